Context: an optimization exercise on an open-source flow, tuned for small area, a short achievable clock period and few clock cycles per item. The choices shown serve that exercise and are no tape-out recipe. RTL that was checked went through simulation tests only; none was proved equivalent to the original. Runs are listed by start time; runs that overlapped did not see each other's results, and the first one shown may already differ from the original design. Not every run is shown, and edits may drop behaviour that the tests do not exercise. Function not checked in run 2: the RTL went through the layout flow alone.

**flow/run.sh**
```bash
#!/bin/bash
# synth_recipe.tcl (not shown) runs the flow's synth.tcl, then flattens the netlist and writes it again
# the make line also repeats each setting of config.mk as NAME=value (left out here)
make -C /OpenROAD-flow-scripts/flow DESIGN_CONFIG=/design/flow/config.mk WORK_HOME=/design/flow/orfs CLKGATE_MAP_FILE= SYNTH_SCRIPT=/design/flow/synth_recipe.tcl finish
```
**flow/config.mk**
```make
export PLATFORM = sky130hd
export DESIGN_NAME = Bicubic
export DESIGN_NICKNAME = Bicubic
export VERILOG_FILES = /design/flow/design.v
export SDC_FILE = /design/flow/constraint.sdc
export NUM_CORES = 4
export LEC_CHECK = 0
export CAP_MARGIN = 20
export CORE_MARGIN = 2
export CORE_UTILIZATION = 40
export SLEW_MARGIN = 20
```
**flow/constraint.sdc**
```tcl
create_clock -name core_clock -period 110.0 [get_ports {CLK}]
set_input_delay 22.0000 -clock core_clock [delete_from_list [all_inputs] [get_ports {CLK}]]
set_output_delay 22.0000 -clock core_clock [all_outputs]
set_load 0.01 [all_outputs]
```
**flow/design.v**
```verilog
module Bicubic(
           input CLK,
           input RST,
           input enable,
           input [7:0] input_data,
           output reg [13:0] iaddr,
           output reg ird,
           output reg we,
           output reg [13:0] waddr,
           output reg [7:0] output_data,
           input [6:0] V0,
           input [6:0] H0,
           input [4:0] SW,
           input [4:0] SH,
           input [5:0] TW,
           input [5:0] TH,
           output reg DONE
       );
parameter
    initialize    =   0,
    get_addr      =   1,
    judge         =   2,
    both_on_step1 =   3,
    both_on_step2 =   4,
    both_on_step3 =   5,
    on_step1    =   6,
    on_step2    =   7,
    on_step3    =   8,
    on_step4    =   9,
    on_step5    =   10,
    on_step6    =   11,
    on_step7    =   12,
    on_step8    =   13,
    on_step9    =   14,
    on_rounding =   15,
    both_not_on   =   16,
    load          =   17;
reg [4:0] state,nextstate;
reg [6:0] x,y;
reg [21:0] row;
reg [21:0] column;
reg [6:0] row_update;
reg [6:0] column_update1;
reg [13:0] column_update2;
reg [13:0] addr;
reg valid;
reg [1:0] two_dimension;
reg [7:0] bicu[0:3];
reg signed [54:0] x0,x1,x2;
wire signed [55:0] mul = x0*x1+x2;
reg [10:0] p0,p1,p2,p3;
reg [11:0] a,b,c,d;
reg set;
reg signal;
reg signal_nxt;
always @(*)
begin
    column = (({x,15'd0}) * (SW - 1)) / (TW - 1); 
    row = (({y,15'd0}) * (SH - 1)) / (TH - 1); 
    row_update = (row[21:15]+V0);
    column_update1 = (column[21:15]+H0);
    column_update2 = ({column_update1,7'd0}-({column_update1,5'd0}))+({column_update1,2'd0});
    addr = (row_update+column_update2);
    a = (({p1,1'd0} + p1) - ({p2,1'd0} + p2)) + (p3 - p0);
    b = ({p0,1'd0} - ({p1,2'd0} + p1)) + ({p2,2'd0} - p3);
    c = (p2-p0);
    d = {p1,1'd0};
end
always @(posedge CLK )
begin
    case(state)
        initialize:
        begin
            DONE<=0;
            x<=-1;
            y<=0;
            ird<=0;
            waddr<=-1;
            two_dimension<=-1;
            we<=0;
            valid<=0;
        end
        get_addr:
        begin
            waddr<=waddr+1;
            we<=0;
            valid<=0;
            if(x == TW - 1 && y == TH - 1)
                DONE <= 1;
            else
                if(x == TW - 1)
                begin
                    x <= 0;
                    y <= y + 1;
                end
                else
                    x <= x + 1;
        end
        both_on_step1:
        begin
            ird<=1;
            iaddr<=addr;
        end
        both_on_step2:
        begin
            we<=1;
        end
        both_on_step3:
        begin
            output_data<=input_data;
        end
        on_step1:
        begin
            ird<=1;
            if(valid==1)
            begin
                iaddr<=((addr-101)+({two_dimension,2'd0}))+(({two_dimension,7'd0})-({two_dimension,5'd0}));
            end
            else
            begin
                if(signal==1)
                    iaddr<=addr-100;
                else
                    iaddr<=addr-1;
            end
        end
        on_step2:
        begin
            if(signal==1)
                iaddr<=iaddr+100;
            else
                iaddr<=iaddr+1;
        end
        on_step3:
        begin
            p0<=input_data;
            if(signal==1)
                iaddr<=iaddr+100;
            else
                iaddr<=iaddr+1;
        end
        on_step4:
        begin
            p1<=input_data;
            if(signal==1)
                iaddr<=iaddr+100;
            else
                iaddr<=iaddr+1;
        end
        on_step5:
        begin
            p2<=input_data;
        end
        on_step6:
        begin
            p3<=input_data;
        end
        on_step7:
        begin
            x0 <= {{60{a[11]}},a};
            x2 <= {{45{b[11]}},b,15'd0};
            if(signal==1)
                x1 <= column[14:0];
            else
                x1 <= row[14:0];
        end
        on_step8:
        begin
            x0 <= mul;
            x2 <= {{30{c[11]}},c,30'd0};
            if(signal==1)
                x1 <= column[14:0];
            else
                x1 <= row[14:0];
        end
        on_step9:
        begin
            x0 <= mul;
            x2 <= {{15{d[11]}},d,45'd0};
            if(!valid)
            begin
                we<=1;
            end
            if(signal==1)
                x1 <= column[14:0];
            else
                x1 <= row[14:0];
        end
        on_rounding:
        begin
            we<=1;
            if(mul[55]==1)
            begin
                if(signal!=1)
                    bicu[two_dimension]<=0;
                output_data<=0;
            end
            else
            begin
                case (mul[45])
                    0:
                    begin
                        if(mul[55:46]>255)
                        begin
                            if(signal!=1)
                                bicu[two_dimension]<=255;
                            output_data<=255;
                        end
                        else
                        begin
                            if(signal!=1)
                                bicu[two_dimension]<=mul[55:46];
                            output_data<=mul[55:46];
                        end
                    end
                    1:
                    begin
                        if(mul[55:46]>254)
                        begin
                            if(signal!=1)
                                bicu[two_dimension]<=255;
                            output_data<=255;
                        end
                        else
                        begin
                            if(signal!=1)
                                bicu[two_dimension]<=mul[55:46]+1;
                            output_data<=mul[55:46]+1;
                        end
                    end
                endcase
            end
        end
        both_not_on:
        begin
            valid<=1;
            two_dimension<=two_dimension+1;
        end
        load:
        begin
            p0<=bicu[0];
            p1<=bicu[1];
            p2<=bicu[2];
            p3<=bicu[3];
        end
    endcase
end
always @(*)
begin
    signal_nxt=signal;
    case(state)
        initialize:
        begin
            nextstate=get_addr;
            signal_nxt=0;
        end
        get_addr:
        begin
            nextstate=judge;
        end
        judge:
        begin
            if(DONE)
            begin
                nextstate = initialize;
            end
            else
            begin
                if(row[14:0]==0 && column[14:0] == 0)
                begin
                    nextstate = both_on_step1;
                end
                else
                begin
                    if(row[14:0] == 0)
                    begin
                        nextstate = on_step1;
                        signal_nxt=1;
                    end
                    else
                    begin
                        signal_nxt=0;
                        if(column[14:0] == 0)
                        begin
                            nextstate = on_step1;
                        end
                        else
                            nextstate = both_not_on;
                    end
                end
            end
        end
        both_on_step1:
        begin
            nextstate=both_on_step2;
        end
        both_on_step2:
        begin
            nextstate=both_on_step3;
        end
        both_on_step3:
        begin
            nextstate=get_addr;
        end
        on_step1:
            nextstate=on_step2;
        on_step2:
            nextstate=on_step3;
        on_step3:
            nextstate=on_step4;
        on_step4:
            nextstate=on_step5;
        on_step5:
            nextstate=on_step6;
        on_step6:
            nextstate=on_step7;
        on_step7:
            nextstate=on_step8;
        on_step8:
            nextstate=on_step9;
        on_step9:
            nextstate=on_rounding;
        on_rounding:
        begin
            if(signal==1)
                nextstate=get_addr;
            else
            begin
                if(valid)
                    nextstate=(two_dimension==3)?load:both_not_on;
                else
                    nextstate=get_addr;
            end
        end
        both_not_on:
        begin
            nextstate=on_step1;
        end
        load:
        begin
            nextstate=on_step7;
            signal_nxt=1;
        end
        default:
        begin
            nextstate=on_rounding;
            signal_nxt=0;
        end
    endcase
end
always @(posedge CLK)
    signal <= signal_nxt;
always @(posedge CLK or posedge RST)
begin
    if(RST)
    begin
        state<=0;
        set<=0;
    end
    else
    begin
        if(enable)
            set<=1;
        else
            if(set)
               state <= nextstate;
    end
end
endmodule
```
==> key figures, run 1 <==
Status
  • Status: complete, no violations

Synthesis
  • Synth top area cells: ha_1 17%, fa_1 14%, edfxtp_1 6.2%
  • Synth Area in Simple Gates: 0.192
  • Compound-Gate Fraction of Synth Area: 0.257
  • Sequential share of the synthesized area: 0.0632
  • Post-synthesis mux area share: 0.0189
  • Yosys reg bits: 229
  • Synth top area share: 0.173
  • Mapped Cells: 14,537
  • EDFF count, synth: 223
  • Post-Synth XOR/XNOR Area: 0.0747
  • Ys Warns: 1
  • Mean area per synthesized cell: 7.45 sq um
  • Mapped cell area: 108,000 sq um
  • Post-Synth Adder-Cell Area: 0.317
  • Largest family of logic cells by synthesized area: adder cells
  • Async set-or-reset flop fraction in the synthesized netlist: 0.0262
  • Library cells used by synthesis: 104
  • Dominant synthesized flop cell: edfxtp_1
  • Yosys top cell by area: ha_1

Global routing
  • Global-route wire length before repair: 588 mm
  • Total GRT Usage: 0.267
  • Vias in the first global route: 101,364
  • Grt ovf: 0
  • Largest net degree at the start of global routing: 109
  • Initial antenna violation count: 12

Worst setup path
  • R2R cell count: 310
  • R2r setup slk: 26,560 ps
  • Reg2Reg Launch Point: y[1]
  • Crit start category: input pin
  • Crit path kind: in2reg
  • R2R Path End: signal
  • Data required time at the worst endpoint: 110,350 ps
  • CP endpoint kind: flop
  • Worst setup startpoint: SH[0]
  • CP Data Arrival Time: 106,090 ps
  • Max stage delay on crit path: 740 ps
  • Crit path top cell by count: ha_1
  • CP Max Fanout: 27
  • Slowest CP cell: o21ai_0

Clocking
  • Root Driver: clkbuf_16
  • CTS tree: built
  • Post-CTS Hold Buffers: 0
  • Clock buffer count from CTS: 29
  • H-tree Lvls: 1
  • Clock tree buffer depth: 3
  • Clock latency at the later pin of the worst-skew pair: 650 ps
  • Clk pin slew, worst setup/hold paths: 60 ps
  • Clock Sinks: 229

Final layout
  • Commonest non-fill, non-tap cell in the layout: inv_1
  • Most frequent cells in the layout: 1,688 x inv_1, 1,654 x nand2_1, 1,498 x ha_1
  • Fill count: 28,052
  • Layout Area Growth over Synthesis: 6.29%
  • Fin cells: 17,968
  • Net count, final: 16,695
  • Share of layout cells above drive strength 1: 0.0490
  • Final core utilization: 0.426

Detailed routing
  • Avg WL per Cell: 20.9 um
  • Initial DRC Count: 9,276
  • Remaining DRCs: 0
  • DR vias/cell: 5.86
  • ANT nets after route: 0
  • Routed wire length: 376 mm
  • DR pass1 iterations: 8
  • Via count: 105,370

Place
  • HPWL after detailed placement: 304 mm
  • Worst slack, placed: -1170 ps
  • # placed instances: 17,892
  • RD Place Congestion: 1.00
  • IO buf count: 85

Die
  • Std cell rows: 191
  • IO Count: 86
  • Starting Density: 0.401
  • Die area: 275,000 sq um
  • Core region area: 270,000 sq um
  • Die height: 524 um
  • Die width: 524 um

Min path
  • Hold path endpoint: p3[1]
  • Worst Hold Class: reg2reg
  • Worst hold start: bicu[3][1]
  • Hold Path Stages: 1

Timing
  • Clock skew: 48.8 ps
  • Final setup viols: 0
  • Final hold vios: 0
  • Setup WS post-layout: 4270 ps
  • Fin. max-slew vios: 0
  • Fin crit share: 0.961
  • Fin crit period: 105,730 ps
  • Worst Tran Pin Value: 1140 ps
  • Setup tns final: 0 ps
  • Max-slew headroom: 0.230
  • Max Fclk: 9.46 MHz

Run
  • MaxCap Viol Count: 0
[through the flow]
step                      instance area [sq um]  hold WS, ps
after CTS                                115000          478
after detailed placement                 114000          485
after floorplan                          108000          456
after global placement                   114000          471
final                                    115000          490
after global routing                     115000          505
[worst max path at each step]
stage / endpoint / slack (ps)
after floorplan: signal / 12640
after global placement: signal / -1210
after detailed placement: state[4] / -1170
after CTS: state[2] / 130
after global routing: signal / -40
final: signal / 4270
[routing by layer]
layer / track usage / wire length (um) / vias to the layer above
li1: - / - / 50757
met1: 0.363 / 167000 / 50320
met2: 0.441 / 171000 / 3594
met3: 0.0251 / 23500 / 693
met4: 0.0927 / 15200 / 6
met5: 0 / 37 / -
[Yosys cell counts (all sizes together) (163+ instances only)]
library cell and number:
ha 1500, o21a 252, o21bai 163, o21ai 834, and2 312, nand3 270, nor2 1056, fa 776
edfxtp 223, a21o 549, a31oi 173, xnor2 612, clkbuf 396, xor2 312, inv 1700, a21oi 1126
nand2 1662, nor3 259
[critical path, delay by kind of cell]
family                   cells  cell delay [ps]
multiplexers                 2              600
AND/OR/NAND/NOR             89            21550
AO/OA/AOI/OAI              158            43190
adder cells (fa/ha/maj)     38            13270
buffers and inverters       26             5220
[flip-flops by register name, summed over array words and instances (netlist names), 2 cells and up]
register       flops
p2                 8
state              5
y                  7
x1                15
output_data        8
x2                32
x0                55
p3                 8
bicu              32
p1                 8
two_dimension      2
p0                 8
waddr             14
iaddr             14
x                  7
[what timing repair did]
item                       CTS  global route
buffers inserted             0            11
resized for setup            5            95
pin swaps                    0             5
gates cloned                 0             8
setup endpoints to repair    6             9
[logic make-up (layout without fill, tap and decap cells)]
logic type	Yosys count	in the layout
flip-flops	229	229
other	1	7
AND/OR/NAND/NOR	4469	4471
multiplexers	190	190
adder cells (fa/ha/maj)	2276	2276
XOR/XNOR	924	924
buffers and inverters	2201	2052
AO/OA/AOI/OAI	4247	4249
[cell type report]
| class | count | area [sq um] | area share |
|---|---|---|---|
| Timing Repair Buffer | 292 | 2420 | 0.0211 |
| Tap cell | 3570 | 4470 | 0.0388 |
| Timing Repair inverter | 4 | 25.0 | 0.000217 |
| Clock inverter | 22 | 319 | 0.00277 |
| Clock buffer | 32 | 737 | 0.00640 |
| Antenna cell | 3 | 7.51 | 0.0000652 |
| Sequential cell | 229 | 6850 | 0.0595 |
| Inverter | 1702 | 6440 | 0.0559 |
| Multi-Input combinational cell | 12114 | 93800 | 0.815 |
Testbench counts, summed over its fixed seeds: cycles 2,471,760, pixels 56,749.
Power of run 1 is left out: the tool's default activity adds up to more than one toggle a clock period on the data nets, which glitch-free logic cannot reach.
==> inputs of run 2 (changes only) <==
==> flow/design.v (replaced) <==
module Bicubic(
           input CLK,
           input RST,
           input enable,
           input [7:0] input_data,
           output reg [13:0] iaddr,
           output reg ird,
           output reg we,
           output reg [13:0] waddr,
           output reg [7:0] output_data,
           input [6:0] V0,
           input [6:0] H0,
           input [4:0] SW,
           input [4:0] SH,
           input [5:0] TW,
           input [5:0] TH,
           output reg DONE
       );
localparam S_IDLE = 3'd0,
           S_LOAD = 3'd1,
           S_DIV  = 3'd2,
           S_ROW  = 3'd3,
           S_RUN  = 3'd4,
           S_END  = 3'd5;
reg [2:0] state;
reg [6:0] rV0, rH0;
reg [4:0] rSW, rSH;
reg [5:0] rTW, rTH;
always @(posedge CLK) begin
    rV0 <= V0; rH0 <= H0; rSW <= SW; rSH <= SH; rTW <= TW; rTH <= TH;
end
wire [5:0] tw1 = rTW - 6'd1;
wire [5:0] th1 = rTH - 6'd1;
reg [19:0] hq, vq;
reg [5:0]  hr, vr;
reg [4:0]  cnt;
reg [5:0]  x, y;
reg [19:0] col, row;       
reg [5:0]  crem, rrem;
wire [4:0]  ci = col[19:15];
wire [14:0] cf = col[14:0];
wire [14:0] rf = row[14:0];
reg [7:0] W0, W1, W2, W3, N;
reg [4:0] base;
reg [2:0] wcnt;
reg       nvalid;
reg [5:0] rdj;             
reg [1:0] rdk;             
reg       rdact;           
reg       v1;              
reg [7:0] P0, P1, P2, P3;
reg [2:0] pcnt;
wire doV = (state == S_RUN) && (pcnt == 3'd4);
wire doH = (state == S_RUN) && !doV && (wcnt == 3'd4) && (base == ci);
wire [7:0] k0 = doV ? P0 : W0;
wire [7:0] k1 = doV ? P1 : W1;
wire [7:0] k2 = doV ? P2 : W2;
wire [7:0] k3 = doV ? P3 : W3;
wire [14:0] kf = doV ? rf : cf;
wire signed [11:0] ka = $signed({4'd0, k3}) - $signed({4'd0, k0})
                      + $signed({3'd0, k1, 1'b0}) + $signed({4'd0, k1})
                      - $signed({3'd0, k2, 1'b0}) - $signed({4'd0, k2});
wire signed [11:0] kb = $signed({3'd0, k0, 1'b0}) + $signed({2'd0, k2, 2'b0})
                      - $signed({2'd0, k1, 2'b0}) - $signed({4'd0, k1})
                      - $signed({4'd0, k3});
wire signed [9:0]  kc = $signed({2'd0, k2}) - $signed({2'd0, k0});
wire signed [15:0] kfs = $signed({1'b0, kf});
wire signed [27:0] s1 = ka * kfs + $signed({kb, 15'd0});
wire signed [43:0] s2 = s1 * kfs + $signed({kc, 30'd0});
wire signed [58:0] s3 = s2 * kfs + $signed({2'b00, k1, 1'b0, 45'd0});
wire [12:0] rnd = s3[58:46] + {12'd0, s3[45]};
wire [7:0] kres = s3[58] ? 8'd0 : ((|rnd[12:8]) ? 8'd255 : rnd[7:0]);
wire [6:0]  crem_s = {1'b0, crem} + {1'b0, hr};
wire        ccar   = crem_s >= {1'b0, tw1};
wire [19:0] col_n  = col + hq + {19'd0, ccar};
wire [5:0]  crem_n = ccar ? crem_s[5:0] - tw1 : crem_s[5:0];
wire [6:0]  rrem_s = {1'b0, rrem} + {1'b0, vr};
wire        rcar   = rrem_s >= {1'b0, th1};
wire [19:0] row_n  = row + vq + {19'd0, rcar};
wire [5:0]  rrem_n = rcar ? rrem_s[5:0] - th1 : rrem_s[5:0];
wire [6:0] hdt = {hr, hq[19]};
wire       hdb = hdt >= {1'b0, tw1};
wire [6:0] vdt = {vr, vq[19]};
wire       vdb = vdt >= {1'b0, th1};
wire [4:0] ci_next = doH ? col_n[19:15] : ci;
wire       shift   = (state == S_RUN) && nvalid && (ci_next != base);
wire [5:0] lastcol = {1'b0, rSW} + 6'd2;
wire       rdstart = (state == S_RUN) && !rdact && (rdj <= lastcol) && ({1'b0, rdj} <= {2'b0, base} + 7'd4);
wire       rdgo    = rdact || rdstart;
wire [13:0] rowaddr = {1'b0, rH0, 6'd0} + {2'b0, rH0, 5'd0} + {5'b0, rH0, 2'd0}
                    + {7'd0, rV0} + {9'd0, row[19:15]} - 14'd101;
always @(posedge CLK or posedge RST) begin
    if (RST) begin
        state <= S_IDLE;
        DONE  <= 1'b0;
        we    <= 1'b0;
        ird   <= 1'b0;
    end else begin
        case (state)
        S_IDLE: begin
            DONE <= 1'b0;
            we   <= 1'b0;
            ird  <= 1'b0;
            if (enable) state <= S_LOAD;
        end
        S_LOAD: begin
            state <= S_DIV;
        end
        S_DIV: begin
            if (cnt == 5'd19) state <= S_ROW;
        end
        S_ROW: begin
            state <= S_RUN;
        end
        S_RUN: begin
            ird <= rdgo;
            we  <= doH;
            if (doH && x == tw1 && y == th1) state <= S_END;
        end
        S_END: begin
            we   <= 1'b0;
            ird  <= 1'b0;
            DONE <= 1'b1;
        end
        default: state <= S_IDLE;
        endcase
    end
end
always @(posedge CLK) begin
    case (state)
    S_LOAD: begin
        hq  <= {rSW - 5'd1, 15'd0};
        vq  <= {rSH - 5'd1, 15'd0};
        hr  <= 6'd0;
        vr  <= 6'd0;
        cnt <= 5'd0;
        y   <= 6'd0;
        row <= 20'd0;
        rrem <= 6'd0;
        waddr <= 14'h3fff;
    end
    S_DIV: begin
        cnt <= cnt + 5'd1;
        hr  <= hdb ? hdt[5:0] - tw1 : hdt[5:0];
        hq  <= {hq[18:0], hdb};
        vr  <= vdb ? vdt[5:0] - th1 : vdt[5:0];
        vq  <= {vq[18:0], vdb};
    end
    default: ;
    endcase
    if (state == S_ROW || (state == S_RUN && doH && x == tw1)) begin
        x      <= 6'd0;
        col    <= 20'd0;
        crem   <= 6'd0;
        base   <= 5'd0;
        wcnt   <= 3'd0;
        nvalid <= 1'b0;
        rdj    <= 6'd0;
        rdk    <= 2'd0;
        rdact  <= 1'b0;
        pcnt   <= 3'd0;
        v1     <= 1'b0;
        if (state == S_RUN) begin
            y    <= y + 6'd1;
            row  <= row_n;
            rrem <= rrem_n;
        end
    end else if (state == S_RUN) begin
        v1 <= ird;
        if (rdgo) begin
            if (rdstart && rdj == 6'd0) iaddr <= rowaddr;
            else if (rdstart)           iaddr <= iaddr + 14'd97;
            else                        iaddr <= iaddr + 14'd1;
            rdk   <= rdk + 2'd1;
            rdact <= (rdk != 2'd3);
            if (rdk == 2'd3) rdj <= rdj + 6'd1;
        end
        if (v1) begin
            P0 <= P1; P1 <= P2; P2 <= P3; P3 <= input_data;
        end
        if (doV) pcnt <= v1 ? 3'd1 : 3'd0;
        else if (v1) pcnt <= pcnt + 3'd1;
        if (shift) begin
            W0 <= W1; W1 <= W2; W2 <= W3; W3 <= N;
            base <= base + 5'd1;
            nvalid <= doV;
            if (doV) N <= kres;
        end else if (doV) begin
            if (wcnt != 3'd4) begin
                W0 <= W1; W1 <= W2; W2 <= W3; W3 <= kres;
                wcnt <= wcnt + 3'd1;
            end else begin
                N <= kres;
                nvalid <= 1'b1;
            end
        end
        if (doH) begin
            x    <= x + 6'd1;
            col  <= col_n;
            crem <= crem_n;
        end
    end
    if (state == S_RUN && doH) begin
        output_data <= kres;
        waddr <= waddr + 14'd1;
    end
end
endmodule
==> run 2 against run 1 <==
  * Critical path depth fell by 230
  * Non-clock buffer count fell by 110
  * Area after synthesis fell by 42%
  * Flip-flop and latch count rose by 64
  * Design area fell by 42%
  * Sequential share of layout area rose by 5.3 points
  * Still clean
  * Maximum frequency rose to 4.1 times the previous value
  * Routed wire length fell by 53%
  * Register-to-register slack improved by 57000 ps
  * Synthesized cell count fell by 52%
  * Largest cell class unchanged
  * Count of clock-buffer cells in the layout rose by 1
==> key figures, run 2 <==
Status
  • Status: complete, no violations (unchanged)

Worst setup path
  • Reg2Reg Launch Point: state[1] (was y[1])
  • R2R cell count: 83 (was 310)
  • CP Data Arrival Time: 26,440 ps (was 106,090 ps)
  • Crit path top cell by count: fa_1 (was ha_1)
  • Crit start category: flop (was input pin)
  • CP delay by family, top: adder cells (was compound AO/OA/AOI/OAI gates)
  • WP buf/inv: 13 (was 26)
  • R2R Path End: W3[6] (was signal)
  • CP Max Fanout: 42 (was 27)
  • R2r setup slk: 83,900 ps (was 26,560 ps)
  • CP endpoint kind: flop (unchanged)
  • Data required time at the worst endpoint: 110,330 ps (was 110,350 ps)
  • Crit path kind: reg2reg (was in2reg)
  • Slowest CP cell: o21ai_1 (was o21ai_0)
  • Max stage delay on crit path: 830 ps (was 740 ps)

Clocking
  • Root Driver: clkbuf_16 (unchanged)
  • Post-CTS Hold Buffers: 0 (unchanged)
  • Clock tree buffer depth: 3 (unchanged)
  • Clock latency at the later pin of the worst-skew pair: 600 ps (was 650 ps)
  • Clock Sinks: 293 (was 229)
  • Clock buffer count from CTS: 26 (was 29)
  • Post-CTS setup buffers: 0 (unchanged)
  • CTS tree: built (unchanged)
  • H-tree Lvls: 1 (unchanged)
  • Clk pin slew, worst setup/hold paths: 70 ps (was 60 ps)
  • Cts repair resizes: 0 (was 5)

Detailed routing
  • Routed wire length: 175 mm (was 376 mm)
  • Remaining DRCs: 0 (unchanged)
  • DR vias/cell: 5.14 (was 5.86)
  • ANT nets after route: 0 (unchanged)
  • DR pass1 iterations: 6 (was 8)
  • Initial DRC Count: 3,126 (was 9,276)
  • Avg WL per Cell: 19.3 um (was 20.9 um)
  • Via count: 46,513 (was 105,370)

Global routing
  • Vias in the first global route: 49,321 (was 101,364)
  • Grt ovf: 0 (unchanged)
  • Global-route wire length before repair: 281 mm (was 588 mm)
  • Largest net degree at the start of global routing: 58 (was 109)
  • Initial antenna violation count: 2 (was 12)
  • Total GRT Usage: 0.227 (was 0.267)

Die
  • Std cell rows: 145 (was 191)
  • IO Count: 86 (unchanged)
  • Core region area: 156,000 sq um (was 270,000 sq um)
  • Starting Density: 0.401 (about the same)
  • Die width: 399 um (was 524 um)
  • Die height: 399 um (was 524 um)
  • Die area: 160,000 sq um (was 275,000 sq um)

Synthesis
  • Yosys top cell by area: fa_1 (was ha_1)
  • Synth top area cells: fa_1 39%, ha_1 11%, inv_1 9.4% (was ha_1 17%, fa_1 14%, edfxtp_1 6.2%)
  • Synth Area in Simple Gates: 0.142 (was 0.192)
  • Mapped cell area: 62,500 sq um (was 108,000 sq um)
  • Dominant synthesized flop cell: edfxtp_1 (unchanged)
  • Synth cell count leaders: 1,566 x inv_1, 1,219 x fa_1, 869 x nand2_1 (was 1,696 x inv_1, 1,661 x nand2_1, 1,500 x ha_1)
  • Compound-Gate Fraction of Synth Area: 0.0685 (was 0.257)
  • Post-Synth XOR/XNOR Area: 0.0442 (was 0.0747)
  • Largest family of logic cells by synthesized area: adder cells (unchanged)
  • Post-Synth Adder-Cell Area: 0.503 (was 0.317)
  • Async set-or-reset flop fraction in the synthesized netlist: 0.0205 (was 0.0262)
  • Mean area per synthesized cell: 8.92 sq um (was 7.45 sq um)
  • Sequential share of the synthesized area: 0.121 (was 0.0632)
  • Mapped Cells: 7,010 (was 14,537)
  • Synth top area share: 0.390 (was 0.173)
  • Post-synthesis mux area share: 0.0121 (was 0.0189)
  • Library cells used by synthesis: 87 (was 104)
  • Ys Warns: 1 (unchanged)
  • EDFF count, synth: 165 (was 223)
  • Most numerous cell in the Yosys netlist: inv_1 (unchanged)
  • Yosys reg bits: 293 (was 229)

Timing
  • Max-slew headroom: 0.203 (was 0.230)
  • RSZ-0062 raised after global routing: no
  • Fin. max-slew vios: 0 (unchanged)
  • Worst Tran Pin Value: 1190 ps (was 1140 ps)
  • Clock skew: 22.6 ps (was 48.8 ps)
  • Final setup viols: 0 (unchanged)
  • Setup tns final: 0 ps (unchanged)
  • Max Fclk: 38.3 MHz (was 9.46 MHz)
  • Fin crit share: 0.237 (was 0.961)
  • Fin crit period: 26,100 ps (was 105,730 ps)
  • Worst Hold Slack: 451 ps (was 490 ps)
  • Final hold vios: 0 (unchanged)

Final layout
  • Commonest non-fill, non-tap cell in the layout: inv_1 (unchanged)
  • Share of layout cells above drive strength 1: 0.0326 (was 0.0490)
  • Design area: 66,900 sq um (was 115,000 sq um)
  • Net count, final: 8,801 (was 16,695)
  • Layout Area Growth over Synthesis: 6.97% (was 6.29%)
  • Most frequent cells in the layout: 1,567 x inv_1, 1,219 x fa_1, 855 x nand2_1 (was 1,688 x inv_1, 1,654 x nand2_1, 1,498 x ha_1)

Min path
  • Hold path endpoint: W0[4] (was p3[1])
  • Worst hold start: W1[4] (was bicu[3][1])
  • Worst Hold Class: reg2reg (unchanged)
  • Hold Path Stages: 0 (was 1)

Run
  • MaxCap Viol Count: 0 (unchanged)

Place
  • IO buf count: 85 (unchanged)
  • RD Place Congestion: 0.923 (was 1.00)
  • HPWL after detailed placement: 141 mm (was 304 mm)
  • DP Area: 66,000 sq um (was 114,000 sq um)
run 2: cell types whose count changed after synthesis, sizes merged, moves of 186 or more:
cell,delta
a21o,-449
clkbuf,-191
a21oi,-921
nand3,-188
nor2,-358
ha,-941
xor2,-186
fa,+443
nand2,-792
xnor2,-424
o21a,-218
and2,-225
o21ai,-697
run 2: logic make-up (layout without fill, tap and decap cells):
kind of cell / after synthesis / after routing
other: 0 / 1
AO/OA/AOI/OAI: 669 / 669
multiplexers: 74 / 74
adder cells (fa/ha/maj): 1785 / 1785
buffers and inverters: 1810 / 1796
XOR/XNOR: 314 / 314
AND/OR/NAND/NOR: 2065 / 2065
flip-flops: 293 / 293
run 2: stage by stage:
| step | util | setup slack [ps] | cells |
|---|---|---|---|
| CTS | 0.429 | 83550 | 9054 |
| finish | 0.429 | 83900 | 9055 |
| detailed placement | 0.424 | 83640 | 9006 |
| floorplan | - | 86460 | 7010 |
| global route | 0.429 | 81890 | 9054 |
| global placement | 0.423 | 83980 | 9006 |
run 2: metal layers:
layer  up-vias  routed length [um]  global-route usage
li1      21342                   -                   -
met1     23556               74300               0.304
met2      1382               82400               0.380
met3       231               12400              0.0314
met4         2                5930              0.0667
met5         -                  20                   0
run 2: worst max-delay path by stage:
stage | startpoint | to | slack [ps] | cells after the start
after global routing | state[1] | W3[6] | 81890 | 84
final | state[1] | W3[6] | 83900 | 83
after floorplan | pcnt[0] | W3[6] | 86460 | 85
after detailed placement | state[1] | W3[6] | 83640 | 86
after CTS | state[1] | W3[6] | 83550 | 85
after global placement | state[1] | N[7] | 83980 | 85
run 2: cell type report:
class                      instances  area [sq um]
sequential                       293          7550
multi-input combinational       4907         48500
timing repair buffer             182          1580
clock buffer                      33           719
inverter                        1566          5880
antenna                            1          2.50
clock inverter                    15           145
fill                           15372         88900
tap                             2058          2570
Power of run 2 is left out for the same reason.
==> inputs of run 3 (changes only) <==
--- a/flow/design.v
+++ b/flow/design.v
@@ -40,10 +40,14 @@
 wire [4:0]  ci = col[19:15];
 wire [14:0] cf = col[14:0];
 wire [14:0] rf = row[14:0];
-reg [7:0] W0, W1, W2, W3, N;
+localparam QN = 6;
+reg [8*QN-1:0] Q;
 reg [4:0] base;
-reg [2:0] wcnt;
-reg       nvalid;
+reg [3:0] qcnt;
+wire [7:0] W0 = Q[7:0];
+wire [7:0] W1 = Q[15:8];
+wire [7:0] W2 = Q[23:16];
+wire [7:0] W3 = Q[31:24];
 reg [5:0] rdj;             
 reg [1:0] rdk;             
 reg       rdact;           
@@ -51,25 +55,21 @@
 reg [7:0] P0, P1, P2, P3;
 reg [2:0] pcnt;
 wire doV = (state == S_RUN) && (pcnt == 3'd4);
-wire doH = (state == S_RUN) && !doV && (wcnt == 3'd4) && (base == ci);
+wire doH = (state == S_RUN) && !doV && (qcnt >= 4'd4) && (base == ci);
 wire [7:0] k0 = doV ? P0 : W0;
 wire [7:0] k1 = doV ? P1 : W1;
 wire [7:0] k2 = doV ? P2 : W2;
 wire [7:0] k3 = doV ? P3 : W3;
 wire [14:0] kf = doV ? rf : cf;
-wire signed [11:0] ka = $signed({4'd0, k3}) - $signed({4'd0, k0})
-                      + $signed({3'd0, k1, 1'b0}) + $signed({4'd0, k1})
-                      - $signed({3'd0, k2, 1'b0}) - $signed({4'd0, k2});
-wire signed [11:0] kb = $signed({3'd0, k0, 1'b0}) + $signed({2'd0, k2, 2'b0})
-                      - $signed({2'd0, k1, 2'b0}) - $signed({4'd0, k1})
-                      - $signed({4'd0, k3});
-wire signed [9:0]  kc = $signed({2'd0, k2}) - $signed({2'd0, k0});
-wire signed [15:0] kfs = $signed({1'b0, kf});
-wire signed [27:0] s1 = ka * kfs + $signed({kb, 15'd0});
-wire signed [43:0] s2 = s1 * kfs + $signed({kc, 30'd0});
-wire signed [58:0] s3 = s2 * kfs + $signed({2'b00, k1, 1'b0, 45'd0});
-wire [12:0] rnd = s3[58:46] + {12'd0, s3[45]};
-wire [7:0] kres = s3[58] ? 8'd0 : ((|rnd[12:8]) ? 8'd255 : rnd[7:0]);
+wire [10:0] kA = {3'd0, k1, 1'b0} + {3'd0, k1} + {3'd0, k3} - {3'd0, k0}
+               - {3'd0, k2, 1'b0} - {3'd0, k2} + 11'd1024;
+wire [11:0] kB = {3'd0, k0, 1'b0} + {2'd0, k2, 2'b0} - {2'd0, k1, 2'b0}
+               - {4'd0, k1} - {4'd0, k3} + 12'd2048;
+wire [8:0]  kC = {1'b0, k2} - {1'b0, k0} + 9'd256;
+wire [26:0] S1 = kA * kf + {kB, 15'd0} - {12'd0, kf, 10'd0};
+wire [40:0] S2 = S1 * kf + {2'd0, kC, 30'd0} + {41'h3 << 38} - {kf, 26'd0};
+wire [55:0] kQ = S2 * kf + {2'd0, k1, 46'd0} + (56'd1 << 45) + (56'd1 << 54) - {1'b0, kf, 40'd0};
+wire [7:0] kres = kQ[55] ? 8'd255 : (kQ[54] ? kQ[53:46] : 8'd0);
 wire [6:0]  crem_s = {1'b0, crem} + {1'b0, hr};
 wire        ccar   = crem_s >= {1'b0, tw1};
 wire [19:0] col_n  = col + hq + {19'd0, ccar};
@@ -83,9 +83,10 @@
 wire [6:0] vdt = {vr, vq[19]};
 wire       vdb = vdt >= {1'b0, th1};
 wire [4:0] ci_next = doH ? col_n[19:15] : ci;
-wire       shift   = (state == S_RUN) && nvalid && (ci_next != base);
+wire       shift   = (state == S_RUN) && (qcnt >= 4'd5) && (ci_next != base);
+wire [3:0] qpos    = shift ? qcnt - 4'd1 : qcnt;
 wire [5:0] lastcol = {1'b0, rSW} + 6'd2;
-wire       rdstart = (state == S_RUN) && !rdact && (rdj <= lastcol) && ({1'b0, rdj} <= {2'b0, base} + 7'd4);
+wire       rdstart = (state == S_RUN) && !rdact && (rdj <= lastcol) && ({1'b0, rdj} <= {2'b0, base} + QN - 1);
 wire       rdgo    = rdact || rdstart;
 wire [13:0] rowaddr = {1'b0, rH0, 6'd0} + {2'b0, rH0, 5'd0} + {5'b0, rH0, 2'd0}
                     + {7'd0, rV0} + {9'd0, row[19:15]} - 14'd101;
@@ -126,6 +127,7 @@
         endcase
     end
 end
+integer i;
 always @(posedge CLK) begin
     case (state)
     S_LOAD: begin
@@ -153,8 +155,7 @@
         col    <= 20'd0;
         crem   <= 6'd0;
         base   <= 5'd0;
-        wcnt   <= 3'd0;
-        nvalid <= 1'b0;
+        qcnt   <= 4'd0;
         rdj    <= 6'd0;
         rdk    <= 2'd0;
         rdact  <= 1'b0;
@@ -180,20 +181,14 @@
         end
         if (doV) pcnt <= v1 ? 3'd1 : 3'd0;
         else if (v1) pcnt <= pcnt + 3'd1;
-        if (shift) begin
-            W0 <= W1; W1 <= W2; W2 <= W3; W3 <= N;
-            base <= base + 5'd1;
-            nvalid <= doV;
-            if (doV) N <= kres;
-        end else if (doV) begin
-            if (wcnt != 3'd4) begin
-                W0 <= W1; W1 <= W2; W2 <= W3; W3 <= kres;
-                wcnt <= wcnt + 3'd1;
-            end else begin
-                N <= kres;
-                nvalid <= 1'b1;
-            end
-        end
+        for (i = 0; i < QN; i = i + 1) begin
+            if (doV && qpos == i)
+                Q[8*i +: 8] <= kres;
+            else if (shift && i < QN - 1)
+                Q[8*i +: 8] <= Q[8*i + 8 +: 8];
+        end
+        if (shift) base <= base + 5'd1;
+        qcnt <= qcnt + {3'd0, doV} - {3'd0, shift};
         if (doH) begin
             x    <= x + 6'd1;
             col  <= col_n;
==> run 3 against run 2 <==
  * Maximum frequency grew 1.8%
  * Via count decreased by 8.2%
  * Die area shrank 7.0%
  * Core utilization is 0.49 points higher
  * Clock skew increased by 20 ps
  * Global-route usage decreased by 1.1 points
  * Critical path type unchanged
  * First-iteration DRC count shrank 15%
  * Routed wire length fell by 11%
  * Hold slack worse by 11 ps
  * Setup slack improved by 470 ps
  * Register-to-register slack gained 470 ps
  * Area after synthesis shrank 7.1%
==> key figures, run 3 <==
Timing
  • Fin crit share: 0.233 (was 0.237)
  • Final hold vios: 0 (unchanged)
  • Clock skew: 43.0 ps (was 22.6 ps)
  • Max Fclk: 39.0 MHz (was 38.3 MHz)
  • RSZ-0062 raised after global routing: no (unchanged)
  • Final setup viols: 0 (unchanged)
  • Worst Hold Slack: 439 ps (was 451 ps)
  • Worst Tran Pin Value: 1160 ps (was 1190 ps)
  • Fin. max-slew vios: 0 (unchanged)
  • Setup tns final: 0 ps (unchanged)
  • Max-slew headroom: 0.225 (was 0.203)
  • Fin crit period: 25,640 ps (was 26,100 ps)

Synthesis
  • Synth cell count leaders: 1,399 x inv_1, 1,094 x fa_1, 870 x nand2_1 (was 1,566 x inv_1, 1,219 x fa_1, 869 x nand2_1)
  • Mapped Cells: 6,407 (was 7,010)
  • EDFF count, synth: 173 (was 165)
  • Synth top area share: 0.377 (was 0.390)
  • Async set-or-reset flop fraction in the synthesized netlist: 0.0199 (was 0.0205)
  • Library cells used by synthesis: 94 (was 87)
  • Most numerous cell in the Yosys netlist: inv_1 (unchanged)
  • Ys Warns: 2 (was 1)
  • Yosys top cell by area: fa_1 (unchanged)
  • Mapped cell area: 58,100 sq um (was 62,500 sq um)
  • Sequential share of the synthesized area: 0.134 (was 0.121)
  • Synth top area cells: fa_1 38%, ha_1 12%, inv_1 9.0% (was fa_1 39%, ha_1 11%, inv_1 9.4%)
  • Yosys reg bits: 301 (was 293)
  • Mean area per synthesized cell: 9.07 sq um (was 8.92 sq um)
  • Dominant synthesized flop cell: edfxtp_1 (unchanged)

Clocking
  • Root Driver: clkbuf_16 (unchanged)
  • H-tree Lvls: 2 (was 1)
  • Post-CTS setup buffers: 0 (unchanged)
  • Cts repair resizes: 0 (unchanged)
  • Clock latency at the later pin of the worst-skew pair: 550 ps (was 600 ps)
  • Post-CTS Hold Buffers: 0 (unchanged)
  • Clock Sinks: 301 (was 293)
  • CTS tree: built (unchanged)
  • Clk pin slew, worst setup/hold paths: 60 ps (was 70 ps)
  • Clock tree buffer depth: 3 (unchanged)
  • Clock buffer count from CTS: 34 (was 26)

Worst setup path
  • Max stage delay on crit path: 780 ps (was 830 ps)
  • CP Data Arrival Time: 26,000 ps (was 26,440 ps)
  • Slowest CP cell: and2_2 (was o21ai_1)
  • CP Max Fanout: 31 (was 42)
  • CP endpoint kind: flop (unchanged)
  • Data required time at the worst endpoint: 110,360 ps (was 110,330 ps)
  • Crit path kind: reg2reg (unchanged)
  • Crit start category: flop (unchanged)
  • Crit path top cell by count: fa_1 (unchanged)

Place
  • HPWL after detailed placement: 123 mm (was 141 mm)
  • IO buf count: 85 (unchanged)
  • RD Place Congestion: 0.881 (was 0.923)

Global routing
  • Vias in the first global route: 45,566 (was 49,321)
  • Initial antenna violation count: 3 (was 2)
  • Largest net degree at the start of global routing: 56 (was 58)
  • Grt ovf: 0 (unchanged)
  • Global-route wire length before repair: 253 mm (was 281 mm)
  • Total GRT Usage: 0.216 (was 0.227)

Die
  • Die height: 385 um (was 399 um)
  • Die width: 385 um (was 399 um)
  • Starting Density: 0.404 (was 0.401)
  • Std cell rows: 139 (was 145)
  • IO Count: 86 (unchanged)
  • Core region area: 144,000 sq um (was 156,000 sq um)
  • Die area: 148,000 sq um (was 160,000 sq um)

Run
  • MaxCap Viol Count: 0 (unchanged)

Final layout
  • Most frequent cells in the layout: 1,393 x inv_1, 1,094 x fa_1, 859 x nand2_1 (was 1,567 x inv_1, 1,219 x fa_1, 855 x nand2_1)
  • Layout Area Growth over Synthesis: 7.54% (was 6.97%)
  • Max reg flops: 48
  • Most flops, register: Q
  • Share of layout cells above drive strength 1: 0.0414 (was 0.0326)
  • Fill count: 14,217 (was 15,372)
  • Commonest non-fill, non-tap cell in the layout: inv_1 (unchanged)
  • Footprint of the multi-input gates: 44,400 sq um (was 48,500 sq um)
  • Final core utilization: 0.434 (was 0.429)
  • Register Area: 7790 sq um (was 7550 sq um)
  • Net count, final: 8,066 (was 8,801)

Status
  • Status: complete, no violations (unchanged)

Detailed routing
  • Routed wire length: 156 mm (was 175 mm)
  • Via count: 42,686 (was 46,513)
  • Initial DRC Count: 2,642 (was 3,126)
  • Avg WL per Cell: 18.7 um (was 19.3 um)
  • DR pass1 iterations: 5 (was 6)
  • Remaining DRCs: 0 (unchanged)
  • DR vias/cell: 5.14 (about the same)
  • ANT nets after route: 0 (unchanged)

Min path
  • Worst Hold Class: reg2reg (unchanged)
[run 3: cell types whose count changed after synthesis, moves of 29 or more]
cell     before   now
and2_1       87   156
fa_1       1219  1094
inv_1      1566  1399
nor2_1      697   478
nor3_1       78    49
xnor2_1     187   156
[run 3: logic make-up (layout without fill, tap and decap cells)]
| family | Yosys count | after routing | synth area share |
|---|---|---|---|
| buffers and inverters | 1645 | 1645 | 0.106 |
| xor gates and xnor gates | 262 | 262 | 0.0395 |
| AOI/OAI and AO/OA | 620 | 620 | 0.0680 |
| DFF | 301 | 301 | 0.134 |
| other | 1 | 2 | 0.0000645 |
| muxes | 94 | 94 | 0.0189 |
| adders and majority gates | 1640 | 1640 | 0.494 |
| and+or+nand+nor | 1844 | 1844 | 0.139 |
[run 3: area by class of cell]
cell class / count / share of cell area
clock buffer: 48 / 0.0154
antenna: 1 / 0.0000400
clock inverter: 13 / 0.00266
inverter: 1402 / 0.0842
multi-input combinational: 4461 / 0.710
sequential: 301 / 0.125
tap: 1903 / 0.0381
timing repair buffer: 182 / 0.0256
[run 3: layer usage]
layer	track usage	vias to the layer above	wire [um]
li1	-	19553	-
met1	0.291	21782	67300
met2	0.370	1137	76000
met3	0.0249	214	8490
met4	0.0522	0	3920
met5	0	-	0
[run 3: worst paths after layout]
check	slack, ps	to	startpoint	depth (start not counted)
setup / recovery	84360	Q[4]	state[1]	84
hold / removal	440	P0[6]	P1[6]	0
setup reg to reg	84360	Q[4]	state[1]	84
hold reg to reg	440	P0[6]	P1[6]	0
max in group asynchronous	88100	ird	RST	2
min in group asynchronous	21700	state[2]	RST	2
[run 3: worst max-delay path, delay by kind of cell (launching register included)]
family | cells | cell delay [ps]
fa+ha+maj | 23 | 10640
compound gates | 20 | 5370
simple gates | 16 | 3870
xor+xnor | 6 | 2510
buf+inv | 17 | 1810
mux | 2 | 620
flops | 1 | 490
[run 3: metrics by stage]
stage | area (sq um) | setup slack [ps] | instances
final | 62500 | 84360 | 8311
after floorplan | 58100 | 87540 | 6407
after global routing | 62500 | 82610 | 8310
after global placement | 61400 | 85330 | 8248
after detailed placement | 61400 | 84770 | 8249
after CTS | 62500 | 84650 | 8310
Testbench counts for the RTL of run 3, summed over its fixed seeds: cycles 133,827, pixels 56,749.
Power of run 3 is left out for the same reason.
==> run 4: too many edits to list; what changed since run 3 <==
flow/design.v: 203 -> 3583 lines; modules unchanged: 0
  Bicubic: edited, 203 -> 241 lines
  bicubic_kst1: new, 1624 lines, not shown
  bicubic_kst2: new, 1718 lines, shown in part
==> module Bicubic as of run 4 <==
module Bicubic(
           input CLK,
           input RST,
           input enable,
           input [7:0] input_data,
           output reg [13:0] iaddr,
           output reg ird,
           output reg we,
           output reg [13:0] waddr,
           output reg [7:0] output_data,
           input [6:0] V0,
           input [6:0] H0,
           input [4:0] SW,
           input [4:0] SH,
           input [5:0] TW,
           input [5:0] TH,
           output reg DONE
       );
localparam S_IDLE = 3'd0,
           S_LOAD = 3'd1,
           S_DIV  = 3'd2,
           S_STEP = 3'd3,
           S_RUN  = 3'd4,
           S_FIN1 = 3'd5,
           S_FIN2 = 3'd6;
localparam QN = 6;
reg [2:0] state;
reg [6:0] rV0, rH0;
reg [4:0] rSW, rSH;
reg [5:0] rTW, rTH;
always @(posedge CLK) begin
    rV0 <= V0; rH0 <= H0; rSW <= SW; rSH <= SH; rTW <= TW; rTH <= TH;
end
wire [5:0] tw1 = rTW - 6'd1;
wire [5:0] th1 = rTH - 6'd1;
reg [19:0] hq, vq;
reg [5:0]  hr, vr;
reg [4:0]  cnt;
reg [5:0]  y;
reg [19:0] rowA, rowB;
reg [5:0]  remA, remB;
reg [1:0]  nstep;          
reg        pm;             
reg        n5;             
reg [5:0]  x;
reg [19:0] col;
reg [5:0]  crem;
reg        hsel;           
wire [4:0]  ci = col[19:15];
wire [14:0] cf = col[14:0];
reg [8*QN-1:0] QA, QB;
reg [4:0] base;
reg [3:0] qcnt;
reg [5:0] rdj;             
reg [2:0] rdk;             
reg       rdact;           
reg       v1;              
reg [7:0] P0, P1, P2, P3, P4;
reg [2:0] pcnt;
reg       vbp;             
reg       vbs;             
reg [40:0] S2r;
reg [7:0]  k1r;
reg [14:0] kfr;
reg        st2;            
reg [1:0]  st2d;           
reg        st2l;           
reg [13:0] wa;             
wire [2:0] npix  = n5 ? 3'd5 : 3'd4;
wire       run   = (state == S_RUN);
wire       issVa = (pcnt == npix);
wire       issVb = vbp;
wire       hwin  = (base == ci) && ((qcnt >= 4'd4) || (cf == 15'd0 && qcnt >= 4'd2));
wire       issH  = run && !issVa && !issVb && hwin;
wire       xadv  = issH && (hsel || !pm);
wire       plo = issVa ? n5 : vbs;       
wire [7:0] v0 = plo ? P0 : P1;
wire [7:0] v1d = plo ? P1 : P2;
wire [7:0] v2 = plo ? P2 : P3;
wire [7:0] v3 = plo ? P3 : P4;
wire [7:0] k0 = (issVa | issVb) ? v0  : (hsel ? QB[7:0]   : QA[7:0]);
wire [7:0] k1 = (issVa | issVb) ? v1d : (hsel ? QB[15:8]  : QA[15:8]);
wire [7:0] k2 = (issVa | issVb) ? v2  : (hsel ? QB[23:16] : QA[23:16]);
wire [7:0] k3 = (issVa | issVb) ? v3  : (hsel ? QB[31:24] : QA[31:24]);
wire [14:0] kf = issVa ? rowA[14:0] : (issVb ? rowB[14:0] : cf);
wire [40:0] S2;
bicubic_kst1 u_kst1(.k0(k0), .k1(k1), .k2(k2), .k3(k3), .f(kf), .S2(S2));
wire [7:0] kres;
bicubic_kst2 u_kst2(.S2(S2r), .k1(k1r), .f(kfr), .res(kres));
wire [6:0]  crem_s = {1'b0, crem} + {1'b0, hr};
wire        ccar   = crem_s >= {1'b0, tw1};
wire [19:0] col_n  = col + hq + {19'd0, ccar};
wire [5:0]  crem_n = ccar ? crem_s[5:0] - tw1 : crem_s[5:0];
wire [6:0]  rrem_s = {1'b0, remB} + {1'b0, vr};
wire        rcar   = rrem_s >= {1'b0, th1};
wire [19:0] row_n  = rowB + vq + {19'd0, rcar};
wire [5:0]  rrem_n = rcar ? rrem_s[5:0] - th1 : rrem_s[5:0];
wire [6:0] hdt = {hr, hq[19]};
wire       hdb = hdt >= {1'b0, tw1};
wire [6:0] vdt = {vr, vq[19]};
wire       vdb = vdt >= {1'b0, th1};
wire       st2v    = st2 && !st2d[1];
wire       qinc    = st2v && (st2d[0] || !pm);
wire [4:0] ci_next = xadv ? col_n[19:15] : ci;
wire       shift   = (qcnt != 4'd0) && (ci_next != base);
wire [3:0] qpos    = shift ? qcnt - 4'd1 : qcnt;
wire [5:0] lastcol = {1'b0, rSW} + 6'd1;
wire       rdstart = run && !rdact && (rdj <= lastcol) && ({1'b0, rdj} <= {2'b0, base} + QN - 1);
wire       rdgo    = rdact || rdstart;
wire       quiet   = !rdact && !v1 && (pcnt == 3'd0) && !vbp && !st2;
wire [13:0] rowaddr = {1'b0, rH0, 6'd0} + {2'b0, rH0, 5'd0} + {5'b0, rH0, 2'd0}
                    + {7'd0, rV0} + {9'd0, rowA[19:15]} - 14'd101;
wire [4:0] rid    = rowB[19:15] - rowA[19:15];
wire       pm_new = (y != th1) && (rid <= 5'd1);
wire       lastrow = (pm ? y + 6'd1 : y) == th1;
wire [13:0] wsum = wa + ((st2d == 2'd3) ? {8'd0, rTW} : 14'd0);
always @(posedge CLK or posedge RST) begin
    if (RST) begin
        state <= S_IDLE;
        DONE  <= 1'b0;
        we    <= 1'b0;
        ird   <= 1'b0;
        st2   <= 1'b0;
    end else begin
        st2 <= issVa | issVb | issH;
        we  <= st2 && st2d[1];
        ird <= rdgo;
        case (state)
        S_IDLE: begin
            DONE <= 1'b0;
            if (enable) state <= S_LOAD;
        end
        S_LOAD: state <= S_DIV;
        S_DIV:  if (cnt == 5'd19) state <= S_STEP;
        S_STEP: if (nstep == 2'd0 && quiet) state <= S_RUN;
        S_RUN:  if (xadv && x == tw1) state <= lastrow ? S_FIN1 : S_STEP;
        S_FIN1: state <= S_FIN2;
        S_FIN2: DONE <= 1'b1;
        default: state <= S_IDLE;
        endcase
    end
end
integer i;
always @(posedge CLK) begin
    if (state == S_LOAD) begin
        hq    <= {rSW - 5'd1, 15'd0};
        vq    <= {rSH - 5'd1, 15'd0};
        hr    <= 6'd0;
        vr    <= 6'd0;
        cnt   <= 5'd0;
        y     <= 6'h3f;
        rowB  <= 20'd0;
        remB  <= 6'd0;
        nstep <= 2'd1;
        wa    <= 14'd0;
        rdj   <= 6'd63;
        rdact <= 1'b0;
    end
    if (state == S_DIV) begin
        cnt <= cnt + 5'd1;
        hr  <= hdb ? hdt[5:0] - tw1 : hdt[5:0];
        hq  <= {hq[18:0], hdb};
        vr  <= vdb ? vdt[5:0] - th1 : vdt[5:0];
        vq  <= {vq[18:0], vdb};
    end
    if (state == S_STEP) begin
        if (nstep != 2'd0) begin
            y     <= y + 6'd1;
            rowA  <= rowB;
            remA  <= remB;
            rowB  <= row_n;
            remB  <= rrem_n;
            nstep <= nstep - 2'd1;
        end else if (quiet) begin
            pm    <= pm_new;
            n5    <= pm_new && (rid != 5'd0);
            x     <= 6'd0;
            col   <= 20'd0;
            crem  <= 6'd0;
            hsel  <= 1'b0;
            base  <= 5'd0;
            qcnt  <= 4'd0;
            rdj   <= 6'd0;
            rdk   <= 3'd0;
        end
    end
    if (run && xadv && x == tw1) nstep <= pm ? 2'd2 : 2'd1;
    v1 <= ird;
    if (rdgo) begin
        if (rdstart && rdj == 6'd0) iaddr <= rowaddr;
        else if (rdstart)           iaddr <= iaddr + (n5 ? 14'd96 : 14'd97);
        else                        iaddr <= iaddr + 14'd1;
        rdact <= (rdk != npix - 3'd1);
        if (rdk == npix - 3'd1) begin
            rdk <= 3'd0;
            rdj <= rdj + 6'd1;
        end else begin
            rdk <= rdk + 3'd1;
        end
    end
    if (v1) begin
        P0 <= P1; P1 <= P2; P2 <= P3; P3 <= P4; P4 <= input_data;
    end
    if (state == S_LOAD || state == S_DIV) pcnt <= 3'd0;
    else if (issVa) pcnt <= v1 ? 3'd1 : 3'd0;
    else if (v1) pcnt <= pcnt + 3'd1;
    vbp <= issVa && pm;
    vbs <= v1;
    if (issH) hsel <= !xadv;
    if (xadv) begin
        x    <= x + 6'd1;
        col  <= col_n;
        crem <= crem_n;
    end
    S2r  <= S2;
    k1r  <= k1;
    kfr  <= kf;
    st2d <= issVa ? 2'd0 : (issVb ? 2'd1 : (hsel ? 2'd3 : 2'd2));
    st2l <= (x == tw1);
    for (i = 0; i < QN; i = i + 1) begin
        if (st2v && !st2d[0] && qpos == i)
            QA[8*i +: 8] <= kres;
        else if (shift && i < QN - 1)
            QA[8*i +: 8] <= QA[8*i + 8 +: 8];
        if (st2v && st2d[0] && qpos == i)
            QB[8*i +: 8] <= kres;
        else if (shift && i < QN - 1)
            QB[8*i +: 8] <= QB[8*i + 8 +: 8];
    end
    if (run) begin
        if (shift) base <= base + 5'd1;
        qcnt <= qcnt + {3'd0, qinc} - {3'd0, shift};
    end
    if (st2 && st2d[1]) begin
        output_data <= kres;
        waddr       <= wsum;
        if (st2d[0] || !pm)
            wa <= ((st2d[0] && st2l) ? wsum : wa) + 14'd1;
    end
end
endmodule
==> module bicubic_kst2 as of run 4, first 6 of 1718 lines <==
module bicubic_kst2(
    input  [40:0] S2,
    input  [7:0]  k1,
    input  [14:0] f,
    output [7:0]  res
);
==> run 4 against run 3 <==
  * Die area up 6.7%
  * Core utilization increased by 0.20 points
  * Area after synthesis up 6.8%
  * Count of clock-buffer cells in the layout up 20
  * Synthesized cell count shrank 0.42%
  * Register-to-register slack gained 6800 ps
  * Critical path depth fell by 83
  * Non-clock buffer count is 4 higher
  * Final cell count rose by 1.6%
  * Clock skew increased by 8.7 ps
  * Flip-flop and latch count rose by 166
  * Global-route usage fell by 0.58 points
==> key figures, run 4 <==
Status
  • Status: complete, no violations (unchanged)

Final layout
  • Footprint of the multi-input gates: 45,000 sq um (was 44,400 sq um)
  • Layout Area Growth over Synthesis: 8.23% (was 7.54%)
  • Net count, final: 7,840 (was 8,066)
  • Fill count: 14,861 (was 14,217)
  • Commonest non-fill, non-tap cell in the layout: fa_1 (was inv_1)
  • Most frequent cells in the layout: 1,068 x fa_1, 1,036 x inv_1, 577 x and2_1 (was 1,393 x inv_1, 1,094 x fa_1, 859 x nand2_1)
  • Largest regs: QA: 48 flops, QB: 48 flops, S2r: 41 flops
  • Share of layout cells above drive strength 1: 0.0574 (was 0.0414)
  • Register Area: 12,300 sq um (was 7790 sq um)

Clocking
  • Clk pin slew, worst setup/hold paths: 60 ps (about the same)
  • Post-CTS setup buffers: 0 (unchanged)
  • Cts repair resizes: 0 (unchanged)
  • Clock latency at the later pin of the worst-skew pair: 680 ps (was 550 ps)
  • H-tree Lvls: 2 (unchanged)
  • CTS tree: built (unchanged)
  • Clock tree buffer depth: 3 (unchanged)
  • Clock Sinks: 467 (was 301)
  • Clock buffer count from CTS: 54 (was 34)
  • Root Driver: clkbuf_16 (unchanged)
  • Post-CTS Hold Buffers: 0 (unchanged)

Min path
  • Worst hold start: ird (was P1[6])
  • Worst Hold Class: reg2reg (unchanged)
  • Hold path endpoint: v1 (was P0[6])
  • Hold Path Stages: 0 (unchanged)

Timing
  • Fin crit share: 0.215 (was 0.233)
  • Max-slew headroom: 0.237 (was 0.225)
  • Final hold vios: 0 (unchanged)
  • Fin. max-slew vios: 0 (unchanged)
  • Max Fclk: 42.2 MHz (was 39.0 MHz)
  • Clock skew: 51.7 ps (was 43.0 ps)
  • Worst Tran Pin Value: 1140 ps (was 1160 ps)
  • Fin crit period: 23,670 ps (was 25,640 ps)
  • Final setup viols: 0 (unchanged)
  • RSZ-0062 raised after global routing: no (unchanged)
  • Setup tns final: 0 ps (unchanged)

Synthesis
  • Synth cell count leaders: 1,068 x fa_1, 1,036 x inv_1, 578 x and2_1 (was 1,399 x inv_1, 1,094 x fa_1, 870 x nand2_1)
  • Most numerous cell in the Yosys netlist: fa_1 (was inv_1)
  • Mapped cell area: 62,100 sq um (was 58,100 sq um)
  • Async set-or-reset flop fraction in the synthesized netlist: 0.0150 (was 0.0199)
  • Yosys reg bits: 467 (was 301)
  • EDFF count, synth: 292 (was 173)
  • Mean area per synthesized cell: 9.73 sq um (was 9.07 sq um)
  • Yosys top cell by area: fa_1 (unchanged)
  • Dominant synthesized flop cell: edfxtp_1 (unchanged)
  • Synth top area cells: fa_1 34%, edfxtp_1 14%, ha_1 7.5% (was fa_1 38%, ha_1 12%, inv_1 9.0%)
  • Ys Warns: 3 (was 2)
  • Sequential share of the synthesized area: 0.198 (was 0.134)
  • Synth top area share: 0.344 (was 0.377)
  • Library cells used by synthesis: 88 (was 94)
  • Mapped Cells: 6,380 (was 6,407)

Run
  • MaxCap Viol Count: 0 (unchanged)

Die
  • IO Count: 86 (unchanged)
  • Starting Density: 0.403 (was 0.404)
  • Die height: 398 um (was 385 um)
  • Die width: 398 um (was 385 um)
  • Std cell rows: 144 (was 139)
  • Core region area: 154,000 sq um (was 144,000 sq um)
  • Die area: 158,000 sq um (was 148,000 sq um)

Detailed routing
  • ANT nets after route: 0 (unchanged)
  • DR pass1 iterations: 5 (unchanged)
  • Routed wire length: 163 mm (was 156 mm)
  • Remaining DRCs: 0 (unchanged)
  • DR vias/cell: 5.19 (was 5.14)
  • Initial DRC Count: 2,686 (was 2,642)
  • Via count: 43,827 (was 42,686)
  • Avg WL per Cell: 19.3 um (was 18.7 um)

Global routing
  • Total GRT Usage: 0.210 (was 0.216)
  • Largest net degree at the start of global routing: 50 (was 56)
  • Vias in the first global route: 47,347 (was 45,566)
  • Global-route wire length before repair: 263 mm (was 253 mm)
  • Grt ovf: 0 (unchanged)
  • Initial antenna violation count: 3 (unchanged)

Place
  • RD Place Congestion: 0.879 (was 0.881)
  • IO buf count: 85 (unchanged)
  • HPWL after detailed placement: 120 mm (was 123 mm)

Worst setup path
  • CP Data Arrival Time: 1670 ps (was 26,000 ps)
  • Reg2Reg Launch Point: n5 (was state[1])
  • R2R cell count: 63 (was 84)
  • CP Max Fanout: 5 (was 31)
  • Crit start category: flop (unchanged)
  • CP delay by family, top: buffers and inverters (was adder cells)
  • Max stage delay on crit path: 570 ps (was 780 ps)
  • Slowest CP cell: clkdlybuf4s50_1 (was and2_2)
  • WP buf/inv: 1 (was 17)
  • R2r setup slk: 91,150 ps (was 84,360 ps)
  • Crit path cell chain: clkdlybuf4s50_1
  • CP endpoint kind: output port (was flop)
  • Data required time at the worst endpoint: 88,000 ps (was 110,360 ps)
  • Crit path kind: reg2out (was reg2reg)
  • R2R Path End: S2r[34] (was Q[4])
==> run 4: cell count changes after synthesis, sizes merged, moves of 28 or more <==
| cell | change |
|---|---|
| and2 | +422 |
| inv | -365 |
| nand2 | -323 |
| ha | -172 |
| edfxtp | +119 |
| mux2 | +48 |
| dfxtp | +46 |
| mux2i | +38 |
| a21oi | +31 |
| o21ai | +29 |
| nor2b | +28 |
==> run 4: area by class of cell <==
class,count,share of cell area
clock buffer,68,0.0220
clock inverter,32,0.00533
timing repair buffer,186,0.0239
tap,2044,0.0381
antenna,1,0.0000372
inverter,1042,0.0582
sequential,467,0.183
multi-input combinational,4603,0.669
==> run 4: worst max path at each step <==
stage                        start        to  depth (start not counted)
final                     iaddr[7]  iaddr[7]                          1
after global routing        enable   base[4]                          9
after CTS                 iaddr[2]  iaddr[2]                          1
after detailed placement    enable   base[4]                          9
after global placement      enable   base[4]                          9
after floorplan             enable    col[0]                          6
==> run 4: cell families (layout without fill, tap and decap cells) <==
logic type | after synthesis | after routing | share of synthesized area
other | 0 | 1 | 0
xor gates and xnor gates | 283 | 283 | 0.0400
DFF | 467 | 467 | 0.198
buffers and inverters | 1310 | 1328 | 0.0795
muxes | 180 | 180 | 0.0309
and+or+nand+nor | 1971 | 1971 | 0.158
AOI/OAI and AO/OA | 730 | 730 | 0.0740
adders and majority gates | 1439 | 1439 | 0.419
==> run 4: stage by stage <==
stage / setup slack (ps) / utilization / cells / cell area, sq um / hold WS [ps]
6_report: 86330 / 0.436 / 8443 / 67200 / 368
5_1_grt: 86090 / 0.436 / 8442 / 67200 / 380
4_1_cts: 86290 / 0.436 / 8442 / 67200 / 370
3_5_place_dp: 85780 / 0.424 / 8342 / 65300 / 357
3_3_place_gp: 85740 / 0.424 / 8342 / 65300 / 351
2_1_floorplan: 86060 / - / 6380 / 62100 / 410
==> run 4: per-layer routing <==
layer,wire (um),up-vias,GRT usage
met4,4230,2,0.0560
met3,9220,299,0.0265
li1,-,20036,-
met5,12,-,0
met2,79400,1247,0.365
met1,69800,22243,0.276
Testbench counts for the RTL of run 4, summed over its fixed seeds: cycles 98,726, pixels 56,749.
Power of run 4 is left out for the same reason.
--- run 5: outline of the changes from run 4 ---
flow/design.v: 3583 -> 4301 lines; modules unchanged: 0
  Bicubic: edited, 241 -> 275 lines
  bicubic_kst1: edited, 1624 -> 1992 lines, not shown
  bicubic_kst2: edited, 1718 -> 2034 lines, shown in part
==> module Bicubic as of run 5 <==
module Bicubic(
           input CLK,
           input RST,
           input enable,
           input [7:0] input_data,
           output reg [13:0] iaddr,
           output reg ird,
           output reg we,
           output reg [13:0] waddr,
           output reg [7:0] output_data,
           input [6:0] V0,
           input [6:0] H0,
           input [4:0] SW,
           input [4:0] SH,
           input [5:0] TW,
           input [5:0] TH,
           output reg DONE
       );
localparam S_IDLE = 3'd0,
           S_LOAD = 3'd1,
           S_DIV  = 3'd2,
           S_RUN  = 3'd3,
           S_FIN1 = 3'd4,
           S_FIN2 = 3'd5;
localparam R_STEP = 2'd0,      
           R_COLS = 2'd1,      
           R_DONE = 2'd2;      
localparam QN = 6;
reg [2:0] state;
reg [1:0] rstate;
reg       hrun;            
reg       ahead;           
reg [6:0] rV0, rH0;
reg [4:0] rSW, rSH;
reg [5:0] rTW, rTH;
always @(posedge CLK) begin
    rV0 <= V0; rH0 <= H0; rSW <= SW; rSH <= SH; rTW <= TW; rTH <= TH;
end
wire [5:0] tw1 = rTW - 6'd1;
wire [5:0] th1 = rTH - 6'd1;
reg [19:0] hq, vq;
reg [5:0]  hr, vr;
reg [5:0]  y;
reg [19:0] rowA, rowB;
reg [5:0]  remB;
reg [1:0]  nstep;          
reg        pmr;            
reg        n5;             
reg        lastr;          
reg        pmh;            
reg        lasth;          
reg [5:0]  x;
reg [19:0] col;
reg [5:0]  crem;
reg        hsel;           
wire [4:0]  ci = col[19:15];
wire [14:0] cf = col[14:0];
reg [8*QN-1:0] QA, QB;
reg [5:0] base;            
reg [3:0] qcnt;            
reg [2:0] credit;          
reg [5:0] rdj;             
reg [2:0] rdk;             
reg       rdact;           
reg       v1;              
reg [7:0] P0, P1, P2, P3, P4;
reg [2:0] pcnt;
reg       vbp;             
reg       vbs;             
reg [40:0] S2r;
reg [7:0]  k1r;
reg [14:0] kfr;
reg        st2;            
reg [1:0]  st2d;           
reg        st2l;           
reg        st2p;           
reg [13:0] wa;             
wire [2:0] npix  = n5 ? 3'd5 : 3'd4;
wire       run   = (state == S_RUN);
wire       issVa = (pcnt == npix);
wire       issVb = vbp;
wire       hwin  = (base == {1'b0, ci}) && ((qcnt >= 4'd4) || (cf == 15'd0 && qcnt >= 4'd2));
wire       issH  = run && hrun && !issVa && !issVb && hwin;
wire       xadv  = issH && (hsel || !pmh);
wire       hend  = xadv && (x == tw1);
wire       htake  = run && (hend || !hrun) && ahead && !(hend && lasth);
wire       rstart = run && (rstate == R_STEP) && (nstep == 2'd0) && (!ahead || htake);
wire       plo = issVa ? n5 : vbs;       
wire [7:0] v0  = plo ? P0 : P1;
wire [7:0] v1d = plo ? P1 : P2;
wire [7:0] v2  = plo ? P2 : P3;
wire [7:0] v3  = plo ? P3 : P4;
wire [7:0] k0 = (issVa | issVb) ? v0  : (hsel ? QB[7:0]   : QA[7:0]);
wire [7:0] k1 = (issVa | issVb) ? v1d : (hsel ? QB[15:8]  : QA[15:8]);
wire [7:0] k2 = (issVa | issVb) ? v2  : (hsel ? QB[23:16] : QA[23:16]);
wire [7:0] k3 = (issVa | issVb) ? v3  : (hsel ? QB[31:24] : QA[31:24]);
wire [14:0] kf = issVa ? rowA[14:0] : (issVb ? rowB[14:0] : cf);
wire [40:0] S2;
bicubic_kst1 u_kst1(.k0(k0), .k1(k1), .k2(k2), .k3(k3), .f(kf), .S2(S2));
wire [7:0] kres;
bicubic_kst2 u_kst2(.S2(S2r), .k1(k1r), .f(kfr), .res(kres));
wire [6:0]  crem_s = {1'b0, crem} + {1'b0, hr};
wire        ccar   = crem_s >= {1'b0, tw1};
wire [19:0] col_n  = col + hq + {19'd0, ccar};
wire [5:0]  crem_n = ccar ? crem_s[5:0] - tw1 : crem_s[5:0];
wire [6:0]  rrem_s = {1'b0, remB} + {1'b0, vr};
wire        rcar   = rrem_s >= {1'b0, th1};
wire [19:0] row_n  = rowB + vq + {19'd0, rcar};
wire [5:0]  rrem_n = rcar ? rrem_s[5:0] - th1 : rrem_s[5:0];
wire [6:0] hdt = {hr, hq[19]};
wire       hdb = hdt >= {1'b0, tw1};
wire [6:0] vdt = {vr, vq[19]};
wire       vdb = vdt >= {1'b0, th1};
wire       st2v    = st2 && !st2d[1];
wire       qinc    = st2v && (st2d[0] || !pmr);
wire [5:0] ci_next = xadv ? {1'b0, col_n[19:15]} : {1'b0, ci};
wire       shift   = (qcnt != 4'd0) && (ci_next != base);
wire [3:0] qpos    = shift ? qcnt - 4'd1 : qcnt;
wire [5:0] lastcol = {1'b0, rSW} + 6'd1;
wire       rdstart = run && (rstate == R_COLS) && !rdact && (rdj <= lastcol) && (credit != 3'd0);
wire       rdgo    = rdact || rdstart;
wire       vquiet  = !rdact && !v1 && (pcnt == 3'd0) && !vbp;
wire [13:0] rowaddr = {1'b0, rH0, 6'd0} + {2'b0, rH0, 5'd0} + {5'b0, rH0, 2'd0}
                    + {7'd0, rV0} + {9'd0, rowA[19:15]} - 14'd101;
wire [4:0] rid    = rowB[19:15] - rowA[19:15];
wire       pm_new = (y != th1) && (rid <= 5'd1);
wire [13:0] wsum = wa + ((st2d == 2'd3) ? {8'd0, rTW} : 14'd0);
always @(posedge CLK or posedge RST) begin
    if (RST) begin
        state <= S_IDLE;
        DONE  <= 1'b0;
        we    <= 1'b0;
        ird   <= 1'b0;
        st2   <= 1'b0;
    end else begin
        st2 <= issVa | issVb | issH;
        we  <= st2 && st2d[1];
        ird <= rdgo;
        case (state)
        S_IDLE: begin
            DONE <= 1'b0;
            if (enable) state <= S_LOAD;
        end
        S_LOAD: state <= S_DIV;
        S_DIV:  if (x == 6'd19) state <= S_RUN;
        S_RUN:  if (hend && lasth) state <= S_FIN1;
        S_FIN1: state <= S_FIN2;
        S_FIN2: DONE <= 1'b1;
        default: state <= S_IDLE;
        endcase
    end
end
integer i;
always @(posedge CLK) begin
    if (state == S_LOAD) begin
        hq     <= {rSW - 5'd1, 15'd0};
        vq     <= {rSH - 5'd1, 15'd0};
        hr     <= 6'd0;
        vr     <= 6'd0;
        x      <= 6'd0;
        y      <= 6'h3f;
        rowB   <= 20'd0;
        remB   <= 6'd0;
        nstep  <= 2'd1;
        rstate <= R_STEP;
        hrun   <= 1'b0;
        ahead  <= 1'b0;
        wa     <= 14'd0;
        rdact  <= 1'b0;
        base   <= 6'd0;
        qcnt   <= 4'd0;
        credit <= QN;
    end
    if (state == S_DIV) begin
        x   <= x + 6'd1;
        hr  <= hdb ? hdt[5:0] - tw1 : hdt[5:0];
        hq  <= {hq[18:0], hdb};
        vr  <= vdb ? vdt[5:0] - th1 : vdt[5:0];
        vq  <= {vq[18:0], vdb};
    end
    if (run) begin
        case (rstate)
        R_STEP: begin
            if (nstep != 2'd0) begin
                y     <= y + 6'd1;
                rowA  <= rowB;
                rowB  <= row_n;
                remB  <= rrem_n;
                nstep <= nstep - 2'd1;
            end else if (rstart) begin
                pmr    <= pm_new;
                n5     <= pm_new && (rid != 5'd0);
                lastr  <= (pm_new ? y + 6'd1 : y) == th1;
                rdj    <= 6'd0;
                rdk    <= 3'd0;
                rstate <= R_COLS;
            end
        end
        R_COLS: begin
            if (rdj > lastcol && vquiet) begin
                nstep  <= pmr ? 2'd2 : 2'd1;
                rstate <= lastr ? R_DONE : R_STEP;
            end
        end
        default: ;
        endcase
    end
    v1 <= ird;
    if (rdgo) begin
        if (rdstart && rdj == 6'd0) iaddr <= rowaddr;
        else if (rdstart)           iaddr <= iaddr + (n5 ? 14'd96 : 14'd97);
        else                        iaddr <= iaddr + 14'd1;
        rdact <= (rdk != npix - 3'd1);
        if (rdk == npix - 3'd1) begin
            rdk <= 3'd0;
            rdj <= rdj + 6'd1;
        end else begin
            rdk <= rdk + 3'd1;
        end
    end
    if (v1) begin
        P0 <= P1; P1 <= P2; P2 <= P3; P3 <= P4; P4 <= input_data;
    end
    if (state == S_LOAD || state == S_DIV) pcnt <= 3'd0;
    else if (issVa) pcnt <= v1 ? 3'd1 : 3'd0;
    else if (v1) pcnt <= pcnt + 3'd1;
    vbp <= issVa && pmr;
    vbs <= v1;
    if (issH) hsel <= !xadv;
    if (xadv) begin
        x    <= x + 6'd1;
        col  <= col_n;
        crem <= crem_n;
    end
    if (htake || hend) begin
        x     <= 6'd0;
        col   <= 20'd0;
        crem  <= 6'd0;
        hsel  <= 1'b0;
        hrun  <= htake;
    end
    if (htake) begin
        pmh   <= pmr;
        lasth <= lastr;
    end
    if (run) ahead <= rstart || (ahead && !htake);
    S2r  <= S2;
    k1r  <= k1;
    kfr  <= kf;
    st2d <= issVa ? 2'd0 : (issVb ? 2'd1 : (hsel ? 2'd3 : 2'd2));
    st2l <= (x == tw1);
    st2p <= pmh;
    for (i = 0; i < QN; i = i + 1) begin
        if (st2v && !st2d[0] && qpos == i)
            QA[8*i +: 8] <= kres;
        else if (shift && i < QN - 1)
            QA[8*i +: 8] <= QA[8*i + 8 +: 8];
        if (st2v && st2d[0] && qpos == i)
            QB[8*i +: 8] <= kres;
        else if (shift && i < QN - 1)
            QB[8*i +: 8] <= QB[8*i + 8 +: 8];
    end
    if (run) begin
        base   <= base + {5'd0, shift} - (hend ? lastcol + 6'd1 : 6'd0);
        qcnt   <= qcnt + {3'd0, qinc} - {3'd0, shift};
        credit <= credit + {2'd0, shift} - {2'd0, rdstart};
    end
    if (st2 && st2d[1]) begin
        output_data <= kres;
        waddr       <= wsum;
        if (st2d[0] || !st2p)
            wa <= ((st2d[0] && st2l) ? wsum : wa) + 14'd1;
    end
end
endmodule
==> module bicubic_kst2 as of run 5, first 6 of 2034 lines <==
module bicubic_kst2(
    input  [40:0] S2,
    input  [7:0]  k1,
    input  [14:0] f,
    output [7:0]  res
);
==> run 5 against run 4 <==
  * Setup slack lost 38 ps
  * Clock skew shrank 16 ps
  * Area after synthesis grew 0.86%
  * Critical path depth is the same
  * Maximum frequency shrank 0.16%
  * Via count shrank 0.94%
  * Sequential share of layout area shrank 0.34 points
  * Global-route usage shrank 0.34 points
  * Die area grew 0.85%
  * Non-clock buffer count shrank 6
  * Critical path type unchanged
  * Largest cell class unchanged
==> key figures, run 5 <==
Global routing
  • Initial antenna violation count: 2 (was 3)
  • Largest net degree at the start of global routing: 47 (was 50)
  • Total GRT Usage: 0.207 (was 0.210)
  • Grt ovf: 0 (unchanged)
  • Global-route wire length before repair: 260 mm (was 263 mm)
  • Vias in the first global route: 46,647 (was 47,347)

Clocking
  • H-tree Lvls: 2 (unchanged)
  • Cts repair resizes: 0 (unchanged)
  • Clock tree buffer depth: 3 (unchanged)
  • Post-CTS setup buffers: 0 (unchanged)
  • CTS tree: built (unchanged)
  • Clock latency at the later pin of the worst-skew pair: 690 ps (was 680 ps)
  • Clock Sinks: 474 (was 467)
  • Clk pin slew, worst setup/hold paths: 60 ps (about the same)
  • Clock buffer count from CTS: 59 (was 54)
  • Root Driver: clkbuf_16 (unchanged)
  • Post-CTS Hold Buffers: 0 (unchanged)

Detailed routing
  • ANT nets after route: 0 (unchanged)
  • DR vias/cell: 5.12 (was 5.19)
  • Avg WL per Cell: 19.0 um (was 19.3 um)
  • Routed wire length: 161 mm (was 163 mm)
  • Remaining DRCs: 0 (unchanged)
  • Via count: 43,414 (was 43,827)
  • Initial DRC Count: 2,577 (was 2,686)
  • DR pass1 iterations: 7 (was 5)

Timing
  • Worst Tran Pin Value: 1130 ps (was 1140 ps)
  • Fin crit period: 23,710 ps (was 23,670 ps)
  • Max-slew headroom: 0.246 (was 0.237)
  • Setup tns final: 0 ps (unchanged)
  • Final setup viols: 0 (unchanged)
  • RSZ-0062 raised after global routing: no (unchanged)
  • Clock skew: 35.8 ps (was 51.7 ps)
  • Fin. max-slew vios: 0 (unchanged)
  • Final hold vios: 0 (unchanged)
  • Fin crit share: 0.216 (was 0.215)
  • Max Fclk: 42.2 MHz (about the same)

Final layout
  • Fill count: 14,986 (was 14,861)
  • Fin cells: 8,473 (was 8,443)
  • Antenna diode count: 0 (was 1)
  • Largest regs: QA: 48 flops, QB: 48 flops, S2r: 41 flops (unchanged)
  • Most frequent cells in the layout: 1,151 x inv_1, 1,108 x fa_1, 586 x nor2_1 (was 1,068 x fa_1, 1,036 x inv_1, 577 x and2_1)
  • Layout Area Growth over Synthesis: 8.46% (was 8.23%)
  • Design area: 67,900 sq um (was 67,200 sq um)
  • Commonest non-fill, non-tap cell in the layout: inv_1 (was fa_1)
  • Net count, final: 7,893 (was 7,840)
  • Share of layout cells above drive strength 1: 0.0571 (was 0.0574)

Synthesis
  • Library cells used by synthesis: 96 (was 88)
  • Mapped cell area: 62,600 sq um (was 62,100 sq um)
  • Yosys reg bits: 474 (was 467)
  • Dominant synthesized flop cell: edfxtp_1 (unchanged)
  • Post-Synth XOR/XNOR Area: 0.0334 (was 0.0400)
  • Synth top area cells: fa_1 35%, edfxtp_1 13%, ha_1 7.5% (was fa_1 34%, edfxtp_1 14%, ha_1 7.5%)
  • Ys Warns: 3 (unchanged)
  • Yosys top cell by area: fa_1 (unchanged)
  • Synth top area share: 0.354 (was 0.344)
  • Async set-or-reset flop fraction in the synthesized netlist: 0.0148 (was 0.0150)
  • Post-Synth Adder-Cell Area: 0.429 (was 0.419)
  • Synth Area in Simple Gates: 0.154 (was 0.158)
  • Synth cell count leaders: 1,151 x inv_1, 1,108 x fa_1, 586 x nor2_1 (was 1,068 x fa_1, 1,036 x inv_1, 578 x and2_1)
  • Compound-Gate Fraction of Synth Area: 0.0693 (was 0.0740)
  • Post-synthesis mux area share: 0.0327 (was 0.0309)
  • Mapped Cells: 6,399 (was 6,380)
  • Most numerous cell in the Yosys netlist: inv_1 (was fa_1)
  • Mean area per synthesized cell: 9.78 sq um (was 9.73 sq um)
  • EDFF count, synth: 268 (was 292)
  • Largest family of logic cells by synthesized area: adder cells (unchanged)
  • Sequential share of the synthesized area: 0.195 (was 0.198)

Die
  • Starting Density: 0.402 (was 0.403)
  • Die height: 400 um (was 398 um)
  • Die area: 160,000 sq um (was 158,000 sq um)
  • Std cell rows: 145 (was 144)
  • IO Count: 86 (unchanged)
  • Die width: 400 um (was 398 um)
  • Core region area: 156,000 sq um (was 154,000 sq um)

Worst setup path
  • Slowest CP cell: clkdlybuf4s50_1 (unchanged)
  • Crit path kind: reg2out (unchanged)
  • R2R Path End: S2r[40] (was S2r[34])
  • Crit start category: flop (unchanged)
  • Data required time at the worst endpoint: 88,000 ps (about the same)
  • CP delay by family, top: buffers and inverters (unchanged)
  • Reg2Reg Launch Point: n5 (unchanged)
  • Max stage delay on crit path: 580 ps (was 570 ps)
  • Crit path cell chain: clkdlybuf4s50_1 (unchanged)
  • CP endpoint kind: output port (unchanged)
  • R2R cell count: 63 (unchanged)
  • CP Max Fanout: 6 (was 5)
  • CP Data Arrival Time: 1710 ps (was 1670 ps)
  • R2r setup slk: 91,520 ps (was 91,150 ps)
  • WP buf/inv: 1 (unchanged)

Place
  • RD Place Congestion: 0.845 (was 0.879)
  • IO buf count: 85 (unchanged)
  • HPWL after detailed placement: 115 mm (was 120 mm)
  • # placed instances: 8,361 (was 8,342)
  • DP Area: 65,900 sq um (was 65,300 sq um)

Status
  • Status: complete, no violations (unchanged)

Min path
  • Hold path endpoint: v1 (unchanged)
  • Worst Hold Class: reg2reg (unchanged)
  • Worst hold start: ird (unchanged)
  • Hold Path Stages: 0 (unchanged)

Run
  • MaxCap Viol Count: 0 (unchanged)
run 5: changes by cell type after synthesis, sizes merged, moves of 14 or more:
cell | previous run | this run
edfxtp | 292 | 268
xnor2 | 170 | 132
and3 | 40 | 26
fa | 1068 | 1108
inv | 1037 | 1155
nand2 | 547 | 378
dfxtp | 168 | 199
clkbuf | 232 | 246
a21oi | 234 | 207
nor2 | 478 | 586
nand2b | 57 | 93
run 5: worst max-delay path by stage:
stage | start | end | slack [ps] | cells past startpoint
after floorplan | enable | state[0] | 87430 | 3
after global placement | enable | state[0] | 86940 | 4
after detailed placement | iaddr[2] | iaddr[2] | 86990 | 1
after CTS | iaddr[2] | iaddr[2] | 86260 | 1
after global routing | iaddr[2] | iaddr[2] | 86250 | 1
final | iaddr[2] | iaddr[2] | 86290 | 1
run 5: per-layer routing:
metal	vias to the layer above	GRT usage	share of wire
li1	19788	-	-
met1	22150	0.266	0.42
met2	1196	0.364	0.50
met3	278	0.0275	0.054
met4	2	0.0542	0.027
met5	-	0	0.000081
run 5: layout make-up:
cell class | instances | area, sq um | area share
clock inverter | 41 | 467 | 0.00687
sequential | 474 | 12200 | 0.180
tap | 2058 | 2570 | 0.0379
timing repair buffer | 180 | 1560 | 0.0230
inverter | 1157 | 4340 | 0.0639
multi-input combinational | 4492 | 45200 | 0.665
clock buffer | 71 | 1580 | 0.0233
run 5: through the flow:
stage,setup WS [ps],hold WS (ps),util
floorplan,87430,363,-
global placement,86940,355,0.422
detailed placement,86990,363,0.423
CTS,86260,384,0.436
global route,86250,391,0.436
finish,86290,382,0.436
run 5: cell families after synthesis:
logic type               Yosys count
XOR/XNOR                         235
AO/OA/AOI/OAI                    678
AND/OR/NAND/NOR                 1922
buffers and inverters           1433
flip-flops                       474
multiplexers                     174
adder cells (fa/ha/maj)         1483
Testbench counts for the RTL of run 5, summed over its fixed seeds: cycles 93,712, pixels 56,749.
Power of run 5 is left out for the same reason.
==> inputs of run 6 (changes only) <==
--- a/flow/design.v
+++ b/flow/design.v
@@ -66,35 +66,41 @@
 reg [7:0] P0, P1, P2, P3, P4;
 reg [2:0] pcnt;
 reg       vbp;             
-reg       vbs;             
 reg [40:0] S2r;
 reg [7:0]  k1r;
 reg [14:0] kfr;
-reg        st2;            
-reg [1:0]  st2d;           
-reg        st2l;           
-reg        st2p;           
+reg [7:0]  bpv;            
+reg        vs, vsb, vsy;   
+reg        hs, hsb, hsy;   
+reg        hsl;            
+reg        hsp;            
+reg        rfzA, rfzB;     
 reg [13:0] wa;             
 wire [2:0] npix  = n5 ? 3'd5 : 3'd4;
 wire       run   = (state == S_RUN);
 wire       issVa = (pcnt == npix);
 wire       issVb = vbp;
 wire       hwin  = (base == {1'b0, ci}) && ((qcnt >= 4'd4) || (cf == 15'd0 && qcnt >= 4'd2));
-wire       issH  = run && hrun && !issVa && !issVb && hwin;
+wire       issV  = issVa | issVb;
+wire       hcand = run && hrun && hwin;
+wire       fVz   = issVa ? rfzA : rfzB;
+wire       engV  = issV && !(fVz && hcand);    
+wire       issH  = hcand && (!issV || fVz || cf == 15'd0);
 wire       xadv  = issH && (hsel || !pmh);
 wire       hend  = xadv && (x == tw1);
 wire       htake  = run && (hend || !hrun) && ahead && !(hend && lasth);
 wire       rstart = run && (rstate == R_STEP) && (nstep == 2'd0) && (!ahead || htake);
-wire       plo = issVa ? n5 : vbs;       
+wire       plo = issVa ? n5 : 1'b1;      
 wire [7:0] v0  = plo ? P0 : P1;
 wire [7:0] v1d = plo ? P1 : P2;
 wire [7:0] v2  = plo ? P2 : P3;
 wire [7:0] v3  = plo ? P3 : P4;
-wire [7:0] k0 = (issVa | issVb) ? v0  : (hsel ? QB[7:0]   : QA[7:0]);
-wire [7:0] k1 = (issVa | issVb) ? v1d : (hsel ? QB[15:8]  : QA[15:8]);
-wire [7:0] k2 = (issVa | issVb) ? v2  : (hsel ? QB[23:16] : QA[23:16]);
-wire [7:0] k3 = (issVa | issVb) ? v3  : (hsel ? QB[31:24] : QA[31:24]);
-wire [14:0] kf = issVa ? rowA[14:0] : (issVb ? rowB[14:0] : cf);
+wire [7:0] h1 = hsel ? QB[15:8] : QA[15:8];
+wire [7:0] k0 = engV ? v0  : (hsel ? QB[7:0]   : QA[7:0]);
+wire [7:0] k1 = engV ? v1d : h1;
+wire [7:0] k2 = engV ? v2  : (hsel ? QB[23:16] : QA[23:16]);
+wire [7:0] k3 = engV ? v3  : (hsel ? QB[31:24] : QA[31:24]);
+wire [14:0] kf = engV ? (issVa ? rowA[14:0] : rowB[14:0]) : cf;
 wire [40:0] S2;
 bicubic_kst1 u_kst1(.k0(k0), .k1(k1), .k2(k2), .k3(k3), .f(kf), .S2(S2));
 wire [7:0] kres;
@@ -111,8 +117,9 @@
 wire       hdb = hdt >= {1'b0, tw1};
 wire [6:0] vdt = {vr, vq[19]};
 wire       vdb = vdt >= {1'b0, th1};
-wire       st2v    = st2 && !st2d[1];
-wire       qinc    = st2v && (st2d[0] || !pmr);
+wire       qinc    = vs && (vsb || !pmr);
+wire [7:0] vres    = vsy ? bpv : kres;
+wire [7:0] hres    = hsy ? bpv : kres;
 wire [5:0] ci_next = xadv ? {1'b0, col_n[19:15]} : {1'b0, ci};
 wire       shift   = (qcnt != 4'd0) && (ci_next != base);
 wire [3:0] qpos    = shift ? qcnt - 4'd1 : qcnt;
@@ -124,17 +131,19 @@
                     + {7'd0, rV0} + {9'd0, rowA[19:15]} - 14'd101;
 wire [4:0] rid    = rowB[19:15] - rowA[19:15];
 wire       pm_new = (y != th1) && (rid <= 5'd1);
-wire [13:0] wsum = wa + ((st2d == 2'd3) ? {8'd0, rTW} : 14'd0);
+wire [13:0] wsum = wa + (hsb ? {8'd0, rTW} : 14'd0);
 always @(posedge CLK or posedge RST) begin
     if (RST) begin
         state <= S_IDLE;
         DONE  <= 1'b0;
         we    <= 1'b0;
         ird   <= 1'b0;
-        st2   <= 1'b0;
+        vs    <= 1'b0;
+        hs    <= 1'b0;
     end else begin
-        st2 <= issVa | issVb | issH;
-        we  <= st2 && st2d[1];
+        vs  <= issV;
+        hs  <= issH;
+        we  <= hs;
         ird <= rdgo;
         case (state)
         S_IDLE: begin
@@ -160,6 +169,7 @@
         x      <= 6'd0;
         y      <= 6'h3f;
         rowB   <= 20'd0;
+        rfzB   <= 1'b1;
         remB   <= 6'd0;
         nstep  <= 2'd1;
         rstate <= R_STEP;
@@ -185,6 +195,8 @@
                 y     <= y + 6'd1;
                 rowA  <= rowB;
                 rowB  <= row_n;
+                rfzA  <= rfzB;
+                rfzB  <= (row_n[14:0] == 15'd0);
                 remB  <= rrem_n;
                 nstep <= nstep - 2'd1;
             end else if (rstart) begin
@@ -218,14 +230,11 @@
             rdk <= rdk + 3'd1;
         end
     end
-    if (v1) begin
-        P0 <= P1; P1 <= P2; P2 <= P3; P3 <= P4; P4 <= input_data;
-    end
+    P0 <= P1; P1 <= P2; P2 <= P3; P3 <= P4; P4 <= input_data;
     if (state == S_LOAD || state == S_DIV) pcnt <= 3'd0;
     else if (issVa) pcnt <= v1 ? 3'd1 : 3'd0;
     else if (v1) pcnt <= pcnt + 3'd1;
     vbp <= issVa && pmr;
-    vbs <= v1;
     if (issH) hsel <= !xadv;
     if (xadv) begin
         x    <= x + 6'd1;
@@ -247,16 +256,20 @@
     S2r  <= S2;
     k1r  <= k1;
     kfr  <= kf;
-    st2d <= issVa ? 2'd0 : (issVb ? 2'd1 : (hsel ? 2'd3 : 2'd2));
-    st2l <= (x == tw1);
-    st2p <= pmh;
+    bpv  <= engV ? h1 : v1d;
+    vsb  <= issVb;
+    vsy  <= !engV;
+    hsb  <= hsel;
+    hsy  <= engV;
+    hsl  <= (x == tw1);
+    hsp  <= pmh;
     for (i = 0; i < QN; i = i + 1) begin
-        if (st2v && !st2d[0] && qpos == i)
-            QA[8*i +: 8] <= kres;
+        if (vs && !vsb && qpos == i)
+            QA[8*i +: 8] <= vres;
         else if (shift && i < QN - 1)
             QA[8*i +: 8] <= QA[8*i + 8 +: 8];
-        if (st2v && st2d[0] && qpos == i)
-            QB[8*i +: 8] <= kres;
+        if (vs && vsb && qpos == i)
+            QB[8*i +: 8] <= vres;
         else if (shift && i < QN - 1)
             QB[8*i +: 8] <= QB[8*i + 8 +: 8];
     end
@@ -265,11 +278,11 @@
         qcnt   <= qcnt + {3'd0, qinc} - {3'd0, shift};
         credit <= credit + {2'd0, shift} - {2'd0, rdstart};
     end
-    if (st2 && st2d[1]) begin
-        output_data <= kres;
+    if (hs) begin
+        output_data <= hres;
         waddr       <= wsum;
-        if (st2d[0] || !st2p)
-            wa <= ((st2d[0] && st2l) ? wsum : wa) + 14'd1;
+        if (hsb || !hsp)
+            wa <= ((hsb && hsl) ? wsum : wa) + 14'd1;
     end
 end
 endmodule
==> run 6 against run 5 <==
  * Still clean
  * Routed wire length is 0.67% lower
  * Maximum frequency is 0.27% higher
  * First-iteration DRC count is 3.9% lower
  * Register-to-register slack worse by 2300 ps
  * Die area is 0.66% lower
  * Via count is 0.76% lower
  * Flip-flop and latch count is 12 higher
  * Synthesized cell count hardly changed
==> key figures, run 6 <==
Min path
  • Hold path endpoint: P1[1] (was v1)
  • Worst hold start: P2[1] (was ird)
  • Worst Hold Class: reg2reg (unchanged)
  • Hold Path Stages: 0 (unchanged)

Global routing
  • Initial antenna violation count: 2 (unchanged)
  • Grt ovf: 0 (unchanged)
  • Global-route wire length before repair: 258 mm (was 260 mm)
  • Largest net degree at the start of global routing: 44 (was 47)
  • Total GRT Usage: 0.207 (about the same)
  • Vias in the first global route: 46,388 (was 46,647)

Synthesis
  • Sequential share of the synthesized area: 0.194 (was 0.195)
  • Mapped cell area: 62,200 sq um (was 62,600 sq um)
  • Async set-or-reset flop fraction in the synthesized netlist: 0.0165 (was 0.0148)
  • Largest family of logic cells by synthesized area: adder cells (unchanged)
  • Mapped Cells: 6,394 (was 6,399)
  • Synth top area cells: fa_1 36%, edfxtp_1 11%, dfxtp_1 8.0% (was fa_1 35%, edfxtp_1 13%, ha_1 7.5%)
  • Most numerous cell in the Yosys netlist: inv_1 (unchanged)
  • Synth cell count leaders: 1,152 x inv_1, 1,106 x fa_1, 604 x nor2_1 (was 1,151 x inv_1, 1,108 x fa_1, 586 x nor2_1)
  • Yosys top cell by area: fa_1 (unchanged)
  • Ys Warns: 3 (unchanged)
  • Yosys reg bits: 486 (was 474)
  • Post-synthesis mux area share: 0.0372 (was 0.0327)
  • EDFF count, synth: 229 (was 268)
  • Post-Synth XOR/XNOR Area: 0.0342 (was 0.0334)
  • Compound-Gate Fraction of Synth Area: 0.0621 (was 0.0693)
  • Mean area per synthesized cell: 9.73 sq um (was 9.78 sq um)
  • Library cells used by synthesis: 85 (was 96)
  • Dominant synthesized flop cell: dfxtp_1 (was edfxtp_1)
  • Synth Area in Simple Gates: 0.155 (was 0.154)
  • Synth top area share: 0.356 (was 0.354)
  • Post-Synth Adder-Cell Area: 0.430 (was 0.429)

Die
  • Std cell rows: 144 (was 145)
  • IO Count: 86 (unchanged)
  • Die height: 398 um (was 400 um)
  • Core region area: 154,000 sq um (was 156,000 sq um)
  • Die area: 159,000 sq um (was 160,000 sq um)
  • Starting Density: 0.403 (was 0.402)
  • Die width: 398 um (was 400 um)

Timing
  • Fin crit period: 23,640 ps (was 23,710 ps)
  • Worst Tran Pin Value: 1130 ps (about the same)
  • Setup tns final: 0 ps (unchanged)
  • Max-slew headroom: 0.243 (was 0.246)
  • RSZ-0062 raised after global routing: no (unchanged)
  • Clock skew: 44.0 ps (was 35.8 ps)
  • Max Fclk: 42.3 MHz (was 42.2 MHz)
  • Final setup viols: 0 (unchanged)
  • Fin. max-slew vios: 0 (unchanged)
  • Final hold vios: 0 (unchanged)
  • Fin crit share: 0.215 (was 0.216)

Clocking
  • Root Driver: clkbuf_16 (unchanged)
  • Post-CTS Hold Buffers: 0 (unchanged)
  • Clock tree buffer depth: 3 (unchanged)
  • Clock latency at the later pin of the worst-skew pair: 670 ps (was 690 ps)
  • Post-CTS setup buffers: 0 (unchanged)
  • Cts repair resizes: 0 (unchanged)
  • H-tree Lvls: 2 (unchanged)
  • CTS tree: built (unchanged)
  • Clock buffer count from CTS: 58 (was 59)
  • Clk pin slew, worst setup/hold paths: 60 ps (about the same)
  • Clock Sinks: 486 (was 474)

Detailed routing
  • Routed wire length: 160 mm (was 161 mm)
  • ANT nets after route: 0 (unchanged)
  • Remaining DRCs: 0 (unchanged)
  • DR vias/cell: 5.11 (was 5.12)
  • Avg WL per Cell: 19.0 um (about the same)
  • DR pass1 iterations: 5 (was 7)
  • Initial DRC Count: 2,476 (was 2,577)
  • Via count: 43,086 (was 43,414)

Place
  • RD Place Congestion: 0.838 (was 0.845)
  • IO buf count: 85 (unchanged)
  • # placed instances: 8,316 (was 8,361)
  • HPWL after detailed placement: 116 mm (was 115 mm)

Worst setup path
  • CP delay by family, top: buffers and inverters (unchanged)
  • R2R Path End: S2r[38] (was S2r[40])
  • R2R cell count: 62 (was 63)
  • Max stage delay on crit path: 560 ps (was 580 ps)
  • CP Data Arrival Time: 1640 ps (was 1710 ps)
  • Worst setup startpoint: iaddr[11] (was iaddr[2])
  • Crit path cell chain: clkdlybuf4s50_1 (unchanged)
  • CP Max Fanout: 4 (was 6)
  • WP buf/inv: 1 (unchanged)
  • R2r setup slk: 89,220 ps (was 91,520 ps)
  • CP endpoint kind: output port (unchanged)
  • Slowest CP cell: clkdlybuf4s50_1 (unchanged)
  • Reg2Reg Launch Point: state[1] (was n5)
  • Data required time at the worst endpoint: 88,000 ps (about the same)
  • Crit start category: flop (unchanged)
  • Crit path kind: reg2out (unchanged)

Final layout
  • Commonest non-fill, non-tap cell in the layout: inv_1 (unchanged)
  • Fill count: 14,961 (was 14,986)
  • Layout Area Growth over Synthesis: 8.03% (was 8.46%)
  • Share of layout cells above drive strength 1: 0.0508 (was 0.0571)
  • Net count, final: 7,855 (was 7,893)
  • Fin cells: 8,429 (was 8,473)
  • Final core utilization: 0.436 (about the same)
  • Most frequent cells in the layout: 1,152 x inv_1, 1,106 x fa_1, 603 x nor2_1 (was 1,151 x inv_1, 1,108 x fa_1, 586 x nor2_1)
  • Register Area: 12,100 sq um (was 12,200 sq um)
  • Footprint of the multi-input gates: 44,800 sq um (was 45,200 sq um)
  • Largest regs: QA: 48 flops, QB: 48 flops, S2r: 41 flops (unchanged)

Run
  • MaxCap Viol Count: 0 (unchanged)

Status
  • Status: complete, no violations (unchanged)
==> run 6: how the worst max path moves through the flow <==
stage           endpoint  slack (ps)  depth (start not counted)
3_5_place_dp   iaddr[11]       87050                          1
4_1_cts         iaddr[2]       86320                          1
5_1_grt         iaddr[2]       86300                          1
6_report       iaddr[11]       86360                          1
2_1_floorplan  iaddr[11]       87560                          0
3_3_place_gp   iaddr[11]       87040                          1
==> run 6: layout make-up <==
cell class,count,area share
timing repair buffer,161,0.0212
clock inverter,31,0.00533
antenna,5,0.000186
multi-input combinational,4469,0.667
clock buffer,77,0.0245
tap,2044,0.0381
sequential,486,0.180
inverter,1156,0.0646
==> run 6: per-layer routing <==
layer	track usage	vias up	routed length, um
met5	0	-	0
met4	0.0513	0	3960
met3	0.0274	252	8900
met2	0.351	1158	76600
met1	0.280	22061	70400
li1	-	19615	-
==> run 6: kinds of logic (layout without fill, tap and decap cells) <==
kind of cell / Yosys count / in the layout
multiplexers: 212 / 212
other: 0 / 5
buffers and inverters: 1439 / 1425
AO/OA/AOI/OAI: 608 / 608
flip-flops: 486 / 486
AND/OR/NAND/NOR: 1930 / 1930
XOR/XNOR: 243 / 243
adder cells (fa/ha/maj): 1476 / 1476
==> run 6: metrics by stage <==
stage / hold slack (ps) / cell area (sq um) / setup slack [ps]
finish: 368 / 67200 / 86360
CTS: 366 / 67200 / 86320
global placement: 352 / 65200 / 87040
floorplan: 329 / 62200 / 87560
global route: 374 / 67200 / 86300
detailed placement: 359 / 65200 / 87050
Testbench counts for the RTL of run 6, summed over its fixed seeds: cycles 91,885, pixels 56,749.
Power of run 6 is left out for the same reason.
==> inputs of run 7 (changes only) <==
--- a/flow/design.v
+++ b/flow/design.v
@@ -33,6 +33,7 @@
 reg [6:0] rV0, rH0;
 reg [4:0] rSW, rSH;
 reg [5:0] rTW, rTH;
+reg       ren;             
 always @(posedge CLK) begin
     rV0 <= V0; rH0 <= H0; rSW <= SW; rSH <= SH; rTW <= TW; rTH <= TH;
 end
@@ -135,12 +136,14 @@
 always @(posedge CLK or posedge RST) begin
     if (RST) begin
         state <= S_IDLE;
+        ren   <= 1'b0;
         DONE  <= 1'b0;
         we    <= 1'b0;
         ird   <= 1'b0;
         vs    <= 1'b0;
         hs    <= 1'b0;
     end else begin
+        ren <= enable;
         vs  <= issV;
         hs  <= issH;
         we  <= hs;
@@ -148,7 +151,7 @@
         case (state)
         S_IDLE: begin
             DONE <= 1'b0;
-            if (enable) state <= S_LOAD;
+            if (ren) state <= S_LOAD;
         end
         S_LOAD: state <= S_DIV;
         S_DIV:  if (x == 6'd19) state <= S_RUN;
==> run 7 against run 6 <==
  * Still clean
  * Register-to-register slack gained 200 ps
  * Via count grew 0.72%
  * Synthesized cell count rose by 0.44%
  * Core utilization is 0.22 points lower
  * Final cell count is 0.46% higher
  * Highest routed layer is now met5
==> key figures, run 7 <==
Timing
  • Clock skew: 38.2 ps (was 44.0 ps)
  • Fin crit share: 0.215 (about the same)
  • Final hold vios: 0 (unchanged)
  • Max Fclk: 42.2 MHz (was 42.3 MHz)
  • Max-slew headroom: 0.229 (was 0.243)
  • RSZ-0062 raised after global routing: no (unchanged)
  • Worst Hold Slack: 367 ps (was 368 ps)
  • Worst Tran Pin Value: 1160 ps (was 1130 ps)
  • Setup WS post-layout: 86,310 ps (was 86,360 ps)
  • Fin crit period: 23,690 ps (was 23,640 ps)
  • Final setup viols: 0 (unchanged)
  • Fin. max-slew vios: 0 (unchanged)
  • Setup tns final: 0 ps (unchanged)

Synthesis
  • Yosys reg bits: 487 (was 486)
  • Most numerous cell in the Yosys netlist: inv_1 (unchanged)
  • Ys Warns: 3 (unchanged)
  • Synth top area share: 0.354 (was 0.356)
  • Mapped cell area: 62,600 sq um (was 62,200 sq um)
  • Mean area per synthesized cell: 9.75 sq um (was 9.73 sq um)
  • Sequential share of the synthesized area: 0.193 (was 0.194)
  • Library cells used by synthesis: 92 (was 85)
  • Yosys top cell by area: fa_1 (unchanged)
  • Async set-or-reset flop fraction in the synthesized netlist: 0.0185 (was 0.0165)
  • Mapped Cells: 6,422 (was 6,394)
  • EDFF count, synth: 229 (unchanged)
  • Synth top area cells: fa_1 35%, edfxtp_1 11%, dfxtp_1 8.0% (was fa_1 36%, edfxtp_1 11%, dfxtp_1 8.0%)
  • Dominant synthesized flop cell: dfxtp_1 (unchanged)
  • Synth cell count leaders: 1,160 x inv_1, 1,106 x fa_1, 612 x and2_1 (was 1,152 x inv_1, 1,106 x fa_1, 604 x nor2_1)

Global routing
  • Largest net degree at the start of global routing: 56 (was 44)
  • Grt ovf: 0 (unchanged)
  • Global-route wire length before repair: 260 mm (was 258 mm)
  • Total GRT Usage: 0.207 (about the same)
  • Initial antenna violation count: 6 (was 2)
  • Vias in the first global route: 46,802 (was 46,388)

Worst setup path
  • CP Max Fanout: 4 (unchanged)
  • Worst setup startpoint: iaddr[2] (was iaddr[11])
  • Data required time at the worst endpoint: 88,000 ps (about the same)
  • Crit path cell chain: clkdlybuf4s50_1 (unchanged)
  • CP endpoint kind: output port (unchanged)
  • Slowest CP cell: clkdlybuf4s50_1 (unchanged)
  • R2r setup slk: 89,420 ps (was 89,220 ps)
  • Max stage delay on crit path: 580 ps (was 560 ps)
  • R2R Path End: S2r[37] (was S2r[38])
  • Reg2Reg Launch Point: qcnt[2] (was state[1])
  • Crit path depth: 1 (unchanged)
  • CP delay by family, top: buffers and inverters (unchanged)
  • R2R cell count: 68 (was 62)
  • CP Data Arrival Time: 1700 ps (was 1640 ps)
  • WP buf/inv: 1 (unchanged)
  • Crit path kind: reg2out (unchanged)
  • Critical path capture point: iaddr[2] (was iaddr[11])
  • Crit start category: flop (unchanged)

Clocking
  • Cts repair resizes: 0 (unchanged)
  • Post-CTS setup buffers: 0 (unchanged)
  • Clock buffer count from CTS: 55 (was 58)
  • H-tree Lvls: 2 (unchanged)
  • Post-CTS Hold Buffers: 0 (unchanged)
  • Clock latency at the later pin of the worst-skew pair: 670 ps (about the same)
  • Clock Sinks: 487 (was 486)
  • CTS tree: built (unchanged)
  • Clk pin slew, worst setup/hold paths: 60 ps (about the same)
  • Root Driver: clkbuf_16 (unchanged)
  • Clock tree buffer depth: 3 (unchanged)

Place
  • RD Place Congestion: 0.827 (was 0.838)
  • Worst slack, placed: 86,990 ps (was 87,050 ps)
  • HPWL after detailed placement: 116 mm (about the same)
  • IO buf count: 85 (unchanged)

Detailed routing
  • DR vias/cell: 5.12 (was 5.11)
  • ANT nets after route: 0 (unchanged)
  • Routed wire length: 161 mm (was 160 mm)
  • Via count: 43,395 (was 43,086)
  • Avg WL per Cell: 19.0 um (about the same)
  • Remaining DRCs: 0 (unchanged)
  • DR pass1 iterations: 7 (was 5)
  • Initial DRC Count: 2,562 (was 2,476)

Die
  • Die area: 160,000 sq um (was 159,000 sq um)
  • Core region area: 156,000 sq um (was 154,000 sq um)
  • Starting Density: 0.402 (was 0.403)
  • IO Count: 86 (unchanged)
  • Die width: 400 um (was 398 um)
  • Die height: 400 um (was 398 um)
  • Std cell rows: 145 (was 144)

Final layout
  • Most frequent cells in the layout: 1,160 x inv_1, 1,106 x fa_1, 612 x and2_1 (was 1,152 x inv_1, 1,106 x fa_1, 603 x nor2_1)
  • Net count, final: 7,887 (was 7,855)
  • Commonest non-fill, non-tap cell in the layout: inv_1 (unchanged)
  • Layout Area Growth over Synthesis: 7.90% (was 8.03%)
  • Largest regs: QA: 48 flops, QB: 48 flops, S2r: 41 flops (unchanged)
  • Antenna diode count: 0 (was 5)
  • Share of layout cells above drive strength 1: 0.0463 (was 0.0508)

Min path
  • Worst Hold Class: reg2reg (unchanged)

Run
  • MaxCap Viol Count: 0 (unchanged)

Status
  • Status: complete, no violations (unchanged)
==> run 7: cell type report <==
type / count / area (sq um)
inverter: 1163 / 4370
multi-input combinational: 4492 / 45200
timing repair buffer: 165 / 1450
fill: 14858 / 88300
sequential: 487 / 12100
clock inverter: 27 / 298
tap: 2058 / 2570
clock buffer: 76 / 1600
==> run 7: logic make-up (layout without fill, tap and decap cells) <==
logic type / count (synthesis) / after routing / share of synthesized area
simple gates: 1916 / 1916 / 0.153
fa+ha+maj: 1476 / 1476 / 0.428
buf+inv: 1443 / 1431 / 0.0874
compound gates: 703 / 703 / 0.0787
flops: 487 / 487 / 0.193
xor+xnor: 243 / 243 / 0.0340
mux: 154 / 154 / 0.0265
==> run 7: worst min-delay path by stage <==
stage	start	end	slack, ps	depth (start not counted)
after CTS	P2[6]	P1[6]	370	0
final	P1[2]	P0[2]	370	0
after global routing	P3[6]	P2[6]	380	0
after floorplan	hsel	hsb	330	0
after global placement	ird	v1	350	0
after detailed placement	P2[6]	P1[6]	360	0
==> run 7: per-layer routing <==
layer,up-vias,share of wire,track usage
met5,-,0.000081,0
met1,22165,0.44,0.274
met2,1134,0.49,0.357
met3,281,0.053,0.0262
met4,2,0.025,0.0509
li1,19813,-,-
==> run 7: stage by stage <==
stage / cells / util / instance area (sq um)
floorplan: 6422 / - / 62600
global placement: 8364 / 0.421 / 65600
detailed placement: 8364 / 0.421 / 65600
CTS: 8467 / 0.433 / 67500
global route: 8468 / 0.433 / 67500
finish: 8468 / 0.433 / 67500
==> run 7: worst register-to-register path: cells and delay by family, from the launching register on <==
kind | cells | cell delay, ps
fa+ha+maj | 20 | 9620
compound gates | 23 | 4810
buf+inv | 11 | 1930
simple gates | 9 | 1690
xor+xnor | 4 | 1300
mux | 1 | 650
flops | 1 | 480
Testbench counts for the RTL of run 7, summed over its fixed seeds: cycles 91,921, pixels 56,749.
Power of run 7 is left out for the same reason.
==> inputs of run 8 (changes only) <==
==> flow/flow/run.sh (new file) <==
#!/bin/bash
# Layout flow: the standard flow (standard.sh) with two changes.
#  1. After the standard synthesis, flow/polar.py removes inverters between
#     full-adder cells: a full adder is self-dual, so feeding some adders the
#     complements of their inputs (and taking complemented outputs) makes most of
#     the inverters that synthesis left between adders unnecessary. Registers and
#     all other cells are untouched; the netlist stays logically equivalent.
#  2. Ports are buffered with sky130_fd_sc_hd__buf_2 (buffer_ports -buffer_cell)
#     instead of the default cell; every port still gets its buffer.
# Each tool's output goes to a log file in this folder.
set -euo pipefail
R="$PWD/orfs/results/${FLOW_PLATFORM}/Bicubic/base"
bash standard.sh "$R/1_2_yosys.v" > synth.log 2>&1
cp "$R/1_2_yosys.v" "$R/1_2_yosys.std.v"
python3 flow/polar.py "$R/1_2_yosys.std.v" "$R/1_2_yosys.v" > polar.log 2>&1
export BUFFER_PORTS_ARGS="-buffer_cell sky130_fd_sc_hd__buf_2"
bash standard.sh > layout.log 2>&1
==> flow/flow/polar.py (new file) <==
#!/usr/bin/env python3
"""Remove inverters around full-adder cells of a Yosys gate netlist.

A full adder is self-dual: fa(~a, ~b, ~c) = (~cout, ~sum). So any fa cell may be
"flipped": fed the complements of its inputs, it drives the complements of its
outputs. This script picks a flip for each fa cell (greedy local search) so that
fewer inverters are needed, then rewrites the netlist: every inverter tree hanging
off a net driven by a non-inverter cell is replaced by at most one inverter.
Registers, ports and all other cells are kept as they are; the netlist stays
logically equivalent.

usage: polar.py IN.v OUT.v
"""
import re
import sys
import random
from collections import defaultdict

src = open(sys.argv[1]).read()
m = re.search(r"\bmodule\s+(\w+)\s*\((.*?)\);", src, re.S)
body_start = m.end()
body_end = src.rindex("endmodule")
head = src[:body_start]
body = src[body_start:body_end]

# ports
ports = set()
for kind, rest in re.findall(r"^\s*(input|output|inout)\s+(?:\[[^\]]*\]\s*)?([^;]+);", body, re.M):
    for n in rest.split(","):
        ports.add(n.strip())

# items: split the body into statements, keep order
inst_re = re.compile(r"^\s*(sky130_fd_sc_hd__\w+)\s+(\S+)\s*\((.*?)\);\s*$", re.S | re.M)
items = []
pos = 0
for mm in inst_re.finditer(body):
    if mm.start() > pos:
        items.append(("text", body[pos:mm.start()]))
    typ, name, conns = mm.group(1), mm.group(2), mm.group(3)
    pins = []
    for p, n in re.findall(r"\.(\w+)\(([^()]*)\)", conns):
        pins.append([p, n.strip()])
    items.append(("inst", typ, name, pins))
    pos = mm.end()
items.append(("text", body[pos:]))

OUT = {"X", "Y", "Q", "Q_N", "SUM", "COUT", "HI", "LO"}
insts = {}
for it in items:
    if it[0] == "inst":
        insts[it[2]] = it

def is_fa(n):
    return insts[n][1].startswith("sky130_fd_sc_hd__fa_")

def is_inv(n):
    return insts[n][1].startswith("sky130_fd_sc_hd__inv_")

drv = {}
loads = defaultdict(list)      # net -> [(inst, pin index)]
for name, it in insts.items():
    for k, (p, n) in enumerate(it[3]):
        if p in OUT:
            drv[n] = name
        else:
            loads[n].append((name, k))

# nets mentioned in plain text (assign statements) count as external loads
text_nets = set()
for it in items:
    if it[0] == "text":
        for line in it[1].splitlines():
            if line.strip().startswith("assign"):
                for tok in re.findall(r"(\\\S+|[A-Za-z_][\w$]*(?:\[\d+\])?)", line):
                    text_nets.add(tok.strip())

def external(n):
    base = n.split("[")[0].strip()
    return n in ports or base in ports or n in text_nets or base.lstrip("\\") in text_nets

# source nets: driven by a non-inverter cell. Tree of loads through inverters.
trees = {}                     # src net -> (driver, [(inst, pin idx, parity)], [inverters])
member_of = {}                 # net in a tree -> its source net
inv_owned = set()
for n, d in drv.items():
    if is_inv(d):
        continue
    acc = []
    invs = []
    members = [n]
    ok = not external(n)
    stack = [(n, 0)]
    while stack:
        net, par = stack.pop()
        members.append(net)
        for (c, k) in loads[net]:
            if is_inv(c):
                y = insts[c][3][1][1] if insts[c][3][1][0] == "Y" else insts[c][3][0][1]
                invs.append(c)
                if external(y):
                    ok = False
                stack.append((y, par ^ 1))
            else:
                acc.append((c, k, par))
    if not invs and not any(is_fa(c) for c, _, _ in acc) and not is_fa(d):
        continue
    trees[n] = (d, acc, invs, ok)
    inv_owned.update(invs)
    for x in members:
        member_of[x] = n

fas = [n for n in insts if is_fa(n)]
P = {f: 0 for f in fas}
fixed = set()
for n, (d, acc, invs, ok) in trees.items():
    if not ok:
        if d in P:
            fixed.add(d)
        for c, _, _ in acc:
            if c in P:
                fixed.add(c)
# fa inputs driven by nets that are not trees (ports, inverters of non-tree nets...)
for f in fas:
    for p, n in insts[f][3]:
        if p in OUT:
            continue
        if n not in member_of or not trees[member_of[n]][3]:
            fixed.add(f)

def esc(n):
    return n + " " if n.startswith("\\") else n


def pol(c):
    return P.get(c, 0)

def cost(n):
    d, acc, invs, ok = trees[n]
    pd = pol(d)
    return 1 if any((pol(c) ^ par) != pd for c, _, par in acc) else 0

byfa = defaultdict(set)
for n, (d, acc, invs, ok) in trees.items():
    if d in P:
        byfa[d].add(n)
    for c, _, _ in acc:
        if c in P:
            byfa[c].add(n)

before = sum(1 for n in insts if is_inv(n))
random.seed(1)
total = sum(cost(n) for n in trees)
for it in range(30):
    changed = 0
    order = list(fas)
    random.shuffle(order)
    for f in order:
        if f in fixed:
            continue
        ns = byfa[f]
        b = sum(cost(n) for n in ns)
        P[f] ^= 1
        a = sum(cost(n) for n in ns)
        if a < b:
            changed += 1
        else:
            P[f] ^= 1
    if not changed:
        break

# rewrite
removed = set()
new_insts = []
new_wires = []
cnt = 0
for n, (d, acc, invs, ok) in trees.items():
    if not ok:
        continue
    pd = pol(d)
    need = any((pol(c) ^ par) != pd for c, _, par in acc)
    if not invs and not need:
        continue
    removed.update(invs)
    if need:
        cnt += 1
        w = "_polar_n%d_" % cnt
        new_wires.append(w)
        new_insts.append("  sky130_fd_sc_hd__inv_1 _polar_i%d_ (\n    .A(%s),\n    .Y(%s)\n  );\n" % (cnt, esc(n), w))
    for c, k, par in acc:
        want = pol(c) ^ par
        insts[c][3][k][1] = n if want == pd else w

after = before - len(removed) + cnt
out = [head]
for it in items:
    if it[0] == "text":
        out.append(it[1])
    else:
        typ, name, pins = it[1], it[2], it[3]
        if name in removed:
            continue
        out.append("  %s %s (\n%s\n  );" % (typ, name, ",\n".join("    .%s(%s)" % (p, esc(n)) for p, n in pins)))
# declare new wires after the header declarations, add new cells before endmodule
txt = "".join(out)
decl = "".join("  wire %s;\n" % w for w in new_wires)
# put declarations right after the module header
hdr_end = len(head)
txt = txt[:hdr_end] + "\n" + decl + txt[hdr_end:]
txt += "".join(new_insts) + "endmodule\n"
open(sys.argv[2], "w").write(txt)
print("fa cells %d (fixed %d, flipped %d); inverters %d -> %d" % (
    len(fas), len(fixed), sum(P.values()), before, after))
==> flow/standard.sh (new file) <==
#!/bin/bash
# synth_recipe.tcl (not shown) runs the flow's synth.tcl, then flattens the netlist and writes it again
# the make line also repeats each setting of config.mk as NAME=value (left out here)
make -C /OpenROAD-flow-scripts/flow DESIGN_CONFIG=/design/flow/config.mk WORK_HOME=/design/flow/orfs CLKGATE_MAP_FILE= SYNTH_SCRIPT=/design/flow/synth_recipe.tcl "${@:-finish}"
removed: flow/run.sh
==> run 8 against run 7 <==
  * Area after synthesis down 3.9%
  * Synthesized cell count decreased by 10%
  * Core utilization fell by 0.096 points
  * Sequential share of layout area is 0.79 points higher
  * Final cell count decreased by 8.0%
  * Design area down 4.2%
  * Routed wire length shrank 2.3%
  * Flip-flop and latch count is the same
==> key figures, run 8 <==
Timing
  • Final setup viols: 0 (unchanged)
  • Max Fclk: 42.9 MHz (was 42.2 MHz)
  • Max-slew headroom: 0.243 (was 0.229)
  • Fin crit share: 0.212 (was 0.215)
  • Fin crit period: 23,300 ps (was 23,690 ps)
  • Setup tns final: 0 ps (unchanged)
  • Fin. max-slew vios: 0 (unchanged)
  • Worst Tran Pin Value: 1130 ps (was 1160 ps)
  • Final hold vios: 0 (unchanged)
  • Clock skew: 28.4 ps (was 38.2 ps)
  • RSZ-0062 raised after global routing: no (unchanged)

Clocking
  • Root Driver: clkbuf_16 (unchanged)
  • Clock tree buffer depth: 3 (unchanged)
  • CTS tree: built (unchanged)
  • Post-CTS Hold Buffers: 0 (unchanged)
  • Clock Sinks: 487 (unchanged)
  • Clk pin slew, worst setup/hold paths: 70 ps (was 60 ps)
  • Cts repair resizes: 0 (unchanged)
  • Post-CTS setup buffers: 0 (unchanged)
  • H-tree Lvls: 2 (unchanged)
  • Clock latency at the later pin of the worst-skew pair: 660 ps (was 670 ps)
  • Clock buffer count from CTS: 57 (was 55)

Synthesis
  • Mean area per synthesized cell: 10.4 sq um (was 9.75 sq um)
  • Mapped Cells: 5,770 (was 6,422)
  • Ys Warns: 3 (unchanged)
  • Mapped cell area: 60,100 sq um (was 62,600 sq um)

Final layout
  • Largest regs: QA: 48 flops, QB: 48 flops, S2r: 41 flops (unchanged)
  • Share of layout cells above drive strength 1: 0.0689 (was 0.0463)
  • Commonest non-fill, non-tap cell in the layout: fa_1 (was inv_1)
  • Net count, final: 7,248 (was 7,887)
  • Most frequent cells in the layout: 1,106 x fa_1, 612 x and2_1, 586 x nor2_1 (was 1,160 x inv_1, 1,106 x fa_1, 612 x and2_1)
  • Layout Area Growth over Synthesis: 7.56% (was 7.90%)

Die
  • Die area: 153,000 sq um (was 160,000 sq um)
  • IO Count: 86 (unchanged)
  • Die width: 392 um (was 400 um)
  • Std cell rows: 142 (was 145)
  • Core region area: 150,000 sq um (was 156,000 sq um)
  • Starting Density: 0.402 (about the same)
  • Die height: 392 um (was 400 um)

Global routing
  • Largest net degree at the start of global routing: 56 (unchanged)
  • Initial antenna violation count: 3 (was 6)
  • Grt ovf: 0 (unchanged)
  • Vias in the first global route: 44,984 (was 46,802)
  • Global-route wire length before repair: 254 mm (was 260 mm)
  • Total GRT Usage: 0.211 (was 0.207)

Detailed routing
  • DR vias/cell: 5.28 (was 5.12)
  • DR pass1 iterations: 5 (was 7)
  • Initial DRC Count: 2,346 (was 2,562)
  • Remaining DRCs: 0 (unchanged)
  • ANT nets after route: 0 (unchanged)
  • Avg WL per Cell: 20.1 um (was 19.0 um)
  • Routed wire length: 157 mm (was 161 mm)
  • Via count: 41,158 (was 43,395)

Worst setup path
  • CP endpoint kind: output port (unchanged)
  • Max stage delay on crit path: 470 ps (was 580 ps)
  • Crit start category: flop (unchanged)
  • Crit path cell chain: buf_2 (was clkdlybuf4s50_1)
  • Crit path kind: reg2out (unchanged)
  • WP buf/inv: 1 (unchanged)
  • CP Data Arrival Time: 1300 ps (was 1700 ps)
  • Slowest CP cell: edfxtp_1 (was clkdlybuf4s50_1)
  • CP Max Fanout: 4 (unchanged)
  • Data required time at the worst endpoint: 88,000 ps (about the same)
  • CP delay by family, top: flip-flops (was buffers and inverters)

Run
  • MaxCap Viol Count: 0 (unchanged)

Place
  • RD Place Congestion: 0.830 (was 0.827)
  • HPWL after detailed placement: 115 mm (was 116 mm)
  • IO buf count: 85 (unchanged)

Min path
  • Worst Hold Class: reg2reg (unchanged)

Status
  • Status: complete, no violations (unchanged)
## run 8: changes by cell type in the layout (fill, tap and decap cells not counted), moves of 3 or more
cell,before,now
buf_2,1,85
buf_4,79,91
clkbuf_1,11,7
clkbuf_8,6,1
clkdlybuf4s50_1,85,0
clkinv_4,2,5
clkinvlp_4,5,10
inv_1,1160,510
inv_6,1,4
## run 8: path summary, 6_finish.rpt
| kind | from | end | slack, ps | depth (start not counted) |
|---|---|---|---|---|
| min | P2[5] | P1[5] | 370 | 0 |
| max reg2reg | state[1] | S2r[37] | 90040 | 64 |
| min reg2reg | P2[5] | P1[5] | 370 | 0 |
| max | iaddr[2] | iaddr[2] | 86700 | 1 |
| max in group asynchronous | RST | ird | 88450 | 2 |
| min in group asynchronous | RST | hs | 21300 | 2 |
## run 8: routing by layer
layer / track usage / vias to the layer above / wire length [um]
met3: 0.0272 / 261 / 7660
met5: 0 / - / 0
li1: - / 18564 / -
met2: 0.368 / 1100 / 77500
met1: 0.279 / 21233 / 68300
met4: 0.0479 / 0 / 3480
## run 8: area by class of cell
| cell class | instances | area [sq um] |
|---|---|---|
| fill | 14309 | 84900 |
| multi-input combinational | 4492 | 45100 |
| sequential | 487 | 12100 |
| tap | 2016 | 2520 |
| inverter | 511 | 1920 |
| clock buffer | 69 | 1570 |
| timing repair buffer | 176 | 1110 |
| clock inverter | 39 | 360 |
| antenna | 1 | 2.50 |
## run 8: per-stage QoR
step | setup slack [ps] | hold WS (ps) | instance area, sq um | utilization | std cells
after floorplan | 87540 | 329 | 60100 | - | 5770
after global placement | 87370 | 346 | 62800 | 0.420 | 7682
after detailed placement | 87370 | 357 | 62800 | 0.420 | 7682
after CTS | 86660 | 367 | 64700 | 0.432 | 7790
after global routing | 86650 | 372 | 64700 | 0.432 | 7790
final | 86700 | 366 | 64700 | 0.432 | 7791
Power of run 8 is left out for the same reason.
==> inputs of run 9 (changes only) <==
--- a/flow/config.mk
+++ b/flow/config.mk
@@ -8,4 +8,5 @@
 export CAP_MARGIN = 20
 export CORE_MARGIN = 2
 export CORE_UTILIZATION = 40
+export CTS_BUF_LIST = sky130_fd_sc_hd__clkbuf_4
 export SLEW_MARGIN = 20
==> run 9 against run 8 <==
  * Critical endpoint unchanged
  * Critical path type unchanged
  * Routed wire length grew 0.96%
  * Maximum frequency shrank 1.7%
  * Clock skew grew 66 ps
  * Setup slack lost 400 ps
  * Flip-flop and latch count is the same
  * Core utilization is essentially flat
  * Final cell count grew 2.0%
  * Hold slack lost 14 ps
==> key figures, run 9 <==
Timing
  • Setup tns final: 0 ps (unchanged)
  • Fin. max-slew vios: 0 (unchanged)
  • Max-slew headroom: 0.246 (was 0.243)
  • RSZ-0062 raised after global routing: no (unchanged)
  • Final setup viols: 0 (unchanged)
  • Fin crit period: 23,700 ps (was 23,300 ps)
  • Worst Tran Pin Value: 1130 ps (about the same)
  • Fin crit share: 0.215 (was 0.212)
  • Final hold vios: 0 (unchanged)
  • Clock skew: 94.3 ps (was 28.4 ps)
  • Max Fclk: 42.2 MHz (was 42.9 MHz)

Min path
  • Worst Hold Class: reg2reg (unchanged)
  • Worst hold start: P1[0] (was P2[5])

Detailed routing
  • DR pass1 iterations: 5 (unchanged)
  • ANT nets after route: 0 (unchanged)
  • Remaining DRCs: 0 (unchanged)
  • Routed wire length: 158 mm (was 157 mm)
  • DR vias/cell: 5.25 (was 5.28)
  • Via count: 41,726 (was 41,158)
  • Avg WL per Cell: 19.9 um (was 20.1 um)
  • Initial DRC Count: 2,156 (was 2,346)

Clocking
  • Post-CTS Hold Buffers: 0 (unchanged)
  • Clock latency at the later pin of the worst-skew pair: 1090 ps (was 660 ps)
  • Root Driver: clkbuf_4 (was clkbuf_16)
  • Clock Sinks: 487 (unchanged)
  • Clock tree buffer depth: 3 (unchanged)
  • Clock buffer count from CTS: 142 (was 57)
  • H-tree Lvls: 4 (was 2)
  • CTS tree: built (unchanged)
  • Post-CTS setup buffers: 0 (unchanged)
  • Cts repair resizes: 0 (unchanged)
  • Clk pin slew, worst setup/hold paths: 70 ps (about the same)

Global routing
  • Global-route wire length before repair: 257 mm (was 254 mm)
  • Total GRT Usage: 0.214 (was 0.211)
  • Grt ovf: 0 (unchanged)
  • Vias in the first global route: 46,014 (was 44,984)
  • Largest net degree at the start of global routing: 56 (unchanged)
  • Initial antenna violation count: 6 (was 3)

Place
  • DP Area: 62,800 sq um (unchanged)
  • IO buf count: 85 (unchanged)
  • HPWL after detailed placement: 115 mm (unchanged)
  • RD Place Congestion: 0.830 (unchanged)
  • # placed instances: 7,682 (unchanged)

Worst setup path
  • CP Data Arrival Time: 1700 ps (was 1300 ps)
  • Reg2Reg Launch Point: state[1] (unchanged)
  • Crit path cell chain: buf_2 (unchanged)
  • CP endpoint kind: output port (unchanged)
  • Crit start category: flop (unchanged)
  • Crit path kind: reg2out (unchanged)
  • WP buf/inv: 1 (unchanged)
  • Max stage delay on crit path: 470 ps (about the same)
  • CP delay by family, top: flip-flops (unchanged)
  • Worst setup startpoint: iaddr[2] (unchanged)
  • Slowest CP cell: edfxtp_1 (unchanged)
  • CP Max Fanout: 4 (unchanged)
  • Data required time at the worst endpoint: 88,000 ps (about the same)

Die
  • Core region area: 150,000 sq um (unchanged)
  • Die width: 392 um (unchanged)
  • Die height: 392 um (unchanged)
  • Starting Density: 0.402 (unchanged)
  • Die area: 153,000 sq um (unchanged)
  • Std cell rows: 142 (unchanged)
  • IO Count: 86 (unchanged)

Final layout
  • Most frequent cells in the layout: 1,106 x fa_1, 612 x and2_1, 586 x nor2_1 (unchanged)
  • Net count, final: 7,333 (was 7,248)
  • Largest regs: QA: 48 flops, QB: 48 flops, S2r: 41 flops (unchanged)
  • Register Area: 12,100 sq um (unchanged)
  • Share of layout cells above drive strength 1: 0.0894 (was 0.0689)
  • Layout Area Growth over Synthesis: 7.63% (was 7.56%)
  • Fill count: 14,451 (was 14,309)
  • Fin cells: 7,949 (was 7,791)
  • Design area: 64,700 sq um (about the same)
  • Commonest non-fill, non-tap cell in the layout: fa_1 (unchanged)
  • Footprint of the multi-input gates: 45,100 sq um (unchanged)

Status
  • Status: complete, no violations (unchanged)

Synthesis
  • Ys Warns: 3 (unchanged)
  • Mean area per synthesized cell: 10.4 sq um (unchanged)
  • Mapped Cells: 5,770 (unchanged)
  • Mapped cell area: 60,100 sq um (unchanged)

Run
  • MaxCap Viol Count: 0 (unchanged)
==> run 9: worst reg2reg max path, delay by kind of cell, from the launching register on <==
family | cells | cell delay (ps)
XOR/XNOR | 4 | 1290
multiplexers | 1 | 730
adder cells (fa/ha/maj) | 19 | 9280
AO/OA/AOI/OAI | 22 | 4750
flip-flops | 1 | 330
AND/OR/NAND/NOR | 11 | 2320
buffers and inverters | 7 | 1010
==> run 9: metal layers <==
metal | share of wire | GRT usage | routed length (um)
met5 | 0.000044 | 0 | 7
met4 | 0.024 | 0.0599 | 3730
met3 | 0.052 | 0.0340 | 8280
met2 | 0.49 | 0.369 | 77900
met1 | 0.43 | 0.278 | 68500
==> run 9: cell type report <==
cell class	count	area share
multi-input combinational	4492	0.697
sequential	487	0.187
tap	2016	0.0390
inverter	511	0.0296
clock buffer	212	0.0246
timing repair buffer	176	0.0171
clock inverter	48	0.00561
antenna	7	0.000271
==> run 9: final timing paths <==
check	to	slack, ps	depth (start not counted)
max	iaddr[2]	86300	1
min	P0[0]	350	0
max reg2reg	S2r[37]	90190	64
min reg2reg	P0[0]	350	0
max in group asynchronous	DONE	88880	2
min in group asynchronous	ird	20870	2
==> run 9: through the flow <==
step	util	worst slack (ps)	hold WS (ps)
global route	0.433	86160	369
global placement	0.420	87370	346
finish	0.433	86300	353
detailed placement	0.420	87370	357
floorplan	-	87540	329
CTS	0.433	86180	364
Power of run 9 is left out for the same reason.
==> inputs of run 10 (changes only) <==
--- a/flow/design.v
+++ b/flow/design.v
@@ -25,7 +25,7 @@
 localparam R_STEP = 2'd0,      
            R_COLS = 2'd1,      
            R_DONE = 2'd2;      
-localparam QN = 6;
+localparam QN = 7;
 reg [2:0] state;
 reg [1:0] rstate;
 reg       hrun;            
--- a/flow/config.mk
+++ b/flow/config.mk
@@ -8,5 +8,4 @@
 export CAP_MARGIN = 20
 export CORE_MARGIN = 2
 export CORE_UTILIZATION = 40
-export CTS_BUF_LIST = sky130_fd_sc_hd__clkbuf_4
 export SLEW_MARGIN = 20
==> run 10 against run 9 <==
  * Still clean
  * Core utilization up 0.15 points
  * Count of clock-buffer cells in the layout down 148
  * First-iteration DRC count up 16%
  * Area after synthesis up 0.23%
  * Hold slack better by 5.5 ps
  * Via count down 1.8%
  * Sequential share of layout area up 0.65 points
  * Maximum frequency up 1.8%
  * Setup slack better by 410 ps
  * Global-route usage down 0.62 points
  * Critical path depth unchanged
  * Register-to-register slack better by 350 ps
  * Highest routed layer is now met4
==> key figures, run 10 <==
Global routing
  • Most used routing layer: met2 (unchanged)
  • Global-route wire length before repair: 250 mm (was 257 mm)
  • Grt ovf: 0 (unchanged)
  • Met3 global-route usage: 0.0333 (was 0.0340)
  • Vias in the first global route: 44,276 (was 46,014)
  • Initial antenna violation count: 4 (was 6)
  • Met2 Use GR: 0.347 (was 0.369)
  • Largest net degree at the start of global routing: 56 (unchanged)
  • Met1 Resource Use GR: 0.283 (was 0.278)
  • Total GRT Usage: 0.208 (was 0.214)

Detailed routing
  • Routed wire length: 156 mm (was 158 mm)
  • DR pass1 iterations: 7 (was 5)
  • Remaining DRCs: 0 (unchanged)
  • DR vias/cell: 5.28 (was 5.25)
  • Avg WL per Cell: 20.0 um (was 19.9 um)
  • Initial DRC Count: 2,505 (was 2,156)
  • Via count: 40,977 (was 41,726)
  • ANT nets after route: 0 (unchanged)

Place
  • RD Place Congestion: 0.830 (about the same)
  • HPWL after detailed placement: 110 mm (was 115 mm)
  • IO buf count: 85 (unchanged)
  • # placed instances: 7,655 (was 7,682)

Min path
  • Worst hold start: P1[0] (unchanged)
  • Hold path endpoint: P0[0] (unchanged)
  • Worst Hold Class: reg2reg (unchanged)
  • Hold Path Stages: 0 (unchanged)

Timing
  • Fin crit share: 0.212 (was 0.215)
  • Fin. max-slew vios: 0 (unchanged)
  • Final setup viols: 0 (unchanged)
  • RSZ-0062 raised after global routing: no (unchanged)
  • Setup tns final: 0 ps (unchanged)
  • Max-slew headroom: 0.233 (was 0.246)
  • Worst Tran Pin Value: 1150 ps (was 1130 ps)
  • Final hold vios: 0 (unchanged)
  • Worst Hold Slack: 358 ps (was 353 ps)
  • Clock skew: 36.1 ps (was 94.3 ps)
  • Max Fclk: 42.9 MHz (was 42.2 MHz)
  • Fin crit period: 23,290 ps (was 23,700 ps)

Worst setup path
  • Max stage delay on crit path: 450 ps (was 470 ps)
  • CP endpoint kind: output port (unchanged)
  • R2r setup slk: 90,540 ps (was 90,190 ps)
  • Data required time at the worst endpoint: 88,000 ps (about the same)
  • Crit start category: flop (unchanged)
  • CP Data Arrival Time: 1290 ps (was 1700 ps)
  • Slowest CP cell: edfxtp_1 (unchanged)
  • Crit path cell chain: buf_2 (unchanged)
  • R2R cell count: 60 (was 64)
  • Crit path kind: reg2out (unchanged)
  • WP buf/inv: 1 (unchanged)
  • CP delay by family, top: flip-flops (unchanged)
  • R2R Path End: S2r[35] (was S2r[37])
  • CP Max Fanout: 4 (unchanged)
  • Reg2Reg Launch Point: state[2] (was state[1])

Final layout
  • Commonest non-fill, non-tap cell in the layout: fa_1 (unchanged)
  • Net count, final: 7,221 (was 7,333)
  • Most frequent cells in the layout: 1,106 x fa_1, 597 x nor2_1, 559 x and2_1 (was 1,106 x fa_1, 612 x and2_1, 586 x nor2_1)
  • Largest regs: QA: 56 flops, QB: 56 flops, S2r: 41 flops (was QA: 48 flops, QB: 48 flops, S2r: 41 flops)
  • Share of layout cells above drive strength 1: 0.0774 (was 0.0894)
  • Fin cells: 7,764 (was 7,949)
  • Layout Area Growth over Synthesis: 7.88% (was 7.63%)
  • Final core utilization: 0.434 (was 0.433)

Synthesis
  • Mapped Cells: 5,756 (was 5,770)
  • Mean area per synthesized cell: 10.5 sq um (was 10.4 sq um)
  • Ys Warns: 3 (unchanged)
  • Mapped cell area: 60,300 sq um (was 60,100 sq um)

Run
  • MaxCap Viol Count: 0 (unchanged)

Status
  • Status: complete, no violations (unchanged)

Clocking
  • Clock Sinks: 503 (was 487)
  • Post-CTS Hold Buffers: 0 (unchanged)
  • CTS tree: built (unchanged)
  • Clock tree buffer depth: 3 (unchanged)
  • Post-CTS setup buffers: 0 (unchanged)
  • Clk pin slew, worst setup/hold paths: 70 ps (about the same)
  • Clock latency at the later pin of the worst-skew pair: 670 ps (was 1090 ps)
  • H-tree Lvls: 2 (was 4)
  • Clock buffer count from CTS: 57 (was 142)
  • Cts repair resizes: 0 (unchanged)
  • Root Driver: clkbuf_16 (was clkbuf_4)

Die
  • Die area: 154,000 sq um (was 153,000 sq um)
  • Die width: 392 um (about the same)
  • Starting Density: 0.402 (about the same)
  • Die height: 392 um (about the same)
  • IO Count: 86 (unchanged)
  • Std cell rows: 142 (unchanged)
  • Core region area: 150,000 sq um (about the same)
-- run 10: worst max path at each step --
stage | cells after the start | end | slack, ps | from
after floorplan | 0 | iaddr[11] | 87560 | iaddr[11]
after global placement | 1 | iaddr[10] | 87410 | iaddr[10]
after detailed placement | 1 | iaddr[4] | 87400 | iaddr[4]
after CTS | 1 | iaddr[10] | 86670 | iaddr[10]
after global routing | 1 | iaddr[10] | 86660 | iaddr[10]
final | 1 | iaddr[4] | 86710 | iaddr[4]
-- run 10: metal layers --
| layer | wire length (um) | vias up |
|---|---|---|
| li1 | - | 18427 |
| met1 | 67900 | 21054 |
| met5 | 0 | - |
| met4 | 3820 | 0 |
| met3 | 10200 | 236 |
| met2 | 73700 | 1260 |
-- run 10: per-stage QoR --
stage / area (sq um) / setup slack, ps
detailed placement: 62900 / 87400
finish: 65000 / 86710
CTS: 65000 / 86670
global route: 65000 / 86660
floorplan: 60300 / 87560
global placement: 62900 / 87410
-- run 10: layout make-up --
| class | instances | area [sq um] |
|---|---|---|
| antenna | 1 | 2.50 |
| clock buffer | 64 | 1540 |
| clock inverter | 44 | 644 |
| fill | 14142 | 84700 |
| inverter | 502 | 1880 |
| multi-input combinational | 4470 | 44900 |
| sequential | 503 | 12600 |
| tap | 2016 | 2520 |
| timing repair buffer | 164 | 1020 |
-- run 10: worst register-to-register path: cells and delay by family (launching register included) --
family,cells,cell delay [ps]
AO/OA/AOI/OAI,17,3360
XOR/XNOR,3,470
adder cells (fa/ha/maj),19,9230
buffers and inverters,6,930
flip-flops,1,470
multiplexers,2,1100
AND/OR/NAND/NOR,13,3810
Testbench counts for the RTL of run 10, summed over its fixed seeds: cycles 88,702, pixels 56,749.
Power of run 10 is left out for the same reason.
==> inputs of run 11 (changes only) <==
--- a/flow/flow/run.sh
+++ b/flow/flow/run.sh
@@ -3,7 +3,9 @@
 #  1. After the standard synthesis, flow/polar.py removes inverters between
 #     full-adder cells: a full adder is self-dual, so feeding some adders the
 #     complements of their inputs (and taking complemented outputs) makes most of
-#     the inverters that synthesis left between adders unnecessary. Registers and
+#     the inverters that synthesis left between adders unnecessary (two-input
+#     gates that drive inverters may also be swapped for their complement, e.g.
+#     and2 for nand2). Registers and
 #     all other cells are untouched; the netlist stays logically equivalent.
 #  2. Ports are buffered with sky130_fd_sc_hd__buf_2 (buffer_ports -buffer_cell)
 #     instead of the default cell; every port still gets its buffer.
--- a/flow/flow/polar.py
+++ b/flow/flow/polar.py
@@ -55,6 +55,20 @@
 
 def is_inv(n):
     return insts[n][1].startswith("sky130_fd_sc_hd__inv_")
+
+# two-input gates that have a complemented twin with the same inputs: (twin, output pin, twin's output pin, area change)
+TWIN = {
+    "sky130_fd_sc_hd__and2_1": ("sky130_fd_sc_hd__nand2_1", "X", "Y", 3.7536 - 6.256),
+    "sky130_fd_sc_hd__nand2_1": ("sky130_fd_sc_hd__and2_1", "Y", "X", 6.256 - 3.7536),
+    "sky130_fd_sc_hd__or2_1": ("sky130_fd_sc_hd__nor2_1", "X", "Y", 3.7536 - 6.256),
+    "sky130_fd_sc_hd__nor2_1": ("sky130_fd_sc_hd__or2_1", "Y", "X", 6.256 - 3.7536),
+    "sky130_fd_sc_hd__xor2_1": ("sky130_fd_sc_hd__xnor2_1", "X", "Y", 0.0),
+    "sky130_fd_sc_hd__xnor2_1": ("sky130_fd_sc_hd__xor2_1", "Y", "X", 0.0),
+}
+INV_AREA = 3.7536
+
+def is_twin(n):
+    return insts[n][1] in TWIN
 
 drv = {}
 loads = defaultdict(list)      # net -> [(inst, pin index)]
@@ -111,6 +125,12 @@
 
 fas = [n for n in insts if is_fa(n)]
 P = {f: 0 for f in fas}
+twins = []
+for n, (d, acc, invs, ok) in trees.items():
+    if ok and is_twin(d) and sum(1 for p, _ in insts[d][3] if p in OUT) == 1:
+        twins.append(d)
+        P[d] = 0
+fas_and_twins = fas + twins
 fixed = set()
 for n, (d, acc, invs, ok) in trees.items():
     if not ok:
@@ -131,42 +151,72 @@
     return n + " " if n.startswith("\\") else n
 
 
+def lpol(c):
+    return P[c] if c in P and is_fa(c) else 0
+
+
 def pol(c):
     return P.get(c, 0)
 
 def cost(n):
     d, acc, invs, ok = trees[n]
     pd = pol(d)
-    return 1 if any((pol(c) ^ par) != pd for c, _, par in acc) else 0
+    c = INV_AREA if any((lpol(c) ^ par) != pd for c, _, par in acc) else 0.0
+    if d in P and is_twin(d) and P[d]:
+        c += TWIN[insts[d][1]][3]
+    return c
 
 byfa = defaultdict(set)
 for n, (d, acc, invs, ok) in trees.items():
     if d in P:
         byfa[d].add(n)
     for c, _, _ in acc:
-        if c in P:
+        if c in P and is_fa(c):
             byfa[c].add(n)
 
 before = sum(1 for n in insts if is_inv(n))
+# compound moves: an adder together with the twin gates that feed only it
+feeders = defaultdict(list)
+for n, (d, acc, invs, ok) in trees.items():
+    if d in twins and len(set(c for c, _, _ in acc)) == 1 and is_fa(acc[0][0]):
+        feeders[acc[0][0]].append(d)
+
+def move_cost(vs):
+    ns = set()
+    for v in vs:
+        ns |= byfa[v]
+    return sum(cost(n) for n in ns)
+
 random.seed(1)
 total = sum(cost(n) for n in trees)
-for it in range(30):
+start_total = None
+def model():
+    return sum(cost(n) for n in trees)
+for phase, it in [(0, i) for i in range(30)] + [(1, i) for i in range(30)] + [(2, i) for i in range(30)]:
+    if it == 0:
+        print("phase", phase, "start", round(model()))
+        done = False
+    if done:
+        continue
     changed = 0
-    order = list(fas)
+    order = list(fas_and_twins) if phase != 1 else list(fas)
     random.shuffle(order)
     for f in order:
         if f in fixed:
             continue
-        ns = byfa[f]
-        b = sum(cost(n) for n in ns)
-        P[f] ^= 1
-        a = sum(cost(n) for n in ns)
-        if a < b:
-            changed += 1
-        else:
-            P[f] ^= 1
+        moves = [[f]] if phase != 1 else ([[f] + feeders[f]] if feeders.get(f) else [])
+        for vs in moves:
+            b = move_cost(vs)
+            for v in vs:
+                P[v] ^= 1
+            a = move_cost(vs)
+            if a < b - 1e-9:
+                changed += 1
+            else:
+                for v in vs:
+                    P[v] ^= 1
     if not changed:
-        break
+        done = True
 
 # rewrite
 removed = set()
@@ -177,7 +227,7 @@
     if not ok:
         continue
     pd = pol(d)
-    need = any((pol(c) ^ par) != pd for c, _, par in acc)
+    need = any((lpol(c) ^ par) != pd for c, _, par in acc)
     if not invs and not need:
         continue
     removed.update(invs)
@@ -187,9 +237,20 @@
         new_wires.append(w)
         new_insts.append("  sky130_fd_sc_hd__inv_1 _polar_i%d_ (\n    .A(%s),\n    .Y(%s)\n  );\n" % (cnt, esc(n), w))
     for c, k, par in acc:
-        want = pol(c) ^ par
+        want = lpol(c) ^ par
         insts[c][3][k][1] = n if want == pd else w
 
+for d in twins:
+    if P[d]:
+        typ = insts[d][1]
+        twin, op, np_, _ = TWIN[typ]
+        pins = insts[d][3]
+        for pp in pins:
+            if pp[0] == op:
+                pp[0] = np_
+        idx = items.index(insts[d])
+        items[idx] = ("inst", twin, d, pins)
+        insts[d] = items[idx]
 after = before - len(removed) + cnt
 out = [head]
 for it in items:
@@ -208,5 +269,6 @@
 txt = txt[:hdr_end] + "\n" + decl + txt[hdr_end:]
 txt += "".join(new_insts) + "endmodule\n"
 open(sys.argv[2], "w").write(txt)
-print("fa cells %d (fixed %d, flipped %d); inverters %d -> %d" % (
-    len(fas), len(fixed), sum(P.values()), before, after))
+print("area model %.0f -> %.0f" % (sum(INV_AREA for n in insts if is_inv(n)), sum(cost(n) for n in trees) + sum(INV_AREA for n in insts if is_inv(n) and n not in inv_owned)))
+print("fa cells %d (fixed %d, flipped %d); gates swapped for their twin %d of %d; inverters %d -> %d" % (
+    len(fas), len(fixed), sum(P[f] for f in fas), sum(P[d] for d in twins), len(twins), before, after))
--- a/flow/config.mk
+++ b/flow/config.mk
@@ -8,4 +8,6 @@
 export CAP_MARGIN = 20
 export CORE_MARGIN = 2
 export CORE_UTILIZATION = 40
+export CTS_CLUSTER_DIAMETER = 60
+export CTS_CLUSTER_SIZE = 30
 export SLEW_MARGIN = 20
==> run 11 against run 10 <==
  * Register-to-register slack gained 130 ps
  * First-iteration DRC count shrank 7.8%
  * Count of clock-buffer cells in the layout shrank 15
  * Design area shrank 0.80%
  * Synthesized cell count shrank 0.99%
  * Routed wire length shrank 0.87%
  * Largest cell class unchanged
  * Flip-flop and latch count is the same
  * Via count shrank 0.92%
==> key figures, run 11 <==
Die
  • Std cell rows: 142 (unchanged)
  • Die area: 153,000 sq um (was 154,000 sq um)
  • Starting Density: 0.402 (about the same)
  • Die width: 392 um (about the same)
  • Die height: 392 um (about the same)
  • Core region area: 150,000 sq um (about the same)
  • IO Count: 86 (unchanged)

Worst setup path
  • R2r setup slk: 90,670 ps (was 90,540 ps)
  • Worst setup startpoint: iaddr[9] (was iaddr[4])
  • CP Max Fanout: 4 (unchanged)
  • WP buf/inv: 1 (unchanged)
  • R2R cell count: 61 (was 60)
  • Critical path capture point: iaddr[9] (was iaddr[4])
  • Data required time at the worst endpoint: 88,000 ps (about the same)
  • Crit path depth: 1 (unchanged)
  • R2R Path End: S2r[35] (unchanged)
  • CP endpoint kind: output port (unchanged)
  • Crit path kind: reg2out (unchanged)
  • Max stage delay on crit path: 460 ps (was 450 ps)
  • Crit path cell chain: buf_2 (unchanged)
  • CP Data Arrival Time: 1300 ps (was 1290 ps)
  • Reg2Reg Launch Point: state[2] (unchanged)
  • Slowest CP cell: edfxtp_1 (unchanged)
  • Crit start category: flop (unchanged)
  • CP delay by family, top: flip-flops (unchanged)

Final layout
  • Net count, final: 7,151 (was 7,221)
  • Share of layout cells above drive strength 1: 0.0750 (was 0.0774)
  • Most frequent cells in the layout: 1,106 x fa_1, 586 x nor2_1, 577 x and2_1 (was 1,106 x fa_1, 597 x nor2_1, 559 x and2_1)
  • Layout Area Growth over Synthesis: 7.27% (was 7.88%)
  • Commonest non-fill, non-tap cell in the layout: fa_1 (unchanged)
  • Largest regs: QA: 56 flops, QB: 56 flops, S2r: 41 flops (unchanged)
  • Final core utilization: 0.431 (was 0.434)
  • Design area: 64,500 sq um (was 65,000 sq um)

Clocking
  • CTS tree: built (unchanged)
  • H-tree Lvls: 2 (unchanged)
  • Clk pin slew, worst setup/hold paths: 90 ps (was 70 ps)
  • Clock latency at the later pin of the worst-skew pair: 660 ps (was 670 ps)
  • Post-CTS Hold Buffers: 0 (unchanged)
  • Root Driver: clkbuf_16 (unchanged)
  • Clock buffer count from CTS: 47 (was 57)
  • Post-CTS setup buffers: 0 (unchanged)
  • Clock tree buffer depth: 3 (unchanged)
  • Cts repair resizes: 0 (unchanged)
  • Clock Sinks: 503 (unchanged)

Detailed routing
  • Remaining DRCs: 0 (unchanged)
  • Routed wire length: 154 mm (was 156 mm)
  • Via count: 40,598 (was 40,977)
  • Avg WL per Cell: 20.1 um (was 20.0 um)
  • DR pass1 iterations: 5 (was 7)
  • DR vias/cell: 5.28 (about the same)
  • Initial DRC Count: 2,310 (was 2,505)
  • ANT nets after route: 0 (unchanged)

Timing
  • Fin crit share: 0.212 (about the same)
  • Fin. max-slew vios: 0 (unchanged)
  • Setup WS post-layout: 86,700 ps (was 86,710 ps)
  • Max Fclk: 42.9 MHz (about the same)
  • Clock skew: 80.8 ps (was 36.1 ps)
  • Final hold vios: 0 (unchanged)
  • Final setup viols: 0 (unchanged)
  • Worst Tran Pin Value: 1160 ps (was 1150 ps)
  • RSZ-0062 raised after global routing: no (unchanged)
  • Max-slew headroom: 0.226 (was 0.233)
  • Setup tns final: 0 ps (unchanged)
  • Fin crit period: 23,300 ps (was 23,290 ps)

Place
  • Worst slack, placed: 87,390 ps (was 87,400 ps)
  • IO buf count: 85 (unchanged)
  • RD Place Congestion: 0.844 (was 0.830)
  • HPWL after detailed placement: 111 mm (was 110 mm)
  • DP Area: 62,700 sq um (was 62,900 sq um)

Min path
  • Worst hold start: P4[6] (was P1[0])
  • Worst Hold Class: reg2reg (unchanged)

Global routing
  • Total GRT Usage: 0.208 (about the same)
  • Largest net degree at the start of global routing: 51 (was 56)
  • Initial antenna violation count: 5 (was 4)
  • Grt ovf: 0 (unchanged)
  • Vias in the first global route: 44,416 (was 44,276)
  • Global-route wire length before repair: 251 mm (was 250 mm)

Run
  • MaxCap Viol Count: 0 (unchanged)

Synthesis
  • Mapped Cells: 5,699 (was 5,756)
  • Mean area per synthesized cell: 10.6 sq um (was 10.5 sq um)
  • Mapped cell area: 60,100 sq um (was 60,300 sq um)
  • Ys Warns: 3 (unchanged)

Status
  • Status: complete, no violations (unchanged)
-- run 11: cell types whose count changed in the layout (fill, tap and decap cells not counted), sizes merged, moves of 4 or more --
cell and change:
inv -47, and2 +18, nand2 -18, clkbuf -15
bufinv -11, nor2 -11, or2 +11, xnor2 -4
xor2 +4
-- run 11: metal layers --
layer | up-vias | routed length (um) | track usage
met2 | 1147 | 73800 | 0.350
li1 | 18291 | - | -
met4 | 4 | 3290 | 0.0429
met1 | 20921 | 68200 | 0.288
met3 | 235 | 8870 | 0.0245
met5 | - | 32 | 0
-- run 11: final cells by class --
class / count / area, sq um
antenna: 2 / 5.00
clock buffer: 49 / 1190
clock inverter: 39 / 617
fill: 14293 / 85100
inverter: 445 / 1670
multi-input combinational: 4470 / 44900
sequential: 503 / 12600
tap: 2016 / 2520
timing repair buffer: 161 / 996
-- run 11: worst min-delay path by stage --
stage | slack (ps) | cells after the start | to
6_report | 360 | 0 | P3[6]
2_1_floorplan | 330 | 0 | hsb
3_5_place_dp | 350 | 0 | P3[6]
4_1_cts | 370 | 0 | P3[6]
5_1_grt | 370 | 0 | P1[0]
3_3_place_gp | 350 | 0 | v1
-- run 11: stage by stage --
stage,hold slack [ps],instances
2_1_floorplan,329,5699
3_3_place_gp,351,7595
3_5_place_dp,353,7595
4_1_cts,365,7683
5_1_grt,369,7684
6_report,364,7685
Power of run 11 is left out for the same reason.
==> inputs of run 12 (changes only) <==
--- a/flow/design.v
+++ b/flow/design.v
@@ -281,12 +281,10 @@
         qcnt   <= qcnt + {3'd0, qinc} - {3'd0, shift};
         credit <= credit + {2'd0, shift} - {2'd0, rdstart};
     end
-    if (hs) begin
-        output_data <= hres;
-        waddr       <= wsum;
-        if (hsb || !hsp)
-            wa <= ((hsb && hsl) ? wsum : wa) + 14'd1;
-    end
+    output_data <= hres;
+    waddr       <= wsum;
+    if (hs && (hsb || !hsp))
+        wa <= ((hsb && hsl) ? wsum : wa) + 14'd1;
 end
 endmodule
 module bicubic_kst1(
--- a/flow/config.mk
+++ b/flow/config.mk
@@ -8,6 +8,4 @@
 export CAP_MARGIN = 20
 export CORE_MARGIN = 2
 export CORE_UTILIZATION = 40
-export CTS_CLUSTER_DIAMETER = 60
-export CTS_CLUSTER_SIZE = 30
 export SLEW_MARGIN = 20
==> run 12 against run 11 <==
  * Critical path type unchanged
  * Clock skew shrank 43 ps
  * Final cell count did not move
  * Count of clock-buffer cells in the layout rose by 39
  * Still clean on timing, DRC and antenna
  * Synthesized cell count decreased by 0.49%
  * Design area grew 0.46%
  * Routed wire length is 0.30% higher
  * First-iteration DRC count increased by 18%
  * Critical path depth unchanged
==> key figures, run 12 <==
Detailed routing
  • Metal-1 WL: 69.8 mm (was 68.2 mm)
  • Avg WL per Cell: 20.1 um (about the same)
  • Via count: 40,551 (was 40,598)
  • Initial DRC Count: 2,730 (was 2,310)
  • Met2 WL: 73.5 mm (was 73.8 mm)
  • DR vias/cell: 5.28 (about the same)
  • Met3 routed wirelength: 8.14 mm (was 8.87 mm)
  • Remaining DRCs: 0 (unchanged)
  • Routed wire length: 155 mm (was 154 mm)
  • ANT nets after route: 0 (unchanged)
  • Max Used Layer: met4 (was met5)
  • DR pass1 iterations: 5 (unchanged)

Place
  • HPWL after detailed placement: 110 mm (was 111 mm)
  • RD Place Congestion: 0.836 (was 0.844)
  • # placed instances: 7,572 (was 7,595)
  • DP Area: 62,900 sq um (was 62,700 sq um)
  • IO buf count: 85 (unchanged)

Die
  • Starting Density: 0.403 (was 0.402)
  • IO Count: 86 (unchanged)
  • Die area: 154,000 sq um (was 153,000 sq um)
  • Core region area: 150,000 sq um (about the same)
  • Std cell rows: 142 (unchanged)
  • Die width: 392 um (about the same)
  • Die height: 392 um (about the same)

Clocking
  • Clock tree buffer depth: 3 (unchanged)
  • Post-CTS setup buffers: 0 (unchanged)
  • Clk pin slew, worst setup/hold paths: 60 ps (was 90 ps)
  • Clock latency at the later pin of the worst-skew pair: 660 ps (about the same)
  • Clock Sinks: 503 (unchanged)
  • H-tree Lvls: 2 (unchanged)
  • Post-CTS Hold Buffers: 0 (unchanged)
  • Cts repair resizes: 0 (unchanged)
  • Clock buffer count from CTS: 57 (was 47)
  • Root Driver: clkbuf_16 (unchanged)
  • CTS tree: built (unchanged)

Final layout
  • Register Area: 12,500 sq um (was 12,600 sq um)
  • Fill count: 14,125 (was 14,293)
  • Largest regs: QA: 56 flops, QB: 56 flops, S2r: 41 flops (unchanged)
  • Footprint of the multi-input gates: 45,200 sq um (was 44,900 sq um)
  • Design area: 64,800 sq um (was 64,500 sq um)
  • Most frequent cells in the layout: 1,106 x fa_1, 586 x and2_1, 579 x nor2_1 (was 1,106 x fa_1, 586 x nor2_1, 577 x and2_1)
  • Commonest non-fill, non-tap cell in the layout: fa_1 (unchanged)
  • Fin cells: 7,685 (unchanged)
  • Net count, final: 7,139 (was 7,151)
  • Share of layout cells above drive strength 1: 0.0798 (was 0.0750)
  • Layout Area Growth over Synthesis: 7.44% (was 7.27%)

Timing
  • Worst Hold Slack: 366 ps (was 364 ps)
  • Fin. max-slew vios: 0 (unchanged)
  • Worst Tran Pin Value: 1080 ps (was 1160 ps)
  • Fin crit share: 0.212 (about the same)
  • Final hold vios: 0 (unchanged)
  • RSZ-0062 raised after global routing: no (unchanged)
  • Fin crit period: 23,300 ps (about the same)
  • Clock skew: 37.6 ps (was 80.8 ps)
  • Max-slew headroom: 0.277 (was 0.226)
  • Final setup viols: 0 (unchanged)
  • Max Fclk: 42.9 MHz (about the same)
  • Setup tns final: 0 ps (unchanged)

Synthesis
  • Mapped cell area: 60,300 sq um (was 60,100 sq um)
  • Ys Warns: 3 (unchanged)
  • Mapped Cells: 5,671 (was 5,699)
  • Mean area per synthesized cell: 10.6 sq um (about the same)

Worst setup path
  • Data required time at the worst endpoint: 88,000 ps (about the same)
  • R2R cell count: 65 (was 61)
  • CP endpoint kind: output port (unchanged)
  • Reg2Reg Launch Point: qcnt[2] (was state[2])
  • CP Max Fanout: 5 (was 4)
  • R2r setup slk: 90,750 ps (was 90,670 ps)
  • CP delay by family, top: flip-flops (unchanged)
  • Slowest CP cell: edfxtp_1 (unchanged)
  • Crit path cell chain: buf_2 (unchanged)
  • Max stage delay on crit path: 450 ps (was 460 ps)
  • Crit start category: flop (unchanged)
  • CP Data Arrival Time: 1300 ps (about the same)
  • R2R Path End: S2r[40] (was S2r[35])
  • Crit path kind: reg2out (unchanged)
  • WP buf/inv: 1 (unchanged)

Run
  • MaxCap Viol Count: 0 (unchanged)

Min path
  • Hold path endpoint: P2[5] (was P3[6])
  • Worst Hold Class: reg2reg (unchanged)
  • Hold Path Stages: 0 (unchanged)
  • Worst hold start: P3[5] (was P4[6])

Global routing
  • Global-route wire length before repair: 252 mm (was 251 mm)
  • Grt ovf: 0 (unchanged)
  • Total GRT Usage: 0.208 (about the same)
  • Initial antenna violation count: 2 (was 5)
  • Largest net degree at the start of global routing: 54 (was 51)
  • Vias in the first global route: 44,437 (was 44,416)

Status
  • Status: complete, no violations (unchanged)
## run 12: worst max-delay path by stage
stage / startpoint / end / depth (start not counted)
after floorplan: iaddr[4] / iaddr[4] / 0
after global placement: iaddr[3] / iaddr[3] / 1
after detailed placement: iaddr[4] / iaddr[4] / 1
after CTS: iaddr[4] / iaddr[4] / 1
after global routing: iaddr[4] / iaddr[4] / 1
final: iaddr[4] / iaddr[4] / 1
## run 12: per-stage QoR
step | worst slack, ps | util
after floorplan | 87540 | -
after global placement | 87400 | 0.420
after detailed placement | 87390 | 0.420
after CTS | 86670 | 0.433
after global routing | 86660 | 0.433
final | 86700 | 0.433
## run 12: cell type report
| type | count | area share |
|---|---|---|
| repair buffers | 164 | 0.0157 |
| flip-flops and latches | 503 | 0.193 |
| multi-input cells | 4450 | 0.697 |
| well taps | 2016 | 0.0389 |
| diodes | 4 | 0.000154 |
| clock buffers | 88 | 0.0271 |
| clock inverters | 20 | 0.00261 |
| inverters | 440 | 0.0255 |
## run 12: metal layers
metal,vias to the layer above,track usage
met3,196,0.0242
met5,-,0
met4,0,0.0476
met2,1087,0.346
li1,18289,-
met1,20979,0.291
## run 12: worst reg2reg max path: cells and delay by family, from the launching register on
kind            cells  cell delay, ps
fa+ha+maj          19            8880
buf+inv             9            1410
xor+xnor            3             680
simple gates        8            1570
flops               1             410
mux                 1             950
compound gates     25            5270
Testbench counts for the RTL of run 12, summed over its fixed seeds: cycles 88,702, pixels 56,749.
Power of run 12 is left out for the same reason.
==> inputs of run 13 (changes only) <==
--- a/flow/config.mk
+++ b/flow/config.mk
@@ -5,7 +5,7 @@
 export SDC_FILE = /design/flow/constraint.sdc
 export NUM_CORES = 4
 export LEC_CHECK = 0
-export CAP_MARGIN = 20
+export CAP_MARGIN = 0
 export CORE_MARGIN = 2
 export CORE_UTILIZATION = 40
-export SLEW_MARGIN = 20
+export SLEW_MARGIN = 0
==> run 13 against run 12 <==
  * Critical endpoint unchanged
  * Maximum frequency about the same
  * Hold slack worse by 7.6 ps
  * Routed wire length about the same
  * Clock skew up 18 ps
  * Final cell count about the same
  * Setup slack better by 3.0 ps
  * Sequential share of layout area about the same
  * Non-clock buffer count down 1
  * Via count up 0.12%
  * Design area about the same
  * Die area unchanged
==> key figures, run 13 <==
Clocking
  • CTS tree: built (unchanged)
  • Clock tree buffer depth: 3 (unchanged)
  • Post-CTS setup buffers: 0 (unchanged)
  • Cts repair resizes: 0 (unchanged)
  • Clock buffer count from CTS: 58 (was 57)
  • Clock Sinks: 503 (unchanged)
  • H-tree Lvls: 2 (unchanged)
  • Clock latency at the later pin of the worst-skew pair: 670 ps (was 660 ps)
  • Root Driver: clkbuf_16 (unchanged)
  • Clk pin slew, worst setup/hold paths: 60 ps (about the same)
  • Post-CTS Hold Buffers: 0 (unchanged)

Worst setup path
  • Worst setup startpoint: iaddr[4] (unchanged)
  • R2R Path End: S2r[40] (unchanged)
  • Crit start category: flop (unchanged)
  • Data required time at the worst endpoint: 88,000 ps (about the same)
  • CP endpoint kind: output port (unchanged)
  • Crit path kind: reg2out (unchanged)
  • R2R cell count: 65 (unchanged)
  • WP buf/inv: 1 (unchanged)
  • R2r setup slk: 90,660 ps (was 90,750 ps)
  • CP Data Arrival Time: 1290 ps (was 1300 ps)
  • Critical path capture point: iaddr[4] (unchanged)
  • Crit path cell chain: buf_2 (unchanged)
  • CP delay by family, top: flip-flops (unchanged)
  • Crit path depth: 1 (unchanged)
  • CP Max Fanout: 5 (unchanged)
  • Max stage delay on crit path: 450 ps (about the same)
  • Slowest CP cell: edfxtp_1 (unchanged)
  • Reg2Reg Launch Point: qcnt[2] (unchanged)

Final layout
  • Net count, final: 7,139 (unchanged)
  • Commonest non-fill, non-tap cell in the layout: fa_1 (unchanged)
  • Most frequent cells in the layout: 1,106 x fa_1, 586 x and2_1, 579 x nor2_1 (unchanged)
  • Share of layout cells above drive strength 1: 0.0798 (unchanged)
  • Fill count: 14,091 (was 14,125)
  • Register Area: 12,500 sq um (unchanged)
  • Footprint of the multi-input gates: 45,200 sq um (about the same)
  • Layout Area Growth over Synthesis: 7.47% (was 7.44%)
  • Largest regs: QA: 56 flops, QB: 56 flops, S2r: 41 flops (unchanged)
  • Fin cells: 7,682 (was 7,685)

Timing
  • Clock skew: 55.2 ps (was 37.6 ps)
  • Final setup viols: 0 (unchanged)
  • Fin crit share: 0.212 (about the same)
  • Setup tns final: 0 ps (unchanged)
  • Worst Tran Pin Value: 1250 ps (was 1080 ps)
  • RSZ-0062 raised after global routing: no (unchanged)
  • Fin. max-slew vios: 0 (unchanged)
  • Final hold vios: 0 (unchanged)
  • Fin crit period: 23,290 ps (was 23,300 ps)
  • Max-slew headroom: 0.165 (was 0.277)
  • Max Fclk: 42.9 MHz (about the same)

Global routing
  • Total GRT Usage: 0.208 (about the same)
  • Global-route wire length before repair: 252 mm (about the same)
  • Largest net degree at the start of global routing: 54 (unchanged)
  • Initial antenna violation count: 3 (was 2)
  • Vias in the first global route: 44,356 (was 44,437)
  • Grt ovf: 0 (unchanged)

Die
  • Core region area: 150,000 sq um (unchanged)
  • Die area: 154,000 sq um (unchanged)
  • Die height: 392 um (unchanged)
  • Std cell rows: 142 (unchanged)
  • Die width: 392 um (unchanged)
  • IO Count: 86 (unchanged)
  • Starting Density: 0.403 (unchanged)

Run
  • MaxCap Viol Count: 0 (unchanged)

Place
  • IO buf count: 85 (unchanged)
  • RD Place Congestion: 0.836 (unchanged)
  • HPWL after detailed placement: 110 mm (about the same)
  • # placed instances: 7,572 (unchanged)

Detailed routing
  • DR pass1 iterations: 5 (unchanged)
  • Initial DRC Count: 2,535 (was 2,730)
  • Avg WL per Cell: 20.1 um (about the same)
  • ANT nets after route: 0 (unchanged)
  • Routed wire length: 155 mm (about the same)
  • Remaining DRCs: 0 (unchanged)
  • Via count: 40,601 (was 40,551)
  • DR vias/cell: 5.29 (was 5.28)

Min path
  • Worst Hold Class: reg2reg (unchanged)

Synthesis
  • Mapped Cells: 5,671 (unchanged)
  • Mean area per synthesized cell: 10.6 sq um (unchanged)
  • Ys Warns: 3 (unchanged)
  • Mapped cell area: 60,300 sq um (unchanged)

Status
  • Status: complete, no violations (unchanged)
==> run 13: changes by cell type in the layout (fill, tap and decap cells not counted) <==
cell	change
clkinv_4	+1
clkinv_1	+2
inv_4	-2
inv_6	+2
xor2_4	-1
clkinv_2	+1
clkbuf_1	-2
clkbuf_8	-9
xor2_2	+1
diode_2	-3
clkinvlp_4	+3
bufinv_16	+4
==> run 13: stage by stage <==
stage / worst slack, ps / hold WS [ps] / instance area, sq um / utilization
floorplan: 87540 / 331 / 60300 / -
global placement: 87400 / 348 / 62900 / 0.420
detailed placement: 87390 / 359 / 62900 / 0.420
CTS: 86660 / 354 / 64800 / 0.433
global route: 86640 / 374 / 64800 / 0.433
finish: 86710 / 359 / 64800 / 0.433
==> run 13: worst min path at each step <==
stage / start / end / cells after the start
after global routing: P2[7] / P1[7] / 0
after floorplan: P4[0] / P3[0] / 0
after global placement: ird / v1 / 0
after detailed placement: P2[7] / P1[7] / 0
after CTS: P2[1] / P1[1] / 0
final: P2[1] / P1[1] / 0
==> run 13: area by class of cell <==
class | count | share of cell area
inverter | 440 | 0.0255
tap | 2016 | 0.0389
clock buffer | 78 | 0.0251
timing repair buffer | 163 | 0.0156
clock inverter | 31 | 0.00521
multi-input combinational | 4450 | 0.697
sequential | 503 | 0.193
antenna | 1 | 0.0000386
==> run 13: metal layers <==
layer	track usage	up-vias	share of wire
met2	0.347	1075	0.48
met5	0	-	0.000084
li1	-	18273	-
met4	0.0471	2	0.022
met1	0.290	21029	0.45
met3	0.0254	222	0.053
Power of run 13 is left out for the same reason.
==> inputs of run 14 (changes only) <==
==> flow/config.mk (replaced) <==
export PLATFORM = sky130hd
export DESIGN_NAME = Bicubic
export DESIGN_NICKNAME = Bicubic
export VERILOG_FILES = /design/flow/design.v
export SDC_FILE = /design/flow/constraint.sdc
export NUM_CORES = 4
export LEC_CHECK = 0
export CAP_MARGIN = 20
export CORE_MARGIN = 2
export CORE_UTILIZATION = 60
export PLACE_DENSITY = 0.75
export SLEW_MARGIN = 20
==> run 14 against run 13 <==
  * Still clean on timing, DRC and antenna
  * Synthesized cell count did not move
  * Global-route usage up 9.0 points
  * Clock skew is 19 ps lower
  * Routed wire length down 4.0%
  * Core utilization is 20 points higher
  * Maximum frequency about the same
  * Critical endpoint is now iaddr[11]
==> key figures, run 14 <==
Global routing
  • Largest net degree at the start of global routing: 51 (was 54)
  • Global-route wire length before repair: 243 mm (was 252 mm)
  • Initial antenna violation count: 2 (was 3)
  • Grt ovf: 0 (unchanged)
  • Total GRT Usage: 0.299 (was 0.208)
  • Vias in the first global route: 45,486 (was 44,356)

Timing
  • Max Fclk: 42.9 MHz (about the same)
  • RSZ-0062 raised after global routing: no (unchanged)
  • Worst Hold Slack: 357 ps (was 359 ps)
  • Worst Tran Pin Value: 1170 ps (was 1250 ps)
  • Final setup viols: 0 (unchanged)
  • Fin crit share: 0.212 (about the same)
  • Fin. max-slew vios: 0 (unchanged)
  • Fin crit period: 23,290 ps (about the same)
  • Max-slew headroom: 0.221 (was 0.165)
  • Setup tns final: 0 ps (unchanged)
  • Clock skew: 36.1 ps (was 55.2 ps)
  • Final hold vios: 0 (unchanged)

Die
  • Std cell rows: 116 (was 142)
  • Die height: 321 um (was 392 um)
  • Die width: 321 um (was 392 um)
  • Core region area: 99,900 sq um (was 150,000 sq um)
  • IO Count: 86 (unchanged)
  • Starting Density: 0.604 (was 0.403)
  • Die area: 103,000 sq um (was 154,000 sq um)

Clocking
  • Clock Sinks: 503 (unchanged)
  • Root Driver: clkbuf_16 (unchanged)
  • Clock buffer count from CTS: 53 (was 58)
  • Clock latency at the later pin of the worst-skew pair: 640 ps (was 670 ps)
  • H-tree Lvls: 2 (unchanged)
  • Post-CTS setup buffers: 0 (unchanged)
  • Cts repair resizes: 0 (unchanged)
  • Clk pin slew, worst setup/hold paths: 70 ps (was 60 ps)
  • CTS tree: built (unchanged)
  • Clock tree buffer depth: 3 (unchanged)
  • Post-CTS Hold Buffers: 0 (unchanged)

Worst setup path
  • Max stage delay on crit path: 460 ps (was 450 ps)
  • CP delay by family, top: flip-flops (unchanged)
  • Slowest CP cell: edfxtp_1 (unchanged)
  • Crit start category: flop (unchanged)
  • Crit path cell chain: buf_2 (unchanged)
  • CP Max Fanout: 4 (was 5)
  • CP endpoint kind: output port (unchanged)
  • WP buf/inv: 1 (unchanged)
  • Crit path depth: 1 (unchanged)
  • Critical path capture point: iaddr[11] (was iaddr[4])
  • CP Data Arrival Time: 1290 ps (about the same)
  • Reg2Reg Launch Point: state[2] (was qcnt[2])
  • R2R cell count: 64 (was 65)
  • R2r setup slk: 90,830 ps (was 90,660 ps)
  • Data required time at the worst endpoint: 88,000 ps (about the same)
  • Worst setup startpoint: iaddr[11] (was iaddr[4])
  • Crit path kind: reg2out (unchanged)
  • R2R Path End: S2r[40] (unchanged)

Detailed routing
  • Initial DRC Count: 2,792 (was 2,535)
  • Routed wire length: 149 mm (was 155 mm)
  • Remaining DRCs: 0 (unchanged)
  • ANT nets after route: 0 (unchanged)
  • Via count: 41,301 (was 40,601)
  • DR vias/cell: 5.94 (was 5.29)
  • DR pass1 iterations: 6 (was 5)
  • Avg WL per Cell: 21.4 um (was 20.1 um)

Final layout
  • Layout Area Growth over Synthesis: 5.51% (was 7.47%)
  • Most frequent cells in the layout: 1,106 x fa_1, 586 x and2_1, 579 x nor2_1 (unchanged)
  • Net count, final: 7,129 (was 7,139)
  • Largest regs: QA: 56 flops, QB: 56 flops, S2r: 41 flops (unchanged)
  • Share of layout cells above drive strength 1: 0.0779 (was 0.0798)
  • Antenna diode count: 0 (was 1)
  • Fill count: 7,897 (was 14,091)
  • Commonest non-fill, non-tap cell in the layout: fa_1 (unchanged)

Status
  • Status: complete, no violations (unchanged)

Place
  • IO buf count: 85 (unchanged)
  • HPWL after detailed placement: 109 mm (was 110 mm)
  • RD Place Congestion: 0.896 (was 0.836)

Synthesis
  • Ys Warns: 3 (unchanged)
  • Mapped cell area: 60,300 sq um (unchanged)
  • Mean area per synthesized cell: 10.6 sq um (unchanged)
  • Mapped Cells: 5,671 (unchanged)

Run
  • MaxCap Viol Count: 0 (unchanged)

Min path
  • Hold Path Stages: 0 (unchanged)
  • Worst Hold Class: reg2reg (unchanged)
[run 14: changes by cell type in the layout (fill, tap and decap cells not counted), sizes merged]
| cell | previous run | this run |
|---|---|---|
| clkinvlp | 5 | 10 |
| diode | 1 | 0 |
| clkinv | 21 | 15 |
| bufinv | 5 | 3 |
| clkbuf | 78 | 71 |
| buf | 163 | 158 |
| inv | 440 | 441 |
[run 14: layer usage]
metal	wire length, um	track usage	share of wire	vias up
li1	-	-	-	18252
met1	58700	0.381	0.39	21065
met2	74000	0.519	0.50	1602
met3	10400	0.0470	0.070	380
met4	5520	0.105	0.037	2
met5	11	0	0.000074	-
[run 14: metrics by stage]
step | setup WS [ps] | util | instances | area [sq um]
global route | 86680 | 0.637 | 6949 | 63600
finish | 86710 | 0.637 | 6949 | 63600
detailed placement | 87380 | 0.620 | 6849 | 61900
CTS | 86690 | 0.637 | 6949 | 63600
global placement | 87390 | 0.620 | 6848 | 61900
floorplan | 87540 | - | 5671 | 60300
[run 14: final cells by class]
cell class / count / area [sq um] / share of cell area
inverters: 440 / 1650 / 0.0260
flip-flops and latches: 503 / 12500 / 0.196
clock buffers: 71 / 1430 / 0.0225
repair buffers: 158 / 971 / 0.0153
clock inverters: 29 / 297 / 0.00466
well taps: 1298 / 1620 / 0.0255
multi-input cells: 4450 / 45200 / 0.710
[run 14: worst min-delay path by stage]
stage | startpoint | end
after floorplan | P4[0] | P3[0]
after global placement | ird | v1
after detailed placement | P4[5] | P3[5]
after CTS | P4[5] | P3[5]
after global routing | ird | v1
final | P4[5] | P3[5]
Power of run 14 is left out for the same reason.
==> inputs of run 15 (changes only) <==
--- a/flow/config.mk
+++ b/flow/config.mk
@@ -8,5 +8,4 @@
 export CAP_MARGIN = 20
 export CORE_MARGIN = 2
 export CORE_UTILIZATION = 60
-export PLACE_DENSITY = 0.75
 export SLEW_MARGIN = 20
==> run 15 against run 14 <==
  * Via count grew 0.12%
  * Global-route usage grew 2.3 points
  * Setup slack lost 29 ps
  * Flip-flop and latch count is the same
  * Final cell count grew 0.59%
  * Still clean
  * First-iteration DRC count grew 9.0%
  * Largest cell class unchanged
  * Die area is the same
  * Synthesized cell count is the same
  * Non-clock buffer count grew 29
==> key figures, run 15 <==
Detailed routing
  • Remaining DRCs: 0 (unchanged)
  • DR vias/cell: 5.92 (was 5.94)
  • Via count: 41,351 (was 41,301)
  • ANT nets after route: 0 (unchanged)
  • Routed wire length: 159 mm (was 149 mm)
  • Avg WL per Cell: 22.8 um (was 21.4 um)
  • Initial DRC Count: 3,042 (was 2,792)
  • DR pass1 iterations: 5 (was 6)

Min path
  • Worst Hold Class: reg2reg (unchanged)
  • Worst hold start: P4[6] (was P4[5])
  • Hold Path Stages: 0 (unchanged)
  • Hold path endpoint: P3[6] (was P3[5])

Place
  • HPWL after detailed placement: 114 mm (was 109 mm)
  • RD Place Congestion: 0.865 (was 0.896)
  • DP Area: 62,100 sq um (was 61,900 sq um)
  • IO buf count: 85 (unchanged)
  • Worst slack, placed: 87,370 ps (was 87,380 ps)

Clocking
  • CTS tree: built (unchanged)
  • Clk pin slew, worst setup/hold paths: 60 ps (was 70 ps)
  • Clock Sinks: 503 (unchanged)
  • H-tree Lvls: 2 (unchanged)
  • Root Driver: clkbuf_16 (unchanged)
  • Post-CTS Hold Buffers: 0 (unchanged)
  • Post-CTS setup buffers: 0 (unchanged)
  • Clock buffer count from CTS: 59 (was 53)
  • Clock latency at the later pin of the worst-skew pair: 690 ps (was 640 ps)
  • Cts repair resizes: 0 (unchanged)
  • Clock tree buffer depth: 3 (unchanged)

Worst setup path
  • R2R Path End: S2r[40] (unchanged)
  • Slowest CP cell: edfxtp_1 (unchanged)
  • Crit path kind: reg2out (unchanged)
  • CP delay by family, top: flip-flops (unchanged)
  • Reg2Reg Launch Point: qcnt[2] (was state[2])
  • R2r setup slk: 90,520 ps (was 90,830 ps)
  • Crit path cell chain: buf_2 (unchanged)
  • WP buf/inv: 1 (unchanged)
  • Data required time at the worst endpoint: 88,000 ps (about the same)
  • Crit start category: flop (unchanged)
  • Max stage delay on crit path: 450 ps (was 460 ps)
  • CP endpoint kind: output port (unchanged)
  • CP Max Fanout: 5 (was 4)
  • Crit path depth: 1 (unchanged)
  • R2R cell count: 61 (was 64)
  • CP Data Arrival Time: 1320 ps (was 1290 ps)

Die
  • Starting Density: 0.604 (unchanged)
  • Die height: 321 um (unchanged)
  • Die area: 103,000 sq um (unchanged)
  • Std cell rows: 116 (unchanged)
  • Die width: 321 um (unchanged)
  • Core region area: 99,900 sq um (unchanged)
  • IO Count: 86 (unchanged)

Synthesis
  • Mapped Cells: 5,671 (unchanged)
  • Mean area per synthesized cell: 10.6 sq um (unchanged)
  • Mapped cell area: 60,300 sq um (unchanged)
  • Ys Warns: 3 (unchanged)

Status
  • Status: complete, no violations (unchanged)

Final layout
  • Largest regs: QA: 56 flops, QB: 56 flops, S2r: 41 flops (unchanged)
  • Most frequent cells in the layout: 1,106 x fa_1, 586 x and2_1, 579 x nor2_1 (unchanged)
  • Commonest non-fill, non-tap cell in the layout: fa_1 (unchanged)
  • Share of layout cells above drive strength 1: 0.0836 (was 0.0779)
  • Final core utilization: 0.642 (was 0.637)
  • Antenna diode count: 0 (unchanged)
  • Net count, final: 7,164 (was 7,129)
  • Design area: 64,100 sq um (was 63,600 sq um)
  • Layout Area Growth over Synthesis: 6.35% (was 5.51%)

Timing
  • Setup tns final: 0 ps (unchanged)
  • Worst Tran Pin Value: 1060 ps (was 1170 ps)
  • Setup WS post-layout: 86,680 ps (was 86,710 ps)
  • Final hold vios: 0 (unchanged)
  • Fin crit share: 0.212 (about the same)
  • Fin. max-slew vios: 0 (unchanged)
  • Fin crit period: 23,320 ps (was 23,290 ps)
  • Final setup viols: 0 (unchanged)
  • Max-slew headroom: 0.291 (was 0.221)
  • Max Fclk: 42.9 MHz (about the same)
  • RSZ-0062 raised after global routing: no (unchanged)
  • Clock skew: 60.2 ps (was 36.1 ps)

Global routing
  • Grt ovf: 0 (unchanged)
  • Largest net degree at the start of global routing: 52 (was 51)
  • Initial antenna violation count: 2 (unchanged)
  • Global-route wire length before repair: 255 mm (was 243 mm)
  • Total GRT Usage: 0.322 (was 0.299)
  • Vias in the first global route: 44,431 (was 45,486)

Run
  • MaxCap Viol Count: 0 (unchanged)
==> run 15: cell types whose count changed in the layout (fill, tap and decap cells not counted), sizes merged <==
cell	previous run	this run
bufinv	3	4
clkinvlp	10	4
clkinv	15	24
buf	158	187
clkbuf	71	79
==> run 15: cell type report <==
type / count / area, sq um
multi-input cells: 4450 / 45100
fillers: 8221 / 35700
flip-flops and latches: 503 / 12500
clock buffers: 79 / 1700
inverters: 440 / 1650
well taps: 1298 / 1620
repair buffers: 187 / 1190
clock inverters: 33 / 348
==> run 15: metal layers <==
metal | vias up | GRT usage | share of wire
met5 | - | 0 | 0.000082
met4 | 2 | 0.0817 | 0.027
met3 | 286 | 0.0429 | 0.063
met2 | 1334 | 0.545 | 0.49
met1 | 21391 | 0.440 | 0.42
li1 | 18338 | - | -
==> run 15: how the worst max path moves through the flow <==
stage	end	slack (ps)	from
6_report	iaddr[3]	86680	iaddr[3]
4_1_cts	iaddr[3]	86640	iaddr[3]
5_1_grt	iaddr[3]	86620	iaddr[3]
3_3_place_gp	iaddr[3]	87370	iaddr[3]
3_5_place_dp	iaddr[3]	87370	iaddr[3]
2_1_floorplan	iaddr[4]	87540	iaddr[4]
==> run 15: metrics by stage <==
step,hold WS (ps),std cells
2_1_floorplan,331,5671
3_3_place_gp,347,6878
3_5_place_dp,350,6878
4_1_cts,363,6990
5_1_grt,369,6990
6_report,361,6990
Power of run 15 is left out for the same reason.
==> inputs of run 16 (changes only) <==
--- a/flow/config.mk
+++ b/flow/config.mk
@@ -5,7 +5,8 @@
 export SDC_FILE = /design/flow/constraint.sdc
 export NUM_CORES = 4
 export LEC_CHECK = 0
+export ABC_AREA = 1
 export CAP_MARGIN = 20
 export CORE_MARGIN = 2
-export CORE_UTILIZATION = 60
+export CORE_UTILIZATION = 40
 export SLEW_MARGIN = 20
==> run 16 against run 15 <==
  * Global-route usage down 11 points
  * Synthesized cell count increased by 16%
  * Final cell count up 22%
  * Clock skew increased by 11 ps
  * Register-to-register slack improved by 1200 ps
  * Non-clock buffer count down 33
  * Count of clock-buffer cells in the layout down 1
  * Hold slack got worse by 51 ps
  * Critical endpoint is now iaddr[7]
==> key figures, run 16 <==
Status
  • Status: complete, no violations (unchanged)

Die
  • Std cell rows: 142 (was 116)
  • Starting Density: 0.404 (was 0.604)
  • Core region area: 150,000 sq um (was 99,900 sq um)
  • Die area: 155,000 sq um (was 103,000 sq um)
  • IO Count: 86 (unchanged)
  • Die height: 394 um (was 321 um)
  • Die width: 394 um (was 321 um)

Timing
  • Max Fclk: 42.9 MHz (about the same)
  • Fin crit period: 23,330 ps (was 23,320 ps)
  • Fin crit share: 0.212 (about the same)
  • Worst Tran Pin Value: 1200 ps (was 1060 ps)
  • Final hold vios: 0 (unchanged)
  • Max-slew headroom: 0.198 (was 0.291)
  • Fin. max-slew vios: 0 (unchanged)
  • Setup tns final: 0 ps (unchanged)
  • Final setup viols: 0 (unchanged)
  • Clock skew: 70.8 ps (was 60.2 ps)
  • RSZ-0062 raised after global routing: no (unchanged)

Clocking
  • Post-CTS setup buffers: 0 (unchanged)
  • Clock tree buffer depth: 3 (unchanged)
  • CTS tree: built (unchanged)
  • Root Driver: clkbuf_16 (unchanged)
  • Clock buffer count from CTS: 57 (was 59)
  • Clock Sinks: 503 (unchanged)
  • Clock latency at the later pin of the worst-skew pair: 690 ps (about the same)
  • H-tree Lvls: 2 (unchanged)
  • Clk pin slew, worst setup/hold paths: 60 ps (about the same)
  • Post-CTS Hold Buffers: 0 (unchanged)
  • Cts repair resizes: 0 (unchanged)

Global routing
  • Met1 Resource Use GR: 0.282 (was 0.440)
  • Grt ovf: 0 (unchanged)
  • Largest net degree at the start of global routing: 72 (was 52)
  • Vias in the first global route: 48,082 (was 44,431)
  • Most used routing layer: met2 (unchanged)
  • Initial antenna violation count: 0 (was 2)
  • Global-route wire length before repair: 264 mm (was 255 mm)
  • Met3 global-route usage: 0.0281 (was 0.0429)
  • Total GRT Usage: 0.214 (was 0.322)
  • Met2 Use GR: 0.368 (was 0.545)

Final layout
  • Final core utilization: 0.433 (was 0.642)
  • Design area: 65,100 sq um (was 64,100 sq um)
  • Fill count: 14,685 (was 8,221)
  • Antenna diode count: 0 (unchanged)
  • Share of layout cells above drive strength 1: 0.0526 (was 0.0836)
  • Layout Area Growth over Synthesis: 7.20% (was 6.35%)
  • Most frequent cells in the layout: 1,243 x nand2_1, 1,106 x fa_1, 778 x inv_1 (was 1,106 x fa_1, 586 x and2_1, 579 x nor2_1)
  • Commonest non-fill, non-tap cell in the layout: nand2_1 (was fa_1)
  • Net count, final: 8,009 (was 7,164)
  • Largest regs: QA: 56 flops, QB: 56 flops, S2r: 41 flops (unchanged)

Detailed routing
  • DR vias/cell: 5.22 (was 5.92)
  • Routed wire length: 162 mm (was 159 mm)
  • ANT nets after route: 0 (unchanged)
  • DR pass1 iterations: 6 (was 5)
  • Avg WL per Cell: 19.0 um (was 22.8 um)
  • Remaining DRCs: 0 (unchanged)
  • Initial DRC Count: 3,194 (was 3,042)
  • Via count: 44,615 (was 41,351)

Min path
  • Hold Path Stages: 0 (unchanged)
  • Worst hold start: P2[7] (was P4[6])
  • Hold path endpoint: P1[7] (was P3[6])
  • Worst Hold Class: reg2reg (unchanged)

Synthesis
  • Ys Warns: 3 (unchanged)
  • Mapped Cells: 6,564 (was 5,671)
  • Mapped cell area: 60,700 sq um (was 60,300 sq um)
  • Mean area per synthesized cell: 9.25 sq um (was 10.6 sq um)

Place
  • IO buf count: 85 (unchanged)
  • HPWL after detailed placement: 116 mm (was 114 mm)
  • DP Area: 63,200 sq um (was 62,100 sq um)
  • RD Place Congestion: 0.862 (was 0.865)

Worst setup path
  • CP Max Fanout: 5 (unchanged)
  • WP buf/inv: 1 (unchanged)
  • Crit path cell chain: buf_2 (unchanged)
  • Data required time at the worst endpoint: 88,000 ps (about the same)
  • R2R cell count: 63 (was 61)
  • Slowest CP cell: edfxtp_1 (unchanged)
  • Reg2Reg Launch Point: qcnt[2] (unchanged)
  • Max stage delay on crit path: 460 ps (was 450 ps)
  • CP Data Arrival Time: 1330 ps (was 1320 ps)
  • Crit start category: flop (unchanged)
  • CP delay by family, top: flip-flops (unchanged)
  • R2R Path End: S2r[38] (was S2r[40])
  • R2r setup slk: 91,690 ps (was 90,520 ps)
  • Crit path kind: reg2out (unchanged)
  • CP endpoint kind: output port (unchanged)

Run
  • MaxCap Viol Count: 0 (unchanged)
run 16: worst max path at each step:
stage / startpoint / endpoint / slack, ps / depth (start not counted)
6_report: iaddr[7] / iaddr[7] / 86670 / 1
2_1_floorplan: iaddr[2] / iaddr[2] / 87560 / 0
3_5_place_dp: iaddr[2] / iaddr[2] / 87400 / 1
5_1_grt: iaddr[7] / iaddr[7] / 86600 / 1
3_3_place_gp: RST / ird / 87290 / 2
4_1_cts: iaddr[7] / iaddr[7] / 86620 / 1
run 16: metrics by stage:
stage / std cells / hold WS, ps / worst slack (ps)
finish: 8550 / 309 / 86670
global route: 8550 / 340 / 86600
CTS: 8550 / 321 / 86620
detailed placement: 8443 / 336 / 87400
global placement: 8443 / 333 / 87290
floorplan: 6564 / 331 / 87560
run 16: layout make-up:
cell class              count  area, sq um  share of cell area
clock buffers              78         1560              0.0239
clock inverters            29          342             0.00525
inverters                 785         2950              0.0453
multi-input cells        4985        44300               0.680
flip-flops and latches    503        12500               0.192
well taps                2016         2520              0.0388
repair buffers            154          943              0.0145
run 16: routing by layer:
metal / part of all wire / up-vias
met3: 0.058 / 306
met5: 0 / -
li1: - / 20450
met1: 0.43 / 22540
met4: 0.028 / 0
met2: 0.49 / 1319
Power of run 16 is left out for the same reason.
--- run 17: outline of the changes from run 16 ---
flow/design.v: 4315 -> 3259 lines; modules unchanged: 1
  bicubic_kst1: edited, 1992 -> 1474 lines, not shown
  bicubic_kst2: edited, 2034 -> 1488 lines, shown in part
  bicubic_fa: new, 4 lines
  bicubic_ha: new, 4 lines
==> module bicubic_kst2 as of run 17, first 6 of 1488 lines <==
module bicubic_kst2(
    input  [40:0] S2,
    input  [7:0]  k1,
    input  [14:0] f,
    output [7:0]  res
);
==> module bicubic_fa as of run 17 <==
module bicubic_fa(input a, input b, input c, output s, output co);
assign s = a ^ b ^ c;
assign co = (a & b) | (a & c) | (b & c);
endmodule
==> module bicubic_ha as of run 17 <==
module bicubic_ha(input a, input b, output s, output co);
assign s = a ^ b;
assign co = a & b;
endmodule
--- a/flow/config.mk
+++ b/flow/config.mk
@@ -10,3 +10,5 @@
 export CORE_MARGIN = 2
 export CORE_UTILIZATION = 40
 export SLEW_MARGIN = 20
+export SYNTH_HIERARCHICAL = 1
+export SYNTH_MINIMUM_KEEP_SIZE = 0
==> run 17 against run 16 <==
  * Still clean
  * Sequential share of layout area decreased by 0.20 points
  * Critical path depth unchanged
  * Maximum frequency about the same
  * Register-to-register slack improved by 580 ps
  * Setup slack improved by 4.3 ps
  * Synthesized cell count decreased by 3.9%
  * First-iteration DRC count decreased by 13%
  * Routed wire length decreased by 0.58%
  * Flip-flop and latch count unchanged
  * Clock skew decreased by 21 ps
  * Hold slack improved by 16 ps
  * Area after synthesis increased by 0.74%
  * Critical endpoint is now iaddr[2]
  * Highest routed layer is now met5
==> key figures, run 17 <==
Status
  • Status: complete, no violations (unchanged)

Final layout
  • Layout Area Growth over Synthesis: 7.56% (was 7.20%)
  • Net count, final: 7,791 (was 8,009)
  • Final core utilization: 0.433 (about the same)
  • Largest regs: QA: 56 flops, QB: 56 flops, S2r: 41 flops (unchanged)
  • Most frequent cells in the layout: 1,134 x fa_1, 975 x nand2_1, 749 x and2_1 (was 1,243 x nand2_1, 1,106 x fa_1, 778 x inv_1)
  • Commonest non-fill, non-tap cell in the layout: fa_1 (was nand2_1)
  • Share of layout cells above drive strength 1: 0.0686 (was 0.0526)

Die
  • Core region area: 152,000 sq um (was 150,000 sq um)
  • Die height: 395 um (was 394 um)
  • IO Count: 86 (unchanged)
  • Starting Density: 0.402 (was 0.404)
  • Die width: 395 um (was 394 um)
  • Std cell rows: 143 (was 142)
  • Die area: 156,000 sq um (was 155,000 sq um)

Worst setup path
  • R2R Path End: S2r[39] (was S2r[38])
  • Crit path kind: reg2out (unchanged)
  • R2R cell count: 60 (was 63)
  • Reg2Reg Launch Point: state[2] (was qcnt[2])
  • CP delay by family, top: flip-flops (unchanged)
  • Crit path depth: 1 (unchanged)
  • Critical path capture point: iaddr[2] (was iaddr[7])
  • WP buf/inv: 1 (unchanged)
  • CP Max Fanout: 5 (unchanged)
  • Slowest CP cell: edfxtp_1 (unchanged)
  • Crit path cell chain: buf_2 (unchanged)
  • CP endpoint kind: output port (unchanged)
  • CP Data Arrival Time: 1330 ps (about the same)
  • Max stage delay on crit path: 470 ps (was 460 ps)
  • Crit start category: flop (unchanged)
  • R2r setup slk: 92,270 ps (was 91,690 ps)
  • Worst setup startpoint: iaddr[2] (was iaddr[7])
  • Data required time at the worst endpoint: 88,000 ps (about the same)

Synthesis
  • Mean area per synthesized cell: 9.69 sq um (was 9.25 sq um)
  • Mapped cell area: 61,100 sq um (was 60,700 sq um)
  • Mapped Cells: 6,310 (was 6,564)
  • Ys Warns: 9 (was 3)

Detailed routing
  • DR vias/cell: 5.20 (was 5.22)
  • ANT nets after route: 0 (unchanged)
  • Routed wire length: 161 mm (was 162 mm)
  • DR pass1 iterations: 7 (was 6)
  • Initial DRC Count: 2,773 (was 3,194)
  • Via count: 43,355 (was 44,615)
  • Avg WL per Cell: 19.3 um (was 19.0 um)
  • Remaining DRCs: 0 (unchanged)

Place
  • RD Place Congestion: 0.864 (was 0.862)
  • IO buf count: 85 (unchanged)
  • HPWL after detailed placement: 115 mm (was 116 mm)

Clocking
  • CTS tree: built (unchanged)
  • Clock latency at the later pin of the worst-skew pair: 670 ps (was 690 ps)
  • Clk pin slew, worst setup/hold paths: 70 ps (was 60 ps)
  • Post-CTS Hold Buffers: 0 (unchanged)
  • Clock tree buffer depth: 3 (unchanged)
  • H-tree Lvls: 2 (unchanged)
  • Root Driver: clkbuf_16 (unchanged)
  • Clock Sinks: 503 (unchanged)
  • Post-CTS setup buffers: 0 (unchanged)
  • Clock buffer count from CTS: 58 (was 57)
  • Cts repair resizes: 0 (unchanged)

Timing
  • Fin crit share: 0.212 (about the same)
  • Fin. max-slew vios: 0 (unchanged)
  • RSZ-0062 raised after global routing: no (unchanged)
  • Setup tns final: 0 ps (unchanged)
  • Final hold vios: 0 (unchanged)
  • Clock skew: 49.6 ps (was 70.8 ps)
  • Final setup viols: 0 (unchanged)
  • Worst Tran Pin Value: 1220 ps (was 1200 ps)
  • Fin crit period: 23,330 ps (about the same)
  • Max-slew headroom: 0.185 (was 0.198)
  • Max Fclk: 42.9 MHz (about the same)

Global routing
  • Grt ovf: 0 (unchanged)
  • Largest net degree at the start of global routing: 73 (was 72)
  • Initial antenna violation count: 1 (was 0)
  • Vias in the first global route: 47,041 (was 48,082)
  • Global-route wire length before repair: 261 mm (was 264 mm)
  • Total GRT Usage: 0.211 (was 0.214)

Run
  • MaxCap Viol Count: 0 (unchanged)

Min path
  • Worst Hold Class: reg2reg (unchanged)
run 17: cell types whose count changed in the layout (fill, tap and decap cells not counted), moves of 15 or more:
| cell | delta |
|---|---|
| and2_1 | +363 |
| nand2_1 | -268 |
| inv_1 | -251 |
| nor2_1 | -108 |
| fa_1 | +28 |
| nand3_1 | -24 |
| buf_4 | +21 |
| ha_1 | -19 |
| xor2_1 | -16 |
| a31oi_2 | +15 |
run 17: layout make-up:
cell class	count	area (sq um)
Inverter	545	2050
Timing Repair Buffer	177	1120
Sequential cell	503	12500
Clock buffer	78	1670
Multi-Input combinational cell	4974	45600
Clock inverter	31	334
Fill cell	14489	86100
Tap cell	2030	2540
Antenna cell	1	2.50
run 17: through the flow:
stage	cell area (sq um)	cells	hold WS, ps	setup WS (ps)
2_1_floorplan	61200	6318	329	87540
3_3_place_gp	63700	8227	334	87380
3_5_place_dp	63700	8228	339	87370
4_1_cts	65700	8337	332	86640
5_1_grt	65800	8338	349	86620
6_report	65800	8339	325	86670
run 17: routing by layer:
metal / vias to the layer above / wire length [um] / part of all wire / global-route usage
met5: - / 7 / 0.000043 / 0
met2: 1365 / 78300 / 0.49 / 0.362
met3: 259 / 9740 / 0.060 / 0.0323
met1: 21865 / 68600 / 0.43 / 0.277
met4: 2 / 4420 / 0.027 / 0.0562
li1: 19864 / - / - / -
run 17: worst min path at each step:
stage                     startpoint     to  cells after the start
after floorplan                 hsel    hsb                      0
after global placement         P3[5]  P2[5]                      0
after detailed placement       P3[6]  P2[6]                      0
after CTS                      P1[1]  P0[1]                      0
after global routing           P1[1]  P0[1]                      0
final                          P1[1]  P0[1]                      0
Testbench counts for the RTL of run 17, summed over its fixed seeds: cycles 88,702, pixels 56,749.
Power of run 17 is left out for the same reason.
==> inputs of run 18 (changes only) <==
==> flow/design.v: back to that of run 12 <==
--- a/flow/flow/run.sh
+++ b/flow/flow/run.sh
@@ -16,4 +16,5 @@
 cp "$R/1_2_yosys.v" "$R/1_2_yosys.std.v"
 python3 flow/polar.py "$R/1_2_yosys.std.v" "$R/1_2_yosys.v" > polar.log 2>&1
 export BUFFER_PORTS_ARGS="-buffer_cell sky130_fd_sc_hd__buf_2"
+export CTS_ARGS="-sink_clustering_enable -repair_clock_nets -dont_use_dummy_load -sink_clustering_size 30 -sink_clustering_max_diameter 60"
 bash standard.sh > layout.log 2>&1
==> flow/config.mk (replaced) <==
export PLATFORM = sky130hd
export DESIGN_NAME = Bicubic
export DESIGN_NICKNAME = Bicubic
export VERILOG_FILES = /design/flow/design.v
export SDC_FILE = /design/flow/constraint.sdc
export NUM_CORES = 4
export LEC_CHECK = 0
export CAP_MARGIN = 20
export CORE_MARGIN = 2
export CORE_UTILIZATION = 40
export SLEW_MARGIN = 20
==> run 18 against run 17 <==
  * First-iteration DRC count down 11%
  * Maximum frequency up 0.21%
  * Flip-flop and latch count unchanged
  * Synthesized cell count down 10%
  * Via count down 6.6%
  * Count of clock-buffer cells in the layout down 26
  * Critical endpoint is now iaddr[4]
  * Highest routed layer is now met4
==> key figures, run 18 <==
Status
  • Status: complete, no violations (unchanged)

Worst setup path
  • CP delay by family, top: flip-flops (unchanged)
  • Slowest CP cell: edfxtp_1 (unchanged)
  • Crit start category: flop (unchanged)
  • Data required time at the worst endpoint: 88,000 ps (about the same)
  • CP Data Arrival Time: 1280 ps (was 1330 ps)
  • WP buf/inv: 1 (unchanged)
  • CP Max Fanout: 5 (unchanged)
  • Crit path kind: reg2out (unchanged)
  • CP endpoint kind: output port (unchanged)
  • Max stage delay on crit path: 450 ps (was 470 ps)
  • Crit path cell chain: buf_2 (unchanged)

Clocking
  • Post-CTS setup buffers: 0 (unchanged)
  • Cts repair resizes: 0 (unchanged)
  • Clock latency at the later pin of the worst-skew pair: 660 ps (was 670 ps)
  • Clock tree buffer depth: 3 (unchanged)
  • Clock buffer count from CTS: 52 (was 58)
  • H-tree Lvls: 2 (unchanged)
  • CTS tree: built (unchanged)
  • Root Driver: clkbuf_16 (unchanged)
  • Clock Sinks: 503 (unchanged)
  • Post-CTS Hold Buffers: 0 (unchanged)
  • Clk pin slew, worst setup/hold paths: 90 ps (was 70 ps)

Global routing
  • Global-route wire length before repair: 251 mm (was 261 mm)
  • Total GRT Usage: 0.207 (was 0.211)
  • Initial antenna violation count: 1 (unchanged)
  • Largest net degree at the start of global routing: 54 (was 73)
  • Grt ovf: 0 (unchanged)
  • Vias in the first global route: 44,373 (was 47,041)

Final layout
  • Share of layout cells above drive strength 1: 0.0735 (was 0.0686)
  • Commonest non-fill, non-tap cell in the layout: fa_1 (unchanged)
  • Most frequent cells in the layout: 1,106 x fa_1, 586 x and2_1, 579 x nor2_1 (was 1,134 x fa_1, 975 x nand2_1, 749 x and2_1)
  • Layout Area Growth over Synthesis: 6.40% (was 7.56%)
  • Largest regs: QA: 56 flops, QB: 56 flops, S2r: 41 flops (unchanged)
  • Net count, final: 7,134 (was 7,791)
  • Fill count: 14,187 (was 14,489)

Timing
  • Clock skew: 98.8 ps (was 49.6 ps)
  • Fin crit period: 23,280 ps (was 23,330 ps)
  • Final hold vios: 0 (unchanged)
  • Fin. max-slew vios: 0 (unchanged)
  • Worst Tran Pin Value: 1080 ps (was 1220 ps)
  • Max Fclk: 43.0 MHz (was 42.9 MHz)
  • Max-slew headroom: 0.281 (was 0.185)
  • Final setup viols: 0 (unchanged)
  • Setup tns final: 0 ps (unchanged)
  • RSZ-0062 raised after global routing: no (unchanged)
  • Fin crit share: 0.212 (about the same)

Detailed routing
  • Routed wire length: 154 mm (was 161 mm)
  • Avg WL per Cell: 20.2 um (was 19.3 um)
  • ANT nets after route: 0 (unchanged)
  • Initial DRC Count: 2,477 (was 2,773)
  • DR pass1 iterations: 6 (was 7)
  • Via count: 40,513 (was 43,355)
  • DR vias/cell: 5.31 (was 5.20)
  • Remaining DRCs: 0 (unchanged)

Place
  • IO buf count: 85 (unchanged)
  • RD Place Congestion: 0.836 (was 0.864)
  • HPWL after detailed placement: 110 mm (was 115 mm)

Die
  • Die area: 154,000 sq um (was 156,000 sq um)
  • IO Count: 86 (unchanged)
  • Starting Density: 0.403 (was 0.402)
  • Core region area: 150,000 sq um (was 152,000 sq um)
  • Die width: 392 um (was 395 um)
  • Die height: 392 um (was 395 um)
  • Std cell rows: 142 (was 143)

Synthesis
  • Mapped Cells: 5,671 (was 6,310)
  • Mapped cell area: 60,300 sq um (was 61,100 sq um)
  • Mean area per synthesized cell: 10.6 sq um (was 9.69 sq um)
  • Ys Warns: 3 (was 9)

Run
  • MaxCap Viol Count: 0 (unchanged)

Min path
  • Worst Hold Class: reg2reg (unchanged)
==> run 18: layout make-up <==
type | count | area, sq um | share of cell area
sequential | 503 | 12500 | 0.195
timing repair buffer | 164 | 1010 | 0.0158
inverter | 440 | 1650 | 0.0257
antenna | 3 | 7.51 | 0.000117
clock buffer | 52 | 1300 | 0.0203
multi-input combinational | 4450 | 45200 | 0.704
tap | 2016 | 2520 | 0.0393
==> run 18: worst paths after layout <==
check,cells after the start,slack (ps),to,startpoint
worst min register to register,0,330,P3[5],P4[5]
worst max-delay path,1,86720,iaddr[4],iaddr[4]
max in group asynchronous,2,88450,state[0],RST
min in group asynchronous,2,21280,DONE,RST
worst max register to register,65,90720,S2r[40],qcnt[2]
worst min-delay path,0,330,P3[5],P4[5]
==> run 18: stage by stage <==
step	instance area [sq um]	hold slack [ps]	cells	worst slack [ps]	utilization
after floorplan	60300	331	5671	87540	-
after global placement	62900	348	7572	87400	0.420
after detailed placement	62900	358	7572	87390	0.420
after CTS	64200	338	7624	86690	0.428
after global routing	64200	345	7625	86670	0.428
final	64200	332	7628	86720	0.429
==> run 18: routing by layer <==
metal / wire length [um] / track usage
met3: 7830 / 0.0244
met2: 73500 / 0.346
met5: 0 / 0
met4: 3260 / 0.0474
met1: 69600 / 0.289
Testbench counts for the RTL of run 18, summed over its fixed seeds: cycles 88,702, pixels 56,749.
Power of run 18 is left out for the same reason.
==> inputs of run 19 (changes only) <==
--- a/flow/flow/run.sh
+++ b/flow/flow/run.sh
@@ -16,5 +16,5 @@
 cp "$R/1_2_yosys.v" "$R/1_2_yosys.std.v"
 python3 flow/polar.py "$R/1_2_yosys.std.v" "$R/1_2_yosys.v" > polar.log 2>&1
 export BUFFER_PORTS_ARGS="-buffer_cell sky130_fd_sc_hd__buf_2"
-export CTS_ARGS="-sink_clustering_enable -repair_clock_nets -dont_use_dummy_load -sink_clustering_size 30 -sink_clustering_max_diameter 60"
+export CTS_ARGS="-sink_clustering_enable -repair_clock_nets -dont_use_dummy_load"
 bash standard.sh > layout.log 2>&1
==> run 19 against run 18 <==
  * Area after synthesis unchanged
  * Routed wire length increased by 0.12%
  * Synthesized cell count unchanged
  * Flip-flop and latch count unchanged
  * Via count up 0.19%
  * Final cell count is essentially flat
  * Count of clock-buffer cells in the layout rose by 5
  * Global-route usage is 0.061 points higher
  * Clock skew down 23 ps
  * Die area unchanged
  * Critical path type unchanged
  * Critical endpoint unchanged
==> key figures, run 19 <==
Die
  • Core region area: 150,000 sq um (unchanged)
  • IO Count: 86 (unchanged)
  • Die height: 392 um (unchanged)
  • Std cell rows: 142 (unchanged)
  • Die width: 392 um (unchanged)
  • Starting Density: 0.403 (unchanged)
  • Die area: 154,000 sq um (unchanged)

Timing
  • Clock skew: 75.9 ps (was 98.8 ps)
  • RSZ-0062 raised after global routing: no (unchanged)
  • Setup tns final: 0 ps (unchanged)
  • Final hold vios: 0 (unchanged)
  • Fin. max-slew vios: 0 (unchanged)
  • Worst Tran Pin Value: 1070 ps (was 1080 ps)
  • Final setup viols: 0 (unchanged)
  • Max Fclk: 42.9 MHz (was 43.0 MHz)
  • Fin crit share: 0.212 (about the same)
  • Fin crit period: 23,290 ps (was 23,280 ps)
  • Max-slew headroom: 0.287 (was 0.281)

Synthesis
  • Ys Warns: 3 (unchanged)
  • Mapped Cells: 5,671 (unchanged)
  • Mean area per synthesized cell: 10.6 sq um (unchanged)
  • Mapped cell area: 60,300 sq um (unchanged)

Worst setup path
  • CP Data Arrival Time: 1290 ps (was 1280 ps)
  • Data required time at the worst endpoint: 88,000 ps (about the same)
  • Max stage delay on crit path: 450 ps (about the same)
  • CP Max Fanout: 5 (unchanged)
  • CP delay by family, top: flip-flops (unchanged)
  • WP buf/inv: 1 (unchanged)
  • Crit path kind: reg2out (unchanged)
  • Crit path cell chain: buf_2 (unchanged)
  • Slowest CP cell: edfxtp_1 (unchanged)
  • CP endpoint kind: output port (unchanged)
  • Crit start category: flop (unchanged)

Final layout
  • Fill count: 14,164 (was 14,187)
  • Largest regs: QA: 56 flops, QB: 56 flops, S2r: 41 flops (unchanged)
  • Layout Area Growth over Synthesis: 6.61% (was 6.40%)
  • Share of layout cells above drive strength 1: 0.0743 (was 0.0735)
  • Most frequent cells in the layout: 1,106 x fa_1, 586 x and2_1, 579 x nor2_1 (unchanged)
  • Register Area: 12,500 sq um (unchanged)
  • Fin cells: 7,633 (was 7,628)
  • Net count, final: 7,139 (was 7,134)
  • Commonest non-fill, non-tap cell in the layout: fa_1 (unchanged)
  • Footprint of the multi-input gates: 45,200 sq um (unchanged)

Detailed routing
  • DR pass1 iterations: 5 (was 6)
  • Initial DRC Count: 2,581 (was 2,477)
  • Via count: 40,592 (was 40,513)
  • DR vias/cell: 5.32 (was 5.31)
  • Routed wire length: 154 mm (about the same)
  • ANT nets after route: 0 (unchanged)
  • Avg WL per Cell: 20.2 um (about the same)
  • Remaining DRCs: 0 (unchanged)

Clocking
  • Clock latency at the later pin of the worst-skew pair: 660 ps (about the same)
  • H-tree Lvls: 2 (unchanged)
  • Clk pin slew, worst setup/hold paths: 60 ps (was 90 ps)
  • Cts repair resizes: 0 (unchanged)
  • Clock tree buffer depth: 3 (unchanged)
  • Clock buffer count from CTS: 57 (was 52)
  • CTS tree: built (unchanged)
  • Root Driver: clkbuf_16 (unchanged)
  • Post-CTS Hold Buffers: 0 (unchanged)
  • Post-CTS setup buffers: 0 (unchanged)
  • Clock Sinks: 503 (unchanged)

Place
  • IO buf count: 85 (unchanged)
  • HPWL after detailed placement: 110 mm (unchanged)
  • RD Place Congestion: 0.836 (unchanged)
  • # placed instances: 7,572 (unchanged)

Global routing
  • Global-route wire length before repair: 252 mm (was 251 mm)
  • Grt ovf: 0 (unchanged)
  • Total GRT Usage: 0.208 (was 0.207)
  • Initial antenna violation count: 2 (was 1)
  • Largest net degree at the start of global routing: 54 (unchanged)
  • Vias in the first global route: 44,434 (was 44,373)

Min path
  • Worst Hold Class: reg2reg (unchanged)

Run
  • MaxCap Viol Count: 0 (unchanged)

Status
  • Status: complete, no violations (unchanged)
-- run 19: cell count changes in the layout (fill, tap and decap cells not counted), sizes merged --
| cell | before | now |
|---|---|---|
| clkbuf | 53 | 58 |
-- run 19: final timing paths --
kind | slack, ps | cells after the start | startpoint | to
worst max-delay path | 86710 | 1 | iaddr[4] | iaddr[4]
worst min-delay path | 340 | 0 | P2[1] | P1[1]
min in group asynchronous | 21280 | 2 | RST | we
max in group asynchronous | 88460 | 2 | RST | ird
worst max register to register | 90730 | 65 | qcnt[2] | S2r[40]
worst min register to register | 340 | 0 | P2[1] | P1[1]
-- run 19: final cells by class --
cell class,instances,share of cell area
multi-input combinational,4450,0.703
sequential,503,0.194
tap,2016,0.0392
inverter,440,0.0257
clock buffer,57,0.0222
timing repair buffer,164,0.0158
antenna,3,0.000117
-- run 19: per-layer routing --
metal	global-route usage	up-vias	wire length (um)
met1	0.290	21013	69200
met5	0	-	13
li1	-	18250	-
met2	0.346	1111	73800
met3	0.0251	216	8170
met4	0.0478	2	3260
-- run 19: through the flow --
stage | cell area, sq um | setup WS (ps) | hold WS (ps) | util
after global routing | 64300 | 86660 | 347 | 0.429
after floorplan | 60300 | 87540 | 331 | -
after detailed placement | 62900 | 87390 | 358 | 0.420
final | 64300 | 86710 | 339 | 0.429
after CTS | 64300 | 86670 | 337 | 0.429
after global placement | 62900 | 87400 | 348 | 0.420
Power of run 19 is left out for the same reason.
==> inputs of run 20 (changes only) <==
--- a/flow/flow/run.sh
+++ b/flow/flow/run.sh
@@ -9,6 +9,9 @@
 #     all other cells are untouched; the netlist stays logically equivalent.
 #  2. Ports are buffered with sky130_fd_sc_hd__buf_2 (buffer_ports -buffer_cell)
 #     instead of the default cell; every port still gets its buffer.
+#  3. Clock tree synthesis without dummy loads and with sink clusters of up to
+#     30 flip-flops within 60 um (fewer, fuller leaf buffers); the clock still
+#     reaches every register through buffers.
 # Each tool's output goes to a log file in this folder.
 set -euo pipefail
 R="$PWD/orfs/results/${FLOW_PLATFORM}/Bicubic/base"
@@ -16,5 +19,5 @@
 cp "$R/1_2_yosys.v" "$R/1_2_yosys.std.v"
 python3 flow/polar.py "$R/1_2_yosys.std.v" "$R/1_2_yosys.v" > polar.log 2>&1
 export BUFFER_PORTS_ARGS="-buffer_cell sky130_fd_sc_hd__buf_2"
-export CTS_ARGS="-sink_clustering_enable -repair_clock_nets -dont_use_dummy_load"
+export CTS_ARGS="-sink_clustering_enable -repair_clock_nets -dont_use_dummy_load -sink_clustering_size 30 -sink_clustering_max_diameter 60"
 bash standard.sh > layout.log 2>&1
==> run 20 against run 19 <==
  * Global-route usage shrank 0.061 points
  * Routed wire length shrank 0.12%
  * Design area fell by 0.19%
  * Maximum frequency is essentially flat
  * Via count decreased by 0.19%
  * Register-to-register slack barely moved
  * Setup slack better by 8.9 ps
  * Largest cell class unchanged
  * Hold slack got worse by 6.9 ps
  * Die area unchanged
  * Still clean
==> key figures, run 20 <==
Status
  • Status: complete, no violations (unchanged)

Worst setup path
  • CP endpoint kind: output port (unchanged)
  • CP Max Fanout: 5 (unchanged)
  • Crit path kind: reg2out (unchanged)
  • CP Data Arrival Time: 1280 ps (was 1290 ps)
  • Max stage delay on crit path: 450 ps (about the same)
  • R2r setup slk: 90,720 ps (was 90,730 ps)
  • WP buf/inv: 1 (unchanged)
  • CP delay by family, top: flip-flops (unchanged)
  • Slowest CP cell: edfxtp_1 (unchanged)
  • Crit start category: flop (unchanged)
  • Crit path cell chain: buf_2 (unchanged)
  • Data required time at the worst endpoint: 88,000 ps (about the same)

Die
  • Die area: 154,000 sq um (unchanged)
  • Starting Density: 0.403 (unchanged)
  • Die height: 392 um (unchanged)
  • Core region area: 150,000 sq um (unchanged)
  • Std cell rows: 142 (unchanged)
  • IO Count: 86 (unchanged)
  • Die width: 392 um (unchanged)

Timing
  • Max-slew headroom: 0.281 (was 0.287)
  • RSZ-0062 raised after global routing: no (unchanged)
  • Fin crit period: 23,280 ps (was 23,290 ps)
  • Worst Tran Pin Value: 1080 ps (was 1070 ps)
  • Setup tns final: 0 ps (unchanged)
  • Fin crit share: 0.212 (about the same)
  • Final hold vios: 0 (unchanged)
  • Max Fclk: 43.0 MHz (was 42.9 MHz)
  • Clock skew: 98.8 ps (was 75.9 ps)
  • Fin. max-slew vios: 0 (unchanged)
  • Final setup viols: 0 (unchanged)

Clocking
  • Clock buffer count from CTS: 52 (was 57)
  • Clk pin slew, worst setup/hold paths: 90 ps (was 60 ps)
  • Post-CTS setup buffers: 0 (unchanged)
  • Root Driver: clkbuf_16 (unchanged)
  • Post-CTS Hold Buffers: 0 (unchanged)
  • Clock Sinks: 503 (unchanged)
  • Cts repair resizes: 0 (unchanged)
  • H-tree Lvls: 2 (unchanged)
  • CTS tree: built (unchanged)
  • Clock latency at the later pin of the worst-skew pair: 660 ps (about the same)
  • Clock tree buffer depth: 3 (unchanged)

Final layout
  • Net count, final: 7,134 (was 7,139)
  • Commonest non-fill, non-tap cell in the layout: fa_1 (unchanged)
  • Most frequent cells in the layout: 1,106 x fa_1, 586 x and2_1, 579 x nor2_1 (unchanged)
  • Fill count: 14,187 (was 14,164)
  • Share of layout cells above drive strength 1: 0.0735 (was 0.0743)
  • Largest regs: QA: 56 flops, QB: 56 flops, S2r: 41 flops (unchanged)
  • Fin cells: 7,628 (was 7,633)
  • Design area: 64,200 sq um (was 64,300 sq um)
  • Layout Area Growth over Synthesis: 6.40% (was 6.61%)

Place
  • # placed instances: 7,572 (unchanged)
  • DP Area: 62,900 sq um (unchanged)
  • IO buf count: 85 (unchanged)
  • RD Place Congestion: 0.836 (unchanged)
  • HPWL after detailed placement: 110 mm (unchanged)

Detailed routing
  • Remaining DRCs: 0 (unchanged)
  • Avg WL per Cell: 20.2 um (about the same)
  • Initial DRC Count: 2,477 (was 2,581)
  • ANT nets after route: 0 (unchanged)
  • Via count: 40,513 (was 40,592)
  • Routed wire length: 154 mm (about the same)
  • DR pass1 iterations: 6 (was 5)
  • DR vias/cell: 5.31 (was 5.32)

Global routing
  • Total GRT Usage: 0.207 (was 0.208)
  • Largest net degree at the start of global routing: 54 (unchanged)
  • Grt ovf: 0 (unchanged)
  • Vias in the first global route: 44,373 (was 44,434)
  • Global-route wire length before repair: 251 mm (was 252 mm)
  • Initial antenna violation count: 1 (was 2)

Run
  • MaxCap Viol Count: 0 (unchanged)

Synthesis
  • Mean area per synthesized cell: 10.6 sq um (unchanged)
  • Mapped cell area: 60,300 sq um (unchanged)
  • Mapped Cells: 5,671 (unchanged)
  • Ys Warns: 3 (unchanged)

Min path
  • Worst Hold Class: reg2reg (unchanged)
-- run 20: metrics by stage --
step,hold slack (ps),util,worst slack (ps)
4_1_cts,338,0.428,86690
6_report,332,0.429,86720
3_3_place_gp,348,0.420,87400
5_1_grt,345,0.428,86670
2_1_floorplan,331,-,87540
3_5_place_dp,358,0.420,87390
-- run 20: metal layers --
metal | vias up | global-route usage | wire length [um]
met2 | 1044 | 0.346 | 73500
met3 | 192 | 0.0244 | 7830
met4 | 0 | 0.0474 | 3260
met1 | 21050 | 0.289 | 69600
li1 | 18227 | - | -
met5 | - | 0 | 0
-- run 20: worst reg2reg max path, delay by kind of cell, from the launching register on --
| kind | cells | cell delay, ps |
|---|---|---|
| AOI/OAI and AO/OA | 25 | 5280 |
| xor gates and xnor gates | 3 | 680 |
| adders and majority gates | 19 | 8870 |
| buffers and inverters | 9 | 1430 |
| DFF | 1 | 400 |
| muxes | 1 | 940 |
| and+or+nand+nor | 8 | 1560 |
-- run 20: worst paths after layout --
check                      cells past startpoint     start       end
max                                            1  iaddr[4]  iaddr[4]
min                                            0     P4[5]     P3[5]
max reg2reg                                   65   qcnt[2]   S2r[40]
min reg2reg                                    0     P4[5]     P3[5]
max in group asynchronous                      2       RST  state[0]
min in group asynchronous                      2       RST      DONE
-- run 20: layout make-up --
| type | instances | area, sq um | share of cell area |
|---|---|---|---|
| diodes | 3 | 7.51 | 0.000117 |
| clock buffers | 52 | 1300 | 0.0203 |
| inverters | 440 | 1650 | 0.0257 |
| multi-input cells | 4450 | 45200 | 0.704 |
| flip-flops and latches | 503 | 12500 | 0.195 |
| well taps | 2016 | 2520 | 0.0393 |
| repair buffers | 164 | 1010 | 0.0158 |
Power of run 20 is left out for the same reason.
==> inputs of run 21 (changes only) <==
--- a/flow/flow/run.sh
+++ b/flow/flow/run.sh
@@ -19,5 +19,5 @@
 cp "$R/1_2_yosys.v" "$R/1_2_yosys.std.v"
 python3 flow/polar.py "$R/1_2_yosys.std.v" "$R/1_2_yosys.v" > polar.log 2>&1
 export BUFFER_PORTS_ARGS="-buffer_cell sky130_fd_sc_hd__buf_2"
-export CTS_ARGS="-sink_clustering_enable -repair_clock_nets -dont_use_dummy_load -sink_clustering_size 30 -sink_clustering_max_diameter 60"
+export CTS_ARGS="-sink_clustering_enable -repair_clock_nets -dont_use_dummy_load -sink_clustering_size 24 -sink_clustering_max_diameter 120"
 bash standard.sh > layout.log 2>&1
==> run 21 against run 20 <==
  * Flip-flop and latch count did not move
  * Core utilization is 0.43 points lower
  * Critical path depth is the same
  * Maximum frequency down 0.13%
==> key figures, run 21 <==
Final layout
  • Net count, final: 7,108 (was 7,134)
  • Final core utilization: 0.424 (was 0.429)
  • Most frequent cells in the layout: 1,106 x fa_1, 586 x and2_1, 579 x nor2_1 (unchanged)
  • Commonest non-fill, non-tap cell in the layout: fa_1 (unchanged)
  • Share of layout cells above drive strength 1: 0.0691 (was 0.0735)
  • Largest regs: QA: 56 flops, QB: 56 flops, S2r: 41 flops (unchanged)
  • Layout Area Growth over Synthesis: 5.32% (was 6.40%)

Clocking
  • Post-CTS Hold Buffers: 0 (unchanged)
  • Post-CTS setup buffers: 0 (unchanged)
  • Clock latency at the later pin of the worst-skew pair: 660 ps (about the same)
  • CTS tree: built (unchanged)
  • Clock tree buffer depth: 3 (unchanged)
  • Clock buffer count from CTS: 26 (was 52)
  • Cts repair resizes: 0 (unchanged)
  • Clk pin slew, worst setup/hold paths: 100 ps (was 90 ps)
  • Root Driver: clkbuf_16 (unchanged)
  • H-tree Lvls: 1 (was 2)
  • Clock Sinks: 503 (unchanged)

Timing
  • Max-slew headroom: 0.288 (was 0.281)
  • Final hold vios: 0 (unchanged)
  • Setup WS post-layout: 86,690 ps (was 86,720 ps)
  • Clock skew: 99.1 ps (was 98.8 ps)
  • Setup tns final: 0 ps (unchanged)
  • Max Fclk: 42.9 MHz (was 43.0 MHz)
  • Fin crit period: 23,310 ps (was 23,280 ps)
  • RSZ-0062 raised after global routing: no (unchanged)
  • Fin crit share: 0.212 (about the same)
  • Fin. max-slew vios: 0 (unchanged)
  • Worst Hold Slack: 320 ps (was 332 ps)
  • Final setup viols: 0 (unchanged)
  • Worst Tran Pin Value: 1070 ps (was 1080 ps)

Worst setup path
  • CP delay by family, top: flip-flops (unchanged)
  • CP Max Fanout: 5 (unchanged)
  • Crit start category: flop (unchanged)
  • Crit path cell chain: buf_2 (unchanged)
  • WP buf/inv: 1 (unchanged)
  • Max stage delay on crit path: 470 ps (was 450 ps)
  • CP Data Arrival Time: 1310 ps (was 1280 ps)
  • CP endpoint kind: output port (unchanged)
  • Crit path kind: reg2out (unchanged)
  • Data required time at the worst endpoint: 88,000 ps (about the same)
  • Slowest CP cell: edfxtp_1 (unchanged)

Die
  • Die width: 392 um (unchanged)
  • Starting Density: 0.403 (unchanged)
  • Std cell rows: 142 (unchanged)
  • IO Count: 86 (unchanged)
  • Die height: 392 um (unchanged)
  • Core region area: 150,000 sq um (unchanged)
  • Die area: 154,000 sq um (unchanged)

Detailed routing
  • DR vias/cell: 5.31 (about the same)
  • ANT nets after route: 0 (unchanged)
  • Remaining DRCs: 0 (unchanged)
  • Routed wire length: 153 mm (was 154 mm)
  • DR pass1 iterations: 6 (unchanged)
  • Avg WL per Cell: 20.2 um (about the same)
  • Via count: 40,375 (was 40,513)
  • Initial DRC Count: 2,489 (was 2,477)

Global routing
  • Total GRT Usage: 0.206 (was 0.207)
  • Initial antenna violation count: 1 (unchanged)
  • Grt ovf: 0 (unchanged)
  • Global-route wire length before repair: 250 mm (was 251 mm)
  • Largest net degree at the start of global routing: 54 (unchanged)
  • Vias in the first global route: 44,135 (was 44,373)

Min path
  • Worst Hold Class: reg2reg (unchanged)

Run
  • MaxCap Viol Count: 0 (unchanged)

Place
  • HPWL after detailed placement: 110 mm (unchanged)
  • Worst slack, placed: 87,390 ps (unchanged)
  • IO buf count: 85 (unchanged)
  • RD Place Congestion: 0.836 (unchanged)

Synthesis
  • Mean area per synthesized cell: 10.6 sq um (unchanged)
  • Mapped cell area: 60,300 sq um (unchanged)
  • Ys Warns: 3 (unchanged)
  • Mapped Cells: 5,671 (unchanged)

Status
  • Status: complete, no violations (unchanged)
==> run 21: cell types whose count changed in the layout (fill, tap and decap cells not counted) <==
cell and delta:
clkbuf_16 -26
==> run 21: final cells by class <==
type / count / area [sq um]
antenna: 3 / 7.51
clock buffer: 26 / 651
fill: 14236 / 86200
inverter: 440 / 1650
multi-input combinational: 4450 / 45200
sequential: 503 / 12500
tap: 2016 / 2520
timing repair buffer: 164 / 1010
==> run 21: path summary, 6_finish.rpt <==
| kind | start | endpoint | slack, ps | depth (start not counted) |
|---|---|---|---|---|
| worst max-delay path | iaddr[4] | iaddr[4] | 86690 | 1 |
| worst min register to register | P4[6] | P3[6] | 320 | 0 |
| worst min-delay path | P4[6] | P3[6] | 320 | 0 |
| max in group asynchronous | RST | DONE | 88480 | 2 |
| min in group asynchronous | RST | we | 21270 | 2 |
| worst max register to register | qcnt[2] | S2r[40] | 90790 | 65 |
==> run 21: metrics by stage <==
stage          cells  area [sq um]
4_1_cts         7598         63500
3_5_place_dp    7572         62900
5_1_grt         7599         63500
2_1_floorplan   5671         60300
3_3_place_gp    7572         62900
6_report        7602         63500
==> run 21: routing by layer <==
| metal | GRT usage | wire, um |
|---|---|---|
| met5 | 0 | 0 |
| met2 | 0.345 | 73300 |
| met4 | 0.0428 | 3260 |
| met1 | 0.289 | 69100 |
| met3 | 0.0201 | 7710 |
Power of run 21 is left out for the same reason.
==> inputs of run 22 (changes only) <==
--- a/flow/flow/run.sh
+++ b/flow/flow/run.sh
@@ -1,16 +1,16 @@
 #!/bin/bash
-# Layout flow: the standard flow (standard.sh) with two changes.
+# Layout flow: the standard flow (standard.sh) with three changes.
 #  1. After the standard synthesis, flow/polar.py removes inverters between
 #     full-adder cells: a full adder is self-dual, so feeding some adders the
 #     complements of their inputs (and taking complemented outputs) makes most of
 #     the inverters that synthesis left between adders unnecessary (two-input
 #     gates that drive inverters may also be swapped for their complement, e.g.
-#     and2 for nand2). Registers and
-#     all other cells are untouched; the netlist stays logically equivalent.
+#     and2 for nand2). Registers and all other cells are untouched; the
+#     netlist stays logically equivalent.
 #  2. Ports are buffered with sky130_fd_sc_hd__buf_2 (buffer_ports -buffer_cell)
 #     instead of the default cell; every port still gets its buffer.
 #  3. Clock tree synthesis without dummy loads and with sink clusters of up to
-#     30 flip-flops within 60 um (fewer, fuller leaf buffers); the clock still
+#     24 flip-flops within 120 um (fewer, fuller leaf buffers); the clock still
 #     reaches every register through buffers.
 # Each tool's output goes to a log file in this folder.
 set -euo pipefail
==> run 22 against run 21 <==
  * Routed wire length is the same
  * Largest cell class unchanged
  * Clock skew is the same
  * Critical path depth is the same
  * Setup slack is the same
  * Global-route usage is the same
  * Non-clock buffer count is the same
  * First-iteration DRC count is the same
  * Die area is the same
  * Count of clock-buffer cells in the layout is the same
==> key figures, run 22 <==
Clocking
  • Clk pin slew, worst setup/hold paths: 100 ps (about the same)
  • Post-CTS Hold Buffers: 0 (unchanged)
  • CTS tree: built (unchanged)
  • Clock tree buffer depth: 3 (unchanged)
  • Clock latency at the later pin of the worst-skew pair: 660 ps (about the same)
  • Root Driver: clkbuf_16 (unchanged)
  • H-tree Lvls: 1 (unchanged)
  • Post-CTS setup buffers: 0 (unchanged)
  • Cts repair resizes: 0 (unchanged)
  • Clock Sinks: 503 (unchanged)
  • Clock buffer count from CTS: 26 (unchanged)

Worst setup path
  • CP Data Arrival Time: 1310 ps (about the same)
  • Crit path cell chain: buf_2 (unchanged)
  • Max stage delay on crit path: 470 ps (about the same)
  • WP buf/inv: 1 (unchanged)
  • CP Max Fanout: 5 (unchanged)
  • Data required time at the worst endpoint: 88,000 ps (about the same)
  • CP delay by family, top: flip-flops (unchanged)
  • Slowest CP cell: edfxtp_1 (unchanged)
  • CP endpoint kind: output port (unchanged)
  • Crit start category: flop (unchanged)
  • Crit path kind: reg2out (unchanged)

Global routing
  • Total GRT Usage: 0.206 (unchanged)
  • Initial antenna violation count: 1 (unchanged)
  • Largest net degree at the start of global routing: 54 (unchanged)
  • Grt ovf: 0 (unchanged)
  • Vias in the first global route: 44,135 (unchanged)
  • Global-route wire length before repair: 250 mm (unchanged)

Synthesis
  • Mean area per synthesized cell: 10.6 sq um (unchanged)
  • Ys Warns: 3 (unchanged)
  • Mapped Cells: 5,671 (unchanged)
  • Mapped cell area: 60,300 sq um (unchanged)

Final layout
  • Layout Area Growth over Synthesis: 5.32% (unchanged)
  • Fin cells: 7,602 (unchanged)
  • Largest regs: QA: 56 flops, QB: 56 flops, S2r: 41 flops (unchanged)
  • Fill count: 14,236 (unchanged)
  • Commonest non-fill, non-tap cell in the layout: fa_1 (unchanged)
  • Most frequent cells in the layout: 1,106 x fa_1, 586 x and2_1, 579 x nor2_1 (unchanged)
  • Share of layout cells above drive strength 1: 0.0691 (unchanged)
  • Net count, final: 7,108 (unchanged)

Die
  • Starting Density: 0.403 (unchanged)
  • Die width: 392 um (unchanged)
  • Std cell rows: 142 (unchanged)
  • Die area: 154,000 sq um (unchanged)
  • IO Count: 86 (unchanged)
  • Core region area: 150,000 sq um (unchanged)
  • Die height: 392 um (unchanged)

Place
  • HPWL after detailed placement: 110 mm (unchanged)
  • IO buf count: 85 (unchanged)
  • # placed instances: 7,572 (unchanged)
  • RD Place Congestion: 0.836 (unchanged)

Detailed routing
  • Via count: 40,375 (unchanged)
  • Avg WL per Cell: 20.2 um (unchanged)
  • Initial DRC Count: 2,489 (unchanged)
  • ANT nets after route: 0 (unchanged)
  • Remaining DRCs: 0 (unchanged)
  • Routed wire length: 153 mm (unchanged)
  • DR vias/cell: 5.31 (unchanged)
  • DR pass1 iterations: 6 (unchanged)

Timing
  • Fin crit period: 23,310 ps (unchanged)
  • Fin. max-slew vios: 0 (unchanged)
  • Clock skew: 99.1 ps (unchanged)
  • Final hold vios: 0 (unchanged)
  • Setup tns final: 0 ps (unchanged)
  • Worst Tran Pin Value: 1070 ps (unchanged)
  • Max-slew headroom: 0.288 (unchanged)
  • Max Fclk: 42.9 MHz (unchanged)
  • Fin crit share: 0.212 (unchanged)
  • Final setup viols: 0 (unchanged)
  • RSZ-0062 raised after global routing: no (unchanged)

Min path
  • Worst Hold Class: reg2reg (unchanged)

Run
  • MaxCap Viol Count: 0 (unchanged)

Status
  • Status: complete, no violations (unchanged)
[run 22: cell counts in the layout (fill, tap and decap cells not counted)]
No cell type changed its count.
[run 22: final timing paths]
| kind | from | end | slack, ps | cells past startpoint |
|---|---|---|---|---|
| setup / recovery | iaddr[4] | iaddr[4] | 86690 | 1 |
| min in group asynchronous | RST | we | 21270 | 2 |
| max in group asynchronous | RST | DONE | 88480 | 2 |
| hold / removal | P4[6] | P3[6] | 320 | 0 |
| hold reg to reg | P4[6] | P3[6] | 320 | 0 |
| setup reg to reg | qcnt[2] | S2r[40] | 90790 | 65 |
[run 22: area by class of cell]
class                   instances  area (sq um)  share of cell area
flip-flops and latches        503         12500               0.197
repair buffers                164          1010              0.0160
diodes                          3          7.51            0.000118
multi-input cells            4450         45200               0.711
clock buffers                  26           651              0.0102
inverters                     440          1650              0.0260
well taps                    2016          2520              0.0397
[run 22: per-stage QoR]
step / setup WS, ps / utilization / cell area [sq um] / hold WS (ps)
after CTS: 86650 / 0.424 / 63500 / 337
after detailed placement: 87390 / 0.420 / 62900 / 358
after global routing: 86640 / 0.424 / 63500 / 336
after global placement: 87400 / 0.420 / 62900 / 348
after floorplan: 87540 / - / 60300 / 331
final: 86690 / 0.424 / 63500 / 320
[run 22: layer usage]
layer	GRT usage	vias up	wire, um
met4	0.0428	0	3260
met3	0.0201	190	7710
met1	0.289	20926	69100
met2	0.345	1089	73300
met5	0	-	0
li1	-	18170	-
Power of run 22 is left out for the same reason.

static timing again, ports no longer ideal:
The results above use ideal ports. As a check the final layouts listed here were re-extracted and re-timed, cells and wires unchanged.
Step 1: set_driving_cell puts a clkbuf_16 on CLK and a buf_2 on each other input, an assumption about the parent block.
Step 2 moves the port delays by t, midway between the first and last clock arrival at a register: inputs arrive t later, outputs are due t later. That takes back most of the time a late clock gives input paths.
Slacks: ideal / step 1 / step 2; pairs: ideal / step 1.
| run | t, ns | setup WS [ns] | worst setup path after step 2 |
|---|---|---|---|
| run 1 | 0.715 | 4.267 / 4.327 / 3.612 | input to register |
| run 2 | 0.638 | 83.896 / 83.896 / 83.896 | register to register |
| run 3 | 0.594 | 84.364 / 84.364 / 84.364 | register to register |
| run 4 | 0.718 | 86.331 / 86.263 / 85.762 | input to register |
| run 5 | 0.748 | 86.294 / 86.218 / 86.966 | register to output |
| run 6 | 0.719 | 86.357 / 86.284 / 87.003 | register to output |
| run 7 | 0.714 | 86.305 / 86.238 / 86.951 | register to output |
| run 8 | 0.714 | 86.695 / 86.629 / 87.342 | register to output |
| run 9 | 1.109 | 86.297 / 86.235 / 87.344 | register to output |
| run 10 | 0.718 | 86.709 / 86.640 / 87.358 | register to output |
| run 11 | 0.697 | 86.703 / 86.629 / 87.325 | register to output |
| run 12 | 0.712 | 86.702 / 86.636 / 87.348 | register to output |
| run 13 | 0.711 | 86.705 / 86.636 / 87.347 | register to output |
| run 14 | 0.687 | 86.712 / 86.648 / 87.335 | register to output |
| run 15 | 0.735 | 86.683 / 86.612 / 87.347 | register to output |
| run 16 | 0.726 | 86.668 / 86.600 / 87.326 | register to output |
| run 17 | 0.712 | 86.673 / 86.607 / 87.319 | register to output |
| run 18 | 0.690 | 86.722 / 86.645 / 87.334 | register to output |
| run 19 | 0.693 | 86.713 / 86.640 / 87.333 | register to output |
| run 20 | 0.690 | 86.722 / 86.645 / 87.334 | register to output |
| run 21 | 0.681 | 86.691 / 86.623 / 87.304 | register to output |
| run 22 | 0.681 | 86.691 / 86.623 / 87.304 | register to output |
After both steps every run listed still meets setup and hold. The setup slack of run 1, which loses most, moves by +0.060 ns with the drivers and by -0.655 ns with both steps.
